This is an optimization exercise on Yosys and OpenROAD, whose aim is small area, not a production implementation.
Where RTL was checked, it was by simulation tests only, not by an equivalence proof against the original.
The runs stand in the order in which they began. Some may have run side by side, so a run need not build on the results above it, and the first need not be the original design.
Not every run is shown, and edits may drop behaviour that the tests do not exercise.
Only the layout flow was run in runs 1, 2 and 4 to 6; the RTL was not checked for function there.

==> flow/design.v <==
`timescale 1ns / 1ps
module udp_parser (
    input        clk,
    input        rst,
    input [7:0]  data_in,
    input        valid_in,
    output reg [7:0] payload_data,
    output reg       payload_valid,
    output reg       packet_done
);
    reg [15:0] byte_count,delay_byte_count;
    reg [15:0] udp_length;
    reg [1:0] c_state,n_state;
    reg [7:0] temp_payload_data;
    reg temp_payload_valid,temp_packet_done;
    localparam IDLE   = 2'd0;
    localparam HEADER = 2'd1;
    localparam PAYLOAD = 2'd2;
    always@(posedge clk or posedge rst) begin
    if(rst) begin
    c_state <= IDLE;
    end
    else begin
    c_state <= n_state;
    end
    end
    always@(posedge clk or posedge rst) begin
    if(rst) byte_count <=0;
    else begin 
     if(valid_in) byte_count<=byte_count+1;
    else byte_count<=0;
    end
    end
    always@(posedge clk or posedge rst) begin
    if(rst) udp_length <=0;
    else begin
     if(c_state != IDLE) begin
       if(byte_count == 4)
          udp_length[15:8] <=  data_in;
       else if(byte_count == 5)
          udp_length[7:0] <= data_in;
       else
          udp_length <= udp_length;
      end 
      else udp_length <=0 ;
     end
    end
    always@(*) begin 
    if((byte_count==udp_length)&(c_state==IDLE)) packet_done = 1;
    else packet_done = 0;
    end
    always@(posedge clk or posedge rst) begin
    if(rst) begin
    payload_data  <= 0;
    payload_valid <= 0;
    end
    else begin
     payload_data  <= temp_payload_data;
    payload_valid <= temp_payload_valid;
    end
    end
    always@(posedge clk or posedge rst) begin
    if(rst) begin 
      temp_payload_data <= 0; 
      temp_payload_valid <= 0; 
    end
    else begin
    if(c_state == PAYLOAD) begin
       if(valid_in) begin
         temp_payload_data <= data_in;
         temp_payload_valid <= 1;
       end 
       else begin
         temp_payload_data <= 0;
         temp_payload_valid <= 0;
       end
    end
    else begin
      temp_payload_data  <= 0;
      temp_payload_valid <= 0;
    end 
   end
   end       
    always@(*) begin
    n_state = c_state;
    case(c_state)
    IDLE: begin
     if(valid_in) begin
        n_state = HEADER;
        end
     end
     HEADER: begin
     if(byte_count == 7)
     n_state = PAYLOAD;
     end
     PAYLOAD: begin
       if(byte_count == (udp_length -1)) begin 
        n_state = IDLE; 
       end 
     end 
   endcase
 end
endmodule
`timescale 1ns / 1ps
module fix_parser (
    input        clk,
    input        rst,
    input  [7:0] data_in,
    input        valid_in,
    output reg   msg_complete,
    output reg [7:0] tag,
    output reg tag_valid,
    output reg value_valid,
    output reg [7:0] value
);
reg [7:0]LENGTH[0:4];
wire [16:0]body_length_value,temp0,temp1,temp2,temp3,temp4,temp_sum2,temp_sum1,temp_sum3;
localparam IDLE    = 3'b000;
localparam TAG     = 3'b100;
localparam EQUAL   = 3'b101;
localparam VALUE   = 3'b111;
localparam CONTROL = 3'b110; 
localparam DONE    = 3'b010;
reg [2:0]c_state,n_state;
reg body_length_value_en;
reg [16:0]body_length_counter;
reg body_length_done;
reg [2:0]c_s,n_s;
localparam RESET       = 3'b000;
localparam BEGINSTRING = 3'b001;
localparam BODY_LENGTH = 3'b011;
localparam BODY        = 3'b010;
localparam CHECKSUM    = 3'b110;
always@(*) begin
body_length_value_en = (c_s==BODY_LENGTH)&(n_state==VALUE)? 1'b1:1'b0;
tag_valid = (n_state == TAG);
value_valid = (n_state == VALUE);
end
assign temp4=17'd10000*{9'b000000000,LENGTH[4]};
assign temp3=17'd1000*{9'b000000000,LENGTH[3]};
assign temp2=17'd100*{9'b000000000,LENGTH[2]};
assign temp1=17'd10*{9'b000000000,LENGTH[1]};
assign temp0={9'b000000000,LENGTH[0]};
assign temp_sum1 = temp4+temp0;
assign temp_sum2 = temp3+temp1;
assign temp_sum3 = temp_sum2+temp2;
assign body_length_value=temp_sum3+temp_sum1;
always@(posedge clk or posedge rst) begin : body_length_stack
if(rst) begin
LENGTH[0] <= 0;
LENGTH[1] <= 0;
LENGTH[2] <= 0;
LENGTH[3] <= 0;
LENGTH[4] <= 0;
end 
else begin
if(body_length_value_en) begin
LENGTH[0] <= data_in - 8'h30;
LENGTH[1] <= LENGTH[0];
LENGTH[2] <= LENGTH[1];
LENGTH[3] <= LENGTH[2];
LENGTH[4] <= LENGTH[3];
end 
else if(c_s==BODY_LENGTH | c_s==BODY) begin
LENGTH[0] <= LENGTH[0];
LENGTH[1] <= LENGTH[1];
LENGTH[2] <= LENGTH[2];
LENGTH[3] <= LENGTH[3];
LENGTH[4] <= LENGTH[4];
end 
else begin
LENGTH[0] <= 0;
LENGTH[1] <= 0;
LENGTH[2] <= 0;
LENGTH[3] <= 0;
LENGTH[4] <= 0;
end 
end
end
always@(posedge clk or posedge rst) begin
if(rst) begin
body_length_counter <= 0;
body_length_done <=0;
end
else begin
if(body_length_counter == body_length_value+1) begin
body_length_counter <= 0;
body_length_done <= 1;
end 
else if(c_s == BODY) begin
body_length_counter <= body_length_counter + 1;
body_length_done <= 0;
end 
else begin
body_length_counter <= 0;
body_length_done <= 0;
end
end
end
always@(posedge clk or posedge rst) begin 
  if(rst) c_state <=0;
  else c_state <= n_state;
end
always@(posedge clk or posedge rst) begin 
if(rst) tag <= 0;
else begin
if(tag_valid) tag <= data_in ;
else tag<=0;
end
end
always@(posedge clk or posedge rst) begin
if(rst) value <= 0;
else begin
if(value_valid) value <= data_in ;
else value <= 0;
end
end
always@(*) begin
n_state = c_state;
msg_complete =0;
case(c_state)
IDLE : begin
if((n_s == BEGINSTRING) | (n_s == BODY) |(n_s == BODY_LENGTH))
n_state = TAG;
end
TAG : begin
if(data_in == 8'h3d)
n_state = EQUAL;
end
EQUAL : begin
n_state = VALUE;
end
VALUE : begin
if(data_in == 8'h01) begin
  if(c_s == CHECKSUM)
  n_state = DONE;
  else
  n_state = CONTROL;
end
end
CONTROL : begin
n_state = TAG;
end
DONE : begin
msg_complete = 1;
n_state = IDLE;
end
endcase
end 
always@(posedge clk or posedge rst) begin
  if(rst)
   c_s <= 0;
  else
   c_s <= n_s;
end 
always@(*) begin
n_s=c_s;
case(c_s)
RESET : begin
if(data_in == 8'h38)
n_s = BEGINSTRING;
end
BEGINSTRING : begin
if(data_in == 8'h01)
n_s = BODY_LENGTH;
end 
BODY_LENGTH : begin
if(data_in == 8'h01)
n_s = BODY;
end
BODY : begin
if(body_length_done)
n_s = CHECKSUM;
end
CHECKSUM :  begin
if(data_in == 8'h01)
n_s = RESET;
end 
endcase
end
endmodule
`timescale 1ns / 1ps
module fix_to_order_book(
    input   clk,
    input   rst,
    input   msg_complete,
    input [7:0] tag,
    input tag_valid,
    input value_valid,
    input [7:0] value,
    output reg msg_valid,
    output reg msg_type,
    output reg [47:0]symbol_id,
    output reg side,
    output reg [63:0]price,
    output reg [63:0]quantity,
    output reg [31:0]order_id
    );
    reg [7:0]tag_stack[0:4];
    reg [7:0]value_stack[0:7];
    wire [39:0]tag_data;
    reg  [39:0]tag_data2;
    wire [63:0]value_data;
    reg [63:0]value_data2;
    reg msg_complete_delay1,msg_complete_delay2,msg_complete_delay3,msg_complete_delay4,msg_complete_delay5;
    reg tag_valid_delay1,value_valid_delay1;
     reg [2:0]tag_cs,tag_ns,value_cs,value_ns;
     localparam TAG_IDLE  = 3'b000 ;
     localparam TAG_START = 3'b001;
     localparam TAG_END   = 3'b011;
     localparam TAG_WAIT  = 3'b010;
     localparam VALUE_IDLE  = 3'b000 ;
     localparam VALUE_START = 3'b001;
     localparam VALUE_END   = 3'b011;
     localparam VALUE_WAIT  = 3'b010;
     reg [7:0]MsgType,ExecType,OrdStatus;
     reg [31:0]ClOrdID;
     reg [47:0]Symbol;
     reg Side;
     reg [63:0]LeavesQty,LastPx;
     wire [39:0]MsgType_tag,ClOrdID_tag,OrigClOrdID_tag,OrderID_tag,ExecType_tag,OrdStatus_tag,Price_tag,OrderQty_tag,Side_tag,CumQty_tag,LeavesQty_tag,Symbol_tag,LastPx_tag;
     reg [2:0] MsgType_encode;
     localparam NEW_SINGLE_ORDER     = 3'b001;
     localparam ORDER_MODIFY_REQUEST = 3'b010;
     localparam ORDER_CANCEL_REQUEST = 3'b011;
     localparam EXECUTION            = 3'b100;
     localparam ORDER_CANCEL_REJECT  = 3'b101;
     wire [7:0]  ExecType_temp,OrdStatus_temp;
     wire [31:0] ClOrdID_temp;
     wire [47:0] Symbol_temp;
     wire Side_temp;
     wire [63:0] Quantity_temp_leave;
     wire [63:0] LastPx_temp;
    always@(posedge clk or posedge rst) begin
    if(rst) begin
    msg_complete_delay1   <= 1'b0;
    msg_complete_delay2   <= 1'b0;
    msg_complete_delay3   <= 1'b0;
    msg_complete_delay4   <= 1'b0;
    msg_complete_delay5   <= 1'b0;
    tag_valid_delay1      <= 1'b0;
    value_valid_delay1    <= 1'b0;
    end
    else begin
    msg_complete_delay1   <= msg_complete;
    msg_complete_delay2   <= msg_complete_delay1;
    msg_complete_delay3   <= msg_complete_delay2;
    msg_complete_delay4   <= msg_complete_delay3;
    msg_complete_delay5   <= msg_complete_delay4;
    tag_valid_delay1      <= tag_valid;
    value_valid_delay1    <= value_valid;
    end 
    end
    assign tag_data = {tag_stack[4],tag_stack[3],tag_stack[2],tag_stack[1],tag_stack[0]};
    assign value_data = {value_stack[7],value_stack[6],value_stack[5],value_stack[4],value_stack[3],value_stack[2],value_stack[1],value_stack[0]};
    always@(posedge clk or posedge rst) begin
    if(rst) begin
    tag_data2 <= 0;
    value_data2 <=0;
    end
    else begin
    if(tag_cs == TAG_END) tag_data2 <= tag_data;
    if(value_cs == VALUE_END) value_data2 <= value_data;
    end
    end
    integer i;
    always@(posedge clk or posedge rst) begin :tag_data_assiging
       if(rst) begin
        for(i=0;i<5;i=i+1) begin
        tag_stack[i] <= 0;
        end
        end
       else begin
         if(tag_valid_delay1) begin
          for(i=1;i<5;i=i+1) begin
           tag_stack[i] <= tag_stack[i-1];
          end
         tag_stack[0] <= tag;
         end 
         else if(value_valid_delay1) begin
          for(i=0;i<5;i=i+1) begin
           tag_stack[i] <= 0;
          end
         end
      end
     end
      always@(posedge clk or posedge rst) begin :value_data_assiging
       if(rst) begin
        for(i=0;i<8;i=i+1) begin
        value_stack[i] <= 0;
        end
        end
       else begin
         if(value_valid_delay1) begin
          for(i=1;i<8;i=i+1) begin
           value_stack[i] <= value_stack[i-1];
          end
         value_stack[0] <= value;
         end 
         else if(tag_valid_delay1) begin
          for(i=0;i<8;i=i+1) begin
           value_stack[i] <= 0;
          end
         end
      end
     end
     always@(posedge clk or posedge rst) begin : TAG_FSM
     if(rst) 
     tag_cs <= TAG_IDLE;
     else
     tag_cs <= tag_ns;
     end 
     always@(*) begin
     tag_ns = tag_cs;
     case(tag_cs)
      TAG_IDLE : begin
        if(tag_valid_delay1) tag_ns = TAG_START;
      end
      TAG_START : begin
        if(~tag_valid_delay1) tag_ns = TAG_END;
      end 
      TAG_END : begin
       tag_ns = TAG_WAIT;
      end 
      TAG_WAIT : begin
       tag_ns = TAG_IDLE;
      end 
      endcase
     end 
    always@(posedge clk or posedge rst) begin : VALUE_FSM
     if(rst) 
     value_cs <= VALUE_IDLE;
     else
     value_cs <= value_ns;
     end 
     always@(*) begin
     value_ns = value_cs;
     case(value_cs)
      VALUE_IDLE : begin
        if(value_valid_delay1) value_ns = VALUE_START;
      end
      VALUE_START : begin
        if(~value_valid_delay1) value_ns = VALUE_END;
      end 
      VALUE_END : begin
       value_ns = VALUE_WAIT;
      end 
      VALUE_WAIT : begin
       value_ns = VALUE_IDLE;
      end 
      endcase
     end 
     assign MsgType_tag     = {{24{1'b0}},16'h3335};
     assign ClOrdID_tag     = {{24{1'b0}},16'h3131};
     assign OrigClOrdID_tag = {{24{1'b0}},16'h3431};
     assign OrderID_tag     = {{24{1'b0}},16'h3337};
     assign ExecType_tag    = {{16{1'b0}},24'h313530};
     assign OrdStatus_tag   = {{24{1'b0}},16'h3339};
     assign Price_tag       = {{24{1'b0}},16'h3434};
     assign OrderQty_tag    = {{24{1'b0}},16'h3338};
     assign Side_tag        = {{24{1'b0}},16'h3534};
     assign CumQty_tag      = {{24{1'b0}},16'h3134};
     assign LeavesQty_tag   = {{16{1'b0}},24'h313531};
     assign Symbol_tag      = {{24{1'b0}},16'h3535};
     assign LastPx_tag      = {{24{1'b0}},16'h3331};
     always@(posedge clk or posedge rst) begin
     if(rst) begin
     MsgType     <= 0;
     ClOrdID     <= 0;
     ExecType    <= 0;
     OrdStatus   <= 0;
     Side        <= 0;
     LeavesQty   <= 0;
     Symbol      <= 0;
     LastPx      <= 0;
     end
     else begin
     if(tag_cs == TAG_END) begin
      if( tag_data2 == MsgType_tag )          MsgType <= value_data2[7:0];
      else if( tag_data2 == ClOrdID_tag )     ClOrdID <= value_data2[31:0];
      else if( tag_data2 == ExecType_tag )    ExecType <= value_data2[7:0];
      else if( tag_data2 == OrdStatus_tag )   OrdStatus <= value_data2[7:0];
      else if( tag_data2 == Side_tag )        Side <= value_data2[0];
      else if( tag_data2 == LeavesQty_tag)    LeavesQty <= value_data2;
      else if( tag_data2 == Symbol_tag)       Symbol <= value_data2[47:0];
      else if( tag_data2 == LastPx_tag)       LastPx <= value_data2;
     end 
     else if(msg_complete_delay5) begin
      MsgType     <= 0;
      ClOrdID     <= 0;
      ExecType    <= 0;
      OrdStatus   <= 0;
      Side        <= 0;
      LeavesQty   <= 0;
      Symbol      <= 0;
      LastPx      <= 0;
     end
     end
     end
     always@(posedge clk or posedge rst) begin 
       if(rst) begin
       MsgType_encode <= 0;
       end
       else begin
       if(msg_complete) begin
       case(MsgType[7:0])
        8'h44 : begin MsgType_encode <= NEW_SINGLE_ORDER; end       
        8'h46 : begin MsgType_encode <= ORDER_CANCEL_REQUEST; end   
        8'h47 : begin MsgType_encode <= ORDER_MODIFY_REQUEST; end   
        8'h38 : begin MsgType_encode <= EXECUTION; end              
        8'h39 : begin MsgType_encode <= ORDER_CANCEL_REJECT; end    
        default : begin MsgType_encode <= 3'b000; end
       endcase
       end
       else if(msg_complete_delay4) begin MsgType_encode <= 3'b000;
       end
       end
       end
       assign ExecType_temp       = ExecType[7:0];
       assign OrdStatus_temp      = OrdStatus[7:0];
       assign ClOrdID_temp        = ClOrdID[31:0];
       assign Symbol_temp         = Symbol[47:0];
       assign Side_temp           = Side;
       assign Quantity_temp_leave = LeavesQty[63:0];
       assign LastPx_temp         = LastPx[63:0];      
   always@(*) begin
   msg_valid     = 0;
   msg_type      = 1;
   symbol_id     = 0;
   side          = 0;
   price         = 0;
   quantity      = 0;
   order_id      = 0;
   if((msg_complete|msg_complete_delay1|msg_complete_delay2) && (MsgType_encode==EXECUTION)) begin
   msg_valid = 1;
     casex({ExecType_temp,OrdStatus_temp})
       16'h3030 : begin   
       msg_type      = 1;
       symbol_id     = Symbol_temp;
       side          = Side_temp;
       price         = LastPx_temp;
       quantity      = Quantity_temp_leave;
       order_id      = ClOrdID_temp;
       end 
       16'h4631 : begin   
       msg_type  = 0;
       symbol_id = Symbol_temp;
       side      = Side_temp;
       price     = LastPx_temp;
       quantity  = Quantity_temp_leave;
       order_id  = ClOrdID_temp;
       end
       16'h4632 : begin    
       msg_type  = 0;
       symbol_id = Symbol_temp;
       side      = Side_temp;
       price     = LastPx_temp;
       quantity  = Quantity_temp_leave;
       order_id  = ClOrdID_temp;
       end
       16'h3434 : begin   
       msg_type  = 0;
       symbol_id = Symbol_temp;
       side      = Side_temp;
       price     = LastPx_temp;
       quantity  = Quantity_temp_leave;
       order_id  = ClOrdID_temp;
       end 
       16'h35xx : begin
       msg_type  = 0;
       symbol_id = Symbol_temp;
       side      = Side_temp;
       price     = LastPx_temp;
       quantity  = Quantity_temp_leave;
       order_id  = ClOrdID_temp;
       end 
     endcase
    end 
  end   
endmodule
`timescale 1ns / 1ps
module udp_plus_fix(
    input        clk,
    input        rst,
    input [7:0]  data_in,
    input        valid_in,
    output       fix_packet_done_in,
    output  msg_valid,
    output  msg_type,
    output  [47:0]symbol_id,
    output  side,
    output  [63:0]price,
    output  [63:0]quantity,
    output  [31:0]order_id
    );
    wire [7:0]fix_data_in;
    wire fix_valid_in;
    wire  msg_complete;
    wire [7:0]tag;
    wire tag_valid;
    wire value_valid;
    wire [7:0]value;
    udp_parser udp(
    .clk(clk),
    .rst(rst),
    .data_in(data_in),
    .valid_in(valid_in),
    .payload_data(fix_data_in),
    .payload_valid(fix_valid_in),
    .packet_done(fix_packet_done_in)
    );
    fix_parser fp(
    .clk(clk),
    .rst(rst),
    .data_in(fix_data_in),
    .valid_in(fix_valid_in),
    .msg_complete(msg_complete),
    .tag(tag),
    .tag_valid(tag_valid),
    .value_valid(value_valid),
    .value(value)
);
    fix_to_order_book fto(
    .clk(clk),
    .rst(rst),
    .msg_complete(msg_complete),
    .tag(tag),
    .tag_valid(tag_valid),
    .value_valid(value_valid),
    .value(value),
    .msg_valid(msg_valid),
    .msg_type(msg_type),
    .symbol_id(symbol_id),
    .side(side),
    .price(price),
    .quantity(quantity),
    .order_id(order_id)
    );
endmodule
==> flow/run.sh <==
#!/bin/bash
# synth_recipe.tcl (not shown) runs the flow's synth.tcl, then flattens the netlist and writes it again
# the make line also repeats each setting of config.mk as NAME=value (left out here)
make -C /OpenROAD-flow-scripts/flow DESIGN_CONFIG=/design/flow/config.mk WORK_HOME=/design/flow/orfs CLKGATE_MAP_FILE= SYNTH_SCRIPT=/design/flow/synth_recipe.tcl finish
==> flow/config.mk <==
export PLATFORM = sky130hd
export DESIGN_NAME = udp_plus_fix
export DESIGN_NICKNAME = udp_plus_fix
export VERILOG_FILES = /design/flow/design.v
export SDC_FILE = /design/flow/constraint.sdc
export NUM_CORES = 4
export LEC_CHECK = 0
export CAP_MARGIN = 20
export CORE_MARGIN = 2
export CORE_UTILIZATION = 40
export SLEW_MARGIN = 20
==> flow/constraint.sdc <==
create_clock -name core_clock -period 10.0 [get_ports {clk}]
set_input_delay 2.0000 -clock core_clock [delete_from_list [all_inputs] [get_ports {clk}]]
set_output_delay 2.0000 -clock core_clock [all_outputs]
set_load 0.01 [all_outputs]
==> summary.txt, run 1 <==
Clocking
  • CTS tree: built
  • Post-CTS Setup Repair Bufs: 0
  • Clock Path Buffers: 3
  • Clk slew on worst S/H paths: 0.06 ns
  • Cts bufs inserted: 68
  • Clk root buf: clkbuf_16
  • Post-CTS sizing: 0
  • # hold bufs at CTS: 0
  • Clk sinks: 585
  • H-tree Lvls: 3
  • Clock latency on the worst-skew pair: 0.61 ns

Place
  • PortBufs: 222
  • Post-Place Setup Slack: 1.44 ns
  • Dpl cells: 4034
  • GPL Wtd Cong: 0.860
  • Placed Area: 32700 um^2
  • DP HPWL: 49400 um

Synthesis
  • Distinct cell type count after synthesis: 71
  • Yosys top cell by area: dfrtp_1
  • Synth area leaders: dfrtp_1 (49%), nand2_1 (7.1%), o21ai_0 (6.0%), ha_1 (5.8%), and2_1 (5.1%)
  • Post-synth top cells: dfrtp_1 (585), nand2_1 (565), o21ai_0 (355), and2_1 (244), inv_1 (163)
  • Share of the synthesized area in the top cell type: 0.493
  • Post-synth EDFFs: 0
  • Most common cell in the netlist: dfrtp_1
  • Syn avg cell area: 9.90 um^2
  • Post-Syn Instances: 2999
  • #FFs+latches synth: 585
  • Syn_nets: 3212
  • Asr flop ratio synth: 1.00
  • Mapped cell area: 29700 um^2
  • Seq/Total Area, Yosys: 0.493
  • Most used DFF post-synth: dfrtp_1
  • Ys Warns: 6

STA
  • RSZ-0062 raised after global routing: false
  • Final period util: 0.838
  • Minimum clock period after layout: 8.38 ns
  • Clock Skew: 0.0178 ns
  • Fmax: 119 MHz
  • Setup Viol. Count Final: 0
  • Slew HR: 0.308
  • Max-slew violations: 0
  • Total negative setup slack: 0 ns
  • Final Hold Vio Count: 0
  • Setup ws final: 1.62 ns
  • Worst Max-Slew Pin Slew: 1.02 ns

Layout
  • Area added between synthesis and finish: 18.3%
  • # fillers: 6792
  • Layout net count: 3359
  • Antenna diodes: 0
  • Final Instance Count excl. Fillers: 4157
  • Ratio of cells with drive above 1 in the final layout: 0.0700
  • Design Area, Final: 35100 um^2

Hold path
  • Hold Path End: udp.payload_data[7]
  • Hold path startpoint: udp.temp_payload_data[7]
  • Hold Crit Class: reg2reg
  • Worst hold path depth: 0

Setup path
  • Most common cell on crit path: fa_1
  • Startpoint types: register
  • Crit-path slowest cell: mux2i_2
  • R2r setup slk: 1.62 ns
  • Crit-path max FO: 18
  • R2R cell count: 26
  • Critical path arrival: 8.79 ns
  • CP endpoint kind: register
  • R2r endpoint: fp.body_length_counter[0]
  • Max stage delay on crit path: 0.82 ns
  • CP Data Required Time: 10.41 ns
  • CP Class: reg2reg
  • Critical R2R Launch: fp.LENGTH[3][0]

Die
  • Die Area: 76400 um^2
  • Die width: 276 um
  • Die H: 276 um
  • Initial Util: 0.406
  • I/O pin count: 223
  • Rows: 99
  • Core area: 73200 um^2

Detailed routing
  • DRC: 0
  • Post-DR wirelength/cell: 17.2 um
  • Routed WL: 71300 um
  • DRT Pass-1 Iters: 5
  • Via/cell ratio: 5.11
  • Remaining antenna violation count: 0
  • Initial DRC count: 1337
  • Via count: 21.2k

Global route
  • Total grt overflow: 0
  • Global-route wire length before repair: 118000 um
  • Maximum number of pins on one net before global-route repair: 181
  • Initial antenna violation count: 3
  • Vias in the first global route: 21.9k
  • GR Util All Layers: 0.188

Status
  • Status: no timing/DRC/antenna violations

Run
  • Max cap viols: 0
## flip-flops by register name, summed over array words and instances (netlist names), 16 cells and up
register and cells:
fto.Symbol 48, fto.ClOrdID 32, fto.LeavesQty 64, udp.byte_count 16, fto.tag_data2 40, fto.value_stack 64
fp.body_length_counter 17, fto.value_data2 64, fp.LENGTH 40, fto.tag_stack 40, udp.udp_length 16, fto.LastPx 64
## through the flow
| step | hold slack (ns) | util |
|---|---|---|
| global route | 0.347 | 0.480 |
| CTS | 0.345 | 0.480 |
| detailed placement | 0.336 | 0.447 |
| global placement | 0.333 | 0.447 |
| finish | 0.347 | 0.480 |
| floorplan | 0.331 | - |
## worst max path at each step
stage                                 to  slack, ns  cells after the start            start
3_5_place_dp   fp.body_length_counter[0]       1.44                     25  fp.LENGTH[3][0]
6_report       fp.body_length_counter[0]       1.62                     26  fp.LENGTH[3][0]
4_1_cts        fp.body_length_counter[0]       1.42                     25  fp.LENGTH[3][0]
3_3_place_gp   fp.body_length_counter[0]       1.65                     25  fp.LENGTH[3][0]
5_1_grt        fp.body_length_counter[0]       1.02                     26  fp.LENGTH[3][0]
2_1_floorplan            fp.LENGTH[0][0]       0.03                      1              rst
## logic make-up (layout without fill, tap and decap cells)
group / Yosys count / count (layout) / share of synthesized area
XOR/XNOR: 122 / 122 / 0.0375
buffers and inverters: 327 / 526 / 0.0419
AND/OR/NAND/NOR: 1135 / 1135 / 0.186
flip-flops: 585 / 585 / 0.493
AO/OA/AOI/OAI: 538 / 538 / 0.107
adder cells (fa/ha/maj): 202 / 202 / 0.102
multiplexers: 90 / 90 / 0.0333
## area by class of cell
cell class,instances,area [um^2],area share
Timing Repair Buffer,241,2400,0.0684
Inverter,163,616,0.0175
Clock inverter,29,427,0.0121
Clock buffer,93,1940,0.0552
Multi-Input combinational cell,2087,13900,0.396
Sequential cell,585,14600,0.417
Tap cell,959,1200,0.0342
## per-layer routing
layer | up-vias | GRT usage | wire (um)
met5 | - | 0 | 18
met4 | 2 | 0.0497 | 1500
met1 | 10567 | 0.250 | 32600
met2 | 360 | 0.319 | 34700
met3 | 96 | 0.0320 | 2540
li1 | 10207 | - | -
## critical path: cells and delay by family, from the launching register on
kind | cells | cell delay (ns)
DFF | 1 | 0.49
xor gates and xnor gates | 1 | 0.19
muxes | 2 | 1.04
buffers and inverters | 3 | 0.21
and+or+nand+nor | 3 | 0.83
AOI/OAI and AO/OA | 8 | 1.52
adders and majority gates | 9 | 3.90
## placed cells by master, fill, tap and decap left out, types with 6 or more instances in the layout
master             n
clkdlybuf4s50_1  222
clkbuf_16         70
and3_1            22
o21ai_0          355
dfrtp_1          583
and2_1           243
a22o_1            47
fa_1              65
nor2_1            59
nor3_1            22
a21o_1            13
o21a_1             7
nand4_1           14
a211oi_1           6
clkinv_2           8
bufinv_16          7
inv_1            162
buf_4             16
nor4_1            19
ha_1             137
nand2_1          564
nor2b_1            9
o21bai_1           9
clkbuf_1          13
xnor2_1           82
mux2i_1           22
nand2b_1         107
xor2_1            37
a21oi_1           50
mux2_2            67
clkbuf_8          10
nand3_1           37
Power of run 1 is not shown: the default activity estimate is doubtful for this run.
==> run 2, diff against run 1 <==
==> flow/design.v (replaced) <==
`timescale 1ns / 1ps
module udp_parser (
    input            clk,
    input            rst,
    input      [7:0] data_in,
    input            valid_in,
    output reg [7:0] payload_data,
    output           packet_done
);
    localparam IDLE    = 2'd0;
    localparam HEADER  = 2'd1;
    localparam PAYLOAD = 2'd2;
    reg [15:0] byte_count;
    reg [15:0] udp_length;
    reg [1:0]  c_state;
    wire [15:0] byte_count_inc = byte_count + 16'd1;
    always @(posedge clk or posedge rst) begin
        if (rst) byte_count <= 16'd0;
        else if (valid_in) byte_count <= byte_count_inc;
        else byte_count <= 16'd0;
    end
    always @(posedge clk or posedge rst) begin
        if (rst) udp_length <= 16'd0;
        else if (c_state == IDLE) udp_length <= 16'd0;
        else if (byte_count == 16'd4) udp_length[15:8] <= data_in;
        else if (byte_count == 16'd5) udp_length[7:0] <= data_in;
    end
    assign packet_done = (byte_count == udp_length) & (c_state == IDLE);
    always @(posedge clk or posedge rst) begin
        if (rst) payload_data <= 8'd0;
        else if ((c_state == PAYLOAD) & valid_in) payload_data <= data_in;
        else payload_data <= 8'd0;
    end
    always @(posedge clk or posedge rst) begin
        if (rst) c_state <= IDLE;
        else case (c_state)
            IDLE:    if (valid_in) c_state <= HEADER;
            HEADER:  if (byte_count == 16'd7) c_state <= PAYLOAD;
            PAYLOAD: if (byte_count_inc == udp_length) c_state <= IDLE;
            default: ;
        endcase
    end
endmodule
`timescale 1ns / 1ps
module fix_parser (
    input        clk,
    input        rst,
    input  [7:0] data_in,
    output       msg_complete,
    output       tag_valid,
    output       tag_first,
    output       value_valid,
    output       value_first
);
localparam IDLE    = 3'b000;
localparam TAG     = 3'b100;
localparam EQUAL   = 3'b101;
localparam VALUE   = 3'b111;
localparam CONTROL = 3'b110;
localparam DONE    = 3'b010;
localparam RESET       = 3'b000;
localparam BEGINSTRING = 3'b001;
localparam BODY_LENGTH = 3'b011;
localparam BODY        = 3'b010;
localparam CHECKSUM    = 3'b110;
reg [2:0] c_state, n_state;
reg [2:0] c_s, n_s;
reg [7:0] LENGTH [0:4];
reg [16:0] body_length_counter;
reg body_length_done;
wire body_length_value_en = (c_s == BODY_LENGTH) & (n_state == VALUE);
wire [16:0] body_length_value =
      17'd10000 * {9'd0, LENGTH[4]} + {9'd0, LENGTH[0]}
    + 17'd1000  * {9'd0, LENGTH[3]} + 17'd10 * {9'd0, LENGTH[1]}
    + 17'd100   * {9'd0, LENGTH[2]};
assign tag_valid    = (n_state == TAG);
assign tag_first    = tag_valid & (c_state != TAG);
assign value_valid  = (n_state == VALUE);
assign value_first  = (c_state == EQUAL);
assign msg_complete = (c_state == DONE);
integer i;
always @(posedge clk or posedge rst) begin
    if (rst) begin
        for (i = 0; i < 5; i = i + 1) LENGTH[i] <= 8'd0;
    end else if (body_length_value_en) begin
        LENGTH[0] <= data_in - 8'h30;
        for (i = 1; i < 5; i = i + 1) LENGTH[i] <= LENGTH[i-1];
    end else if (!(c_s == BODY_LENGTH || c_s == BODY)) begin
        for (i = 0; i < 5; i = i + 1) LENGTH[i] <= 8'd0;
    end
end
always @(posedge clk or posedge rst) begin
    if (rst) begin
        body_length_counter <= 17'd0;
        body_length_done <= 1'b0;
    end else if (body_length_counter == body_length_value + 17'd1) begin
        body_length_counter <= 17'd0;
        body_length_done <= 1'b1;
    end else begin
        body_length_counter <= (c_s == BODY) ? body_length_counter + 17'd1 : 17'd0;
        body_length_done <= 1'b0;
    end
end
always @(posedge clk or posedge rst) begin
    if (rst) c_state <= IDLE;
    else c_state <= n_state;
end
always @(*) begin
    n_state = c_state;
    case (c_state)
    IDLE:    if ((n_s == BEGINSTRING) | (n_s == BODY) | (n_s == BODY_LENGTH)) n_state = TAG;
    TAG:     if (data_in == 8'h3d) n_state = EQUAL;
    EQUAL:   n_state = VALUE;
    VALUE:   if (data_in == 8'h01) n_state = (c_s == CHECKSUM) ? DONE : CONTROL;
    CONTROL: n_state = TAG;
    DONE:    n_state = IDLE;
    default: ;
    endcase
end
always @(posedge clk or posedge rst) begin
    if (rst) c_s <= RESET;
    else c_s <= n_s;
end
always @(*) begin
    n_s = c_s;
    case (c_s)
    RESET:       if (data_in == 8'h38) n_s = BEGINSTRING;
    BEGINSTRING: if (data_in == 8'h01) n_s = BODY_LENGTH;
    BODY_LENGTH: if (data_in == 8'h01) n_s = BODY;
    BODY:        if (body_length_done) n_s = CHECKSUM;
    CHECKSUM:    if (data_in == 8'h01) n_s = RESET;
    default: ;
    endcase
end
endmodule
`timescale 1ns / 1ps
module fix_to_order_book (
    input             clk,
    input             rst,
    input      [7:0]  data,
    input             msg_complete,
    input             tag_valid,
    input             tag_first,
    input             value_valid,
    input             value_first,
    output            msg_valid,
    output            msg_type,
    output     [47:0] symbol_id,
    output            side,
    output     [63:0] price,
    output     [63:0] quantity,
    output     [31:0] order_id
);
    localparam [4:0] S_zzz = 5'd0;
    localparam [4:0] S_E = 5'd1;
    localparam [4:0] S_z = 5'd2;
    localparam [4:0] S_zz = 5'd3;
    localparam [4:0] S_zz1 = 5'd4;
    localparam [4:0] S_zzz1 = 5'd5;
    localparam [4:0] S_zzz3 = 5'd6;
    localparam [4:0] S_zzz5 = 5'd7;
    localparam [4:0] S_zz15 = 5'd8;
    localparam [4:0] S_zzz35 = 5'd17;
    localparam [4:0] S_zzz11 = 5'd18;
    localparam [4:0] S_zz150 = 5'd19;
    localparam [4:0] S_zzz39 = 5'd20;
    localparam [4:0] S_zzz54 = 5'd21;
    localparam [4:0] S_zz151 = 5'd22;
    localparam [4:0] S_zzz55 = 5'd23;
    localparam [4:0] S_zzz31 = 5'd24;
    function [4:0] dfa_next(input [4:0] s, input [7:0] b);
      begin
        case (s)
          S_zzz: begin
            if (b == 8'h00) dfa_next = S_zzz;
            else if (b == 8'h31) dfa_next = S_zzz1;
            else if (b == 8'h33) dfa_next = S_zzz3;
            else if (b == 8'h35) dfa_next = S_zzz5;
            else dfa_next = S_E;
          end
          S_E: begin
            if (b == 8'h00) dfa_next = S_z;
            else dfa_next = S_E;
          end
          S_z: begin
            if (b == 8'h00) dfa_next = S_zz;
            else dfa_next = S_E;
          end
          S_zz: begin
            if (b == 8'h00) dfa_next = S_zzz;
            else if (b == 8'h31) dfa_next = S_zz1;
            else dfa_next = S_E;
          end
          S_zz1: begin
            if (b == 8'h00) dfa_next = S_z;
            else if (b == 8'h35) dfa_next = S_zz15;
            else dfa_next = S_E;
          end
          S_zzz1: begin
            if (b == 8'h00) dfa_next = S_z;
            else if (b == 8'h31) dfa_next = S_zzz11;
            else if (b == 8'h35) dfa_next = S_zz15;
            else dfa_next = S_E;
          end
          S_zzz3: begin
            if (b == 8'h00) dfa_next = S_z;
            else if (b == 8'h31) dfa_next = S_zzz31;
            else if (b == 8'h35) dfa_next = S_zzz35;
            else if (b == 8'h39) dfa_next = S_zzz39;
            else dfa_next = S_E;
          end
          S_zzz5: begin
            if (b == 8'h00) dfa_next = S_z;
            else if (b == 8'h34) dfa_next = S_zzz54;
            else if (b == 8'h35) dfa_next = S_zzz55;
            else dfa_next = S_E;
          end
          S_zz15: begin
            if (b == 8'h00) dfa_next = S_z;
            else if (b == 8'h30) dfa_next = S_zz150;
            else if (b == 8'h31) dfa_next = S_zz151;
            else dfa_next = S_E;
          end
          S_zzz35: begin
            if (b == 8'h00) dfa_next = S_z;
            else dfa_next = S_E;
          end
          S_zzz11: begin
            if (b == 8'h00) dfa_next = S_z;
            else dfa_next = S_E;
          end
          S_zz150: begin
            if (b == 8'h00) dfa_next = S_z;
            else dfa_next = S_E;
          end
          S_zzz39: begin
            if (b == 8'h00) dfa_next = S_z;
            else dfa_next = S_E;
          end
          S_zzz54: begin
            if (b == 8'h00) dfa_next = S_z;
            else dfa_next = S_E;
          end
          S_zz151: begin
            if (b == 8'h00) dfa_next = S_z;
            else dfa_next = S_E;
          end
          S_zzz55: begin
            if (b == 8'h00) dfa_next = S_z;
            else dfa_next = S_E;
          end
          S_zzz31: begin
            if (b == 8'h00) dfa_next = S_z;
            else dfa_next = S_E;
          end
          default: dfa_next = S_E;
        endcase
      end
    endfunction
    localparam [3:0] C_NONE      = 4'd0;
    localparam [3:0] C_MSGTYPE   = 4'd1;
    localparam [3:0] C_CLORDID   = 4'd2;
    localparam [3:0] C_EXECTYPE  = 4'd3;
    localparam [3:0] C_ORDSTATUS = 4'd4;
    localparam [3:0] C_SIDE      = 4'd5;
    localparam [3:0] C_LEAVESQTY = 4'd6;
    localparam [3:0] C_SYMBOL    = 4'd7;
    localparam [3:0] C_LASTPX    = 4'd8;
    localparam [2:0] E_NONE = 3'd0, E_0 = 3'd1, E_F = 3'd2, E_4 = 3'd3, E_5 = 3'd4;
    localparam [1:0] O_NONE = 2'd0, O_0 = 2'd1, O_12 = 2'd2, O_4 = 2'd3;
    reg [4:0]  tag_dfa;
    reg [3:0]  tag_class;
    reg [63:0] value_stack;
    reg        MsgType8;
    reg [2:0]  ExecType;
    reg [1:0]  OrdStatus;
    reg [31:0] ClOrdID;
    reg [47:0] Symbol;
    reg        Side;
    reg [63:0] LeavesQty, LastPx;
    reg        mc1, mc2, mc3, mc4;
    reg        is_exec;
    wire tag_end = value_first;
    always @(posedge clk or posedge rst) begin
        if (rst) tag_dfa <= S_zzz;
        else if (tag_first) tag_dfa <= dfa_next(S_zzz, data);
        else if (tag_valid) tag_dfa <= dfa_next(tag_dfa, data);
    end
    always @(posedge clk or posedge rst) begin
        if (rst) tag_class <= C_NONE;
        else if (tag_end) tag_class <= tag_dfa[4] ? tag_dfa[3:0] : C_NONE;
    end
    always @(posedge clk or posedge rst) begin
        if (rst) value_stack <= 64'd0;
        else if (value_first) value_stack <= {56'd0, data};
        else if (value_valid) value_stack <= {value_stack[55:0], data};
    end
    wire [7:0] v0 = value_stack[7:0];
    wire clear = mc4 & ~tag_end;
    always @(posedge clk or posedge rst) begin
        if (rst) begin
            MsgType8  <= 1'b0;
            ExecType  <= E_NONE;
            OrdStatus <= O_NONE;
            ClOrdID   <= 32'd0;
            Symbol    <= 48'd0;
            Side      <= 1'b0;
            LeavesQty <= 64'd0;
            LastPx    <= 64'd0;
        end else if (tag_end) begin
            case (tag_class)
            C_MSGTYPE:   MsgType8 <= (v0 == 8'h38);
            C_CLORDID:   ClOrdID <= value_stack[31:0];
            C_EXECTYPE:  ExecType <= (v0 == 8'h30) ? E_0 : (v0 == 8'h46) ? E_F :
                                     (v0 == 8'h34) ? E_4 : (v0 == 8'h35) ? E_5 : E_NONE;
            C_ORDSTATUS: OrdStatus <= (v0 == 8'h30) ? O_0 :
                                      (v0 == 8'h31 || v0 == 8'h32) ? O_12 :
                                      (v0 == 8'h34) ? O_4 : O_NONE;
            C_SIDE:      Side <= v0[0];
            C_LEAVESQTY: LeavesQty <= value_stack;
            C_SYMBOL:    Symbol <= value_stack[47:0];
            C_LASTPX:    LastPx <= value_stack;
            default: ;
            endcase
        end else if (clear) begin
            MsgType8  <= 1'b0;
            ExecType  <= E_NONE;
            OrdStatus <= O_NONE;
            ClOrdID   <= 32'd0;
            Symbol    <= 48'd0;
            Side      <= 1'b0;
            LeavesQty <= 64'd0;
            LastPx    <= 64'd0;
        end
    end
    always @(posedge clk or posedge rst) begin
        if (rst) begin
            mc1 <= 1'b0; mc2 <= 1'b0; mc3 <= 1'b0; mc4 <= 1'b0;
            is_exec <= 1'b0;
        end else begin
            mc1 <= msg_complete; mc2 <= mc1; mc3 <= mc2; mc4 <= mc3;
            if (msg_complete) is_exec <= MsgType8;
        end
    end
    wire accepted = ((ExecType == E_0) & (OrdStatus == O_0)) |
                    ((ExecType == E_F) & (OrdStatus == O_12)) |
                    ((ExecType == E_4) & (OrdStatus == O_4)) |
                    (ExecType == E_5);
    wire shown = (mc2 | mc3) & is_exec;
    wire sel = shown & accepted;
    assign msg_valid = shown;
    assign msg_type  = ~(sel & ~((ExecType == E_0) & (OrdStatus == O_0)));
    assign symbol_id = sel ? Symbol : 48'd0;
    assign side      = sel & Side;
    assign price     = sel ? LastPx : 64'd0;
    assign quantity  = sel ? LeavesQty : 64'd0;
    assign order_id  = sel ? ClOrdID : 32'd0;
endmodule
`timescale 1ns / 1ps
module udp_plus_fix(
    input         clk,
    input         rst,
    input  [7:0]  data_in,
    input         valid_in,
    output        fix_packet_done_in,
    output        msg_valid,
    output        msg_type,
    output [47:0] symbol_id,
    output        side,
    output [63:0] price,
    output [63:0] quantity,
    output [31:0] order_id
    );
    wire [7:0] fix_data;
    wire msg_complete, tag_valid, tag_first, value_valid, value_first;
    udp_parser udp(
        .clk(clk), .rst(rst), .data_in(data_in), .valid_in(valid_in),
        .payload_data(fix_data), .packet_done(fix_packet_done_in));
    fix_parser fp(
        .clk(clk), .rst(rst), .data_in(fix_data),
        .msg_complete(msg_complete), .tag_valid(tag_valid), .tag_first(tag_first),
        .value_valid(value_valid), .value_first(value_first));
    fix_to_order_book fto(
        .clk(clk), .rst(rst), .data(fix_data), .msg_complete(msg_complete),
        .tag_valid(tag_valid), .tag_first(tag_first),
        .value_valid(value_valid), .value_first(value_first),
        .msg_valid(msg_valid), .msg_type(msg_type), .symbol_id(symbol_id),
        .side(side), .price(price), .quantity(quantity), .order_id(order_id));
endmodule
==> run 2 against run 1 <==
Compared with the run above: critical endpoint is now fp.body_length_counter[3]; synthesized area decreased by 22%; still clean; sequential share of layout area decreased by 5.6 points; fmax increased by 9.8%; synthesized cell count decreased by 13%.
==> summary.txt, run 2 <==
Setup path
  • Crit-path max FO: 17
  • CP endpoint kind: register
  • Startpoint types: register
  • Critical Path Source: fp.LENGTH[3][2]
  • Critical R2R Launch: fp.LENGTH[3][2]
  • CP Data Required Time: 10.44 ns
  • CP Class: reg2reg
  • Critical path arrival: 8.07 ns

Detailed routing
  • DRT Pass-1 Iters: 5
  • Via/cell ratio: 5.19
  • Initial DRC count: 1245
  • Post-DR wirelength/cell: 18.2 um
  • Via count: 18.3k
  • Routed WL: 64500 um
  • Remaining antenna violation count: 0
  • DRC: 0

Global route
  • Initial antenna violation count: 0
  • GR Util All Layers: 0.216
  • Global-route wire length before repair: 104000 um
  • Total grt overflow: 0
  • Maximum number of pins on one net before global-route repair: 109
  • Vias in the first global route: 18.2k

Synthesis
  • Mapped cell area: 23300 um^2
  • Post-synth top cells: nand2_1 (602), dfrtp_1 (399), and2_1 (227), o21ai_0 (184), inv_1 (142)
  • Post-synth EDFFs: 0
  • Asr flop ratio synth: 1.00
  • Most common cell in the netlist: nand2_1
  • Yosys top cell by area: dfrtp_1
  • Ys Warns: 4
  • Syn_nets: 2815
  • Post-Syn Instances: 2602
  • #FFs+latches synth: 399
  • Distinct cell type count after synthesis: 72
  • Most used DFF post-synth: dfrtp_1
  • Seq/Total Area, Yosys: 0.428
  • Share of the synthesized area in the top cell type: 0.428
  • Synth area leaders: dfrtp_1 (43%), nand2_1 (9.7%), ha_1 (7.4%), and2_1 (6.1%), fa_1 (5.6%)
  • Syn avg cell area: 8.96 um^2

Clocking
  • Clk slew on worst S/H paths: 0.06 ns
  • CTS tree: built
  • Clk root buf: clkbuf_16
  • H-tree Lvls: 2
  • Clock Path Buffers: 3
  • Post-CTS Setup Repair Bufs: 0
  • Post-CTS sizing: 0
  • # hold bufs at CTS: 0
  • Cts bufs inserted: 46
  • Clk sinks: 399
  • Clock latency on the worst-skew pair: 0.59 ns

STA
  • Minimum clock period after layout: 7.63 ns
  • Fmax: 131 MHz
  • RSZ-0062 raised after global routing: false
  • Slew HR: 0.364
  • Setup Viol. Count Final: 0
  • Clock Skew: 0.0192 ns
  • Final period util: 0.763
  • Worst Max-Slew Pin Slew: 0.954 ns
  • Final Hold Vio Count: 0
  • Total negative setup slack: 0 ns
  • Max-slew violations: 0

Hold path
  • Hold Crit Class: reg2reg
  • Hold path startpoint: fto.mc1

Place
  • PortBufs: 222
  • Dpl cells: 3451
  • DP HPWL: 44000 um
  • GPL Wtd Cong: 0.879

Layout
  • Most frequent cells in the layout: nand2_1 (601), dfrtp_1 (399), and2_1 (227), clkdlybuf4s50_1 (222), o21ai_0 (184)
  • Area added between synthesis and finish: 18.7%
  • Post-layout utilization of the core: 0.480
  • Antenna diodes: 0
  • Largest registers: fto.LastPx x64, fto.LeavesQty x64, fto.value_stack x64
  • Commonest non-fill, non-tap cell in the layout: nand2_1
  • Layout net count: 2947
  • Final Instance Count excl. Fillers: 3534
  • Ratio of cells with drive above 1 in the final layout: 0.0394

Die
  • Rows: 88
  • Die Area: 60200 um^2
  • I/O pin count: 223
  • Die width: 245 um
  • Initial Util: 0.404
  • Core area: 57700 um^2
  • Die H: 245 um

Status
  • Status: no timing/DRC/antenna violations

Run
  • Max cap viols: 0
run 2: changes by cell type after synthesis, sizes merged, moves of 17 or more:
cell    before  now
nand3       37  105
nor2        59   86
dfrtp      585  399
nand2b     107   12
nand2      565  602
a21oi       55   92
o21ai      356  185
and2       244  227
mux2        67    1
inv        163  142
run 2: area by class of cell:
| cell class | count | area, um^2 |
|---|---|---|
| multi-input combinational | 1901 | 12200 |
| tap | 765 | 957 |
| clock buffer | 68 | 1320 |
| inverter | 142 | 537 |
| clock inverter | 15 | 254 |
| sequential | 399 | 9980 |
| fill | 5459 | 30000 |
| timing repair buffer | 244 | 2390 |
run 2: worst paths after layout:
check / to / slack (ns) / depth (start not counted)
min in group asynchronous: fto.LastPx[6] / 1.93 / 2
hold reg to reg: fto.mc2 / 0.36 / 0
setup / recovery: fp.body_length_counter[3] / 2.37 / 25
hold / removal: fto.mc2 / 0.36 / 0
max in group asynchronous: fto.value_stack[59] / 6.13 / 4
setup reg to reg: fp.body_length_counter[3] / 2.37 / 25
run 2: cells by family after synthesis:
kind of cell	after synthesis	share of synthesized area
mux	21	0.00907
xor+xnor	115	0.0445
simple gates	1154	0.233
fa+ha+maj	202	0.129
compound gates	409	0.107
buf+inv	302	0.0493
flops	399	0.428
run 2: stage by stage:
stage / hold slack [ns] / area [um^2] / setup WS (ns)
after floorplan: 0.331 / 23300 / 2.63
after global placement: 0.336 / 26100 / 2.05
after detailed placement: 0.360 / 26100 / 2.00
after CTS: 0.366 / 27700 / 1.99
after global routing: 0.376 / 27700 / 1.82
final: 0.362 / 27700 / 2.37
run 2: metal layers:
metal / vias up / track usage / part of all wire
met5: - / 0 / 0
met4: 0 / 0.0708 / 0.028
met1: 9048 / 0.308 / 0.46
met2: 367 / 0.342 / 0.47
li1: 8836 / - / -
met3: 83 / 0.0258 / 0.039
run 2: critical path: stages, from the launching register on:
cell and delay [ns]:
dfrtp_1 0.50, fa_1 0.56, inv_1 0.06, fa_1 0.49, fa_1 0.54, inv_1 0.06, fa_1 0.48, ha_1 0.34
inv_1 0.09, o21bai_1 0.09, a21oi_1 0.23, o21bai_1 0.09, a21oi_1 0.28, xnor2_1 0.20, fa_1 0.46, ha_1 0.31
ha_1 0.29, ha_1 0.38, xnor2_1 0.20, a211o_1 0.31, nor4_1 0.22, nand4_1 0.11, nor4_1 0.38, nand4_1 0.16
o21ai_2 0.56, nor2_1 0.12
Power of run 2 is not shown: the default activity estimate is doubtful for this run.
==> run 3, diff against run 2 <==
--- a/flow/design.v
+++ b/flow/design.v
@@ -67,11 +67,11 @@
 reg [2:0] c_s, n_s;
 reg [7:0] LENGTH [0:4];
-reg [16:0] body_length_counter;
 reg body_length_done;
 wire body_length_value_en = (c_s == BODY_LENGTH) & (n_state == VALUE);
-wire [16:0] body_length_value =
-      17'd10000 * {9'd0, LENGTH[4]} + {9'd0, LENGTH[0]}
-    + 17'd1000  * {9'd0, LENGTH[3]} + 17'd10 * {9'd0, LENGTH[1]}
-    + 17'd100   * {9'd0, LENGTH[2]};
+wire [16:0] L0 = {9'd0, LENGTH[0]}, L1 = {9'd0, LENGTH[1]}, L2 = {9'd0, LENGTH[2]};
+wire [16:0] L3 = {9'd0, LENGTH[3]}, L4 = {9'd0, LENGTH[4]};
+wire [16:0] len_hi = L3 + (L4 << 3) + (L4 << 1);
+wire [16:0] body_length_value = L0 + (L1 << 1) + (L1 << 3) + (L2 << 2) + (L2 << 5) + (L2 << 6)
+                              + (len_hi << 10) - (len_hi << 4) - (len_hi << 3);
 assign tag_valid    = (n_state == TAG);
 assign tag_first    = tag_valid & (c_state != TAG);
@@ -90,13 +90,14 @@
     end
 end
+reg [16:0] count_m1;
 always @(posedge clk or posedge rst) begin
     if (rst) begin
-        body_length_counter <= 17'd0;
+        count_m1 <= 17'h1ffff;
         body_length_done <= 1'b0;
-    end else if (body_length_counter == body_length_value + 17'd1) begin
-        body_length_counter <= 17'd0;
+    end else if (count_m1 == body_length_value) begin
+        count_m1 <= 17'h1ffff;
         body_length_done <= 1'b1;
     end else begin
-        body_length_counter <= (c_s == BODY) ? body_length_counter + 17'd1 : 17'd0;
+        count_m1 <= (c_s == BODY) ? count_m1 + 17'd1 : 17'h1ffff;
         body_length_done <= 1'b0;
     end
@@ -275,14 +276,13 @@
     reg [2:0]  ExecType;
     reg [1:0]  OrdStatus;
-    reg [31:0] ClOrdID;
-    reg [47:0] Symbol;
+    reg [31:0] ClOrdID_n;
+    reg [47:0] Symbol_n;
     reg        Side;
-    reg [63:0] LeavesQty, LastPx;
+    reg [63:0] LeavesQty_n, LastPx_n;
     reg        mc1, mc2, mc3, mc4;
     reg        is_exec;
     wire tag_end = value_first;
-    always @(posedge clk or posedge rst) begin
-        if (rst) tag_dfa <= S_zzz;
-        else if (tag_first) tag_dfa <= dfa_next(S_zzz, data);
+    always @(posedge clk) begin
+        if (tag_first) tag_dfa <= dfa_next(S_zzz, data);
         else if (tag_valid) tag_dfa <= dfa_next(tag_dfa, data);
     end
@@ -291,11 +291,35 @@
         else if (tag_end) tag_class <= tag_dfa[4] ? tag_dfa[3:0] : C_NONE;
     end
-    always @(posedge clk or posedge rst) begin
-        if (rst) value_stack <= 64'd0;
-        else if (value_first) value_stack <= {56'd0, data};
-        else if (value_valid) value_stack <= {value_stack[55:0], data};
+    reg [63:0] value_stack_n;
+    always @(posedge clk) begin
+        if (value_first) value_stack_n <= {56'hffffffffffffff, ~data};
+        else if (value_valid) value_stack_n <= {value_stack_n[55:0], ~data};
     end
+    always @(*) value_stack = ~value_stack_n;
     wire [7:0] v0 = value_stack[7:0];
     wire clear = mc4 & ~tag_end;
+    wire wr_clordid   = tag_end & (tag_class == C_CLORDID);
+    wire wr_symbol    = tag_end & (tag_class == C_SYMBOL);
+    wire wr_leavesqty = tag_end & (tag_class == C_LEAVESQTY);
+    wire wr_lastpx    = tag_end & (tag_class == C_LASTPX);
+    reg has_clordid, has_symbol, has_leavesqty, has_lastpx;
+    always @(posedge clk) begin
+        if (wr_clordid)   ClOrdID_n   <= value_stack_n[31:0];
+        if (wr_symbol)    Symbol_n    <= value_stack_n[47:0];
+        if (wr_leavesqty) LeavesQty_n <= value_stack_n;
+        if (wr_lastpx)    LastPx_n    <= value_stack_n;
+    end
+    always @(posedge clk or posedge rst) begin
+        if (rst) begin
+            has_clordid <= 1'b0; has_symbol <= 1'b0; has_leavesqty <= 1'b0; has_lastpx <= 1'b0;
+        end else if (tag_end) begin
+            if (wr_clordid)   has_clordid <= 1'b1;
+            if (wr_symbol)    has_symbol <= 1'b1;
+            if (wr_leavesqty) has_leavesqty <= 1'b1;
+            if (wr_lastpx)    has_lastpx <= 1'b1;
+        end else if (clear) begin
+            has_clordid <= 1'b0; has_symbol <= 1'b0; has_leavesqty <= 1'b0; has_lastpx <= 1'b0;
+        end
+    end
     always @(posedge clk or posedge rst) begin
         if (rst) begin
@@ -303,13 +327,8 @@
             ExecType  <= E_NONE;
             OrdStatus <= O_NONE;
-            ClOrdID   <= 32'd0;
-            Symbol    <= 48'd0;
             Side      <= 1'b0;
-            LeavesQty <= 64'd0;
-            LastPx    <= 64'd0;
         end else if (tag_end) begin
             case (tag_class)
             C_MSGTYPE:   MsgType8 <= (v0 == 8'h38);
-            C_CLORDID:   ClOrdID <= value_stack[31:0];
             C_EXECTYPE:  ExecType <= (v0 == 8'h30) ? E_0 : (v0 == 8'h46) ? E_F :
                                      (v0 == 8'h34) ? E_4 : (v0 == 8'h35) ? E_5 : E_NONE;
@@ -318,7 +337,4 @@
                                       (v0 == 8'h34) ? O_4 : O_NONE;
             C_SIDE:      Side <= v0[0];
-            C_LEAVESQTY: LeavesQty <= value_stack;
-            C_SYMBOL:    Symbol <= value_stack[47:0];
-            C_LASTPX:    LastPx <= value_stack;
             default: ;
             endcase
@@ -327,9 +343,5 @@
             ExecType  <= E_NONE;
             OrdStatus <= O_NONE;
-            ClOrdID   <= 32'd0;
-            Symbol    <= 48'd0;
             Side      <= 1'b0;
-            LeavesQty <= 64'd0;
-            LastPx    <= 64'd0;
         end
     end
@@ -351,9 +363,9 @@
     assign msg_valid = shown;
     assign msg_type  = ~(sel & ~((ExecType == E_0) & (OrdStatus == O_0)));
-    assign symbol_id = sel ? Symbol : 48'd0;
+    assign symbol_id = ~(Symbol_n    | {48{~(sel & has_symbol)}});
     assign side      = sel & Side;
-    assign price     = sel ? LastPx : 64'd0;
-    assign quantity  = sel ? LeavesQty : 64'd0;
-    assign order_id  = sel ? ClOrdID : 32'd0;
+    assign price     = ~(LastPx_n    | {64{~(sel & has_lastpx)}});
+    assign quantity  = ~(LeavesQty_n | {64{~(sel & has_leavesqty)}});
+    assign order_id  = ~(ClOrdID_n   | {32{~(sel & has_clordid)}});
 endmodule
 `timescale 1ns / 1ps
==> run 3 against run 2 <==
Compared with the run above: hold slack got worse by 0.021 ns; global-route usage shrank 2.4 points; design area decreased by 16%; non-clock buffer count decreased by 10; fmax decreased by 0.29%; flip-flop and latch count rose by 4; register-to-register slack got worse by 0.02 ns; sequential share of layout area grew 11 points; first-iteration DRC count decreased by 24%; highest routed layer unchanged; core utilization grew 1.2 points; still clean; count of clock-buffer cells in the layout is 16 lower.
==> summary.txt, run 3 <==
Status
  • Status: no timing/DRC/antenna violations

Detailed routing
  • Post-DR wirelength/cell: 18.3 um
  • Routed WL: 46900 um
  • DRC: 0
  • Via count: 13.4k
  • DRT Pass-1 Iters: 5
  • Via/cell ratio: 5.22
  • Remaining antenna violation count: 0
  • Initial DRC count: 940

Synthesis
  • Mapped cell area: 19100 um^2
  • Post-synthesis mux area share: 0.0122
  • Syn_nets: 1831
  • Syn avg cell area: 11.2 um^2
  • Most common cell in the netlist: nor2_1
  • Post-synth top cells: nor2_1 (275), edfxtp_1 (221), nand2_1 (166), dfrtp_1 (109), nand3_1 (99)
  • Synth area leaders: edfxtp_1 (35%), dfrtp_1 (14%), dfxtp_1 (5.9%), nor2_1 (5.4%), fa_1 (4.8%)
  • XOR/XNOR share of the synthesized area: 0.0425
  • Synth Area in Simple Gates: 0.167
  • Yosys top cell by area: edfxtp_1
  • Main combinational cell family by area after synthesis: simple AND/OR/NAND/NOR gates
  • Post-synth EDFFs: 221
  • Synth Area in Adders: 0.0888
  • Synth Area in Compound Gates: 0.0816
  • Seq/Total Area, Yosys: 0.572
  • Asr flop ratio synth: 0.313
  • #FFs+latches synth: 403
  • Ys Warns: 4
  • Share of the synthesized area in the top cell type: 0.347
  • Most used DFF post-synth: edfxtp_1
  • Distinct cell type count after synthesis: 84
  • Post-Syn Instances: 1712

Place
  • DP HPWL: 31800 um
  • PortBufs: 222
  • GPL Wtd Cong: 0.856

Die
  • Core area: 47400 um^2
  • Die width: 223 um
  • Initial Util: 0.403
  • Rows: 80
  • Die H: 223 um
  • Die Area: 49500 um^2
  • I/O pin count: 223

STA
  • Minimum clock period after layout: 7.65 ns
  • Final Hold Vio Count: 0
  • Setup Viol. Count Final: 0
  • Fmax: 131 MHz
  • Max-slew violations: 0
  • Worst Max-Slew Pin Slew: 1.04 ns
  • Clock Skew: 0.0316 ns
  • Total negative setup slack: 0 ns
  • RSZ-0062 raised after global routing: false
  • Final period util: 0.765
  • Slew HR: 0.303

Clocking
  • H-tree Lvls: 2
  • Clock Path Buffers: 3
  • CTS tree: built
  • Clk slew on worst S/H paths: 0.06 ns
  • Clk sinks: 403
  • Post-CTS sizing: 0
  • Clock latency on the worst-skew pair: 0.58 ns
  • Cts bufs inserted: 42
  • Post-CTS Setup Repair Bufs: 0
  • # hold bufs at CTS: 0
  • Clk root buf: clkbuf_16

Global route
  • GR Util All Layers: 0.191
  • Global-route wire length before repair: 75900 um
  • Total grt overflow: 0
  • Initial antenna violation count: 0
  • Maximum number of pins on one net before global-route repair: 80
  • Vias in the first global route: 13.4k

Setup path
  • Crit-path max FO: 17
  • Critical path arrival: 8.15 ns
  • R2r endpoint: fp.count_m1[8]
  • Startpoint types: register
  • CP endpoint kind: register
  • Critical R2R Launch: fp.LENGTH[4][0]
  • CP Data Required Time: 10.50 ns
  • CP Class: reg2reg
  • R2R cell count: 26
  • R2r setup slk: 2.35 ns

Layout
  • Commonest non-fill, non-tap cell in the layout: nor2_1
  • Largest registers: fto.LastPx_n x64, fto.LeavesQty_n x64, fto.value_stack_n x64
  • Layout net count: 2031
  • Ratio of cells with drive above 1 in the final layout: 0.0709
  • Most frequent cells in the layout: nor2_1 (272), clkdlybuf4s50_1 (222), edfxtp_1 (221), nand2_1 (163), dfrtp_1 (109)
  • Antenna diodes: 0
  • Area added between synthesis and finish: 22.1%

Hold path
  • Hold path startpoint: fto.mc1
  • Hold Crit Class: reg2reg
  • Worst hold path depth: 0
  • Hold Path End: fto.mc2

Run
  • Max cap viols: 0
==> run 3: cell count changes after synthesis, sizes merged, moves of 48 or more <==
cell / previous run / this run
nand2: 602 / 176
dfrtp: 399 / 109
edfxtp: 0 / 221
and2: 227 / 25
nor2: 86 / 275
o21ai: 185 / 45
clkbuf: 141 / 64
ha: 137 / 62
a21oi: 92 / 36
dfxtp: 0 / 56
inv: 142 / 94
==> run 3: per-layer routing <==
metal  vias up  wire length (um)  global-route usage
li1       6337                 -                   -
met4         0              1060              0.0500
met3        70              2690              0.0386
met1      6556             21500               0.262
met5         -                 0                   0
met2       402             21700               0.312
==> run 3: through the flow <==
stage / cells / setup slack [ns] / hold WS [ns] / utilization / area (um^2)
floorplan: 1712 / 2.96 / 0.331 / - / 19100
global placement: 2483 / 2.50 / 0.335 / 0.462 / 21900
detailed placement: 2483 / 2.39 / 0.345 / 0.462 / 21900
CTS: 2561 / 2.33 / 0.351 / 0.491 / 23300
global route: 2561 / 1.87 / 0.345 / 0.492 / 23300
finish: 2561 / 2.35 / 0.340 / 0.492 / 23300
==> run 3: critical path, cell delays in order, from the launching register on <==
cell and delay (ns):
dfrtp_1 0.37, ha_1 0.18, inv_1 0.06, fa_1 0.53
inv_1 0.04, ha_1 0.33, and2_1 0.19, a2111o_1 0.46
a2111oi_0 0.43, nor3_1 0.16, a211o_1 0.28, nand3_1 0.14
xnor2_1 0.16, fa_1 0.47, fa_1 0.51, inv_1 0.06
fa_1 0.52, inv_1 0.04, ha_1 0.28, ha_1 0.34
xor2_1 0.27, o22a_1 0.18, nand4_1 0.09, or4_4 0.55
nor4_4 0.38, a41oi_4 0.38, o21ai_0 0.19
==> run 3: how the worst max path moves through the flow <==
stage,start,end,slack [ns],cells after the start
floorplan,fp.LENGTH[4][0],fp.count_m1[12],2.96,27
global placement,fp.LENGTH[4][0],fp.count_m1[8],2.50,26
detailed placement,fp.LENGTH[4][0],fp.count_m1[8],2.39,26
CTS,fp.LENGTH[4][0],fp.count_m1[8],2.33,26
global route,fp.LENGTH[3][3],fp.count_m1[15],1.87,26
finish,fp.LENGTH[4][0],fp.count_m1[8],2.35,26
==> run 3: cell type report <==
type | instances | area [um^2]
clock inverters | 26 | 300
fillers | 4280 | 24100
well taps | 615 | 769
clock buffers | 52 | 1110
flip-flops and latches | 403 | 10900
inverters | 94 | 355
multi-input cells | 1137 | 7550
repair buffers | 234 | 2320
==> run 3: cell families (layout without fill, tap and decap cells) <==
| kind of cell | count (synthesis) | in the layout |
|---|---|---|
| compound gates | 217 | 217 |
| xor+xnor | 91 | 91 |
| fa+ha+maj | 108 | 108 |
| buf+inv | 172 | 406 |
| flops | 403 | 403 |
| mux | 23 | 23 |
| other cells | 1 | 1 |
| simple gates | 697 | 697 |
Power of run 3 is not shown: the default activity estimate is doubtful for this run.
==> run 4, diff against run 3 <==
--- a/flow/design.v
+++ b/flow/design.v
@@ -80,8 +80,6 @@
 assign msg_complete = (c_state == DONE);
 integer i;
-always @(posedge clk or posedge rst) begin
-    if (rst) begin
-        for (i = 0; i < 5; i = i + 1) LENGTH[i] <= 8'd0;
-    end else if (body_length_value_en) begin
+always @(posedge clk) begin
+    if (body_length_value_en) begin
         LENGTH[0] <= data_in - 8'h30;
         for (i = 1; i < 5; i = i + 1) LENGTH[i] <= LENGTH[i-1];
@@ -91,9 +89,6 @@
 end
 reg [16:0] count_m1;
-always @(posedge clk or posedge rst) begin
-    if (rst) begin
-        count_m1 <= 17'h1ffff;
-        body_length_done <= 1'b0;
-    end else if (count_m1 == body_length_value) begin
+always @(posedge clk) begin
+    if (count_m1 == body_length_value) begin
         count_m1 <= 17'h1ffff;
         body_length_done <= 1'b1;
==> run 4 against run 3 <==
Compared with the run above: critical path type unchanged; final cell count grew 0.51%; hold slack gained 0.0067 ns; via count shrank 1.0%; global-route usage shrank 0.087 points; synthesized area grew 0.41%; register-to-register slack is essentially flat; design area grew 0.17%; still clean; synthesized cell count grew 0.58%; largest cell class unchanged; fmax grew 0.19%; routed wire length grew 0.88%.
==> summary.txt, run 4 <==
STA
  • Slew HR: 0.300
  • Final Hold Vio Count: 0
  • Minimum clock period after layout: 7.64 ns
  • RSZ-0062 raised after global routing: false
  • Total negative setup slack: 0 ns
  • Fmax: 131 MHz
  • Setup Viol. Count Final: 0
  • Final period util: 0.764
  • Max-slew violations: 0
  • Clock Skew: 0.0136 ns
  • Worst Max-Slew Pin Slew: 1.05 ns

Detailed routing
  • Initial DRC count: 777
  • Via/cell ratio: 5.14
  • DRT Pass-1 Iters: 4
  • Routed WL: 47300 um
  • DRC: 0
  • Remaining antenna violation count: 0
  • Post-DR wirelength/cell: 18.4 um
  • Via count: 13.2k

Setup path
  • CP endpoint kind: register
  • Crit-path max FO: 18
  • Critical R2R Launch: fp.LENGTH[4][0]
  • CP Data Required Time: 10.47 ns
  • CP Class: reg2reg
  • R2r endpoint: fp.count_m1[1]
  • Startpoint types: register
  • Critical path arrival: 8.10 ns
  • R2R cell count: 26
  • R2r setup slk: 2.36 ns

Die
  • Rows: 80
  • Core area: 47500 um^2
  • Die Area: 49700 um^2
  • Die H: 223 um
  • Die width: 223 um
  • Initial Util: 0.404
  • I/O pin count: 223

Hold path
  • Hold Crit Class: reg2reg
  • Worst hold path depth: 0
  • Hold Path End: fto.mc2
  • Hold path startpoint: fto.mc1

Synthesis
  • Ys Warns: 4
  • Asr flop ratio synth: 0.169
  • Syn avg cell area: 11.1 um^2
  • Seq/Total Area, Yosys: 0.574
  • Most common cell in the netlist: nor2_1
  • #FFs+latches synth: 403
  • Distinct cell type count after synthesis: 87
  • Post-synth EDFFs: 261
  • Post-synth top cells: nor2_1 (277), edfxtp_1 (261), nand2_1 (178), nand3_1 (102), inv_1 (92)
  • Post-Syn Instances: 1722
  • Yosys top cell by area: edfxtp_1
  • Most used DFF post-synth: edfxtp_1
  • Syn_nets: 1841
  • Mapped cell area: 19200 um^2
  • Synth area leaders: edfxtp_1 (41%), dfrtp_1 (8.9%), dfxtp_1 (7.7%), nor2_1 (5.4%), fa_1 (4.8%)
  • Share of the synthesized area in the top cell type: 0.409

Global route
  • Initial antenna violation count: 0
  • Total grt overflow: 0
  • GR Util All Layers: 0.191
  • Maximum number of pins on one net before global-route repair: 69
  • Global-route wire length before repair: 75200 um
  • Vias in the first global route: 13.4k

Layout
  • Layout net count: 2043
  • Design Area, Final: 23400 um^2
  • Ratio of cells with drive above 1 in the final layout: 0.0613
  • Area added between synthesis and finish: 21.8%
  • Antenna diodes: 0
  • Largest registers: fto.LastPx_n x64, fto.LeavesQty_n x64, fto.value_stack_n x64
  • Commonest non-fill, non-tap cell in the layout: nor2_1
  • Most frequent cells in the layout: nor2_1 (276), edfxtp_1 (261), clkdlybuf4s50_1 (222), nand2_1 (175), nand3_1 (101)

Place
  • DP HPWL: 32300 um
  • PortBufs: 222
  • GPL Wtd Cong: 0.828
  • Placed Area: 22000 um^2

Clocking
  • Post-CTS Setup Repair Bufs: 0
  • Clk root buf: clkbuf_16
  • Clk slew on worst S/H paths: 0.06 ns
  • Clk sinks: 403
  • CTS tree: built
  • # hold bufs at CTS: 0
  • Clock Path Buffers: 3
  • Post-CTS sizing: 0
  • H-tree Lvls: 2
  • Cts bufs inserted: 43
  • Clock latency on the worst-skew pair: 0.55 ns

Run
  • Max cap viols: 0

Status
  • Status: no timing/DRC/antenna violations
## run 4: layer usage
metal  vias up  global-route usage  share of wire
met1      6548               0.264           0.45
met3        57              0.0294          0.047
met4         0              0.0401          0.016
li1       6347                   -              -
met5         -                   0              0
met2       280               0.319           0.49
## run 4: through the flow
| step | cells | hold WS (ns) | util | setup slack (ns) |
|---|---|---|---|---|
| 3_5_place_dp | 2494 | 0.336 | 0.462 | 2.40 |
| 5_1_grt | 2574 | 0.355 | 0.492 | 1.85 |
| 3_3_place_gp | 2494 | 0.333 | 0.462 | 2.52 |
| 6_report | 2574 | 0.347 | 0.492 | 2.36 |
| 2_1_floorplan | 1722 | 0.331 | - | 3.13 |
| 4_1_cts | 2574 | 0.350 | 0.492 | 2.36 |
## run 4: worst max-delay path: stages (launching register included)
cell       delay (ns)
edfxtp_1         0.36
ha_1             0.18
inv_1            0.06
fa_1             0.52
inv_1            0.04
ha_1             0.30
o21ai_0          0.14
o21ai_0          0.17
a21o_1           0.20
a21o_1           0.20
a21o_1           0.17
a21oi_1          0.21
xor2_1           0.22
fa_1             0.47
fa_1             0.52
inv_1            0.06
fa_1             0.53
inv_1            0.05
ha_1             0.19
ha_1             0.33
xnor2_1          0.28
o31ai_1          0.10
a2111oi_1        0.39
o221ai_1         0.20
or4_1            0.54
or4b_1           0.87
nand3b_1         0.21
## run 4: layout make-up
cell class / instances / area (um^2)
fillers: 4205 / 24200
clock buffers: 58 / 1170
inverters: 94 / 353
clock inverters: 22 / 241
well taps: 615 / 769
flip-flops and latches: 403 / 11000
multi-input cells: 1145 / 7480
repair buffers: 237 / 2330
## run 4: how the worst max path moves through the flow
stage / from / to / slack, ns / cells after the start
floorplan: fp.LENGTH[4][0] / fp.count_m1[10] / 3.13 / 28
global placement: fp.LENGTH[4][0] / fp.count_m1[1] / 2.52 / 26
detailed placement: fp.LENGTH[4][0] / fp.count_m1[1] / 2.40 / 26
CTS: fp.LENGTH[4][0] / fp.count_m1[1] / 2.36 / 26
global route: fp.LENGTH[4][1] / fp.count_m1[0] / 1.85 / 24
finish: fp.LENGTH[4][0] / fp.count_m1[1] / 2.36 / 26
## run 4: logic make-up after synthesis
logic type               share of synthesized area
AO/OA/AOI/OAI                               0.0617
AND/OR/NAND/NOR                              0.180
multiplexers                                0.0148
buffers and inverters                       0.0377
adder cells (fa/ha/maj)                     0.0884
other                                     0.000195
XOR/XNOR                                    0.0430
flip-flops                                   0.574
Power of run 4 is not shown: the default activity estimate is doubtful for this run.
==> run 5, diff against run 4 <==
--- a/flow/config.mk
+++ b/flow/config.mk
@@ -9,3 +9,5 @@
 export CORE_MARGIN = 2
 export CORE_UTILIZATION = 40
+export CTS_BUF_LIST = sky130_fd_sc_hd__clkbuf_4
+export CTS_CLUSTER_SIZE = 30
 export SLEW_MARGIN = 20
==> run 5 against run 4 <==
Compared with the run above: sequential share of layout area shrank 0.12 points; count of clock-buffer cells in the layout is 102 higher; clock skew up 0.026 ns; design area is 0.25% higher; highest routed layer unchanged.
==> summary.txt, run 5 <==
Status
  • Status: no timing/DRC/antenna violations

Die
  • Die width: 223 um
  • Die Area: 49700 um^2
  • I/O pin count: 223
  • Rows: 80
  • Die H: 223 um
  • Initial Util: 0.404
  • Core area: 47500 um^2

Place
  • Post-Place Setup Slack: 2.40 ns
  • GPL Wtd Cong: 0.828
  • PortBufs: 222
  • DP HPWL: 32300 um
  • Dpl cells: 2494

Clocking
  • Clock latency on the worst-skew pair: 0.85 ns
  • Cts bufs inserted: 106
  • Clk slew on worst S/H paths: 0.07 ns
  • Clk root buf: clkbuf_4
  • CTS tree: built
  • Clock Path Buffers: 3
  • H-tree Lvls: 3
  • Post-CTS Setup Repair Bufs: 0
  • Post-CTS sizing: 0
  • Clk sinks: 403
  • # hold bufs at CTS: 0

STA
  • Setup ws final: 2.39 ns
  • Setup Viol. Count Final: 0
  • Total negative setup slack: 0 ns
  • Minimum clock period after layout: 7.61 ns
  • Clock Skew: 0.0394 ns
  • Final Hold Vio Count: 0
  • Final period util: 0.761
  • Fmax: 131 MHz
  • Max-slew violations: 0
  • Worst Max-Slew Pin Slew: 1.04 ns
  • RSZ-0062 raised after global routing: false
  • Slew HR: 0.302

Synthesis
  • Post-Syn Instances: 1722
  • Share of the synthesized area in the top cell type: 0.409
  • Post-synth EDFFs: 261
  • Post-synth top cells: nor2_1 (277), edfxtp_1 (261), nand2_1 (178), nand3_1 (102), inv_1 (92)
  • Most used DFF post-synth: edfxtp_1
  • Seq/Total Area, Yosys: 0.574
  • Syn avg cell area: 11.1 um^2
  • Yosys top cell by area: edfxtp_1
  • Syn_nets: 1841
  • Mapped cell area: 19200 um^2
  • Most common cell in the netlist: nor2_1
  • Synth area leaders: edfxtp_1 (41%), dfrtp_1 (8.9%), dfxtp_1 (7.7%), nor2_1 (5.4%), fa_1 (4.8%)
  • #FFs+latches synth: 403
  • Distinct cell type count after synthesis: 87
  • Ys Warns: 4
  • Asr flop ratio synth: 0.169

Global route
  • Vias in the first global route: 14.1k
  • Initial antenna violation count: 2
  • Global-route wire length before repair: 76900 um
  • Total grt overflow: 0
  • Maximum number of pins on one net before global-route repair: 69
  • GR Util All Layers: 0.196

Setup path
  • Crit-path max FO: 18
  • Max stage delay on crit path: 0.87 ns
  • R2r setup slk: 2.39 ns
  • R2r endpoint: fp.count_m1[1]
  • R2R cell count: 26
  • Critical R2R Launch: fp.LENGTH[4][0]
  • CP Data Required Time: 10.76 ns
  • Critical path arrival: 8.37 ns
  • Crit-path slowest cell: or4b_1
  • CP Class: reg2reg
  • Startpoint types: register
  • CP endpoint kind: register

Layout
  • Ratio of cells with drive above 1 in the final layout: 0.109
  • Area added between synthesis and finish: 22.1%
  • Most frequent cells in the layout: nor2_1 (276), edfxtp_1 (261), clkdlybuf4s50_1 (222), nand2_1 (175), clkbuf_4 (160)
  • Largest registers: fto.LastPx_n x64, fto.LeavesQty_n x64, fto.value_stack_n x64
  • Multi-input gate area: 7480 um^2
  • Layout net count: 2106
  • Final Instance Count excl. Fillers: 2700
  • Post-layout utilization of the core: 0.493
  • Reg area: 11000 um^2
  • Commonest non-fill, non-tap cell in the layout: nor2_1
  • # fillers: 4283

Detailed routing
  • DRC: 0
  • Routed WL: 48400 um
  • Via/cell ratio: 5.08
  • Remaining antenna violation count: 0
  • DRT Pass-1 Iters: 5
  • Post-DR wirelength/cell: 17.9 um
  • Initial DRC count: 780
  • Via count: 13.7k

Hold path
  • Worst hold path depth: 0
  • Hold Crit Class: reg2reg
  • Hold path startpoint: fto.mc1
  • Hold Path End: fto.mc2

Run
  • Max cap viols: 0
[run 5: cell counts after synthesis]
Identical to the previous run, type by type.
[run 5: worst max-delay path by stage]
stage | depth (start not counted) | start | end
6_report | 26 | fp.LENGTH[4][0] | fp.count_m1[1]
5_1_grt | 24 | fp.LENGTH[4][1] | fp.count_m1[0]
4_1_cts | 26 | fp.LENGTH[4][0] | fp.count_m1[1]
3_5_place_dp | 26 | fp.LENGTH[4][0] | fp.count_m1[1]
3_3_place_gp | 26 | fp.LENGTH[4][0] | fp.count_m1[1]
2_1_floorplan | 28 | fp.LENGTH[4][0] | fp.count_m1[10]
[run 5: routing by layer]
metal | global-route usage | share of wire | vias up | wire (um)
met5 | 0 | 0 | - | 0
met4 | 0.0563 | 0.017 | 0 | 831
met3 | 0.0440 | 0.052 | 53 | 2520
met2 | 0.321 | 0.49 | 360 | 23500
met1 | 0.262 | 0.45 | 6761 | 21500
li1 | - | - | 6546 | -
[run 5: final cells by class]
| class | instances | area share |
|---|---|---|
| Multi-Input combinational cell | 1145 | 0.319 |
| Sequential cell | 403 | 0.470 |
| Clock inverter | 42 | 0.0111 |
| Inverter | 94 | 0.0151 |
| Timing Repair Buffer | 237 | 0.0997 |
| Antenna cell | 4 | 0.000427 |
| Clock buffer | 160 | 0.0513 |
| Tap cell | 615 | 0.0328 |
[run 5: kinds of logic after synthesis]
kind of cell               after synthesis  synth area share
AOI/OAI and AO/OA                      174            0.0617
xor gates and xnor gates                91            0.0430
adders and majority gates              108            0.0884
buffers and inverters                  174            0.0377
DFF                                    403             0.574
muxes                                   28            0.0148
other                                    1          0.000195
and+or+nand+nor                        743             0.180
[run 5: per-stage QoR]
step / instance area [um^2] / hold WS, ns
3_3_place_gp: 22000 / 0.333
2_1_floorplan: 19200 / 0.331
5_1_grt: 23400 / 0.354
6_report: 23400 / 0.347
4_1_cts: 23400 / 0.350
3_5_place_dp: 22000 / 0.336
[run 5: critical path, delay by kind of cell (launching register included)]
family | cells | cell delay, ns
adder cells (fa/ha/maj) | 8 | 3.04
buffers and inverters | 4 | 0.20
AO/OA/AOI/OAI | 9 | 1.78
XOR/XNOR | 2 | 0.50
flip-flops | 1 | 0.36
AND/OR/NAND/NOR | 3 | 1.62
Power of run 5 is not shown: the default activity estimate is doubtful for this run.
==> run 6, diff against run 5 <==
==> flow/flow/run.sh (new file) <==
#!/bin/bash
# The standard layout, with every port buffered by the smallest buffer
# (sky130_fd_sc_hd__buf_1) instead of the one buffer_ports picks by default.
set -euo pipefail
bash standard.sh "BUFFER_PORTS_ARGS=-buffer_cell sky130_fd_sc_hd__buf_1" finish > standard_flow.log 2>&1
==> flow/standard.sh (new file) <==
#!/bin/bash
# synth_recipe.tcl (not shown) runs the flow's synth.tcl, then flattens the netlist and writes it again
# the make line also repeats each setting of config.mk as NAME=value (left out here)
make -C /OpenROAD-flow-scripts/flow DESIGN_CONFIG=/design/flow/config.mk WORK_HOME=/design/flow/orfs CLKGATE_MAP_FILE= SYNTH_SCRIPT=/design/flow/synth_recipe.tcl "${@:-finish}"
--- a/flow/config.mk
+++ b/flow/config.mk
@@ -9,5 +9,3 @@
 export CORE_MARGIN = 2
 export CORE_UTILIZATION = 40
-export CTS_BUF_LIST = sky130_fd_sc_hd__clkbuf_4
-export CTS_CLUSTER_SIZE = 30
 export SLEW_MARGIN = 20
removed: flow/run.sh
==> run 6 against run 5 <==
Compared with the run above: first-iteration DRC count up 24%; count of clock-buffer cells in the layout down 108; register-to-register slack worse by 0.05 ns; via count down 2.6%; critical path type unchanged; critical endpoint is now fp.count_m1[0]; largest cell class unchanged.
==> summary.txt, run 6 <==
Layout
  • Most frequent cells in the layout: nor2_1 (276), edfxtp_1 (261), buf_1 (222), nand2_1 (175), nand3_1 (101)
  • Layout net count: 2040
  • Antenna diodes: 0
  • Area added between synthesis and finish: 14.8%
  • Commonest non-fill, non-tap cell in the layout: nor2_1
  • Largest registers: fto.LastPx_n x64, fto.LeavesQty_n x64, fto.value_stack_n x64
  • Ratio of cells with drive above 1 in the final layout: 0.0645

Hold path
  • Hold Crit Class: reg2reg

Setup path
  • Crit-path max FO: 18
  • CP endpoint kind: register
  • CP Class: reg2reg
  • Crit path max-delay family: adder cells
  • Startpoint types: register
  • Max stage delay on crit path: 0.86 ns
  • Crit-path slowest cell: or4b_1
  • Critical path arrival: 8.13 ns
  • Worst Path Buf+Inv: 4
  • CP Data Required Time: 10.47 ns

STA
  • Setup Viol. Count Final: 0
  • RSZ-0062 raised after global routing: false
  • Total negative setup slack: 0 ns
  • Clock Skew: 0.0177 ns
  • Minimum clock period after layout: 7.66 ns
  • Final period util: 0.766
  • Max-slew violations: 0
  • Worst Max-Slew Pin Slew: 1.03 ns
  • Fmax: 131 MHz
  • Slew HR: 0.312
  • Final Hold Vio Count: 0

Clocking
  • Cts bufs inserted: 42
  • Clk root buf: clkbuf_16
  • Clk sinks: 403
  • Clock latency on the worst-skew pair: 0.56 ns
  • # hold bufs at CTS: 0
  • CTS tree: built
  • Post-CTS Setup Repair Bufs: 0
  • Clock Path Buffers: 3
  • Post-CTS sizing: 0
  • Clk slew on worst S/H paths: 0.06 ns
  • H-tree Lvls: 2

Die
  • Die H: 223 um
  • I/O pin count: 223
  • Die width: 223 um
  • Initial Util: 0.404
  • Core area: 47500 um^2
  • Die Area: 49700 um^2
  • Rows: 80

Global route
  • GR Util All Layers: 0.185
  • Global-route wire length before repair: 73700 um
  • Maximum number of pins on one net before global-route repair: 69
  • Vias in the first global route: 13.3k
  • Total grt overflow: 0
  • Initial antenna violation count: 0

Synthesis
  • Post-synth EDFFs: 261
  • Seq/Total Area, Yosys: 0.574
  • Distinct cell type count after synthesis: 87
  • Synth area leaders: edfxtp_1 (41%), dfrtp_1 (8.9%), dfxtp_1 (7.7%), nor2_1 (5.4%), fa_1 (4.8%)
  • Yosys top cell by area: edfxtp_1
  • Post-synth top cells: nor2_1 (277), edfxtp_1 (261), nand2_1 (178), nand3_1 (102), inv_1 (92)
  • Post-Syn Instances: 1722
  • Most common cell in the netlist: nor2_1
  • Asr flop ratio synth: 0.169
  • #FFs+latches synth: 403
  • Mapped cell area: 19200 um^2
  • Syn_nets: 1841
  • Syn avg cell area: 11.1 um^2
  • Ys Warns: 4
  • Most used DFF post-synth: edfxtp_1
  • Share of the synthesized area in the top cell type: 0.409

Detailed routing
  • Initial DRC count: 965
  • Routed WL: 45900 um
  • Remaining antenna violation count: 0
  • DRT Pass-1 Iters: 7
  • Via/cell ratio: 5.20
  • Post-DR wirelength/cell: 17.9 um
  • DRC: 0
  • Via count: 13.4k

Place
  • DP HPWL: 31000 um
  • PortBufs: 222
  • GPL Wtd Cong: 0.846

Run
  • Max cap viols: 0

Status
  • Status: no timing/DRC/antenna violations
## run 6: cell count changes in the layout (fill, tap and decap cells not counted), sizes merged
cell | before | now
bufinv | 3 | 6
clkdlybuf4s50 | 222 | 0
diode | 4 | 0
clkinv | 37 | 15
inv | 95 | 96
buf | 15 | 235
clkbuf | 160 | 52
## run 6: worst paths after layout
path	from	end	slack (ns)	cells after the start
min in group asynchronous	rst	udp.udp_length[10]	1.70	3
setup reg to reg	fp.LENGTH[4][0]	fp.count_m1[0]	2.34	26
setup / recovery	fp.LENGTH[4][0]	fp.count_m1[0]	2.34	26
max in group asynchronous	rst	fto.mc2	7.73	3
hold reg to reg	fto.mc1	fto.mc2	0.35	0
hold / removal	fto.mc1	fto.mc2	0.35	0
## run 6: cell type report
class                      count  area [um^2]
clock buffer                  52         1150
tap                          615          769
sequential                   403        11000
multi-input combinational   1145         7490
timing repair buffer         235          931
inverter                      94          353
fill                        4442        25500
clock inverter                24          303
## run 6: cell families (layout without fill, tap and decap cells)
group	after synthesis	in the layout	synth area share
other cells	1	1	0.000195
compound gates	174	174	0.0617
flops	403	403	0.574
mux	28	28	0.0148
simple gates	743	743	0.180
xor+xnor	91	91	0.0430
fa+ha+maj	108	108	0.0884
buf+inv	174	405	0.0377
## run 6: worst register-to-register path: cells and delay by family, from the launching register on
family / cells / cell delay (ns)
adder cells (fa/ha/maj): 8 / 3.10
AO/OA/AOI/OAI: 9 / 1.77
AND/OR/NAND/NOR: 3 / 1.61
XOR/XNOR: 2 / 0.51
buffers and inverters: 4 / 0.21
flip-flops: 1 / 0.37
## run 6: per-layer routing
layer | part of all wire | GRT usage | vias up
met5 | 0 | 0 | -
met2 | 0.48 | 0.301 | 325
met4 | 0.022 | 0.0515 | 0
met3 | 0.047 | 0.0299 | 73
li1 | - | - | 6324
met1 | 0.45 | 0.256 | 6639
## run 6: metrics by stage
step	utilization	instance area (um^2)	setup slack [ns]	hold WS [ns]	cells
2_1_floorplan	-	19200	3.13	0.331	1722
3_3_place_gp	0.432	20600	2.54	0.336	2492
3_5_place_dp	0.432	20600	2.45	0.341	2492
4_1_cts	0.463	22000	2.39	0.354	2568
5_1_grt	0.463	22000	1.92	0.356	2568
6_report	0.463	22000	2.34	0.351	2568
Power of run 6 is not shown: the default activity estimate is doubtful for this run.
==> run 7, diff against run 6 <==
--- a/flow/design.v
+++ b/flow/design.v
@@ -72,6 +72,7 @@
 wire [16:0] L3 = {9'd0, LENGTH[3]}, L4 = {9'd0, LENGTH[4]};
 wire [16:0] len_hi = L3 + (L4 << 3) + (L4 << 1);
+wire [16:0] len_hi_n = ~len_hi;
 wire [16:0] body_length_value = L0 + (L1 << 1) + (L1 << 3) + (L2 << 2) + (L2 << 5) + (L2 << 6)
-                              + (len_hi << 10) - (len_hi << 4) - (len_hi << 3);
+                              + (len_hi << 10) + (len_hi_n << 4) + (len_hi_n << 3) + 17'd24;
 assign tag_valid    = (n_state == TAG);
 assign tag_first    = tag_valid & (c_state != TAG);
@@ -79,12 +80,15 @@
 assign value_first  = (c_state == EQUAL);
 assign msg_complete = (c_state == DONE);
-integer i;
+wire length_keep = (c_s == BODY_LENGTH) | (c_s == BODY);
+wire length_hold = length_keep & ~body_length_value_en;
+wire [39:0] length_q = {LENGTH[4], LENGTH[3], LENGTH[2], LENGTH[1], LENGTH[0]};
+wire [39:0] length_shift = {LENGTH[3], LENGTH[2], LENGTH[1], LENGTH[0], data_in - 8'h30};
+wire [39:0] length_d = (length_shift & {40{body_length_value_en}}) | (length_q & {40{length_hold}});
 always @(posedge clk) begin
-    if (body_length_value_en) begin
-        LENGTH[0] <= data_in - 8'h30;
-        for (i = 1; i < 5; i = i + 1) LENGTH[i] <= LENGTH[i-1];
-    end else if (!(c_s == BODY_LENGTH || c_s == BODY)) begin
-        for (i = 0; i < 5; i = i + 1) LENGTH[i] <= 8'd0;
-    end
+    LENGTH[0] <= length_d[7:0];
+    LENGTH[1] <= length_d[15:8];
+    LENGTH[2] <= length_d[23:16];
+    LENGTH[3] <= length_d[31:24];
+    LENGTH[4] <= length_d[39:32];
 end
 reg [16:0] count_m1;
--- a/flow/config.mk
+++ b/flow/config.mk
@@ -9,3 +9,4 @@
 export CORE_MARGIN = 2
 export CORE_UTILIZATION = 40
+export CTS_CLUSTER_SIZE = 25
 export SLEW_MARGIN = 20
==> run 7 against run 6 <==
Compared with the run above: global-route usage down 0.070 points; synthesized area down 2.0%; hold slack worse by 0.0058 ns.
==> summary.txt, run 7 <==
Die
  • Rows: 79
  • Die H: 221 um
  • I/O pin count: 223
  • Die width: 221 um
  • Core area: 46500 um^2
  • Initial Util: 0.405
  • Die Area: 48800 um^2

STA
  • Total negative setup slack: 0 ns
  • RSZ-0062 raised after global routing: false
  • Setup Viol. Count Final: 0
  • Max-slew violations: 0
  • Slew HR: 0.299
  • Clock Skew: 0.0218 ns
  • Setup ws final: 3.45 ns
  • Minimum clock period after layout: 6.55 ns
  • Worst Max-Slew Pin Slew: 1.05 ns
  • Fmax: 153 MHz
  • Final Hold Vio Count: 0
  • Final period util: 0.655

Synthesis
  • Post-Syn Instances: 1754
  • Post-synth EDFFs: 221
  • Asr flop ratio synth: 0.169
  • Syn_nets: 1868
  • #FFs+latches synth: 403
  • Synth area leaders: edfxtp_1 (35%), dfxtp_1 (12%), dfrtp_1 (9.0%), nor2_1 (5.4%), fa_1 (5.0%)
  • Most used DFF post-synth: edfxtp_1
  • Ys Warns: 4
  • Most common cell in the netlist: nor2_1
  • Yosys top cell by area: edfxtp_1
  • Seq/Total Area, Yosys: 0.565
  • Post-synth top cells: nor2_1 (269), nand2_1 (234), edfxtp_1 (221), nand3_1 (125), dfxtp_1 (114)
  • Syn avg cell area: 10.7 um^2
  • Mapped cell area: 18800 um^2
  • Distinct cell type count after synthesis: 82
  • Share of the synthesized area in the top cell type: 0.353

Detailed routing
  • DRC: 0
  • Routed WL: 44300 um
  • Initial DRC count: 1026
  • Remaining antenna violation count: 0
  • Via/cell ratio: 5.13
  • Post-DR wirelength/cell: 17.1 um
  • Via count: 13.3k
  • DRT Pass-1 Iters: 7

Hold path
  • Worst hold path depth: 0
  • Hold Crit Class: reg2reg

Layout
  • Ratio of cells with drive above 1 in the final layout: 0.0615
  • Largest registers: fto.LastPx_n x64, fto.LeavesQty_n x64, fto.value_stack_n x64
  • Most frequent cells in the layout: nor2_1 (267), nand2_1 (231), buf_1 (222), edfxtp_1 (221), nand3_1 (125)
  • Post-layout utilization of the core: 0.467
  • Commonest non-fill, non-tap cell in the layout: nor2_1
  • Area added between synthesis and finish: 15.3%
  • Layout net count: 2062
  • Antenna diodes: 0
  • Design Area, Final: 21700 um^2

Place
  • Placed Area: 20100 um^2
  • GPL Wtd Cong: 0.848
  • DP HPWL: 29900 um
  • Post-Place Setup Slack: 3.48 ns
  • PortBufs: 222

Global route
  • Vias in the first global route: 13.0k
  • Initial antenna violation count: 0
  • Total grt overflow: 0
  • Global-route wire length before repair: 73200 um
  • Maximum number of pins on one net before global-route repair: 71
  • GR Util All Layers: 0.184

Setup path
  • CP Class: reg2reg
  • Startpoint types: register
  • Crit-path max FO: 17
  • CP Data Required Time: 10.42 ns
  • Critical path arrival: 6.96 ns
  • R2R cell count: 24
  • CP endpoint kind: register

Clocking
  • Cts bufs inserted: 43
  • Clk sinks: 403
  • Post-CTS sizing: 0
  • # hold bufs at CTS: 0
  • Post-CTS Setup Repair Bufs: 0
  • Clk root buf: clkbuf_16
  • Clock Path Buffers: 3
  • CTS tree: built
  • H-tree Lvls: 2
  • Clock latency on the worst-skew pair: 0.58 ns
  • Clk slew on worst S/H paths: 0.06 ns

Run
  • Max cap viols: 0

Status
  • Status: no timing/DRC/antenna violations
[run 7: cells by family after synthesis]
logic type	Yosys count	synth area share
compound gates	168	0.0587
xor+xnor	96	0.0447
fa+ha+maj	103	0.0873
buf+inv	174	0.0392
flops	403	0.565
mux	25	0.0134
other cells	1	0.000199
simple gates	784	0.192
[run 7: layout make-up]
class	count	area (um^2)
Multi-Input combinational cell	1177	7490
Inverter	88	330
Sequential cell	403	10600
Timing Repair Buffer	235	931
Tap cell	607	759
Clock buffer	52	1170
Fill cell	4384	24800
Clock inverter	28	384
[run 7: final timing paths]
kind | slack [ns] | to | from
worst max-delay path | 3.45 | fp.count_m1[15] | fp.LENGTH[3][3]
min in group asynchronous | 1.68 | udp.byte_count[3] | rst
max in group asynchronous | 7.73 | fto.ExecType[1] | rst
worst min register to register | 0.35 | fto.mc2 | fto.mc1
worst max register to register | 3.45 | fp.count_m1[15] | fp.LENGTH[3][3]
worst min-delay path | 0.35 | fto.mc2 | fto.mc1
[run 7: layer usage]
| metal | GRT usage | vias up | share of wire | wire length [um] |
|---|---|---|---|---|
| met5 | 0 | - | 0 | 0 |
| met2 | 0.292 | 385 | 0.46 | 20600 |
| met1 | 0.263 | 6469 | 0.47 | 20600 |
| met3 | 0.0316 | 63 | 0.051 | 2270 |
| li1 | - | 6380 | - | - |
| met4 | 0.0452 | 0 | 0.020 | 865 |
[run 7: critical path: stages, from the launching register on]
cell and delay (ns):
dfxtp_1 0.36, ha_1 0.19, inv_1 0.07, fa_1 0.55, inv_1 0.04, ha_1 0.32, a21oi_1 0.24, nor2b_1 0.07
o21ai_0 0.23, nor2b_1 0.19, xor2_1 0.32, fa_1 0.47, inv_1 0.07, fa_1 0.40, inv_1 0.09, fa_1 0.41
ha_1 0.31, ha_1 0.43, a211oi_4 0.31, o311ai_1 0.14, a31o_2 0.25, a21oi_1 0.17, xnor2_1 0.14, a31oi_4 0.46
o21ai_0 0.16
[run 7: per-stage QoR]
| step | hold WS [ns] | cells |
|---|---|---|
| global placement | 0.335 | 2510 |
| CTS | 0.349 | 2590 |
| global route | 0.358 | 2590 |
| detailed placement | 0.336 | 2510 |
| floorplan | 0.331 | 1754 |
| finish | 0.345 | 2590 |
Power of run 7 is not shown: the default activity estimate is doubtful for this run.
==> run 8, diff against run 7 <==
--- a/flow/config.mk
+++ b/flow/config.mk
@@ -9,4 +9,4 @@
 export CORE_MARGIN = 2
 export CORE_UTILIZATION = 40
-export CTS_CLUSTER_SIZE = 25
+export CTS_CLUSTER_SIZE = 35
 export SLEW_MARGIN = 20
==> run 8 against run 7 <==
Compared with the run above: still clean on timing, DRC and antenna; flip-flop and latch count unchanged; die area unchanged; critical path depth unchanged.
==> summary.txt, run 8 <==
Status
  • Status: no timing/DRC/antenna violations

Detailed routing
  • Via/cell ratio: 5.13
  • Remaining antenna violation count: 0
  • Post-DR wirelength/cell: 17.1 um
  • Via count: 13.3k
  • Routed WL: 44300 um
  • DRT Pass-1 Iters: 7
  • Initial DRC count: 1026
  • DRC: 0

Place
  • Placed Area: 20100 um^2
  • PortBufs: 222
  • GPL Wtd Cong: 0.848
  • DP HPWL: 29900 um

Hold path
  • Hold Crit Class: reg2reg
  • Worst hold path depth: 0
  • Hold Path End: fto.mc2
  • Hold path startpoint: fto.mc1

Die
  • Rows: 79
  • Core area: 46500 um^2
  • Die width: 221 um
  • I/O pin count: 223
  • Die H: 221 um
  • Die Area: 48800 um^2
  • Initial Util: 0.405

Synthesis
  • Most common cell in the netlist: nor2_1
  • Post-synth top cells: nor2_1 (269), nand2_1 (234), edfxtp_1 (221), nand3_1 (125), dfxtp_1 (114)
  • Synth area leaders: edfxtp_1 (35%), dfxtp_1 (12%), dfrtp_1 (9.0%), nor2_1 (5.4%), fa_1 (5.0%)
  • Ys Warns: 4
  • Post-Syn Instances: 1754
  • Seq/Total Area, Yosys: 0.565
  • Yosys top cell by area: edfxtp_1
  • Distinct cell type count after synthesis: 82
  • Most used DFF post-synth: edfxtp_1
  • Mapped cell area: 18800 um^2
  • #FFs+latches synth: 403
  • Post-synth EDFFs: 221
  • Syn_nets: 1868
  • Share of the synthesized area in the top cell type: 0.353
  • Asr flop ratio synth: 0.169
  • Syn avg cell area: 10.7 um^2

Clocking
  • Clock latency on the worst-skew pair: 0.58 ns
  • Post-CTS Setup Repair Bufs: 0
  • Clk sinks: 403
  • Clk root buf: clkbuf_16
  • CTS tree: built
  • Clock Path Buffers: 3
  • Clk slew on worst S/H paths: 0.06 ns
  • H-tree Lvls: 2
  • Post-CTS sizing: 0
  • Cts bufs inserted: 43
  • # hold bufs at CTS: 0

STA
  • Final Hold Vio Count: 0
  • RSZ-0062 raised after global routing: false
  • Minimum clock period after layout: 6.55 ns
  • Clock Skew: 0.0218 ns
  • Slew HR: 0.299
  • Max-slew violations: 0
  • Worst Max-Slew Pin Slew: 1.05 ns
  • Setup Viol. Count Final: 0
  • Fmax: 153 MHz
  • Final period util: 0.655
  • Total negative setup slack: 0 ns

Setup path
  • Critical Path Source: fp.LENGTH[3][3]
  • R2r endpoint: fp.count_m1[15]
  • R2R cell count: 24
  • CP Data Required Time: 10.42 ns
  • CP endpoint kind: register
  • Critical R2R Launch: fp.LENGTH[3][3]
  • CP Class: reg2reg
  • Critical path arrival: 6.96 ns
  • Crit-path slowest cell: fa_1
  • Crit-path max FO: 17
  • Crit-path cells: ha_1, inv_1, fa_1, inv_1, ha_1, a21oi_1, nor2b_1, o21ai_0, nor2b_1, xor2_1, fa_1, inv_1, fa_1, inv_1, fa_1, ha_1, ha_1, a211oi_4, o311ai_1, a31o_2, a21oi_1, xnor2_1, a31oi_4, o21ai_0
  • Max stage delay on crit path: 0.55 ns
  • R2r setup slk: 3.45 ns
  • Startpoint types: register

Global route
  • Global-route wire length before repair: 73200 um
  • Vias in the first global route: 13.0k
  • GR Util All Layers: 0.184
  • Total grt overflow: 0
  • Maximum number of pins on one net before global-route repair: 71
  • Initial antenna violation count: 0

Layout
  • Largest registers: fto.LastPx_n x64, fto.LeavesQty_n x64, fto.value_stack_n x64
  • Reg area: 10600 um^2
  • Antenna diodes: 0
  • Multi-input gate area: 7490 um^2
  • Ratio of cells with drive above 1 in the final layout: 0.0615
  • Commonest non-fill, non-tap cell in the layout: nor2_1
  • Design Area, Final: 21700 um^2
  • Area added between synthesis and finish: 15.3%
  • # fillers: 4384
  • Most frequent cells in the layout: nor2_1 (267), nand2_1 (231), buf_1 (222), edfxtp_1 (221), nand3_1 (125)
  • Post-layout utilization of the core: 0.467
  • Layout net count: 2062

Run
  • Max cap viols: 0
==> run 8: routing by layer <==
metal  wire, um  track usage  up-vias  share of wire
met1      20600        0.263     6469           0.47
met3       2270       0.0316       63          0.051
met4        865       0.0452        0          0.020
li1           -            -     6380              -
met5          0            0        -              0
met2      20600        0.292      385           0.46
==> run 8: critical path: cells and delay by family (launching register included) <==
family	cells	cell delay, ns
adders and majority gates	8	3.08
AOI/OAI and AO/OA	8	1.96
xor gates and xnor gates	2	0.46
DFF	1	0.36
buffers and inverters	4	0.27
and+or+nand+nor	2	0.26
==> run 8: worst max-delay path by stage <==
stage / endpoint / slack [ns] / cells past startpoint
final: fp.count_m1[15] / 3.45 / 24
after global routing: fp.count_m1[15] / 2.91 / 26
after CTS: fp.count_m1[15] / 3.45 / 24
after detailed placement: fp.count_m1[15] / 3.48 / 27
after global placement: fp.count_m1[5] / 3.60 / 27
after floorplan: fp.count_m1[10] / 4.02 / 27
==> run 8: cell families after synthesis <==
kind of cell / count (synthesis) / share of synthesized area
buffers and inverters: 174 / 0.0392
XOR/XNOR: 96 / 0.0447
other: 1 / 0.000199
AO/OA/AOI/OAI: 168 / 0.0587
adder cells (fa/ha/maj): 103 / 0.0873
AND/OR/NAND/NOR: 784 / 0.192
flip-flops: 403 / 0.565
multiplexers: 25 / 0.0134
==> run 8: area by class of cell <==
type / count / area share
sequential: 403 / 0.490
multi-input combinational: 1177 / 0.345
clock buffer: 52 / 0.0540
timing repair buffer: 235 / 0.0429
tap: 607 / 0.0350
clock inverter: 28 / 0.0177
inverter: 88 / 0.0152
==> run 8: through the flow <==
stage | instances | setup slack, ns | hold slack [ns]
floorplan | 1754 | 4.02 | 0.331
global placement | 2510 | 3.60 | 0.335
detailed placement | 2510 | 3.48 | 0.336
CTS | 2590 | 3.45 | 0.349
global route | 2590 | 2.91 | 0.358
finish | 2590 | 3.45 | 0.345
Power of run 8 is not shown: the default activity estimate is doubtful for this run.
==> run 9, diff against run 8 <==
--- a/flow/config.mk
+++ b/flow/config.mk
@@ -9,4 +9,5 @@
 export CORE_MARGIN = 2
 export CORE_UTILIZATION = 40
-export CTS_CLUSTER_SIZE = 35
+export CTS_CLUSTER_DIAMETER = 90
+export CTS_CLUSTER_SIZE = 32
 export SLEW_MARGIN = 20
==> run 9 against run 8 <==
Compared with the run above: still clean on timing, DRC and antenna; design area shrank 3.6%; hold slack better by 0.013 ns; critical path type unchanged; clock skew rose by 0.031 ns; sequential share of layout area rose by 1.8 points; highest routed layer unchanged.
==> summary.txt, run 9 <==
Status
  • Status: no timing/DRC/antenna violations

Synthesis
  • Asr flop ratio synth: 0.169
  • #FFs+latches synth: 403
  • Distinct cell type count after synthesis: 82
  • Syn avg cell area: 10.7 um^2
  • Post-Syn Instances: 1754
  • Most used DFF post-synth: edfxtp_1
  • Seq/Total Area, Yosys: 0.565
  • Synth area leaders: edfxtp_1 (35%), dfxtp_1 (12%), dfrtp_1 (9.0%), nor2_1 (5.4%), fa_1 (5.0%)
  • Ys Warns: 4
  • Syn_nets: 1868
  • Mapped cell area: 18800 um^2
  • Post-synth EDFFs: 221
  • Post-synth top cells: nor2_1 (269), nand2_1 (234), edfxtp_1 (221), nand3_1 (125), dfxtp_1 (114)
  • Share of the synthesized area in the top cell type: 0.353
  • Yosys top cell by area: edfxtp_1
  • Most common cell in the netlist: nor2_1

Setup path
  • Startpoint types: register
  • CP endpoint kind: register
  • Crit-path cells: ha_1, inv_1, fa_1, inv_1, ha_1, a21oi_1, nor2b_1, o21ai_0, nor2b_1, xor2_1, fa_1, inv_1, fa_1, inv_1, fa_1, ha_1, ha_1, a211oi_4, o311ai_1, a31o_2, a21oi_1, xnor2_1, a31oi_4, o21ai_0
  • CP Class: reg2reg
  • Critical path arrival: 6.94 ns
  • CP Data Required Time: 10.40 ns
  • Crit-path max FO: 17
  • Max stage delay on crit path: 0.55 ns
  • Crit-path slowest cell: fa_1

Layout
  • Area added between synthesis and finish: 11.1%
  • Most frequent cells in the layout: nor2_1 (267), nand2_1 (231), buf_1 (222), edfxtp_1 (221), nand3_1 (125)
  • Commonest non-fill, non-tap cell in the layout: nor2_1
  • Largest registers: fto.LastPx_n x64, fto.LeavesQty_n x64, fto.value_stack_n x64
  • Ratio of cells with drive above 1 in the final layout: 0.0433
  • Antenna diodes: 0
  • Layout net count: 2040

Run
  • Max cap viols: 0

Detailed routing
  • Via count: 13.0k
  • Routed WL: 43700 um
  • DRC: 0
  • Via/cell ratio: 5.11
  • DRT Pass-1 Iters: 5
  • Remaining antenna violation count: 0
  • Initial DRC count: 1068
  • Post-DR wirelength/cell: 17.1 um

STA
  • Worst Max-Slew Pin Slew: 1.02 ns
  • Fmax: 153 MHz
  • RSZ-0062 raised after global routing: false
  • Final Hold Vio Count: 0
  • Max-slew violations: 0
  • Clock Skew: 0.0532 ns
  • Slew HR: 0.316
  • Minimum clock period after layout: 6.54 ns
  • Final period util: 0.654
  • Setup Viol. Count Final: 0
  • Setup ws final: 3.46 ns
  • Total negative setup slack: 0 ns

Die
  • Die width: 221 um
  • Rows: 79
  • Core area: 46500 um^2
  • Initial Util: 0.405
  • Die H: 221 um
  • Die Area: 48800 um^2
  • I/O pin count: 223

Global route
  • GRT Max-Usage Layer: met2
  • Maximum number of pins on one net before global-route repair: 71
  • Global-route wire length before repair: 71500 um
  • Met1 global-route usage: 0.260
  • Vias in the first global route: 12.7k
  • Global Route met2 Usage: 0.290
  • Initial antenna violation count: 0
  • GR Util All Layers: 0.178
  • Total grt overflow: 0
  • Met3 usage: 0.0197

Clocking
  • Post-CTS Setup Repair Bufs: 0
  • H-tree Lvls: 1
  • # hold bufs at CTS: 0
  • CTS tree: built
  • Cts bufs inserted: 21
  • Clock latency on the worst-skew pair: 0.57 ns
  • Clk sinks: 403
  • Clock Path Buffers: 3
  • Clk root buf: clkbuf_16
  • Clk slew on worst S/H paths: 0.11 ns
  • Post-CTS sizing: 0

Place
  • GPL Wtd Cong: 0.848
  • PortBufs: 222
  • Post-Place Setup Slack: 3.48 ns
  • DP HPWL: 29900 um

Hold path
  • Hold Crit Class: reg2reg
[run 9: through the flow]
step	util	instance area, um^2	hold WS (ns)	instances
after floorplan	-	18800	0.331	1754
after global placement	0.433	20100	0.335	2510
after detailed placement	0.433	20100	0.336	2510
after CTS	0.450	20900	0.362	2548
after global routing	0.450	20900	0.371	2548
final	0.450	20900	0.358	2548
[run 9: final cells by class]
cell class	instances	area, um^2
fill	4475	25600
sequential	403	10600
multi-input combinational	1177	7490
timing repair buffer	235	931
tap	607	759
clock buffer	27	548
inverter	88	330
clock inverter	11	220
[run 9: kinds of logic after synthesis]
group                      synth area share
DFF                                   0.565
buffers and inverters                0.0392
other                              0.000199
muxes                                0.0134
adders and majority gates            0.0873
and+or+nand+nor                       0.192
xor gates and xnor gates             0.0447
AOI/OAI and AO/OA                    0.0587
[run 9: metal layers]
layer,share of wire,wire [um],up-vias
li1,-,-,6305
met1,0.47,20600,6333
met2,0.47,20400,333
met3,0.047,2040,46
met4,0.015,648,0
met5,0,0,-
[run 9: final timing paths]
check	end	slack (ns)	startpoint	cells past startpoint
worst min-delay path	fto.mc2	0.36	fto.mc1	0
worst min register to register	fto.mc2	0.36	fto.mc1	0
worst max-delay path	fp.count_m1[15]	3.46	fp.LENGTH[4][0]	24
worst max register to register	fp.count_m1[15]	3.46	fp.LENGTH[4][0]	24
min in group asynchronous	udp.udp_length[3]	1.67	rst	3
max in group asynchronous	fto.ExecType[1]	7.74	rst	3
[run 9: critical path, delay by kind of cell (launching register included)]
family                     cells  cell delay, ns
DFF                            1            0.38
buffers and inverters          4            0.27
adders and majority gates      8            3.05
xor gates and xnor gates       2            0.47
and+or+nand+nor                2            0.26
AOI/OAI and AO/OA              8            1.96
Power of run 9 is not shown: the default activity estimate is doubtful for this run.
==> run 10, diff against run 9 <==
--- a/flow/config.mk
+++ b/flow/config.mk
@@ -9,5 +9,5 @@
 export CORE_MARGIN = 2
 export CORE_UTILIZATION = 40
-export CTS_CLUSTER_DIAMETER = 90
-export CTS_CLUSTER_SIZE = 32
+export CTS_CLUSTER_DIAMETER = 100
+export CTS_CLUSTER_SIZE = 25
 export SLEW_MARGIN = 20
==> run 10 against run 9 <==
Compared with the run above: sequential share of layout area rose by 0.26 points; hold slack got worse by 0.0026 ns; count of clock-buffer cells in the layout rose by 7; core utilization fell by 0.23 points.
==> summary.txt, run 10 <==
Detailed routing
  • DRC: 0
  • Remaining antenna violation count: 0
  • Post-DR wirelength/cell: 17.1 um
  • Initial DRC count: 1047
  • Via count: 13.1k
  • DRT Pass-1 Iters: 7
  • Via/cell ratio: 5.13
  • Routed WL: 43500 um

Layout
  • Area added between synthesis and finish: 10.5%
  • Layout net count: 2040
  • Antenna diodes: 0
  • Commonest non-fill, non-tap cell in the layout: nor2_1
  • Ratio of cells with drive above 1 in the final layout: 0.0407
  • Most frequent cells in the layout: nor2_1 (267), nand2_1 (231), buf_1 (222), edfxtp_1 (221), nand3_1 (125)
  • Largest registers: fto.LastPx_n x64, fto.LeavesQty_n x64, fto.value_stack_n x64
  • # fillers: 4480

Synthesis
  • Post-synth EDFFs: 221
  • Post-Syn Instances: 1754
  • Share of the synthesized area in the top cell type: 0.353
  • Mapped cell area: 18800 um^2
  • Ys Warns: 4
  • Syn avg cell area: 10.7 um^2
  • Most common cell in the netlist: nor2_1
  • Distinct cell type count after synthesis: 82
  • Post-synth top cells: nor2_1 (269), nand2_1 (234), edfxtp_1 (221), nand3_1 (125), dfxtp_1 (114)
  • Syn_nets: 1868
  • Synth area leaders: edfxtp_1 (35%), dfxtp_1 (12%), dfrtp_1 (9.0%), nor2_1 (5.4%), fa_1 (5.0%)
  • Seq/Total Area, Yosys: 0.565
  • Asr flop ratio synth: 0.169
  • Most used DFF post-synth: edfxtp_1
  • Yosys top cell by area: edfxtp_1
  • #FFs+latches synth: 403

STA
  • Worst Max-Slew Pin Slew: 1.03 ns
  • Minimum clock period after layout: 6.54 ns
  • Max-slew violations: 0
  • Total negative setup slack: 0 ns
  • Clock Skew: 0.0219 ns
  • Final Hold Vio Count: 0
  • Slew HR: 0.313
  • RSZ-0062 raised after global routing: false
  • Fmax: 153 MHz
  • Final period util: 0.654
  • Setup Viol. Count Final: 0

Global route
  • GR Util All Layers: 0.179
  • Total grt overflow: 0
  • Initial antenna violation count: 0
  • Maximum number of pins on one net before global-route repair: 71
  • Global-route wire length before repair: 71600 um
  • Vias in the first global route: 12.6k

Die
  • I/O pin count: 223
  • Core area: 46500 um^2
  • Rows: 79
  • Die Area: 48800 um^2
  • Initial Util: 0.405
  • Die width: 221 um
  • Die H: 221 um

Place
  • GPL Wtd Cong: 0.848
  • DP HPWL: 29900 um
  • PortBufs: 222

Hold path
  • Hold Crit Class: reg2reg
  • Worst hold path depth: 0
  • Hold path startpoint: fto.mc1
  • Hold Path End: fto.mc2

Clocking
  • Post-CTS sizing: 0
  • Clk sinks: 403
  • Clk root buf: clkbuf_16
  • Post-CTS Setup Repair Bufs: 0
  • Clock Path Buffers: 3
  • H-tree Lvls: 1
  • Clk slew on worst S/H paths: 0.10 ns
  • # hold bufs at CTS: 0
  • CTS tree: built
  • Cts bufs inserted: 21
  • Clock latency on the worst-skew pair: 0.55 ns

Setup path
  • R2r setup slk: 3.46 ns
  • Crit-path slowest cell: fa_1
  • Most common cell on crit path: ha_1
  • Critical path arrival: 6.94 ns
  • R2r endpoint: fp.count_m1[15]
  • Worst Path Buf+Inv: 4
  • CP Class: reg2reg
  • R2R cell count: 27
  • Crit-path max FO: 17
  • Crit path max-delay family: adder cells
  • Startpoint types: register
  • Critical R2R Launch: fp.LENGTH[4][0]
  • Max stage delay on crit path: 0.54 ns
  • CP Data Required Time: 10.40 ns
  • CP endpoint kind: register

Run
  • Max cap viols: 0

Status
  • Status: no timing/DRC/antenna violations
run 10: stage by stage:
| stage | utilization | setup slack [ns] | std cells | instance area, um^2 | hold slack [ns] |
|---|---|---|---|---|---|
| finish | 0.447 | 3.46 | 2548 | 20800 | 0.356 |
| global route | 0.447 | 2.87 | 2548 | 20800 | 0.369 |
| CTS | 0.447 | 3.43 | 2548 | 20800 | 0.360 |
| detailed placement | 0.433 | 3.48 | 2510 | 20100 | 0.336 |
| global placement | 0.433 | 3.60 | 2510 | 20100 | 0.335 |
| floorplan | - | 4.02 | 1754 | 18800 | 0.331 |
run 10: cells by family after synthesis:
| family | share of synthesized area |
|---|---|
| adders and majority gates | 0.0873 |
| xor gates and xnor gates | 0.0447 |
| buffers and inverters | 0.0392 |
| and+or+nand+nor | 0.192 |
| muxes | 0.0134 |
| other | 0.000199 |
| AOI/OAI and AO/OA | 0.0587 |
| DFF | 0.565 |
run 10: final cells by class:
| class | instances | area (um^2) | share of cell area |
|---|---|---|---|
| clock inverters | 4 | 56.3 | 0.00271 |
| clock buffers | 34 | 606 | 0.0291 |
| multi-input cells | 1177 | 7490 | 0.360 |
| inverters | 88 | 330 | 0.0159 |
| well taps | 607 | 759 | 0.0365 |
| flip-flops and latches | 403 | 10600 | 0.511 |
| repair buffers | 235 | 931 | 0.0448 |
run 10: layer usage:
layer | up-vias | wire, um | global-route usage
met4 | 0 | 618 | 0.0284
met3 | 32 | 2120 | 0.0227
li1 | 6321 | - | -
met2 | 336 | 20300 | 0.289
met5 | - | 0 | 0
met1 | 6377 | 20500 | 0.262
run 10: how the worst max path moves through the flow:
stage	depth (start not counted)	start	slack, ns	to
after CTS	27	fp.LENGTH[3][3]	3.43	fp.count_m1[15]
after global routing	26	fp.LENGTH[3][3]	2.87	fp.count_m1[15]
after floorplan	27	fp.LENGTH[4][0]	4.02	fp.count_m1[10]
after global placement	27	fp.LENGTH[4][0]	3.60	fp.count_m1[5]
after detailed placement	27	fp.LENGTH[3][3]	3.48	fp.count_m1[15]
final	27	fp.LENGTH[4][0]	3.46	fp.count_m1[15]
run 10: worst reg2reg max path, cell delays in order, from the launching register on:
cell       delay, ns
dfxtp_1         0.38
ha_1            0.18
inv_1           0.06
fa_1            0.46
nor2b_1         0.12
o21ai_0         0.10
nor2b_1         0.16
xnor2_1         0.12
ha_1            0.33
or3_1           0.33
o21ai_0         0.13
a21oi_1         0.12
xnor2_1         0.30
inv_1           0.08
ha_1            0.28
inv_1           0.05
fa_1            0.46
fa_1            0.54
inv_1           0.04
ha_1            0.28
ha_1            0.37
o21ai_0         0.17
o2bb2ai_1       0.19
or3b_1          0.35
o311ai_1        0.09
nor4_2          0.12
a31oi_4         0.41
o21ai_0         0.16
Power of run 10 is not shown: the default activity estimate is doubtful for this run.
==> run 11, diff against run 10 <==
--- a/flow/config.mk
+++ b/flow/config.mk
@@ -6,4 +6,5 @@
 export NUM_CORES = 4
 export LEC_CHECK = 0
+export ABC_AREA = 1
 export CAP_MARGIN = 20
 export CORE_MARGIN = 2
==> run 11 against run 10 <==
Compared with the run above: still clean on timing, DRC and antenna; sequential share of layout area is 0.17 points lower; routed wire length is 2.7% higher; final cell count is 6.8% higher; hold slack worse by 0.0042 ns; via count is 2.9% higher; clock skew is 0.0045 ns lower; synthesized cell count is 8.2% higher; critical path type unchanged; highest routed layer unchanged.
==> summary.txt, run 11 <==
Status
  • Status: no timing/DRC/antenna violations

Synthesis
  • Distinct cell type count after synthesis: 58
  • Most common cell in the netlist: nor2_1
  • Seq/Total Area, Yosys: 0.566
  • Most used DFF post-synth: edfxtp_1
  • Synth area leaders: edfxtp_1 (35%), dfxtp_1 (12%), dfrtp_1 (9.1%), nor2_1 (6.2%), nand2_1 (5.6%)
  • Asr flop ratio synth: 0.169
  • Syn_nets: 2011
  • Yosys top cell by area: edfxtp_1
  • #FFs+latches synth: 403
  • Post-synth EDFFs: 221
  • Ys Warns: 4
  • Mapped cell area: 18800 um^2
  • Post-Syn Instances: 1897
  • Share of the synthesized area in the top cell type: 0.354
  • Syn avg cell area: 9.88 um^2
  • Post-synth top cells: nor2_1 (310), nand2_1 (280), inv_1 (254), edfxtp_1 (221), dfxtp_1 (114)

Clocking
  • Clk slew on worst S/H paths: 0.10 ns
  • CTS tree: built
  • Post-CTS Setup Repair Bufs: 0
  • Clk root buf: clkbuf_16
  • # hold bufs at CTS: 0
  • H-tree Lvls: 1
  • Post-CTS sizing: 0
  • Cts bufs inserted: 20
  • Clock latency on the worst-skew pair: 0.55 ns
  • Clk sinks: 403
  • Clock Path Buffers: 3

Detailed routing
  • DRC: 0
  • Via/cell ratio: 4.94
  • Routed WL: 44700 um
  • Initial DRC count: 1133
  • Post-DR wirelength/cell: 16.4 um
  • DRT Pass-1 Iters: 7
  • Via count: 13.4k
  • Remaining antenna violation count: 0

Hold path
  • Hold path startpoint: fto.mc1
  • Hold Path End: fto.mc2
  • Worst hold path depth: 0
  • Hold Crit Class: reg2reg

Global route
  • Maximum number of pins on one net before global-route repair: 110
  • GR Util All Layers: 0.181
  • Global-route wire length before repair: 69600 um
  • Initial antenna violation count: 0
  • Vias in the first global route: 12.8k
  • Total grt overflow: 0

Die
  • Initial Util: 0.404
  • Die width: 221 um
  • Die H: 221 um
  • I/O pin count: 223
  • Rows: 79
  • Core area: 46500 um^2
  • Die Area: 48600 um^2

STA
  • Minimum clock period after layout: 6.24 ns
  • Fmax: 160 MHz
  • Slew HR: 0.370
  • Total negative setup slack: 0 ns
  • RSZ-0062 raised after global routing: false
  • Setup ws final: 3.76 ns
  • Clock Skew: 0.0173 ns
  • Setup Viol. Count Final: 0
  • Worst Max-Slew Pin Slew: 0.945 ns
  • Max-slew violations: 0
  • Final Hold Vio Count: 0
  • Final period util: 0.624

Setup path
  • Crit-path slowest cell: fa_1
  • CP Class: reg2reg
  • R2R cell count: 32
  • Most common cell on crit path: nand2_1
  • Critical R2R Launch: fp.LENGTH[4][0]
  • Critical Path Source: fp.LENGTH[4][0]
  • Critical path arrival: 6.66 ns
  • Instance count on the critical path: 32
  • Crit path max-delay family: adder cells
  • Crit-path max FO: 17
  • CP Data Required Time: 10.42 ns
  • Worst Path Buf+Inv: 6
  • Startpoint types: register
  • R2r setup slk: 3.76 ns
  • Max stage delay on crit path: 0.55 ns
  • R2r endpoint: fp.count_m1[16]
  • CP endpoint kind: register

Layout
  • Ratio of cells with drive above 1 in the final layout: 0.0501
  • # fillers: 4483
  • Layout net count: 2215
  • Post-layout utilization of the core: 0.449
  • Area added between synthesis and finish: 11.2%
  • Commonest non-fill, non-tap cell in the layout: nor2_1
  • Largest registers: fto.LastPx_n x64, fto.LeavesQty_n x64, fto.value_stack_n x64
  • Multi-input gate area: 6950 um^2
  • Most frequent cells in the layout: nor2_1 (308), nand2_1 (276), inv_1 (253), buf_1 (222), edfxtp_1 (221)
  • Reg area: 10600 um^2
  • Antenna diodes: 0

Place
  • DP HPWL: 31400 um
  • PortBufs: 222
  • Post-Place Setup Slack: 3.80 ns
  • GPL Wtd Cong: 0.836

Run
  • Max cap viols: 0
==> run 11: per-layer routing <==
metal,GRT usage,share of wire,vias up
met2,0.306,0.47,336
li1,-,-,6625
met5,0,0,-
met4,0.0411,0.019,0
met3,0.0212,0.049,47
met1,0.250,0.46,6441
==> run 11: how the worst max path moves through the flow <==
stage / to / slack, ns
after CTS: fp.count_m1[5] / 3.75
after global placement: fp.count_m1[2] / 3.87
after global routing: fp.count_m1[1] / 3.25
final: fp.count_m1[16] / 3.76
after detailed placement: fp.count_m1[3] / 3.80
after floorplan: fto.LastPx_n[0] / 4.00
==> run 11: kinds of logic after synthesis <==
logic type               count (synthesis)  share of synthesized area
AND/OR/NAND/NOR                        786                      0.181
flip-flops                             403                      0.566
buffers and inverters                  316                     0.0659
other                                    1                   0.000200
XOR/XNOR                                59                     0.0276
AO/OA/AOI/OAI                          228                     0.0703
adder cells (fa/ha/maj)                103                     0.0875
multiplexers                             1                   0.000600
==> run 11: cell type report <==
type,count,share of cell area
sequential,403,0.509
multi-input combinational,1178,0.333
inverter,263,0.0473
timing repair buffer,235,0.0452
tap,607,0.0364
clock buffer,33,0.0274
clock inverter,3,0.00144
==> run 11: stage by stage <==
step | hold WS, ns | std cells | instance area, um^2
4_1_cts | 0.351 | 2721 | 20800
3_5_place_dp | 0.336 | 2685 | 20200
3_3_place_gp | 0.332 | 2685 | 20200
6_report | 0.351 | 2722 | 20900
5_1_grt | 0.374 | 2722 | 20900
2_1_floorplan | 0.331 | 1897 | 18800
Power of run 11 is not shown: the default activity estimate is doubtful for this run.
==> run 12, diff against run 11 <==
--- a/flow/config.mk
+++ b/flow/config.mk
@@ -9,5 +9,5 @@
 export CAP_MARGIN = 20
 export CORE_MARGIN = 2
-export CORE_UTILIZATION = 40
+export CORE_UTILIZATION = 65
 export CTS_CLUSTER_DIAMETER = 100
 export CTS_CLUSTER_SIZE = 25
==> run 12 against run 11 <==
Compared with the run above: synthesized area did not move; synthesized cell count is the same; first-iteration DRC count decreased by 2.0%; global-route usage rose by 9.3 points; still clean on timing, DRC and antenna; sequential share of layout area increased by 0.75 points; register-to-register slack better by 0.02 ns; critical path depth shrank 1; count of clock-buffer cells in the layout up 1; hold slack better by 0.015 ns; largest cell class unchanged; routed wire length fell by 5.7%; via count increased by 1.7%; final cell count is 8.2% lower.
==> summary.txt, run 12 <==
Synthesis
  • Syn_nets: 2011
  • Seq/Total Area, Yosys: 0.566
  • Syn avg cell area: 9.88 um^2
  • Ys Warns: 4
  • Mapped cell area: 18800 um^2
  • Post-synthesis mux area share: 0.000601
  • Most common cell in the netlist: nor2_1
  • #FFs+latches synth: 403
  • Post-synth top cells: nor2_1 (310), nand2_1 (280), inv_1 (254), edfxtp_1 (221), dfxtp_1 (114)
  • XOR/XNOR share of the synthesized area: 0.0276
  • Share of the synthesized area in the top cell type: 0.354
  • Post-synth EDFFs: 221
  • Yosys top cell by area: edfxtp_1
  • Synth area leaders: edfxtp_1 (35%), dfxtp_1 (12%), dfrtp_1 (9.1%), nor2_1 (6.2%), nand2_1 (5.6%)
  • Post-Syn Instances: 1897
  • Main combinational cell family by area after synthesis: simple AND/OR/NAND/NOR gates
  • Synth Area in Adders: 0.0875
  • Asr flop ratio synth: 0.169
  • Distinct cell type count after synthesis: 58
  • Most used DFF post-synth: edfxtp_1
  • Synth Area in Simple Gates: 0.181
  • Synth Area in Compound Gates: 0.0703

Die
  • Rows: 62
  • Die H: 174 um
  • I/O pin count: 223
  • Core area: 28500 um^2
  • Initial Util: 0.657
  • Die width: 174 um
  • Die Area: 30200 um^2

STA
  • Final period util: 0.622
  • Fmax: 161 MHz
  • Final Hold Vio Count: 0
  • Setup Viol. Count Final: 0
  • Slew HR: 0.275
  • Max-slew violations: 0
  • Worst Max-Slew Pin Slew: 1.08 ns
  • Total negative setup slack: 0 ns
  • RSZ-0062 raised after global routing: false
  • Clock Skew: 0.0154 ns
  • Minimum clock period after layout: 6.22 ns

Place
  • DP HPWL: 30000 um
  • PortBufs: 222
  • GPL Wtd Cong: 0.891

Global route
  • Vias in the first global route: 12.8k
  • GR Util All Layers: 0.274
  • Global-route wire length before repair: 66700 um
  • Initial antenna violation count: 2
  • Maximum number of pins on one net before global-route repair: 119
  • Total grt overflow: 0

Layout
  • Layout net count: 2212
  • Commonest non-fill, non-tap cell in the layout: nor2_1
  • # fillers: 2221
  • Largest registers: fto.LastPx_n x64, fto.LeavesQty_n x64, fto.value_stack_n x64
  • Area added between synthesis and finish: 9.61%
  • Most frequent cells in the layout: nor2_1 (308), nand2_1 (276), inv_1 (253), buf_1 (222), edfxtp_1 (221)
  • Ratio of cells with drive above 1 in the final layout: 0.0483

Hold path
  • Hold Crit Class: reg2reg

Status
  • Status: no timing/DRC/antenna violations

Clocking
  • # hold bufs at CTS: 0
  • CTS tree: built
  • Clock latency on the worst-skew pair: 0.53 ns
  • H-tree Lvls: 1
  • Cts bufs inserted: 20
  • Clk sinks: 403
  • Clock Path Buffers: 3
  • Clk root buf: clkbuf_16
  • Post-CTS Setup Repair Bufs: 0
  • Post-CTS sizing: 0
  • Clk slew on worst S/H paths: 0.09 ns

Detailed routing
  • Routed WL: 42100 um
  • Remaining antenna violation count: 0
  • DRC: 0
  • DRT Pass-1 Iters: 5
  • Post-DR wirelength/cell: 16.8 um
  • Via/cell ratio: 5.48
  • Initial DRC count: 1110
  • Via count: 13.7k

Setup path
  • Startpoint types: register
  • Max stage delay on crit path: 0.53 ns
  • CP Class: reg2reg
  • CP Data Required Time: 10.45 ns
  • CP endpoint kind: register
  • Most common cell on crit path: nand2_1
  • Crit-path max FO: 17
  • Crit-path slowest cell: fa_1
  • Critical path arrival: 6.68 ns

Run
  • Max cap viols: 0
-- run 12: cell counts after synthesis --
Identical to the previous run, type by type.
-- run 12: final cells by class --
type	count	area (um^2)	share of cell area
Sequential cell	403	10600	0.517
Multi-Input combinational cell	1178	6950	0.338
Inverter	263	987	0.0480
Timing Repair Buffer	232	908	0.0442
Clock buffer	34	574	0.0279
Tap cell	384	480	0.0234
Clock inverter	2	27.5	0.00134
Antenna cell	2	5.00	0.000244
-- run 12: routing by layer --
metal	share of wire	vias up	global-route usage
met5	0	-	0
met4	0.019	0	0.0599
met3	0.053	51	0.0224
met2	0.49	466	0.476
met1	0.43	6532	0.382
li1	-	6629	-
-- run 12: path summary, 6_finish.rpt --
kind                            startpoint            endpoint  slack [ns]  cells past startpoint
setup / recovery           fp.LENGTH[4][0]      fp.count_m1[4]        3.78                     31
hold / removal                     fto.mc1             fto.mc2        0.37                      0
setup reg to reg           fp.LENGTH[4][0]      fp.count_m1[4]        3.78                     31
hold reg to reg                    fto.mc1             fto.mc2        0.37                      0
max in group asynchronous              rst             fto.mc2        7.67                      3
min in group asynchronous              rst  udp.udp_length[10]        1.71                      3
-- run 12: cells by family (layout without fill, tap and decap cells) --
family                     count (synthesis)  after routing
and+or+nand+nor                          786            786
DFF                                      403            403
buffers and inverters                    316            531
AOI/OAI and AO/OA                        228            228
adders and majority gates                103            103
xor gates and xnor gates                  59             59
other                                      1              3
muxes                                      1              1
-- run 12: worst max-delay path, delay by kind of cell, from the launching register on --
kind / cells / cell delay, ns
adder cells (fa/ha/maj): 8 / 3.22
AND/OR/NAND/NOR: 13 / 1.65
AO/OA/AOI/OAI: 4 / 0.62
flip-flops: 1 / 0.37
buffers and inverters: 6 / 0.30
-- run 12: stage by stage --
stage | worst slack (ns) | utilization | std cells | cell area, um^2 | hold WS [ns]
finish | 3.78 | 0.720 | 2498 | 20600 | 0.366
global route | 3.30 | 0.720 | 2498 | 20600 | 0.372
detailed placement | 3.82 | 0.698 | 2460 | 19900 | 0.338
floorplan | 4.00 | - | 1897 | 18800 | 0.331
global placement | 3.91 | 0.698 | 2460 | 19900 | 0.343
CTS | 3.80 | 0.719 | 2496 | 20500 | 0.369
Power of run 12 is not shown: the default activity estimate is doubtful for this run.
==> run 13, diff against run 12 <==
--- a/flow/design.v
+++ b/flow/design.v
@@ -69,10 +69,11 @@
 reg body_length_done;
 wire body_length_value_en = (c_s == BODY_LENGTH) & (n_state == VALUE);
-wire [16:0] L0 = {9'd0, LENGTH[0]}, L1 = {9'd0, LENGTH[1]}, L2 = {9'd0, LENGTH[2]};
-wire [16:0] L3 = {9'd0, LENGTH[3]}, L4 = {9'd0, LENGTH[4]};
-wire [16:0] len_hi = L3 + (L4 << 3) + (L4 << 1);
-wire [16:0] len_hi_n = ~len_hi;
-wire [16:0] body_length_value = L0 + (L1 << 1) + (L1 << 3) + (L2 << 2) + (L2 << 5) + (L2 << 6)
-                              + (len_hi << 10) + (len_hi_n << 4) + (len_hi_n << 3) + 17'd24;
+reg [16:0] body_length_value;
+wire [7:0]  new_digit = data_in - 8'h30;
+wire [16:0] L4w = {9'd0, LENGTH[4]};
+wire [16:0] L4n = ~L4w;
+wire [16:0] pushed_value = (body_length_value << 3) + (body_length_value << 1) + {9'd0, new_digit}
+                         + (L4n << 16) + (L4n << 15) + (L4n << 10) + (L4n << 9) + (L4n << 7) + (L4n << 5)
+                         + 17'h186a0;
 assign tag_valid    = (n_state == TAG);
 assign tag_first    = tag_valid & (c_state != TAG);
@@ -86,4 +87,5 @@
 wire [39:0] length_d = (length_shift & {40{body_length_value_en}}) | (length_q & {40{length_hold}});
 always @(posedge clk) begin
+    body_length_value <= body_length_value_en ? pushed_value : (length_keep ? body_length_value : 17'd0);
     LENGTH[0] <= length_d[7:0];
     LENGTH[1] <= length_d[15:8];
--- a/flow/config.mk
+++ b/flow/config.mk
@@ -6,8 +6,7 @@
 export NUM_CORES = 4
 export LEC_CHECK = 0
-export ABC_AREA = 1
 export CAP_MARGIN = 20
 export CORE_MARGIN = 2
-export CORE_UTILIZATION = 65
+export CORE_UTILIZATION = 40
 export CTS_CLUSTER_DIAMETER = 100
 export CTS_CLUSTER_SIZE = 25
==> run 13 against run 12 <==
Compared with the run above: largest cell class unchanged; final cell count is 2.2% lower; count of clock-buffer cells in the layout grew 1; via count shrank 9.6%; critical endpoint is now symbol_id[45]; routed wire length rose by 0.29%.
==> summary.txt, run 13 <==
Status
  • Status: no timing/DRC/antenna violations

Setup path
  • CP endpoint kind: primary output
  • Max stage delay on crit path: 0.63 ns
  • R2r setup slk: 5.21 ns
  • Critical R2R Launch: udp.payload_data[4]
  • Setup crit end: symbol_id[45]
  • CP Class: reg2out
  • CP Data Required Time: 8.00 ns
  • R2r endpoint: fp.body_length_value[16]
  • Startpoint types: register
  • Critical Path Source: fto.ExecType[1]
  • Crit-path max FO: 48
  • Crit path max-delay family: simple AND/OR/NAND/NOR gates
  • Crit-path cells: nand2_1, nor3_1, a31oi_1, o22ai_1, and2_0, nand2_2, nor2_1, buf_1
  • Worst Path Buf+Inv: 1
  • Crit-path slowest cell: nand2_2
  • Instance count on the critical path: 8
  • R2R cell count: 17
  • Critical path arrival: 2.94 ns

Detailed routing
  • Post-DR wirelength/cell: 17.3 um
  • Initial DRC count: 1034
  • Remaining antenna violation count: 0
  • DRT Pass-1 Iters: 7
  • Via/cell ratio: 5.06
  • Routed WL: 42200 um
  • Via count: 12.4k
  • DRC: 0

Synthesis
  • Ys Warns: 4
  • Distinct cell type count after synthesis: 70
  • Post-Syn Instances: 1644
  • Share of the synthesized area in the top cell type: 0.394
  • Post-synth top cells: nor2_1 (272), nand2_1 (240), edfxtp_1 (238), nand3_1 (119), dfxtp_1 (114)
  • Seq/Total Area, Yosys: 0.613
  • Mapped cell area: 18200 um^2
  • Syn avg cell area: 11.0 um^2
  • Asr flop ratio synth: 0.162
  • Most used DFF post-synth: edfxtp_1
  • Most common cell in the netlist: nor2_1
  • Post-synth EDFFs: 238
  • Synth area leaders: edfxtp_1 (39%), dfxtp_1 (13%), dfrtp_1 (9.4%), nor2_1 (5.6%), nand2_1 (5.0%)
  • Yosys top cell by area: edfxtp_1
  • #FFs+latches synth: 420
  • Syn_nets: 1738

STA
  • Max-slew violations: 0
  • Clock Skew: 0.0327 ns
  • Slew HR: 0.285
  • Minimum clock period after layout: 4.94 ns
  • Fmax: 203 MHz
  • RSZ-0062 raised after global routing: false
  • Setup Viol. Count Final: 0
  • Worst Max-Slew Pin Slew: 1.07 ns
  • Final period util: 0.494
  • Final Hold Vio Count: 0
  • Total negative setup slack: 0 ns

Global route
  • Maximum number of pins on one net before global-route repair: 69
  • Total grt overflow: 0
  • GR Util All Layers: 0.177
  • Initial antenna violation count: 0
  • Vias in the first global route: 11.8k
  • Global-route wire length before repair: 66800 um

Hold path
  • Hold Crit Class: reg2reg

Clocking
  • Cts bufs inserted: 22
  • Clk sinks: 420
  • CTS tree: built
  • Clk root buf: clkbuf_16
  • Clk slew on worst S/H paths: 0.10 ns
  • Clock latency on the worst-skew pair: 0.56 ns
  • Clock Path Buffers: 3
  • H-tree Lvls: 1
  • # hold bufs at CTS: 0
  • Post-CTS sizing: 0
  • Post-CTS Setup Repair Bufs: 0

Layout
  • Multi-input gate area: 6450 um^2
  • Commonest non-fill, non-tap cell in the layout: nor2_1
  • Area added between synthesis and finish: 11.6%
  • Post-layout utilization of the core: 0.449
  • Largest registers: fto.LastPx_n x64, fto.LeavesQty_n x64, fto.value_stack_n x64
  • Most frequent cells in the layout: nor2_1 (271), edfxtp_1 (238), nand2_1 (236), buf_1 (222), nand3_1 (118)
  • Ratio of cells with drive above 1 in the final layout: 0.0391
  • Antenna diodes: 0
  • Layout net count: 1921
  • # fillers: 4259
  • Design Area, Final: 20300 um^2
  • Reg area: 11100 um^2

Place
  • GPL Wtd Cong: 0.857
  • PortBufs: 222
  • Placed Area: 19600 um^2
  • DP HPWL: 28500 um

Die
  • Die Area: 47100 um^2
  • Rows: 78
  • Die width: 217 um
  • Die H: 217 um
  • I/O pin count: 223
  • Initial Util: 0.403
  • Core area: 45100 um^2

Run
  • Max cap viols: 0
-- run 13: changes by cell type after synthesis, moves of 22 or more --
cell	previous run	this run
nor2_1	310	272
o21ai_0	94	29
o22ai_1	38	3
nand2_1	280	240
and3_1	2	24
xnor2_1	19	47
nand3_1	96	119
a21oi_1	51	26
clkbuf_1	30	55
inv_1	254	75
-- run 13: worst reg2reg max path, delay by kind of cell, from the launching register on --
| family | cells | cell delay, ns |
|---|---|---|
| compound gates | 5 | 1.24 |
| xor+xnor | 2 | 0.33 |
| fa+ha+maj | 6 | 2.31 |
| buf+inv | 3 | 0.14 |
| flops | 1 | 0.45 |
| simple gates | 1 | 0.05 |
-- run 13: metrics by stage --
stage               setup slack [ns]  hold WS (ns)  instances
global route                    4.85         0.334       2443
CTS                             5.03         0.333       2443
floorplan                       5.37         0.331       1644
detailed placement              5.22         0.348       2403
finish                          5.06         0.332       2443
global placement                5.29         0.339       2403
-- run 13: how the worst min path moves through the flow --
stage,start,to,slack (ns),cells past startpoint
final,fto.mc1,fto.mc2,0.33,0
after CTS,fto.mc1,fto.mc2,0.33,0
after global placement,fto.mc1,fto.mc2,0.34,0
after floorplan,fto.mc1,fto.mc2,0.33,0
after global routing,fto.mc1,fto.mc2,0.33,0
after detailed placement,fto.mc1,fto.mc2,0.35,0
-- run 13: layer usage --
layer,track usage,vias to the layer above,share of wire
met1,0.263,6039,0.47
li1,-,5916,-
met3,0.0215,35,0.052
met2,0.282,371,0.46
met5,0,-,0
met4,0.0336,0,0.015
-- run 13: cell families (layout without fill, tap and decap cells) --
| family | after synthesis | in the layout | synth area share |
|---|---|---|---|
| flops | 420 | 420 | 0.613 |
| compound gates | 106 | 106 | 0.0373 |
| xor+xnor | 90 | 90 | 0.0434 |
| simple gates | 766 | 766 | 0.188 |
| fa+ha+maj | 83 | 83 | 0.0717 |
| mux | 23 | 23 | 0.0129 |
| buf+inv | 156 | 355 | 0.0338 |
-- run 13: area by class of cell --
class	instances	share of cell area
timing repair buffer	239	0.0474
tap	600	0.0371
clock inverter	5	0.00414
inverter	76	0.0141
sequential	420	0.549
clock buffer	35	0.0296
multi-input combinational	1068	0.318
Power of run 13 is not shown: the default activity estimate is doubtful for this run.
==> run 14, diff against run 13 <==
--- a/flow/design.v
+++ b/flow/design.v
@@ -69,11 +69,11 @@
 reg body_length_done;
 wire body_length_value_en = (c_s == BODY_LENGTH) & (n_state == VALUE);
-reg [16:0] body_length_value;
+reg [16:0] remaining;
 wire [7:0]  new_digit = data_in - 8'h30;
-wire [16:0] L4w = {9'd0, LENGTH[4]};
-wire [16:0] L4n = ~L4w;
-wire [16:0] pushed_value = (body_length_value << 3) + (body_length_value << 1) + {9'd0, new_digit}
-                         + (L4n << 16) + (L4n << 15) + (L4n << 10) + (L4n << 9) + (L4n << 7) + (L4n << 5)
-                         + 17'h186a0;
+wire [16:0] L4 = {9'd0, LENGTH[4]};
+wire [16:0] L4n = ~L4;
+wire [16:0] pushed_value = (remaining << 3) + (remaining << 1) + {9'd0, new_digit}
+                         + (L4 << 15) + (L4n << 11) + (L4 << 8) + (L4 << 6) + (L4 << 5)
+                         + 17'd2039;
 assign tag_valid    = (n_state == TAG);
 assign tag_first    = tag_valid & (c_state != TAG);
@@ -87,5 +87,8 @@
 wire [39:0] length_d = (length_shift & {40{body_length_value_en}}) | (length_q & {40{length_hold}});
 always @(posedge clk) begin
-    body_length_value <= body_length_value_en ? pushed_value : (length_keep ? body_length_value : 17'd0);
+    remaining <= body_length_value_en ? pushed_value :
+                 (c_s == BODY_LENGTH) ? remaining :
+                 (c_s == BODY) ? remaining - 17'd1 : 17'd1;
+    body_length_done <= (remaining == 17'd0);
     LENGTH[0] <= length_d[7:0];
     LENGTH[1] <= length_d[15:8];
@@ -94,14 +97,4 @@
     LENGTH[4] <= length_d[39:32];
 end
-reg [16:0] count_m1;
-always @(posedge clk) begin
-    if (count_m1 == body_length_value) begin
-        count_m1 <= 17'h1ffff;
-        body_length_done <= 1'b1;
-    end else begin
-        count_m1 <= (c_s == BODY) ? count_m1 + 17'd1 : 17'h1ffff;
-        body_length_done <= 1'b0;
-    end
-end
 always @(posedge clk or posedge rst) begin
     if (rst) c_state <= IDLE;
==> run 14 against run 13 <==
Compared with the run above: hold slack better by 0.037 ns; critical path depth stayed put; routed wire length is 2.0% lower; largest cell class unchanged; clock skew is 0.0092 ns lower; first-iteration DRC count is 11% lower.
==> summary.txt, run 14 <==
Global route
  • Maximum number of pins on one net before global-route repair: 69
  • Total grt overflow: 0
  • GR Util All Layers: 0.176
  • Initial antenna violation count: 0
  • Vias in the first global route: 11.7k
  • Global-route wire length before repair: 66000 um

Setup path
  • Startpoint types: register
  • Crit path max-delay family: simple AND/OR/NAND/NOR gates
  • Critical path arrival: 3.00 ns
  • R2r setup slk: 5.67 ns
  • Crit-path max FO: 42
  • Crit-path cells: nor3_1, a31oi_1, o22ai_1, and2_0, nand2_2, buf_4, nor2_1, buf_1
  • Worst Path Buf+Inv: 2
  • Crit-path slowest cell: dfrtp_1
  • CP Data Required Time: 8.00 ns
  • CP Class: reg2out
  • Max stage delay on crit path: 0.45 ns
  • Instance count on the critical path: 8
  • CP endpoint kind: primary output
  • R2R cell count: 13

Die
  • Core area: 44000 um^2
  • Die Area: 46200 um^2
  • Die H: 215 um
  • Die width: 215 um
  • Rows: 77
  • Initial Util: 0.404
  • I/O pin count: 223

Detailed routing
  • DRT Pass-1 Iters: 5
  • DRC: 0
  • Wire length on met3: 2000 um
  • Met2 Routed Length: 19400 um
  • Via count: 12.1k
  • Initial DRC count: 918
  • Post-DR wirelength/cell: 17.3 um
  • Routed WL: 41400 um
  • Remaining antenna violation count: 0
  • Highest Signal Layer: met4
  • Via/cell ratio: 5.03
  • Met1 Wirelength: 19400 um

Layout
  • Area added between synthesis and finish: 11.1%
  • Layout net count: 1876
  • Ratio of cells with drive above 1 in the final layout: 0.0416
  • Commonest non-fill, non-tap cell in the layout: nor2_1
  • Most frequent cells in the layout: nor2_1 (265), edfxtp_1 (238), buf_1 (222), nand2_1 (219), nand3_1 (124)
  • Largest registers: fto.LastPx_n x64, fto.LeavesQty_n x64, fto.value_stack_n x64

Clocking
  • Clk root buf: clkbuf_16
  • Post-CTS sizing: 0
  • CTS tree: built
  • Cts bufs inserted: 21
  • Clk slew on worst S/H paths: 0.10 ns
  • Clk sinks: 403
  • Clock latency on the worst-skew pair: 0.55 ns
  • # hold bufs at CTS: 0
  • Clock Path Buffers: 3
  • Post-CTS Setup Repair Bufs: 0
  • H-tree Lvls: 1

Status
  • Status: no timing/DRC/antenna violations

Hold path
  • Worst hold path depth: 0
  • Hold Crit Class: reg2reg

Synthesis
  • Seq/Total Area, Yosys: 0.606
  • Distinct cell type count after synthesis: 71
  • Synth area leaders: edfxtp_1 (40%), dfxtp_1 (11%), dfrtp_1 (9.6%), nor2_1 (5.6%), nand2_1 (4.7%)
  • Post-Syn Instances: 1617
  • #FFs+latches synth: 403
  • Share of the synthesized area in the top cell type: 0.402
  • Syn_nets: 1705
  • Most common cell in the netlist: nor2_1
  • Asr flop ratio synth: 0.169
  • Most used DFF post-synth: edfxtp_1
  • Syn avg cell area: 11.0 um^2
  • Mapped cell area: 17800 um^2
  • Yosys top cell by area: edfxtp_1
  • Post-synth top cells: nor2_1 (266), edfxtp_1 (238), nand2_1 (224), nand3_1 (125), dfxtp_1 (97)
  • Post-synth EDFFs: 238
  • Ys Warns: 4

Place
  • DP HPWL: 28100 um
  • PortBufs: 222
  • Post-Place Setup Slack: 5.56 ns
  • GPL Wtd Cong: 0.838

STA
  • Final period util: 0.500
  • Worst Max-Slew Pin Slew: 1.01 ns
  • Clock Skew: 0.0236 ns
  • Slew HR: 0.329
  • Total negative setup slack: 0 ns
  • Setup Viol. Count Final: 0
  • RSZ-0062 raised after global routing: false
  • Max-slew violations: 0
  • Fmax: 200 MHz
  • Final Hold Vio Count: 0
  • Final hold slack: 0.369 ns
  • Minimum clock period after layout: 5.00 ns
  • Setup ws final: 5.00 ns

Run
  • Max cap viols: 0
==> run 14: cell type report <==
type	count	area (um^2)
well taps	592	741
clock buffers	33	571
diodes	1	2.50
fillers	4195	24300
repair buffers	235	943
inverters	79	297
clock inverters	4	56.3
multi-input cells	1048	6370
flip-flops and latches	403	10800
==> run 14: stage by stage <==
| stage | instances | util | area [um^2] |
|---|---|---|---|
| 2_1_floorplan | 1617 | - | 17800 |
| 3_3_place_gp | 2356 | 0.434 | 19100 |
| 3_5_place_dp | 2357 | 0.435 | 19100 |
| 4_1_cts | 2394 | 0.449 | 19800 |
| 5_1_grt | 2394 | 0.449 | 19800 |
| 6_report | 2395 | 0.449 | 19800 |
==> run 14: final timing paths <==
kind,start,endpoint
setup reg to reg,udp.payload_data[4],fp.remaining[14]
max in group asynchronous,rst,udp.byte_count[3]
min in group asynchronous,rst,fto.mc1
setup / recovery,fto.ExecType[0],price[20]
hold reg to reg,fto.mc1,fto.mc2
hold / removal,fto.mc1,fto.mc2
==> run 14: kinds of logic after synthesis <==
| logic type | synth area share |
|---|---|
| compound gates | 0.0454 |
| xor+xnor | 0.0369 |
| flops | 0.606 |
| buf+inv | 0.0379 |
| simple gates | 0.191 |
| mux | 0.0127 |
| fa+ha+maj | 0.0695 |
==> run 14: metal layers <==
| layer | track usage | vias to the layer above |
|---|---|---|
| met5 | 0 | - |
| li1 | - | 5829 |
| met2 | 0.288 | 304 |
| met1 | 0.255 | 5877 |
| met3 | 0.0205 | 40 |
| met4 | 0.0345 | 0 |
Power of run 14 is not shown: the default activity estimate is doubtful for this run.
==> run 15, diff against run 14 <==
--- a/flow/design.v
+++ b/flow/design.v
@@ -26,5 +26,8 @@
         else if (byte_count == 16'd5) udp_length[7:0] <= data_in;
     end
-    assign packet_done = (byte_count == udp_length) & (c_state == IDLE);
+    wire [15:0] diff = byte_count ^ udp_length;
+    wire count_eq = ~|diff;
+    wire count_eq_next = (diff == (byte_count ^ byte_count_inc));
+    assign packet_done = count_eq & (c_state == IDLE);
     always @(posedge clk or posedge rst) begin
         if (rst) payload_data <= 8'd0;
@@ -37,5 +40,5 @@
             IDLE:    if (valid_in) c_state <= HEADER;
             HEADER:  if (byte_count == 16'd7) c_state <= PAYLOAD;
-            PAYLOAD: if (byte_count_inc == udp_length) c_state <= IDLE;
+            PAYLOAD: if (count_eq_next) c_state <= IDLE;
             default: ;
         endcase
==> flow/flow/run.sh (replaced) <==
#!/bin/bash
# The standard layout, with every port buffered by the smallest buffer
# (sky130_fd_sc_hd__buf_1) and clock tree synthesis without dummy loads.
set -euo pipefail
bash standard.sh "BUFFER_PORTS_ARGS=-buffer_cell sky130_fd_sc_hd__buf_1" \
  "CTS_ARGS=-sink_clustering_enable -repair_clock_nets -sink_clustering_size 30 -sink_clustering_max_diameter 110 -dont_use_dummy_load" \
  finish > standard_flow.log 2>&1
--- a/flow/config.mk
+++ b/flow/config.mk
@@ -9,5 +9,3 @@
 export CORE_MARGIN = 2
 export CORE_UTILIZATION = 40
-export CTS_CLUSTER_DIAMETER = 100
-export CTS_CLUSTER_SIZE = 25
 export SLEW_MARGIN = 20
==> run 15 against run 14 <==
Compared with the run above: still clean; register-to-register slack got worse by 0.13 ns; global-route usage increased by 0.22 points; critical path depth stayed put; via count grew 1.5%; critical path type unchanged; critical endpoint is now quantity[15]; largest cell class unchanged.
==> summary.txt, run 15 <==
Place
  • DP HPWL: 28500 um
  • GPL Wtd Cong: 0.836
  • PortBufs: 222

Layout
  • Ratio of cells with drive above 1 in the final layout: 0.0402
  • Multi-input gate area: 6450 um^2
  • Layout net count: 1884
  • Largest registers: fto.LastPx_n x64, fto.LeavesQty_n x64, fto.value_stack_n x64
  • Area added between synthesis and finish: 10.1%
  • Antenna diodes: 0
  • Reg area: 10800 um^2
  • Commonest non-fill, non-tap cell in the layout: nor2_1
  • Most frequent cells in the layout: nor2_1 (279), edfxtp_1 (238), nand2_1 (231), buf_1 (222), nand3_1 (120)
  • # fillers: 4171

Synthesis
  • Post-synth EDFFs: 238
  • Ys Warns: 4
  • Asr flop ratio synth: 0.169
  • Post-synth top cells: nor2_1 (281), edfxtp_1 (238), nand2_1 (235), nand3_1 (121), dfxtp_1 (97)
  • #FFs+latches synth: 403
  • Seq/Total Area, Yosys: 0.605
  • Most common cell in the netlist: nor2_1
  • Distinct cell type count after synthesis: 79
  • Post-Syn Instances: 1626
  • Most used DFF post-synth: edfxtp_1
  • Synth area leaders: edfxtp_1 (40%), dfxtp_1 (11%), dfrtp_1 (9.5%), nor2_1 (5.9%), nand2_1 (4.9%)
  • Syn avg cell area: 11.0 um^2
  • Syn_nets: 1715
  • Share of the synthesized area in the top cell type: 0.401
  • Mapped cell area: 17800 um^2
  • Yosys top cell by area: edfxtp_1

Die
  • Core area: 44100 um^2
  • Rows: 77
  • I/O pin count: 223
  • Die Area: 46300 um^2
  • Initial Util: 0.404
  • Die H: 215 um
  • Die width: 215 um

Setup path
  • CP Data Required Time: 8.00 ns
  • Startpoint types: register
  • Crit-path cells: nor3_1, a31oi_1, o22ai_1, and2_0, nand2_2, buf_4, nor2_1, buf_1
  • Crit-path slowest cell: nand2_2
  • Crit-path max FO: 38
  • Instance count on the critical path: 8
  • CP endpoint kind: primary output
  • Critical path arrival: 3.02 ns
  • Crit path max-delay family: simple AND/OR/NAND/NOR gates
  • Worst Path Buf+Inv: 2
  • Max stage delay on crit path: 0.46 ns
  • R2R cell count: 12
  • CP Class: reg2out

Global route
  • Initial antenna violation count: 0
  • Global Route met2 Usage: 0.294
  • Met3 usage: 0.0188
  • Global-route wire length before repair: 66900 um
  • GR Util All Layers: 0.178
  • GRT Max-Usage Layer: met2
  • Met1 global-route usage: 0.256
  • Total grt overflow: 0
  • Vias in the first global route: 12.0k
  • Maximum number of pins on one net before global-route repair: 69

STA
  • Slew HR: 0.336
  • Final period util: 0.502
  • Max-slew violations: 0
  • Minimum clock period after layout: 5.02 ns
  • Total negative setup slack: 0 ns
  • Worst Max-Slew Pin Slew: 0.997 ns
  • Final Hold Vio Count: 0
  • Fmax: 199 MHz
  • Setup Viol. Count Final: 0
  • RSZ-0062 raised after global routing: false
  • Clock Skew: 0.0540 ns

Clocking
  • Clock Path Buffers: 3
  • Clk slew on worst S/H paths: 0.12 ns
  • Clock latency on the worst-skew pair: 0.54 ns
  • H-tree Lvls: 1
  • # hold bufs at CTS: 0
  • Clk sinks: 403
  • CTS tree: built
  • Post-CTS Setup Repair Bufs: 0
  • Post-CTS sizing: 0
  • Cts bufs inserted: 17
  • Clk root buf: clkbuf_16

Status
  • Status: no timing/DRC/antenna violations

Detailed routing
  • Remaining antenna violation count: 0
  • DRC: 0
  • Post-DR wirelength/cell: 17.5 um
  • DRT Pass-1 Iters: 5
  • Via count: 12.2k
  • Routed WL: 41700 um
  • Initial DRC count: 789
  • Via/cell ratio: 5.13

Hold path
  • Worst hold path depth: 0
  • Hold Crit Class: reg2reg

Run
  • Max cap viols: 0
## run 15: changes by cell type in the layout (fill, tap and decap cells not counted), moves of 5 or more
| cell | delta |
|---|---|
| nand2_1 | +12 |
| and2_1 | -13 |
| o211ai_1 | +5 |
| nor3b_1 | +7 |
| o21ai_1 | +5 |
| a21oi_1 | -5 |
| nor2_1 | +14 |
| a31oi_1 | -6 |
| clkbuf_1 | -12 |
## run 15: cell families (layout without fill, tap and decap cells)
| family | count (synthesis) | after routing | share of synthesized area |
|---|---|---|---|
| AOI/OAI and AO/OA | 134 | 134 | 0.0504 |
| xor gates and xnor gates | 72 | 72 | 0.0354 |
| adders and majority gates | 78 | 78 | 0.0695 |
| buffers and inverters | 163 | 330 | 0.0362 |
| DFF | 403 | 403 | 0.605 |
| muxes | 20 | 20 | 0.0113 |
| and+or+nand+nor | 756 | 756 | 0.192 |
## run 15: worst paths after layout
kind | startpoint | endpoint | slack (ns)
min in group asynchronous | rst | fto.mc3 | 1.70
setup / recovery | fto.ExecType[0] | quantity[15] | 4.98
setup reg to reg | udp.payload_data[4] | fp.remaining[16] | 5.54
max in group asynchronous | rst | udp.udp_length[14] | 7.70
hold / removal | fto.mc1 | fto.mc2 | 0.36
hold reg to reg | fto.mc1 | fto.mc2 | 0.36
## run 15: through the flow
step | instances | worst slack (ns) | area (um^2) | util | hold slack [ns]
3_3_place_gp | 2368 | 5.55 | 19200 | 0.435 | 0.335
3_5_place_dp | 2368 | 5.46 | 19200 | 0.435 | 0.338
5_1_grt | 2385 | 4.70 | 19600 | 0.445 | 0.372
4_1_cts | 2385 | 4.86 | 19600 | 0.445 | 0.366
2_1_floorplan | 1626 | 3.79 | 17800 | - | 0.331
6_report | 2385 | 4.98 | 19600 | 0.445 | 0.361
## run 15: area by class of cell
cell class / count / area share
Clock buffer: 17 / 0.0217
Inverter: 79 / 0.0151
Multi-Input combinational cell: 1060 / 0.329
Sequential cell: 403 / 0.550
Tap cell: 592 / 0.0377
Timing Repair Buffer: 234 / 0.0470
## run 15: worst register-to-register path: stages (launching register included)
cell and delay (ns):
dfrtp_1 0.47, ha_1 0.26, xnor2_1 0.29, fa_1 0.50
fa_1 0.46, fa_1 0.49, ha_1 0.25, or4_1 0.50
a21oi_1 0.27, o211ai_1 0.16, a31oi_1 0.21, xnor2_1 0.19
o21ai_1 0.09
## run 15: routing by layer
layer,vias up,wire length [um]
li1,5849,-
met1,5970,19200
met2,365,19600
met3,50,2170
met4,0,700
met5,-,0
Power of run 15 is not shown: the default activity estimate is doubtful for this run.
==> run 16, diff against run 15 <==
==> flow/flow/run.sh (replaced) <==
#!/bin/bash
# The standard layout, with every port buffered by the smallest buffer
# (sky130_fd_sc_hd__buf_1) and clock tree synthesis without dummy loads.
set -euo pipefail
bash standard.sh "BUFFER_PORTS_ARGS=-buffer_cell sky130_fd_sc_hd__buf_1" \
  "CTS_ARGS=-sink_clustering_enable -repair_clock_nets -sink_clustering_size 16 -sink_clustering_max_diameter 70 -sink_clustering_buffer sky130_fd_sc_hd__clkbuf_8 -dont_use_dummy_load" \
  finish > standard_flow.log 2>&1
==> run 16 against run 15 <==
Compared with the run above: worst setup slack gained 0.022 ns; register-to-register slack better by 0.04 ns; routed wire length increased by 1.1%; design area increased by 0.50%; hold slack got worse by 0.0067 ns; critical path depth grew 1; clock skew down 0.011 ns; sequential share of layout area shrank 0.28 points; core utilization is 0.22 points higher; critical endpoint unchanged; largest cell class unchanged.
==> summary.txt, run 16 <==
Synthesis
  • Share of the synthesized area in the top cell type: 0.401
  • Syn_nets: 1715
  • Syn avg cell area: 11.0 um^2
  • Asr flop ratio synth: 0.169
  • Mapped cell area: 17800 um^2
  • #FFs+latches synth: 403
  • Seq/Total Area, Yosys: 0.605
  • Ys Warns: 4
  • Post-synth EDFFs: 238
  • Most common cell in the netlist: nor2_1
  • Yosys top cell by area: edfxtp_1
  • Post-Syn Instances: 1626
  • Distinct cell type count after synthesis: 79
  • Post-synth top cells: nor2_1 (281), edfxtp_1 (238), nand2_1 (235), nand3_1 (121), dfxtp_1 (97)
  • Synth area leaders: edfxtp_1 (40%), dfxtp_1 (11%), dfrtp_1 (9.5%), nor2_1 (5.9%), nand2_1 (4.9%)
  • Most used DFF post-synth: edfxtp_1

STA
  • Fmax: 200 MHz
  • Max-slew violations: 0
  • Worst Max-Slew Pin Slew: 0.981 ns
  • Setup Viol. Count Final: 0
  • Final Hold Vio Count: 0
  • Final period util: 0.500
  • RSZ-0062 raised after global routing: false
  • Clock Skew: 0.0426 ns
  • Total negative setup slack: 0 ns
  • Slew HR: 0.344
  • Minimum clock period after layout: 5.00 ns

Setup path
  • Critical R2R Launch: udp.payload_data[4]
  • Crit-path max FO: 38
  • CP Class: reg2out
  • Worst Path Buf+Inv: 2
  • Crit-path slowest cell: nand2_2
  • Critical Path Source: fto.OrdStatus[1]
  • CP Data Required Time: 8.00 ns
  • Crit-path cells: nand2_1, nor3_1, a31oi_1, o22ai_1, and2_0, nand2_2, buf_4, nor2_1, buf_1
  • Startpoint types: register
  • CP endpoint kind: primary output
  • Max stage delay on crit path: 0.46 ns
  • Crit path max-delay family: simple AND/OR/NAND/NOR gates
  • Critical path arrival: 3.00 ns

Layout
  • Area added between synthesis and finish: 10.6%
  • Layout net count: 1901
  • Ratio of cells with drive above 1 in the final layout: 0.0492
  • Antenna diodes: 0
  • Commonest non-fill, non-tap cell in the layout: nor2_1
  • Most frequent cells in the layout: nor2_1 (279), edfxtp_1 (238), nand2_1 (231), buf_1 (222), nand3_1 (120)
  • Largest registers: fto.LastPx_n x64, fto.LeavesQty_n x64, fto.value_stack_n x64

Status
  • Status: no timing/DRC/antenna violations

Detailed routing
  • DRT Pass-1 Iters: 5
  • Post-DR wirelength/cell: 17.5 um
  • Via/cell ratio: 5.12
  • DRC: 0
  • Routed WL: 42100 um
  • Remaining antenna violation count: 0
  • Via count: 12.3k
  • Initial DRC count: 851

Die
  • Die Area: 46300 um^2
  • Die width: 215 um
  • Initial Util: 0.404
  • Die H: 215 um
  • Rows: 77
  • I/O pin count: 223
  • Core area: 44100 um^2

Clocking
  • Clock latency on the worst-skew pair: 0.53 ns
  • # hold bufs at CTS: 0
  • Post-CTS sizing: 0
  • Clk sinks: 403
  • CTS tree: built
  • Clk root buf: clkbuf_16
  • Clk slew on worst S/H paths: 0.09 ns
  • Cts bufs inserted: 34
  • Clock Path Buffers: 3
  • Post-CTS Setup Repair Bufs: 0
  • H-tree Lvls: 2

Place
  • GPL Wtd Cong: 0.836
  • DP HPWL: 28500 um
  • PortBufs: 222

Global route
  • GR Util All Layers: 0.182
  • Total grt overflow: 0
  • Vias in the first global route: 12.0k
  • Initial antenna violation count: 0
  • Global-route wire length before repair: 67300 um
  • Maximum number of pins on one net before global-route repair: 69

Hold path
  • Hold path startpoint: fto.mc1
  • Hold Crit Class: reg2reg

Run
  • Max cap viols: 0
-- run 16: cell counts after synthesis --
No cell type changed its count.
-- run 16: cells by family (layout without fill, tap and decap cells) --
kind of cell    after synthesis  in the layout  synth area share
mux                          20             20            0.0113
xor+xnor                     72             72            0.0354
fa+ha+maj                    78             78            0.0695
compound gates              134            134            0.0504
simple gates                756            756             0.192
flops                       403            403             0.605
buf+inv                     163            347            0.0362
-- run 16: layout make-up --
| type | count | area (um^2) |
|---|---|---|
| flip-flops and latches | 403 | 10800 |
| inverters | 79 | 297 |
| clock buffers | 34 | 524 |
| multi-input cells | 1060 | 6450 |
| well taps | 592 | 741 |
| fillers | 4159 | 24400 |
| repair buffers | 234 | 923 |
-- run 16: metrics by stage --
stage | instances | hold WS [ns] | cell area [um^2] | setup WS [ns] | utilization
after global placement | 2368 | 0.335 | 19200 | 5.55 | 0.435
after CTS | 2402 | 0.359 | 19700 | 4.87 | 0.447
after global routing | 2402 | 0.366 | 19700 | 4.71 | 0.447
final | 2402 | 0.354 | 19700 | 5.00 | 0.447
after detailed placement | 2368 | 0.338 | 19200 | 5.46 | 0.435
after floorplan | 1626 | 0.331 | 17800 | 3.79 | -
-- run 16: layer usage --
metal,wire length (um),GRT usage
met1,19500,0.257
met2,19600,0.293
met3,2270,0.0268
met4,789,0.0487
met5,0,0
-- run 16: path summary, 6_finish.rpt --
path,end,slack (ns),depth (start not counted)
hold / removal,fto.mc2,0.35,0
max in group asynchronous,udp.udp_length[5],7.67,3
min in group asynchronous,fto.MsgType8,1.73,3
setup reg to reg,fp.remaining[16],5.58,12
hold reg to reg,fto.mc2,0.35,0
setup / recovery,quantity[15],5.00,9
Power of run 16 is not shown: the default activity estimate is doubtful for this run.
==> run 17, diff against run 16 <==
==> flow/flow/run.sh (replaced) <==
#!/bin/bash
# The standard layout, with every port buffered by the smallest buffer
# (sky130_fd_sc_hd__buf_1) and clock tree synthesis without dummy loads.
set -euo pipefail
bash standard.sh "BUFFER_PORTS_ARGS=-buffer_cell sky130_fd_sc_hd__buf_1" \
  "CTS_ARGS=-sink_clustering_enable -repair_clock_nets -sink_clustering_size 10 -sink_clustering_max_diameter 50 -sink_clustering_buffer sky130_fd_sc_hd__clkbuf_4 -dont_use_dummy_load" \
  finish > standard_flow.log 2>&1
==> run 17 against run 16 <==
Compared with the run above: synthesized cell count stayed put; design area fell by 0.27%; non-clock buffer count is the same; hold slack got worse by 0.036 ns; die area stayed put; worst setup slack worse by 0.029 ns; critical path depth shrank 1; clock skew up 0.027 ns; final cell count up 0.71%; highest routed layer unchanged.
==> summary.txt, run 17 <==
Status
  • Status: no timing/DRC/antenna violations

Clocking
  • Clk slew on worst S/H paths: 0.11 ns
  • CTS tree: built
  • Clk root buf: clkbuf_16
  • # hold bufs at CTS: 0
  • Clk sinks: 403
  • Post-CTS Setup Repair Bufs: 0
  • H-tree Lvls: 2
  • Clock Path Buffers: 3
  • Clock latency on the worst-skew pair: 0.54 ns
  • Post-CTS sizing: 0
  • Cts bufs inserted: 51

STA
  • Setup ws final: 4.97 ns
  • Max-slew violations: 0
  • Fmax: 199 MHz
  • Setup Viol. Count Final: 0
  • RSZ-0062 raised after global routing: false
  • Final period util: 0.503
  • Final Hold Vio Count: 0
  • Worst Max-Slew Pin Slew: 0.996 ns
  • Clock Skew: 0.0697 ns
  • Slew HR: 0.336
  • Total negative setup slack: 0 ns
  • Minimum clock period after layout: 5.03 ns

Setup path
  • Max stage delay on crit path: 0.46 ns
  • Crit-path slowest cell: nand2_2
  • R2r endpoint: fp.remaining[16]
  • CP Data Required Time: 8.00 ns
  • R2R cell count: 12
  • Critical R2R Launch: udp.payload_data[4]
  • Worst Path Buf+Inv: 2
  • Startpoint types: register
  • CP Class: reg2out
  • Crit-path cells: nor3_1, a31oi_1, o22ai_1, and2_0, nand2_2, buf_4, nor2_1, buf_1
  • R2r setup slk: 5.54 ns
  • Critical path arrival: 3.03 ns
  • CP endpoint kind: primary output
  • Crit path max-delay family: simple AND/OR/NAND/NOR gates
  • Crit-path max FO: 38

Synthesis
  • XOR/XNOR share of the synthesized area: 0.0354
  • Synth Area in Compound Gates: 0.0504
  • Post-Syn Instances: 1626
  • Synth Area in Simple Gates: 0.192
  • Seq/Total Area, Yosys: 0.605
  • Post-synth top cells: nor2_1 (281), edfxtp_1 (238), nand2_1 (235), nand3_1 (121), dfxtp_1 (97)
  • Ys Warns: 4
  • Asr flop ratio synth: 0.169
  • Synth area leaders: edfxtp_1 (40%), dfxtp_1 (11%), dfrtp_1 (9.5%), nor2_1 (5.9%), nand2_1 (4.9%)
  • Main combinational cell family by area after synthesis: simple AND/OR/NAND/NOR gates
  • Syn avg cell area: 11.0 um^2
  • #FFs+latches synth: 403
  • Post-synth EDFFs: 238
  • Syn_nets: 1715
  • Share of the synthesized area in the top cell type: 0.401
  • Most common cell in the netlist: nor2_1
  • Synth Area in Adders: 0.0695
  • Mapped cell area: 17800 um^2
  • Post-synthesis mux area share: 0.0113
  • Most used DFF post-synth: edfxtp_1
  • Yosys top cell by area: edfxtp_1
  • Distinct cell type count after synthesis: 79

Detailed routing
  • Remaining antenna violation count: 0
  • DRT Pass-1 Iters: 5
  • Initial DRC count: 846
  • Via/cell ratio: 5.11
  • Met2 Routed Length: 19600 um
  • DRC: 0
  • Met1 Wirelength: 19400 um
  • Routed WL: 42300 um
  • Via count: 12.4k
  • Post-DR wirelength/cell: 17.5 um
  • Wire length on met3: 2480 um
  • Highest Signal Layer: met4

Place
  • PortBufs: 222
  • Post-Place Setup Slack: 5.46 ns
  • DP HPWL: 28500 um
  • GPL Wtd Cong: 0.836

Die
  • Die H: 215 um
  • Initial Util: 0.404
  • I/O pin count: 223
  • Die width: 215 um
  • Core area: 44100 um^2
  • Die Area: 46300 um^2
  • Rows: 77

Layout
  • Reg area: 10800 um^2
  • Layout net count: 1918
  • Multi-input gate area: 6450 um^2
  • Ratio of cells with drive above 1 in the final layout: 0.0580
  • Largest registers: fto.LastPx_n x64, fto.LeavesQty_n x64, fto.value_stack_n x64
  • Most frequent cells in the layout: nor2_1 (279), edfxtp_1 (238), nand2_1 (231), buf_1 (222), nand3_1 (120)
  • # fillers: 4176
  • Area added between synthesis and finish: 10.3%
  • Antenna diodes: 0
  • Commonest non-fill, non-tap cell in the layout: nor2_1

Global route
  • Vias in the first global route: 12.2k
  • Initial antenna violation count: 1
  • Maximum number of pins on one net before global-route repair: 69
  • GR Util All Layers: 0.183
  • Global-route wire length before repair: 68000 um
  • Total grt overflow: 0

Hold path
  • Hold Path End: fto.mc3
  • Worst hold path depth: 0
  • Hold path startpoint: fto.mc2
  • Hold Crit Class: reg2reg

Run
  • Max cap viols: 0
run 17: cell counts after synthesis:
No cell type changed its count.
run 17: layout make-up:
cell class | count | area share
Multi-Input combinational cell | 1060 | 0.328
Tap cell | 592 | 0.0376
Sequential cell | 403 | 0.548
Timing Repair Buffer | 234 | 0.0469
Clock buffer | 51 | 0.0239
Inverter | 79 | 0.0151
run 17: kinds of logic after synthesis:
group | after synthesis
xor gates and xnor gates | 72
and+or+nand+nor | 756
DFF | 403
AOI/OAI and AO/OA | 134
muxes | 20
adders and majority gates | 78
buffers and inverters | 163
run 17: worst max path at each step:
stage,startpoint,endpoint,slack (ns),cells after the start
2_1_floorplan,fp.c_state[2],fto.Symbol_n[0],3.79,5
3_3_place_gp,fto.ExecType[0],order_id[9],5.55,7
3_5_place_dp,fto.OrdStatus[1],order_id[9],5.46,8
4_1_cts,fto.ExecType[0],order_id[9],4.83,7
5_1_grt,fto.OrdStatus[1],symbol_id[1],4.68,8
6_report,fto.ExecType[0],quantity[15],4.97,8
run 17: layer usage:
metal / up-vias / GRT usage
met2: 383 / 0.295
met1: 5984 / 0.255
met5: - / 0
met3: 61 / 0.0354
met4: 0 / 0.0476
li1: 5932 / -
run 17: per-stage QoR:
step,instance area (um^2),instances,util,hold slack (ns)
floorplan,17800,1626,-,0.331
global placement,19200,2368,0.435,0.335
detailed placement,19200,2368,0.435,0.338
CTS,19700,2419,0.446,0.309
global route,19700,2419,0.446,0.321
finish,19700,2419,0.446,0.318
Power of run 17 is not shown: the default activity estimate is doubtful for this run.
==> run 18, diff against run 17 <==
==> flow/flow/run.sh (replaced) <==
#!/bin/bash
# The standard layout, with every port buffered by the smallest buffer
# (sky130_fd_sc_hd__buf_1) and clock tree synthesis without dummy loads.
set -euo pipefail
bash standard.sh "BUFFER_PORTS_ARGS=-buffer_cell sky130_fd_sc_hd__buf_1" \
  "CTS_ARGS=-sink_clustering_enable -repair_clock_nets -sink_clustering_size 25 -sink_clustering_max_diameter 100 -dont_use_dummy_load" \
  finish > standard_flow.log 2>&1
==> run 18 against run 17 <==
Compared with the run above: first-iteration DRC count decreased by 13%; core utilization increased by 0.12 points; final cell count decreased by 1.2%; via count decreased by 0.60%; fmax decreased by 0.18%; count of clock-buffer cells in the layout decreased by 30; design area increased by 0.28%; clock skew decreased by 0.023 ns; sequential share of layout area decreased by 0.15 points; register-to-register slack improved by 0.05 ns; critical path type unchanged.
==> summary.txt, run 18 <==
STA
  • Clock Skew: 0.0468 ns
  • Fmax: 198 MHz
  • Final Hold Vio Count: 0
  • Worst Max-Slew Pin Slew: 1.00 ns
  • Max-slew violations: 0
  • Slew HR: 0.332
  • RSZ-0062 raised after global routing: false
  • Setup Viol. Count Final: 0
  • Setup ws final: 4.96 ns
  • Final period util: 0.504
  • Total negative setup slack: 0 ns
  • Minimum clock period after layout: 5.04 ns

Layout
  • Final Instance Count excl. Fillers: 2389
  • Antenna diodes: 0
  • Area added between synthesis and finish: 10.6%
  • Commonest non-fill, non-tap cell in the layout: nor2_1
  • # fillers: 4155
  • Largest registers: fto.LastPx_n x64, fto.LeavesQty_n x64, fto.value_stack_n x64
  • Design Area, Final: 19700 um^2
  • Layout net count: 1888
  • Ratio of cells with drive above 1 in the final layout: 0.0423
  • Most frequent cells in the layout: nor2_1 (279), edfxtp_1 (238), nand2_1 (231), buf_1 (222), nand3_1 (120)

Global route
  • Initial antenna violation count: 0
  • Maximum number of pins on one net before global-route repair: 69
  • GR Util All Layers: 0.179
  • Global-route wire length before repair: 67000 um
  • Vias in the first global route: 12.0k
  • Total grt overflow: 0

Place
  • Dpl cells: 2368
  • Post-Place Setup Slack: 5.46 ns
  • PortBufs: 222
  • Placed Area: 19200 um^2
  • GPL Wtd Cong: 0.836
  • DP HPWL: 28500 um

Clocking
  • # hold bufs at CTS: 0
  • Post-CTS Setup Repair Bufs: 0
  • Clk sinks: 403
  • Cts bufs inserted: 21
  • CTS tree: built
  • H-tree Lvls: 1
  • Clock latency on the worst-skew pair: 0.55 ns
  • Post-CTS sizing: 0
  • Clk root buf: clkbuf_16
  • Clock Path Buffers: 3
  • Clk slew on worst S/H paths: 0.10 ns

Synthesis
  • #FFs+latches synth: 403
  • Post-Syn Instances: 1626
  • Mapped cell area: 17800 um^2
  • Ys Warns: 4
  • Asr flop ratio synth: 0.169
  • Post-synth EDFFs: 238
  • Most used DFF post-synth: edfxtp_1
  • Share of the synthesized area in the top cell type: 0.401
  • Most common cell in the netlist: nor2_1
  • Post-synth top cells: nor2_1 (281), edfxtp_1 (238), nand2_1 (235), nand3_1 (121), dfxtp_1 (97)
  • Distinct cell type count after synthesis: 79
  • Syn_nets: 1715
  • Syn avg cell area: 11.0 um^2
  • Seq/Total Area, Yosys: 0.605
  • Synth area leaders: edfxtp_1 (40%), dfxtp_1 (11%), dfrtp_1 (9.5%), nor2_1 (5.9%), nand2_1 (4.9%)
  • Yosys top cell by area: edfxtp_1

Setup path
  • Critical path arrival: 3.04 ns
  • Crit-path max FO: 38
  • CP Class: reg2out
  • Startpoint types: register
  • CP endpoint kind: primary output
  • CP Data Required Time: 8.00 ns

Die
  • Rows: 77
  • Initial Util: 0.404
  • I/O pin count: 223
  • Die width: 215 um
  • Die H: 215 um
  • Core area: 44100 um^2
  • Die Area: 46300 um^2

Hold path
  • Hold Crit Class: reg2reg

Detailed routing
  • DRC: 0
  • Routed WL: 41900 um
  • Post-DR wirelength/cell: 17.5 um
  • Initial DRC count: 732
  • Via count: 12.3k
  • Via/cell ratio: 5.14
  • Remaining antenna violation count: 0
  • DRT Pass-1 Iters: 5

Status
  • Status: no timing/DRC/antenna violations

Run
  • Max cap viols: 0
[run 18: cell count changes in the layout (fill, tap and decap cells not counted)]
cell       previous run  this run
clkbuf_16             5        21
clkbuf_4             46         0
[run 18: worst max-delay path, cell delays in order, from the launching register on]
cell and delay (ns):
dfrtp_1 0.40, nand2_1 0.10, nor3_1 0.15, a31oi_1 0.06
o22ai_1 0.17, and2_0 0.34, nand2_2 0.47, buf_4 0.44
nor2_1 0.18, buf_1 0.17
[run 18: path summary, 6_finish.rpt]
path	to	depth (start not counted)	slack [ns]	startpoint
max	quantity[15]	9	4.96	fto.OrdStatus[1]
min	fto.mc2	0	0.35	fto.mc1
max reg2reg	fp.remaining[16]	12	5.59	udp.payload_data[4]
min reg2reg	fto.mc2	0	0.35	fto.mc1
max in group asynchronous	udp.udp_length[0]	3	7.68	rst
min in group asynchronous	fto.MsgType8	3	1.70	rst
[run 18: cell type report]
type	count	area [um^2]	area share
clock buffer	21	526	0.0266
inverter	79	297	0.0150
multi-input combinational	1060	6450	0.327
sequential	403	10800	0.547
tap	592	741	0.0375
timing repair buffer	234	923	0.0468
[run 18: metal layers]
metal	track usage	vias to the layer above	share of wire	routed length, um
met5	0	-	0	0
met4	0.0359	0	0.019	798
met3	0.0241	54	0.050	2090
met2	0.293	356	0.47	19500
met1	0.257	6018	0.47	19500
li1	-	5858	-	-
[run 18: stage by stage]
| stage | hold slack [ns] | util |
|---|---|---|
| final | 0.348 | 0.447 |
| after CTS | 0.354 | 0.447 |
| after global routing | 0.359 | 0.447 |
| after detailed placement | 0.338 | 0.435 |
| after global placement | 0.335 | 0.435 |
| after floorplan | 0.331 | - |
[run 18: kinds of logic after synthesis]
family,after synthesis,synth area share
and+or+nand+nor,756,0.192
DFF,403,0.605
buffers and inverters,163,0.0362
AOI/OAI and AO/OA,134,0.0504
adders and majority gates,78,0.0695
xor gates and xnor gates,72,0.0354
muxes,20,0.0113
Power of run 18 is not shown: the default activity estimate is doubtful for this run.
==> run 19, diff against run 18 <==
--- a/flow/design.v
+++ b/flow/design.v
@@ -65,6 +65,6 @@
 localparam BEGINSTRING = 3'b001;
 localparam BODY_LENGTH = 3'b011;
-localparam BODY        = 3'b010;
-localparam CHECKSUM    = 3'b110;
+localparam BODY        = 3'b111;
+localparam CHECKSUM    = 3'b100;
 reg [2:0] c_state, n_state;
 reg [2:0] c_s, n_s;
==> run 19 against run 18 <==
Compared with the run above: via count down 1.4%; count of clock-buffer cells in the layout unchanged; sequential share of layout area up 0.18 points; core utilization down 0.053 points; design area down 0.34%; synthesized cell count down 0.68%; clock skew up 0.0052 ns; non-clock buffer count up 2; worst setup slack better by 0.033 ns; global-route usage down 0.17 points; routed wire length down 0.86%; critical path depth down 2.
==> summary.txt, run 19 <==
Global route
  • Total grt overflow: 0
  • GR Util All Layers: 0.178
  • Initial antenna violation count: 0
  • Vias in the first global route: 11.8k
  • Maximum number of pins on one net before global-route repair: 69
  • Global-route wire length before repair: 66300 um

STA
  • Final period util: 0.501
  • Fmax: 200 MHz
  • Setup Viol. Count Final: 0
  • RSZ-0062 raised after global routing: false
  • Max-slew violations: 0
  • Total negative setup slack: 0 ns
  • Clock Skew: 0.0520 ns
  • Minimum clock period after layout: 5.01 ns
  • Slew HR: 0.357
  • Setup ws final: 4.99 ns
  • Final Hold Vio Count: 0
  • Worst Max-Slew Pin Slew: 0.961 ns

Synthesis
  • Ys Warns: 4
  • Post-synth EDFFs: 238
  • #FFs+latches synth: 403
  • Asr flop ratio synth: 0.169
  • Synth area leaders: edfxtp_1 (40%), dfxtp_1 (11%), dfrtp_1 (9.6%), nor2_1 (5.6%), nand2_1 (5.1%)
  • Post-synth top cells: nor2_1 (265), nand2_1 (241), edfxtp_1 (238), nand3_1 (113), dfxtp_1 (97)
  • Mapped cell area: 17800 um^2
  • Most common cell in the netlist: nor2_1
  • Share of the synthesized area in the top cell type: 0.402
  • Yosys top cell by area: edfxtp_1
  • Syn_nets: 1704
  • Seq/Total Area, Yosys: 0.608
  • Syn avg cell area: 11.0 um^2
  • Most used DFF post-synth: edfxtp_1
  • Post-Syn Instances: 1615
  • Distinct cell type count after synthesis: 75

Clocking
  • Clock latency on the worst-skew pair: 0.55 ns
  • Post-CTS Setup Repair Bufs: 0
  • CTS tree: built
  • Clock Path Buffers: 3
  • Clk root buf: clkbuf_16
  • Clk sinks: 403
  • Clk slew on worst S/H paths: 0.10 ns
  • # hold bufs at CTS: 0
  • Post-CTS sizing: 0
  • Cts bufs inserted: 21
  • H-tree Lvls: 1

Place
  • GPL Wtd Cong: 0.875
  • PortBufs: 222
  • DP HPWL: 28200 um
  • Post-Place Setup Slack: 5.49 ns

Layout
  • Largest registers: fto.LastPx_n x64, fto.LeavesQty_n x64, fto.value_stack_n x64
  • Most frequent cells in the layout: nor2_1 (264), edfxtp_1 (238), nand2_1 (237), buf_1 (222), nand3_1 (113)
  • Layout net count: 1880
  • Commonest non-fill, non-tap cell in the layout: nor2_1
  • # fillers: 4163
  • Ratio of cells with drive above 1 in the final layout: 0.0341
  • Area added between synthesis and finish: 10.7%
  • Antenna diodes: 0

Setup path
  • Startpoint types: register
  • Critical path arrival: 3.01 ns
  • CP Data Required Time: 8.00 ns
  • Critical R2R Launch: udp.payload_data[4]
  • Crit-path max FO: 48
  • CP endpoint kind: primary output
  • R2R cell count: 15
  • CP Class: reg2out
  • R2r setup slk: 5.52 ns
  • R2r endpoint: fp.remaining[16]

Die
  • Initial Util: 0.403
  • Rows: 77
  • Die H: 215 um
  • I/O pin count: 223
  • Core area: 44000 um^2
  • Die width: 215 um
  • Die Area: 46100 um^2

Hold path
  • Hold Crit Class: reg2reg
  • Hold Path End: fto.mc2
  • Worst hold path depth: 0
  • Hold path startpoint: fto.mc1

Status
  • Status: no timing/DRC/antenna violations

Detailed routing
  • Remaining antenna violation count: 0
  • DRT Pass-1 Iters: 5
  • Post-DR wirelength/cell: 17.4 um
  • DRC: 0
  • Via/cell ratio: 5.09
  • Routed WL: 41500 um
  • Initial DRC count: 1021
  • Via count: 12.1k

Run
  • Max cap viols: 0
run 19: cell types whose count changed after synthesis, sizes merged, moves of 4 or more:
cell and change:
and3 +4, nand2 +6, and2 +10, nor2 -17
nor3b -5, o211ai -4, o31ai +6, nand3 -10
xnor2 -4, nor4 -4, a21o -6
run 19: worst max path at each step:
stage,start,end,slack [ns],depth (start not counted)
2_1_floorplan,fp.c_state[2],fto.Symbol_n[0],3.74,5
3_3_place_gp,udp.payload_data[4],fp.remaining[16],5.63,15
3_5_place_dp,fto.ExecType[1],order_id[22],5.49,7
4_1_cts,fto.ExecType[1],order_id[22],4.87,7
5_1_grt,fto.ExecType[1],symbol_id[44],4.72,8
6_report,fto.ExecType[1],symbol_id[44],4.99,7
run 19: routing by layer:
metal / up-vias / wire (um) / global-route usage
met5: - / 0 / 0
met4: 0 / 648 / 0.0380
met3: 48 / 1970 / 0.0241
met2: 310 / 19900 / 0.296
met1: 5907 / 19000 / 0.249
li1: 5847 / - / -
run 19: kinds of logic (layout without fill, tap and decap cells):
| family | after synthesis | after routing | synth area share |
|---|---|---|---|
| AOI/OAI and AO/OA | 136 | 136 | 0.0514 |
| DFF | 403 | 403 | 0.608 |
| and+or+nand+nor | 740 | 740 | 0.186 |
| buffers and inverters | 164 | 338 | 0.0366 |
| xor gates and xnor gates | 71 | 71 | 0.0350 |
| adders and majority gates | 78 | 78 | 0.0698 |
| muxes | 23 | 23 | 0.0132 |
run 19: through the flow:
stage	util	instance area, um^2	cells	hold slack, ns
4_1_cts	0.447	19700	2381	0.375
2_1_floorplan	-	17800	1615	0.331
3_3_place_gp	0.435	19100	2360	0.333
6_report	0.447	19700	2381	0.369
3_5_place_dp	0.435	19100	2360	0.352
5_1_grt	0.447	19700	2381	0.384
run 19: area by class of cell:
type	count	area (um^2)	area share
clock buffer	21	526	0.0267
inverter	81	304	0.0155
tap	592	741	0.0377
timing repair buffer	236	938	0.0477
sequential	403	10800	0.549
multi-input combinational	1048	6360	0.324
run 19: critical path, stage by stage, from the launching register on:
cell     delay, ns
dfrtp_1       0.42
xnor2_1       0.20
a31oi_1       0.10
o22ai_1       0.18
and2_0        0.36
nand2_2       0.61
nor2_1        0.37
buf_1         0.18
Power of run 19 is not shown: the default activity estimate is doubtful for this run.
==> run 20, diff against run 19 <==
==> flow/flow/run.sh (replaced) <==
#!/bin/bash
# The standard layout, with every port buffered by the smallest buffer
# (sky130_fd_sc_hd__buf_1) and clock tree synthesis without dummy loads.
set -euo pipefail
bash standard.sh "BUFFER_PORTS_ARGS=-buffer_cell sky130_fd_sc_hd__buf_1" \
  "CTS_ARGS=-sink_clustering_enable -repair_clock_nets -sink_clustering_size 18 -sink_clustering_max_diameter 75 -sink_clustering_buffer sky130_fd_sc_hd__clkbuf_8 -tree_buf sky130_fd_sc_hd__clkbuf_4 -dont_use_dummy_load" \
  finish > standard_flow.log 2>&1
==> run 20 against run 19 <==
Compared with the run above: non-clock buffer count did not move; still clean; sequential share of layout area rose by 0.26 points; register-to-register slack got worse by 0.04 ns; synthesized cell count did not move; die area did not move; worst setup slack improved by 0.0075 ns; routed wire length rose by 0.14%.
==> summary.txt, run 20 <==
Hold path
  • Hold Crit Class: reg2reg
  • Hold path startpoint: fto.mc1

Die
  • Die width: 215 um
  • I/O pin count: 223
  • Die Area: 46100 um^2
  • Rows: 77
  • Core area: 44000 um^2
  • Initial Util: 0.403
  • Die H: 215 um

Place
  • Placed Area: 19100 um^2
  • Post-Place Setup Slack: 5.49 ns
  • PortBufs: 222
  • GPL Wtd Cong: 0.875
  • DP HPWL: 28200 um

Layout
  • Antenna diodes: 0
  • Ratio of cells with drive above 1 in the final layout: 0.0384
  • Most frequent cells in the layout: nor2_1 (264), edfxtp_1 (238), nand2_1 (237), buf_1 (222), nand3_1 (113)
  • Commonest non-fill, non-tap cell in the layout: nor2_1
  • Post-layout utilization of the core: 0.444
  • Design Area, Final: 19600 um^2
  • Layout net count: 1888
  • Largest registers: fto.LastPx_n x64, fto.LeavesQty_n x64, fto.value_stack_n x64
  • Area added between synthesis and finish: 10.2%

Clocking
  • Cts bufs inserted: 29
  • Clk slew on worst S/H paths: 0.10 ns
  • Clock Path Buffers: 3
  • H-tree Lvls: 1
  • CTS tree: built
  • Post-CTS Setup Repair Bufs: 0
  • Clock latency on the worst-skew pair: 0.55 ns
  • Post-CTS sizing: 0
  • Clk sinks: 403
  • # hold bufs at CTS: 0
  • Clk root buf: clkbuf_16

STA
  • Worst Max-Slew Pin Slew: 0.955 ns
  • Minimum clock period after layout: 5.00 ns
  • Max-slew violations: 0
  • Final period util: 0.500
  • Final Hold Vio Count: 0
  • Setup ws final: 5.00 ns
  • Clock Skew: 0.0599 ns
  • Fmax: 200 MHz
  • Slew HR: 0.361
  • Total negative setup slack: 0 ns
  • Setup Viol. Count Final: 0
  • RSZ-0062 raised after global routing: false

Detailed routing
  • Post-DR wirelength/cell: 17.4 um
  • Via count: 12.2k
  • Remaining antenna violation count: 0
  • Via/cell ratio: 5.09
  • Routed WL: 41600 um
  • DRC: 0
  • Initial DRC count: 889
  • DRT Pass-1 Iters: 5

Synthesis
  • Seq/Total Area, Yosys: 0.608
  • Most used DFF post-synth: edfxtp_1
  • Ys Warns: 4
  • Share of the synthesized area in the top cell type: 0.402
  • Most common cell in the netlist: nor2_1
  • Syn avg cell area: 11.0 um^2
  • Asr flop ratio synth: 0.169
  • Mapped cell area: 17800 um^2
  • Distinct cell type count after synthesis: 75
  • Syn_nets: 1704
  • Post-synth EDFFs: 238
  • #FFs+latches synth: 403
  • Post-synth top cells: nor2_1 (265), nand2_1 (241), edfxtp_1 (238), nand3_1 (113), dfxtp_1 (97)
  • Yosys top cell by area: edfxtp_1
  • Synth area leaders: edfxtp_1 (40%), dfxtp_1 (11%), dfrtp_1 (9.6%), nor2_1 (5.6%), nand2_1 (5.1%)
  • Post-Syn Instances: 1615

Global route
  • Global-route wire length before repair: 66700 um
  • Initial antenna violation count: 0
  • GR Util All Layers: 0.178
  • Vias in the first global route: 11.9k
  • Maximum number of pins on one net before global-route repair: 69
  • Total grt overflow: 0

Setup path
  • Critical R2R Launch: udp.payload_data[4]
  • Crit-path max FO: 48
  • CP Data Required Time: 8.00 ns
  • Critical Path Source: fto.ExecType[1]
  • CP Class: reg2out
  • Startpoint types: register
  • Critical path arrival: 3.00 ns
  • CP endpoint kind: primary output

Status
  • Status: no timing/DRC/antenna violations

Run
  • Max cap viols: 0
## run 20: worst paths after layout
path,end,slack (ns),cells past startpoint
setup / recovery,symbol_id[44],5.00,7
hold / removal,fto.mc2,0.37,0
setup reg to reg,fp.remaining[16],5.48,15
hold reg to reg,fto.mc2,0.37,0
max in group asynchronous,fto.tag_class[3],7.65,3
min in group asynchronous,udp.udp_length[9],1.72,3
## run 20: final cells by class
| type | count | area [um^2] |
|---|---|---|
| fill | 4162 | 24500 |
| sequential | 403 | 10800 |
| multi-input combinational | 1048 | 6360 |
| timing repair buffer | 236 | 938 |
| tap | 592 | 741 |
| clock buffer | 29 | 433 |
| inverter | 81 | 304 |
## run 20: cell families (layout without fill, tap and decap cells)
kind of cell / count (synthesis) / in the layout / synth area share
muxes: 23 / 23 / 0.0132
and+or+nand+nor: 740 / 740 / 0.186
buffers and inverters: 164 / 346 / 0.0366
DFF: 403 / 403 / 0.608
xor gates and xnor gates: 71 / 71 / 0.0350
AOI/OAI and AO/OA: 136 / 136 / 0.0514
adders and majority gates: 78 / 78 / 0.0698
## run 20: routing by layer
| metal | share of wire | GRT usage |
|---|---|---|
| met1 | 0.45 | 0.248 |
| met4 | 0.019 | 0.0428 |
| met3 | 0.051 | 0.0245 |
| met2 | 0.48 | 0.297 |
| met5 | 0 | 0 |
## run 20: critical path, stage by stage (launching register included)
cell and delay [ns]:
dfrtp_1 0.43, xnor2_1 0.20, a31oi_1 0.10, o22ai_1 0.18
and2_0 0.35, nand2_2 0.61, nor2_1 0.37, buf_1 0.18
## run 20: stage by stage
stage | hold WS, ns | cells
floorplan | 0.331 | 1615
global placement | 0.333 | 2360
detailed placement | 0.352 | 2360
CTS | 0.377 | 2389
global route | 0.388 | 2389
finish | 0.369 | 2389
Power of run 20 is not shown: the default activity estimate is doubtful for this run.
==> run 21, diff against run 20 <==
==> flow/flow/run.sh (replaced) <==
#!/bin/bash
# The standard layout, with every port buffered by the smallest buffer
# (sky130_fd_sc_hd__buf_1) and clock tree synthesis without dummy loads.
set -euo pipefail
bash standard.sh "BUFFER_PORTS_ARGS=-buffer_cell sky130_fd_sc_hd__buf_1" \
  "CTS_ARGS=-sink_clustering_enable -repair_clock_nets -sink_clustering_size 16 -sink_clustering_max_diameter 70 -sink_clustering_buffer sky130_fd_sc_hd__clkbuf_8 -tree_buf sky130_fd_sc_hd__clkbuf_4 -root_buf sky130_fd_sc_hd__clkbuf_8 -dont_use_dummy_load" \
  finish > standard_flow.log 2>&1
==> run 21 against run 20 <==
Compared with the run above: core utilization up 0.11 points; hold slack better by 0.018 ns; clock skew up 0.037 ns; die area unchanged; non-clock buffer count unchanged; sequential share of layout area down 0.14 points; first-iteration DRC count up 7.4%; flip-flop and latch count unchanged; final cell count up 0.25%; worst setup slack worse by 0.078 ns; critical endpoint is now symbol_id[45].
==> summary.txt, run 21 <==
Clocking
  • Post-CTS Setup Repair Bufs: 0
  • Clock latency on the worst-skew pair: 0.61 ns
  • Clk slew on worst S/H paths: 0.10 ns
  • Clk root buf: clkbuf_8
  • Post-CTS sizing: 0
  • Clock Path Buffers: 3
  • Clk sinks: 403
  • CTS tree: built
  • # hold bufs at CTS: 0
  • H-tree Lvls: 2
  • Cts bufs inserted: 35

Detailed routing
  • Routed WL: 41700 um
  • Post-DR wirelength/cell: 17.4 um
  • Initial DRC count: 955
  • DRC: 0
  • Via count: 12.2k
  • Via/cell ratio: 5.09
  • DRT Pass-1 Iters: 5
  • Remaining antenna violation count: 0

Synthesis
  • Most common cell in the netlist: nor2_1
  • Share of the synthesized area in the top cell type: 0.402
  • Post-Syn Instances: 1615
  • Seq/Total Area, Yosys: 0.608
  • Distinct cell type count after synthesis: 75
  • Synth area leaders: edfxtp_1 (40%), dfxtp_1 (11%), dfrtp_1 (9.6%), nor2_1 (5.6%), nand2_1 (5.1%)
  • Post-synth EDFFs: 238
  • Ys Warns: 4
  • Mapped cell area: 17800 um^2
  • #FFs+latches synth: 403
  • Post-synth top cells: nor2_1 (265), nand2_1 (241), edfxtp_1 (238), nand3_1 (113), dfxtp_1 (97)
  • Syn_nets: 1704
  • Yosys top cell by area: edfxtp_1
  • Syn avg cell area: 11.0 um^2
  • Asr flop ratio synth: 0.169
  • Most used DFF post-synth: edfxtp_1

STA
  • RSZ-0062 raised after global routing: false
  • Final hold slack: 0.387 ns
  • Setup ws final: 4.92 ns
  • Slew HR: 0.347
  • Fmax: 197 MHz
  • Final Hold Vio Count: 0
  • Max-slew violations: 0
  • Clock Skew: 0.0967 ns
  • Setup Viol. Count Final: 0
  • Minimum clock period after layout: 5.08 ns
  • Worst Max-Slew Pin Slew: 0.976 ns
  • Final period util: 0.508
  • Total negative setup slack: 0 ns

Setup path
  • Critical Path Source: fto.ExecType[1]
  • Instance count on the critical path: 7
  • Crit-path max FO: 48
  • Max stage delay on crit path: 0.62 ns
  • CP Data Required Time: 8.00 ns
  • Crit-path slowest cell: nand2_2
  • Crit path max-delay family: simple AND/OR/NAND/NOR gates
  • R2R cell count: 15
  • Critical path arrival: 3.08 ns
  • CP Class: reg2out
  • CP endpoint kind: primary output
  • R2r endpoint: fp.remaining[16]
  • Startpoint types: register
  • Setup crit end: symbol_id[45]
  • Worst Path Buf+Inv: 1
  • R2r setup slk: 5.47 ns
  • Critical R2R Launch: udp.payload_data[4]
  • Crit-path cells: xnor2_1, a31oi_1, o22ai_1, and2_0, nand2_2, nor2_1, buf_1

Global route
  • Met1 global-route usage: 0.249
  • Global Route met2 Usage: 0.296
  • Global-route wire length before repair: 66800 um
  • Maximum number of pins on one net before global-route repair: 69
  • Vias in the first global route: 12.0k
  • GRT Max-Usage Layer: met2
  • Met3 usage: 0.0273
  • Total grt overflow: 0
  • GR Util All Layers: 0.180
  • Initial antenna violation count: 0

Layout
  • Area added between synthesis and finish: 10.5%
  • Final Instance Count excl. Fillers: 2395
  • Layout net count: 1894
  • Commonest non-fill, non-tap cell in the layout: nor2_1
  • Largest registers: fto.LastPx_n x64, fto.LeavesQty_n x64, fto.value_stack_n x64
  • Antenna diodes: 0
  • Ratio of cells with drive above 1 in the final layout: 0.0416
  • Most frequent cells in the layout: nor2_1 (264), edfxtp_1 (238), nand2_1 (237), buf_1 (222), nand3_1 (113)

Die
  • I/O pin count: 223
  • Die Area: 46100 um^2
  • Rows: 77
  • Die H: 215 um
  • Die width: 215 um
  • Core area: 44000 um^2
  • Initial Util: 0.403

Run
  • Max cap viols: 0

Status
  • Status: no timing/DRC/antenna violations

Place
  • Post-Place Setup Slack: 5.49 ns
  • GPL Wtd Cong: 0.875
  • DP HPWL: 28200 um
  • Dpl cells: 2360
  • PortBufs: 222

Hold path
  • Hold Crit Class: reg2reg
## run 21: cells by family after synthesis
family	synth area share
buffers and inverters	0.0366
and+or+nand+nor	0.186
muxes	0.0132
AOI/OAI and AO/OA	0.0514
DFF	0.608
adders and majority gates	0.0698
xor gates and xnor gates	0.0350
## run 21: worst min path at each step
stage / from / to / slack (ns) / cells past startpoint
floorplan: fto.mc1 / fto.mc2 / 0.33 / 0
global placement: fto.mc1 / fto.mc2 / 0.33 / 0
detailed placement: fto.mc1 / fto.mc2 / 0.35 / 0
CTS: fp.LENGTH[2][3] / fp.LENGTH[3][3] / 0.38 / 2
global route: fto.mc3 / fto.mc4 / 0.40 / 0
finish: fto.mc3 / fto.mc4 / 0.39 / 0
## run 21: stage by stage
| step | util | instance area [um^2] |
|---|---|---|
| CTS | 0.446 | 19600 |
| finish | 0.446 | 19600 |
| detailed placement | 0.435 | 19100 |
| global placement | 0.435 | 19100 |
| global route | 0.446 | 19600 |
| floorplan | - | 17800 |
## run 21: layer usage
layer  wire length [um]  vias to the layer above
li1                   -                     5870
met1              19200                     5934
met2              19700                      327
met3               1860                       60
met4                884                        0
met5                  0                        -
## run 21: area by class of cell
type                       instances  area (um^2)
fill                            4177        24400
sequential                       403        10800
multi-input combinational       1048         6360
timing repair buffer             236          938
tap                              592          741
clock buffer                      35          482
inverter                          81          304
## run 21: worst reg2reg max path: stages, from the launching register on
cell and delay [ns]:
dfrtp_1 0.44, ha_1 0.27, xnor2_1 0.18, fa_1 0.50
inv_1 0.05, fa_1 0.52, fa_1 0.56, inv_1 0.04
ha_1 0.32, nand2_1 0.06, o21ai_0 0.28, o221a_2 0.29
o221ai_1 0.18, o21ai_0 0.25, xnor2_1 0.15, o22ai_1 0.10
Power of run 21 is not shown: the default activity estimate is doubtful for this run.
==> run 22, diff against run 21 <==
--- a/flow/design.v
+++ b/flow/design.v
@@ -50,4 +50,5 @@
     input        rst,
     input  [7:0] data_in,
+    input  [7:0] value_byte4,    
     output       msg_complete,
     output       tag_valid,
@@ -69,10 +70,11 @@
 reg [2:0] c_state, n_state;
 reg [2:0] c_s, n_s;
-reg [7:0] LENGTH [0:4];
 reg body_length_done;
 wire body_length_value_en = (c_s == BODY_LENGTH) & (n_state == VALUE);
 reg [16:0] remaining;
 wire [7:0]  new_digit = data_in - 8'h30;
-wire [16:0] L4 = {9'd0, LENGTH[4]};
+reg [2:0] pushed;
+wire [7:0] drop_digit = (pushed == 3'd5) ? value_byte4 - 8'h30 : 8'd0;
+wire [16:0] L4 = {9'd0, drop_digit};
 wire [16:0] L4n = ~L4;
 wire [16:0] pushed_value = (remaining << 3) + (remaining << 1) + {9'd0, new_digit}
@@ -84,19 +86,11 @@
 assign value_first  = (c_state == EQUAL);
 assign msg_complete = (c_state == DONE);
-wire length_keep = (c_s == BODY_LENGTH) | (c_s == BODY);
-wire length_hold = length_keep & ~body_length_value_en;
-wire [39:0] length_q = {LENGTH[4], LENGTH[3], LENGTH[2], LENGTH[1], LENGTH[0]};
-wire [39:0] length_shift = {LENGTH[3], LENGTH[2], LENGTH[1], LENGTH[0], data_in - 8'h30};
-wire [39:0] length_d = (length_shift & {40{body_length_value_en}}) | (length_q & {40{length_hold}});
 always @(posedge clk) begin
+    if (c_s != BODY_LENGTH) pushed <= 3'd0;
+    else if (body_length_value_en && pushed != 3'd5) pushed <= pushed + 3'd1;
     remaining <= body_length_value_en ? pushed_value :
                  (c_s == BODY_LENGTH) ? remaining :
                  (c_s == BODY) ? remaining - 17'd1 : 17'd1;
     body_length_done <= (remaining == 17'd0);
-    LENGTH[0] <= length_d[7:0];
-    LENGTH[1] <= length_d[15:8];
-    LENGTH[2] <= length_d[23:16];
-    LENGTH[3] <= length_d[31:24];
-    LENGTH[4] <= length_d[39:32];
 end
 always @(posedge clk or posedge rst) begin
@@ -142,4 +136,5 @@
     input             value_valid,
     input             value_first,
+    output     [7:0]  value_byte4,
     output            msg_valid,
     output            msg_type,
@@ -295,4 +290,5 @@
     always @(*) value_stack = ~value_stack_n;
     wire [7:0] v0 = value_stack[7:0];
+    assign value_byte4 = value_stack[39:32];
     wire clear = mc4 & ~tag_end;
     wire wr_clordid   = tag_end & (tag_class == C_CLORDID);
@@ -382,4 +378,5 @@
     );
     wire [7:0] fix_data;
+    wire [7:0] value_byte4;
     wire msg_complete, tag_valid, tag_first, value_valid, value_first;
     udp_parser udp(
@@ -387,5 +384,5 @@
         .payload_data(fix_data), .packet_done(fix_packet_done_in));
     fix_parser fp(
-        .clk(clk), .rst(rst), .data_in(fix_data),
+        .clk(clk), .rst(rst), .data_in(fix_data), .value_byte4(value_byte4),
         .msg_complete(msg_complete), .tag_valid(tag_valid), .tag_first(tag_first),
         .value_valid(value_valid), .value_first(value_first));
@@ -393,5 +390,5 @@
         .clk(clk), .rst(rst), .data(fix_data), .msg_complete(msg_complete),
         .tag_valid(tag_valid), .tag_first(tag_first),
-        .value_valid(value_valid), .value_first(value_first),
+        .value_valid(value_valid), .value_first(value_first), .value_byte4(value_byte4),
         .msg_valid(msg_valid), .msg_type(msg_type), .symbol_id(symbol_id),
         .side(side), .price(price), .quantity(quantity), .order_id(order_id));
==> run 22 against run 21 <==
Compared with the run above: still clean on timing, DRC and antenna; synthesized area down 5.9%; flip-flop and latch count shrank 37; die area fell by 5.8%; clock skew down 0.023 ns; core utilization grew 0.52 points; design area shrank 5.8%; critical endpoint is now price[37].
==> summary.txt, run 22 <==
STA
  • Max-slew violations: 0
  • Clock Skew: 0.0742 ns
  • Fmax: 210 MHz
  • Slew HR: 0.388
  • Total negative setup slack: 0 ns
  • Worst Max-Slew Pin Slew: 0.911 ns
  • Setup Viol. Count Final: 0
  • RSZ-0062 raised after global routing: false
  • Final Hold Vio Count: 0
  • Setup ws final: 5.24 ns
  • Final period util: 0.476
  • Minimum clock period after layout: 4.76 ns

Hold path
  • Hold Crit Class: reg2reg

Place
  • DP HPWL: 27500 um
  • Dpl cells: 2198
  • GPL Wtd Cong: 0.843
  • Post-Place Setup Slack: 5.35 ns
  • PortBufs: 222

Status
  • Status: no timing/DRC/antenna violations

Clocking
  • Cts bufs inserted: 29
  • # hold bufs at CTS: 0
  • Clock Path Buffers: 3
  • Post-CTS Setup Repair Bufs: 0
  • Clk sinks: 366
  • Clk root buf: clkbuf_8
  • Post-CTS sizing: 0
  • CTS tree: built
  • H-tree Lvls: 1
  • Clk slew on worst S/H paths: 0.10 ns
  • Clock latency on the worst-skew pair: 0.64 ns

Setup path
  • CP Class: reg2out
  • CP Data Required Time: 8.00 ns
  • Critical path arrival: 2.76 ns
  • Startpoint types: register
  • CP endpoint kind: primary output
  • Crit-path max FO: 64

Layout
  • Layout net count: 1789
  • Ratio of cells with drive above 1 in the final layout: 0.0419
  • # fillers: 3881
  • Antenna diodes: 0
  • Final Instance Count excl. Fillers: 2228
  • Most frequent cells in the layout: nor2_1 (259), edfxtp_1 (238), buf_1 (222), nand2_1 (166), inv_1 (98)
  • Largest registers: fto.LastPx_n x64, fto.LeavesQty_n x64, fto.value_stack_n x64
  • Multi-input gate area: 6030 um^2
  • Area added between synthesis and finish: 10.7%
  • Commonest non-fill, non-tap cell in the layout: nor2_1
  • Reg area: 10000 um^2

Detailed routing
  • Post-DR wirelength/cell: 18.2 um
  • DRT Pass-1 Iters: 5
  • Routed WL: 40600 um
  • DRC: 0
  • Initial DRC count: 872
  • Remaining antenna violation count: 0
  • Via/cell ratio: 5.16
  • Via count: 11.5k

Die
  • Core area: 41000 um^2
  • Die Area: 43400 um^2
  • I/O pin count: 223
  • Rows: 74
  • Die H: 208 um
  • Initial Util: 0.407
  • Die width: 208 um

Synthesis
  • Seq/Total Area, Yosys: 0.602
  • Distinct cell type count after synthesis: 71
  • #FFs+latches synth: 366
  • Most used DFF post-synth: edfxtp_1
  • Most common cell in the netlist: nor2_1
  • Post-Syn Instances: 1498
  • Syn_nets: 1589
  • Mapped cell area: 16700 um^2
  • Synth area leaders: edfxtp_1 (43%), dfrtp_1 (10%), dfxtp_1 (7.2%), nor2_1 (5.9%), fa_1 (4.0%)
  • Share of the synthesized area in the top cell type: 0.428
  • Ys Warns: 3
  • Post-synth top cells: nor2_1 (261), edfxtp_1 (238), nand2_1 (169), inv_1 (99), nand3_1 (78)
  • Yosys top cell by area: edfxtp_1
  • Asr flop ratio synth: 0.186
  • Syn avg cell area: 11.1 um^2
  • Post-synth EDFFs: 238

Global route
  • Met1 global-route usage: 0.259
  • Initial antenna violation count: 0
  • Met3 usage: 0.0255
  • Maximum number of pins on one net before global-route repair: 71
  • Global-route wire length before repair: 63900 um
  • Global Route met2 Usage: 0.304
  • Total grt overflow: 0
  • Vias in the first global route: 11.1k
  • GRT Max-Usage Layer: met2
  • GR Util All Layers: 0.185

Run
  • Max cap viols: 0
[run 22: changes by cell type after synthesis, moves of 6 or more]
cell     before  now
nand3_1     113   78
inv_1        81   99
buf_1         9    3
o31ai_1      11    3
dfxtp_1      97   60
nand2_1     241  169
buf_2         9    2
a21oi_1      18   25
and2_1       13   19
[run 22: cell families after synthesis]
kind of cell	share of synthesized area
compound gates	0.0586
simple gates	0.171
mux	0.0179
flops	0.602
buf+inv	0.0393
fa+ha+maj	0.0748
xor+xnor	0.0367
[run 22: routing by layer]
layer,vias up,part of all wire
met5,-,0
met2,343,0.47
met1,5616,0.46
met4,0,0.022
met3,53,0.050
li1,5492,-
[run 22: layout make-up]
| cell class | instances | area share |
|---|---|---|
| Tap cell | 532 | 0.0360 |
| Multi-Input combinational cell | 963 | 0.326 |
| Clock buffer | 29 | 0.0216 |
| Timing Repair Buffer | 238 | 0.0522 |
| Sequential cell | 366 | 0.544 |
| Inverter | 100 | 0.0203 |
[run 22: critical path, cell delays in order (launching register included)]
cell and delay, ns:
dfrtp_1 0.42, xnor2_1 0.14, nand3_1 0.11, a21oi_1 0.08, o21a_1 0.25, nand2_2 0.09, buf_4 0.57, nor2_1 0.21
buf_1 0.19
[run 22: through the flow]
step	utilization	area, um^2	hold WS [ns]
after floorplan	-	16700	0.331
after global placement	0.441	18100	0.341
after detailed placement	0.441	18100	0.348
after CTS	0.450	18500	0.359
after global routing	0.451	18500	0.377
final	0.451	18500	0.348
[run 22: final timing paths]
path	start	end	slack, ns	cells after the start
min in group asynchronous	rst	fto.has_clordid	1.59	3
setup / recovery	fto.ExecType[0]	price[37]	5.24	8
max in group asynchronous	rst	udp.byte_count[6]	7.72	3
setup reg to reg	fp.pushed[0]	fp.remaining[16]	5.30	15
hold reg to reg	fto.mc3	fto.mc4	0.35	0
hold / removal	fto.mc3	fto.mc4	0.35	0
Power of run 22 is not shown: the default activity estimate is doubtful for this run.

==> separate check: timing with driven ports <==
Ports are ideal in the flow. The routed layouts listed here were re-timed in OpenROAD. Step 1, drivers: a clkbuf_16 drives clk and a buf_2 each remaining input, both assumed. Step 2 also shifts input and output timing later by t, the mid clock arrival at the registers, as if the neighbouring blocks saw the same clock. Three values: ideal ports, drivers, drivers and shift; two values: the first two.
run	t (ns)	slack for setup (ns)	clock arrival spread, ns	pins driven straight from the clock port
run 1	0.661	1.621 / 1.621 / 1.621	0.019 / 0.019	1
run 2	0.632	2.372 / 2.372 / 2.372	0.020 / 0.020	1
run 3	0.621	2.350 / 2.350 / 2.350	0.032 / 0.032	1
run 4	0.601	2.365 / 2.365 / 2.365	0.018 / 0.017	1
run 5	0.879	2.392 / 2.392 / 2.392	0.048 / 0.048	1
run 6	0.603	2.342 / 2.342 / 2.342	0.021 / 0.021	1
run 7	0.617	3.455 / 3.455 / 3.455	0.022 / 0.023	1
run 8	0.617	3.455 / 3.455 / 3.455	0.022 / 0.023	1
run 9	0.599	3.462 / 3.462 / 3.462	0.055 / 0.055	1
run 10	0.596	3.459 / 3.459 / 3.459	0.023 / 0.022	1
run 11	0.591	3.758 / 3.758 / 3.758	0.023 / 0.023	1
run 12	0.571	3.776 / 3.776 / 3.776	0.020 / 0.020	1
run 13	0.603	5.065 / 5.012 / 5.207	0.042 / 0.042	1
run 14	0.584	4.997 / 4.949 / 5.533	0.024 / 0.024	1
run 15	0.565	4.976 / 4.925 / 5.490	0.054 / 0.054	1
run 16	0.561	4.998 / 4.944 / 5.505	0.050 / 0.051	1
run 17	0.558	4.968 / 4.918 / 5.476	0.071 / 0.070	1
run 18	0.578	4.959 / 4.907 / 5.485	0.049 / 0.050	1
run 19	0.577	4.992 / 4.939 / 5.515	0.054 / 0.053	1
run 20	0.572	5.000 / 4.945 / 5.480	0.064 / 0.064	1
run 21	0.615	4.922 / 4.874 / 5.467	0.100 / 0.101	1
run 22	0.653	5.240 / 5.190 / 5.301	0.077 / 0.077	1
After both steps setup and hold are still met in every run listed.
